Background: an optimization exercise with open tools, aiming at small area and a short achievable clock period. Do not read the settings as production practice.
Where RTL was checked, it was by simulation tests only, not by an equivalence proof against the original.
The runs stand in the order in which they began. Some may have run side by side, so a run need not build on the results above it, and the first need not be the original design.
Some runs may be left out. An edit can pass the tests and still lose a function that they never use.
For runs 2 to 6, only the layout was checked, not whether the RTL still works.
The clock cells of runs 10 to 14 come from the design's own scripts or RTL, not from TritonCTS.
The flow treats the clock pin as an ideal source. Dropping or thinning the clock tree relies on that and would not hold on a real chip.

`design.v`:
```
module sigma_delta_ADC(
    input clk,
    input reset,
    input [23:0] analog_in,
    output reg [32:0] digital_out
);
reg [23:0] integrator1;
reg [23:0] integrator2;
reg [23:0] integrator3;
reg [23:0] integrator4;
reg [23:0] integrator5;
reg [23:0] integrator6;
reg [23:0] integrator7;
reg [23:0] integrator8;
reg [23:0] feedback;
always @(posedge clk or posedge reset) begin
    if (reset) begin
        integrator1 <= 0;
        integrator2 <= 0;
        integrator3 <= 0;
        integrator4 <= 0;
        integrator5 <= 0;
        integrator6 <= 0;
        integrator7 <= 0;
        integrator8 <= 0;
        feedback <= 0;
        digital_out <= 0;
    end else begin
        integrator1 <= integrator1 + analog_in - feedback;
        integrator2 <= integrator2 + integrator1 - feedback;
        integrator3 <= integrator3 + integrator2 - feedback;
        integrator4 <= integrator4 + integrator3 - feedback;
        integrator5 <= integrator5 + integrator4 - feedback;
        integrator6 <= integrator6 + integrator5 - feedback;
        integrator7 <= integrator7 + integrator6 - feedback;
        integrator8 <= integrator8 + integrator7 - feedback;
        if (integrator8 > 23'd8388607) begin
            feedback <= 24'hFFFFFF;
        end else begin
            feedback <= 0;
        end
        digital_out <= {feedback, 8'b00000000};
    end
end
endmodule
```
`run.sh`:
```
#!/bin/bash
# synth_recipe.tcl (not shown) runs the flow's synth.tcl, then flattens the netlist and writes it again
# the make line also repeats each setting of config.mk as NAME=value (left out here)
make -C /OpenROAD-flow-scripts/flow DESIGN_CONFIG=/design/flow/config.mk WORK_HOME=/design/flow/orfs CLKGATE_MAP_FILE= SYNTH_SCRIPT=/design/flow/synth_recipe.tcl finish
```
`config.mk`:
```
export PLATFORM = sky130hd
export DESIGN_NAME = sigma_delta_ADC
export DESIGN_NICKNAME = sigma_delta_ADC
export VERILOG_FILES = /design/flow/design.v
export SDC_FILE = /design/flow/constraint.sdc
export NUM_CORES = 4
export LEC_CHECK = 0
export CAP_MARGIN = 20
export CORE_MARGIN = 2
export CORE_UTILIZATION = 40
export SLEW_MARGIN = 20
```
`constraint.sdc`:
```
create_clock -name core_clock -period 4.0 [get_ports {clk}]
set_input_delay 0.8000 -clock core_clock [delete_from_list [all_inputs] [get_ports {clk}]]
set_output_delay 0.8000 -clock core_clock [all_outputs]
set_load 0.01 [all_outputs]
```
==> results of run 1 <==
cells by family (layout without fill, tap and decap cells):
kind of cell	after synthesis	count (layout)	synth area share (%)
AO/OA/AOI/OAI	440	440	14.79
XOR/XNOR	182	182	8.243
adder cells (fa/ha/maj)	376	376	31.47
buffers and inverters	654	725	13.32
flip-flops	194	194	25.10
multiplexers	2	2	0.1035
other	1	9	0.01939
AND/OR/NAND/NOR	272	272	6.955
synthesized netlist by cell type, types with 4 or more instances:
| cell type | number |
|---|---|
| nor2b_1 | 20 |
| nor2_1 | 68 |
| or2_2 | 8 |
| ha_1 | 192 |
| inv_1 | 606 |
| o41ai_1 | 4 |
| fa_1 | 184 |
| a31oi_1 | 19 |
| clkbuf_1 | 15 |
| nand2_1 | 60 |
| o21bai_1 | 18 |
| a21o_1 | 76 |
| nand2b_1 | 23 |
| nand4_1 | 10 |
| a211o_1 | 7 |
| o22ai_1 | 4 |
| nand3_1 | 28 |
| nor3_1 | 14 |
| buf_4 | 32 |
| a31o_2 | 7 |
| a21oi_1 | 148 |
| dfrtp_1 | 194 |
| o211ai_1 | 7 |
| o21ai_0 | 70 |
| a311o_1 | 5 |
| xnor2_1 | 127 |
| o21a_1 | 21 |
| a211oi_1 | 11 |
| and3_1 | 20 |
| nor4_1 | 4 |
| xor2_1 | 55 |
| and2_1 | 6 |
| a21boi_0 | 4 |
area by class of cell:
type / instances / area share (%)
well taps: 615 / 3.466
inverters: 606 / 10.26
clock inverters: 4 / 0.09017
flip-flops and latches: 194 / 21.88
clock buffers: 28 / 2.418
multi-input cells: 1281 / 57.98
repair buffers: 87 / 3.905
path summary, 6_finish.rpt:
check / startpoint / slack [ns] / to
setup / recovery: feedback[22]$_DFF_PP0_ / 0.17 / integrator6[22]$_DFF_PP0_
hold / removal: integrator8[23]$_DFF_PP0_ / 0.46 / feedback[22]$_DFF_PP0_
setup reg to reg: feedback[22]$_DFF_PP0_ / 0.17 / integrator6[22]$_DFF_PP0_
hold reg to reg: integrator8[23]$_DFF_PP0_ / 0.46 / feedback[22]$_DFF_PP0_
max in group asynchronous: reset / 2.52 / integrator6[22]$_DFF_PP0_
min in group asynchronous: reset / 0.66 / integrator8[0]$_DFF_PP0_
registers in the layout, summed over array words and instances (netlist names):
| name | flops |
|---|---|
| integrator1 | 24 |
| integrator2 | 24 |
| integrator3 | 24 |
| integrator4 | 24 |
| integrator5 | 24 |
| integrator6 | 24 |
| integrator7 | 24 |
| integrator8 | 24 |
| digital_out | 1 |
| feedback | 1 |
what timing repair did:
item / 4_1_cts / 5_1_grt
endpoints found under the setup margin: 0 / 10
setup buffers: 0 / 5
hold endpoints to repair: 0 / 0
resized for setup: 0 / 3
through the flow:
stage	cells	area [um^2]	setup TNS [ns]	worst slack, ns
global route	2815	22200	0	0.002800
global placement	2777	21570	-0.1929	-0.1103
detailed placement	2777	21570	-0.2747	-0.1457
floorplan	2129	20300	-400.01	-2.984
finish	2815	22200	0	0.1745
CTS	2809	22130	0	0.06708
metal layers:
metal	wire [um]	up-vias
met5	0	-
met3	809	55
met4	675	0
met1	15430	6296
li1	-	6782
met2	17530	162
==> results.txt, run 1 <==
- Status: complete, no violations
- CP Class: register to register
- Worst-skew pair later-pin latency: 0.46 ns
- Detailed Place HPWL: 29080 um
- Fin nets: 2589
- Area Overhead vs Synth: 14.81%
- H-tree lvl count: 4
- Drt first pass iters: 5
- CTS sink cnt: 194
- Final setup viols: 0
- Overflow left after global routing: 0
- CP cell instances: buf_4 > ha_1 > inv_2 > ha_4 > fa_1 > a21o_1 > a21o_1 > a211oi_2 > o21ai_1 > a31oi_1 > o21ai_1 > a311oi_1 > o21bai_1 > xor2_1
- Crit-path slowest cell: dfrtp_4
- F_max: 261.4 MHz
- Worst-Margin Slew: 0.5683 ns
- Number of remaining DRC errors: 0
- Min Tclk post-route: 3.826 ns
- I/O pin total: 59
- Die area: 50120 um^2
- Commonest non-fill, non-tap cell in the layout: inv_1
- Worst hold slack: 0.4581 ns
- Final core occ: 46.50%
- Dominant cell type by area after synthesis: dfrtp_1
- Commonest non-fill, non-tap cells in the layout: 576 x inv_1, 193 x dfrtp_1, 178 x fa_1
- Mapped Cells: 2121
- CTS Buf Count: 17
- Register area share after synthesis: 25.10%
- Critical path depth: 14
- Final period utilization: 95.64%
- Cell variety after synth: 62
- CP Buf/Inv Count: 2
- Critical Path Sink Type: register
- Multi-input logic area: 12870 um^2
- CP top delay family: compound AO/OA/AOI/OAI gates
- Pin count of the biggest net entering global routing: 50
- Critical path required time: 4.34 ns
- Startpoint Class: register
- Final wirelength: 34440 um
- FF-to-FF path depth: 14
- 1st-iter DRT viols: 461
- Initial antenna violation count: 0
- GR Util All Layers: 15.13%
- Met2 Track Usage GR: 27.53%
- CTS tree: done
- Worst Hold Class: register to register
- CTS Root Buffer Type: clkbuf_16
- Synth warn: 1
- Post-synth EDFFs: 0
- Routing usage on met1: 18.35%
- Reg area: 4858 um^2
- Final Hold Fails: 0
- Vias in the first global route: 13940
- Share of post-route cells with drive strength above 1: 11.82%
- Vias: 13300
- Crit path largest cell delay: 0.62 ns
- Final clock skew: 0.008745 ns
- Port Buffers: 49
- Synth Flop Type: dfrtp_1
- CTS Hold Bufs: 0
- Post-Syn Area: 19340 um^2
- First-pass GRT wire length: 62420 um
- Routed Antenna Nets: 0
- Ranking of synthesized cells by area: dfrtp_1 25%, fa_1 19%, ha_1 12%
- Fraction of registers with async set/reset: 100.0%
- Vias per cell: 4.723
- Global routing's busiest layer: met2
- Worst-path fanout max: 15
- Pins over their slew limit: 0
- Flops & latches, synth: 194
- Die height: 223.9 um
- Effective utilization at floorplan: 40.50%
- Met3 Resource Use GR: 2.531%
- Clk buf depth: 2
- Fill cells: 4523
- Routed length per placed instance: 12.23 um
- # diodes: 0
- RSZ-0062 raised after global routing: false
- CORE AREA: 47750 um^2
- Min-Delay Path Depth: 0
- Slew margin rel.: 62.11%
- Worst-path clk slew: 0.07 ns
- Synth top area share: 25.10%
- Crit path DAT: 4.16 ns
- GPL Wtd Cong: 0.8442
- Avg Cell Area, Syn: 9.118 um^2
- Cell Rows: 80
- Max cap viols: 0
- Width of the die: 223.9 um
Power of run 1 is left out: the tool's default activity adds up to more than one toggle a clock period on the data nets, which glitch-free logic cannot reach.
==> run 2, diff against run 1 <==
==> design.v (replaced) <==
module sigma_delta_ADC(
    input clk,
    input reset,
    input [23:0] analog_in,
    output [32:0] digital_out
);
wire [12*9-1:0] lo_all;   
wire [12*9-1:0] hi_all;
wire f;
reg [11:0] in_hi;         
reg        dout;
assign lo_all[11:0] = analog_in[11:0];
assign hi_all[11:0] = in_hi;
genvar k;
generate for (k = 1; k <= 8; k = k + 1) begin : integ
    reg [11:0] lo;    
    reg [11:0] hi;    
    reg        cy;    
    always @(posedge clk or posedge reset) begin
        if (reset) begin
            lo <= 12'd0;
            hi <= 12'd0;
            cy <= 1'b0;
        end else begin
            {cy, lo} <= {1'b0, lo} + {1'b0, lo_all[12*(k-1) +: 12]} + {12'd0, f};
            hi <= hi + hi_all[12*(k-1) +: 12] + {11'd0, cy};
        end
    end
    assign lo_all[12*k +: 12] = lo;
    assign hi_all[12*k +: 12] = hi;
end endgenerate
assign f = hi_all[12*8 + 11];    
always @(posedge clk or posedge reset) begin
    if (reset) begin
        in_hi <= 12'd0;
        dout <= 1'b0;
    end else begin
        in_hi <= analog_in[23:12];
        dout <= f;
    end
end
assign digital_out = {1'b0, {24{dout}}, 8'b0};
endmodule
==> results.txt, run 2 <==
- Status: complete, no violations
- Crit path DAT: 3.34 ns (-0.82 ns)
- Fin Setup TNS: 0 ns (unchanged)
- Final wirelength: 25030 um (-27%)
- Worst-path clk slew: 0.06 ns (about the same)
- GPL Wtd Cong: 0.8400 (-0.50%)
- First-pass GRT wire length: 43520 um (-30%)
- Ranking of synthesized cells by area: dfrtp_1 38%, ha_1 15%, xnor2_1 6.5%
- Slew margin rel.: 52.98% (-9.1 points)
- 1st-iter DRT viols: 382 (-17%)
- Pins over their slew limit: 0 (unchanged)
- Clk buf depth: 3 (+1)
- Synth cell count leaders: 213 x dfrtp_1, 168 x ha_1, 103 x xnor2_1, 90 x nor2_1, 82 x inv_1
- Routed Antenna Nets: 0 (unchanged)
- Final Hold Fails: 0 (unchanged)
- CTS Root Buffer Type: clkbuf_16
- Final clock skew: 0.005451 ns (-0.003294 ns)
- Fraction of registers with async set/reset: 100.0% (unchanged)
- Synth top area share: 38.23% (+13 points)
- Cell variety after synth: 45 (-27%)
- Pin count of the biggest net entering global routing: 53 (+6.0%)
- Worst-skew pair later-pin latency: 0.53 ns (+0.07 ns)
- Dominant cell type by area after synthesis: dfrtp_1
- Setup WS pre-CTS: 0.6035 ns (+0.7493 ns)
- Commonest non-fill, non-tap cell in the layout: dfrtp_1
- Fin nets: 1577 (-39%)
- Post-synth EDFFs: 0 (unchanged)
- GR Util All Layers: 14.18% (-0.94 points)
- F_max: 346.2 MHz (+32%)
- Mapped Cells: 1292 (-39%)
- CTS Buf Count: 26 (+9)
- Area Overhead vs Synth: 13.29%
- Critical Path Sink Type: register
- Initial antenna violation count: 0 (unchanged)
- CTS tree: done
- Drt first pass iters: 4 (-1)
- Synth Flop Type: dfrtp_1
- Commonest non-fill, non-tap cells in the layout: 213 x dfrtp_1, 168 x ha_1, 103 x xnor2_1
- Min Tclk post-route: 2.889 ns (-0.9370 ns)
- Critical path required time: 4.45 ns (+0.11 ns)
- Width of the die: 190.7 um (-15%)
- CTS resizes: 0 (unchanged)
- Effective utilization at floorplan: 40.46% (-0.042 points)
- RSZ-0062 raised after global routing: false
- Final period utilization: 72.21% (-23 points)
- Final core occ: 45.84% (-0.66 points)
- Hold Crit Start: integ[7].cy$_DFF_PP0_
- Overflow left after global routing: 0 (unchanged)
- Routed length per placed instance: 13.71 um (+12%)
- I/O pin total: 59 (unchanged)
- Die height: 190.7 um (-15%)
- Worst-path fanout max: 10 (-5)
- Most common cell in the synthesized netlist: dfrtp_1
- Worst-Margin Slew: 0.7053 ns (+0.1370 ns)
- Startpoint Class: register
- CTS sink cnt: 213 (+9.8%)
- Worst Hold Class: register to register
- # diodes: 0 (unchanged)
- Critical path startpoint: integ[8].hi[11]$_DFF_PP0_
- CTS Hold Bufs: 0 (unchanged)
- Synth warn: 1 (unchanged)
- Postcts setup bufs: 0 (unchanged)
- Largest regs: integ.hi: 96 flops, integ.lo: 96 flops, in_hi: 12 flops
- Post-Syn Area: 13940 um^2 (-28%)
- Die area: 36360 um^2 (-27%)
- CP Class: register to register
- Detailed Place HPWL: 19600 um (-33%)
- CORE AREA: 34460 um^2 (-28%)
- Vias per cell: 5.289 (+12%)
- Share of post-route cells with drive strength above 1: 7.226% (-4.6 points)
- H-tree lvl count: 1 (-3)
- Number of remaining DRC errors: 0 (unchanged)
- Cell Rows: 68 (-15%)
- Final setup viols: 0 (unchanged)
- Origin of the critical flop-to-flop path: integ[8].hi[11]$_DFF_PP0_
- Flops & latches, synth: 213 (+9.8%)
- Register area share after synthesis: 38.23% (+13 points)
- Vias in the first global route: 9648 (-31%)
- Avg Cell Area, Syn: 10.79 um^2 (+18%)
- Port Buffers: 49 (unchanged)
- Max cap viols: 0 (unchanged)
- Vias: 9653 (-27%)
- Worst setup margin: 1.112 ns (+0.9370 ns)
==> run 2: logic make-up after synthesis <==
group / synth area share, %
xor gates and xnor gates: 8.481
muxes: 0.2154
buffers and inverters: 4.012
DFF: 38.23
AOI/OAI and AO/OA: 20.74
and+or+nand+nor: 8.624
other: 0.02690
adders and majority gates: 19.67
==> run 2: worst max-delay path, cell delays in order (launching register included) <==
cell and delay, ns:
dfrtp_1 0.64, fa_1 0.60, fa_1 0.42, a21o_2 0.24, a2111oi_4 0.49, o31ai_2 0.13
a21oi_2 0.16, xnor2_1 0.12
==> run 2: final cells by class <==
cell class | instances | area, um^2
Fill cell | 3162 | 18660
Multi-Input combinational cell | 971 | 8083
Sequential cell | 213 | 5330
Clock buffer | 37 | 773.2
Timing Repair Buffer | 57 | 575.6
Tap cell | 455 | 569.3
Inverter | 82 | 311.5
Clock inverter | 10 | 152.6
==> run 2: path summary, 6_finish.rpt <==
check                                             to  slack, ns  depth (start not counted)
max in group asynchronous   integ[5].lo[0]$_DFF_PP0_       2.81                          3
max reg2reg                integ[2].lo[10]$_DFF_PP0_       1.11                          7
min                         integ[7].hi[0]$_DFF_PP0_       0.52                          1
max                        integ[2].lo[10]$_DFF_PP0_       1.11                          7
min in group asynchronous        in_hi[11]$_DFF_PP0_       0.58                          2
min reg2reg                 integ[7].hi[0]$_DFF_PP0_       0.52                          1
==> run 2: per-stage QoR <==
stage / hold WS [ns] / instances / area (um^2)
6_report: 0.5171 / 1825 / 15800
5_1_grt: 0.5336 / 1825 / 15800
4_1_cts: 0.5222 / 1824 / 15780
3_5_place_dp: 0.5084 / 1777 / 14850
3_3_place_gp: 0.4992 / 1777 / 14850
2_1_floorplan: 0.4960 / 1300 / 13980
==> run 2: routing by layer <==
metal  vias up  track usage [%]  wire [um]  part of all wire [%]
met5         -                0          0                     0
met4         0            3.280        466                   1.9
met1      4564            18.90      11890                    47
li1       4935                -          -                     -
met3        35            2.006        677                   2.7
met2       119            24.38      12000                    48
Power of run 2 is left out for the same reason.
==> run 3, diff against run 2 <==
--- a/config.mk
+++ b/config.mk
@@ -5,7 +5,9 @@
 export SDC_FILE = /design/flow/constraint.sdc
 export NUM_CORES = 4
 export LEC_CHECK = 0
+export ABC_CLOCK_PERIOD_IN_PS = 1500
 export CAP_MARGIN = 20
 export CORE_MARGIN = 2
-export CORE_UTILIZATION = 40
+export CORE_UTILIZATION = 65
+export SETUP_SLACK_MARGIN = 2.4
 export SLEW_MARGIN = 20
==> results.txt, run 3 <==
- Status: complete, no violations
- Largest regs: integ.hi: 96 flops, integ.lo: 96 flops, in_hi: 12 flops
- Vias per cell: 6.222 (+18%)
- Max cap viols: 0 (unchanged)
- Area Overhead vs Synth: 28.33%
- Die height: 150.5 um (-21%)
- Worst-path fanout max: 5 (-5)
- Die area: 22640 um^2 (-38%)
- Register area share after synthesis: 38.23% (unchanged)
- Pins over their slew limit: 0 (unchanged)
- F_max: 348.1 MHz (+0.56%)
- CTS Hold Bufs: 0 (unchanged)
- Worst-Margin Slew: 0.9334 ns (+0.2282 ns)
- Width of the die: 150.5 um (-21%)
- Synth cell count leaders: 213 x dfrtp_1, 168 x ha_1, 103 x xnor2_1, 90 x nor2_1, 82 x inv_1
- Crit path DAT: 3.32 ns (-0.02 ns)
- Final clock skew: 0.01335 ns (+0.007901 ns)
- Worst hold slack: 0.5672 ns (+0.05010 ns)
- CTS sink cnt: 213 (unchanged)
- Synth Flop Type: dfrtp_1
- Number of remaining DRC errors: 0 (unchanged)
- Synth warn: 1 (unchanged)
- Vias: 10860 (+12%)
- Final Hold Fails: 0 (unchanged)
- Share of post-route cells with drive strength above 1: 30.14% (+23 points)
- Port Buffers: 49 (unchanged)
- Vias in the first global route: 10430 (+8.1%)
- Worst Hold Class: register to register
- Fraction of registers with async set/reset: 100.0% (unchanged)
- Pin count of the biggest net entering global routing: 52 (-1.9%)
- Slew margin rel.: 37.43% (-16 points)
- CTS Root Buffer Type: clkbuf_16
- Initial antenna violation count: 0 (unchanged)
- Commonest non-fill, non-tap cells in the layout: 209 x dfrtp_1, 157 x ha_1, 96 x xnor2_1
- Final wirelength: 33760 um (+35%)
- GR Util All Layers: 26.04% (+12 points)
- Final period utilization: 71.81% (-0.40 points)
- Critical Path Sink Type: register
- CORE AREA: 21020 um^2 (-39%)
- Final setup viols: 0 (unchanged)
- Dominant cell type by area after synthesis: dfrtp_1
- Detailed Place HPWL: 19670 um (+0.37%)
- Flops & latches, synth: 213 (unchanged)
- Overflow left after global routing: 0 (unchanged)
- FF-to-FF path depth: 9 (+2)
- 1st-iter DRT viols: 459 (+20%)
- RSZ-0062 raised after global routing: true
- Post-synth EDFFs: 0 (unchanged)
- Routed Antenna Nets: 0 (unchanged)
- Origin of the critical flop-to-flop path: integ[8].hi[11]$_DFF_PP0_
- First-pass GRT wire length: 48380 um (+11%)
- Worst reg-to-reg setup slack: 1.13 ns (+0.02 ns)
- Fin nets: 1679 (+6.5%)
- Cell Rows: 53 (-22%)
- CTS tree: done
- Fill cells: 1087 (-66%)
- Worst-skew pair later-pin latency: 0.53 ns (about the same)
- Critical path required time: 4.45 ns (about the same)
- Ranking of synthesized cells by area: dfrtp_1 38%, ha_1 15%, xnor2_1 6.5%
- Drt first pass iters: 5 (+1)
- Startpoint Class: register
- H-tree lvl count: 1 (unchanged)
- Mapped Cells: 1292 (unchanged)
- Cell variety after synth: 45 (unchanged)
- # diodes: 0 (unchanged)
- Min-Delay Path Depth: 2 (+1)
- I/O pin total: 59 (unchanged)
- Critical path startpoint: integ[8].hi[11]$_DFF_PP0_
- CTS Buf Count: 24 (-7.7%)
- Min Tclk post-route: 2.872 ns (-0.01602 ns)
- Synth top area share: 38.23% (unchanged)
- Most common cell in the synthesized netlist: dfrtp_1
- Commonest non-fill, non-tap cell in the layout: dfrtp_1
- Post-Syn Area: 13940 um^2 (unchanged)
- Clk buf depth: 3 (unchanged)
- Effective utilization at floorplan: 66.32% (+26 points)
- Avg Cell Area, Syn: 10.79 um^2 (unchanged)
- CP endpoint: integ[8].lo[10]$_DFF_PP0_
- CP Class: register to register
- Fin Setup TNS: 0 ns (unchanged)
- Worst-path clk slew: 0.06 ns (about the same)
- Routed length per placed instance: 19.35 um (+41%)
- RR Endpoint: integ[8].lo[10]$_DFF_PP0_
- GPL Wtd Cong: 0.9056 (+7.8%)
run 3: cell type report:
type | instances | area (um^2) | area share, %
clock buffers | 38 | 744.5 | 4.161
well taps | 275 | 344.1 | 1.923
clock inverters | 5 | 125.1 | 0.6993
repair inverters | 2 | 10.01 | 0.05594
multi-input cells | 971 | 9433 | 52.72
flip-flops and latches | 213 | 5338 | 29.83
repair buffers | 159 | 1587 | 8.867
inverters | 82 | 311.5 | 1.741
run 3: worst min-delay path by stage:
| stage | startpoint | slack (ns) | endpoint |
|---|---|---|---|
| finish | in_hi[11]$_DFF_PP0_ | 0.57 | integ[1].hi[11]$_DFF_PP0_ |
| global route | integ[5].cy$_DFF_PP0_ | 0.59 | integ[5].hi[0]$_DFF_PP0_ |
| CTS | in_hi[11]$_DFF_PP0_ | 0.57 | integ[1].hi[11]$_DFF_PP0_ |
| detailed placement | integ[8].lo[0]$_DFF_PP0_ | 0.53 | integ[8].lo[0]$_DFF_PP0_ |
| global placement | integ[8].lo[0]$_DFF_PP0_ | 0.52 | integ[8].lo[0]$_DFF_PP0_ |
| floorplan | integ[8].lo[0]$_DFF_PP0_ | 0.50 | integ[8].lo[0]$_DFF_PP0_ |
run 3: worst max-delay path, cell delays in order (launching register included):
cell       delay, ns
dfrtp_4         0.50
buf_12          0.15
buf_4           0.13
fa_2            0.42
fa_2            0.46
a21o_4          0.27
a2111oi_4       0.40
o31ai_2         0.11
a21oi_2         0.19
xnor2_1         0.15
run 3: cell families (layout without fill, tap and decap cells):
family | Yosys count | after routing | synth area share, %
buf+inv | 116 | 286 | 4.012
mux | 3 | 3 | 0.2154
other cells | 1 | 9 | 0.02690
flops | 213 | 213 | 38.23
simple gates | 237 | 237 | 8.624
compound gates | 387 | 387 | 20.74
xor+xnor | 135 | 135 | 8.481
fa+ha+maj | 200 | 200 | 19.67
run 3: what timing repair did:
| item | 4_1_cts | 5_1_grt |
|---|---|---|
| resized for setup | 234 | 137 |
| gates cloned | 1 | 3 |
| pin swaps | 143 | 95 |
| buffers inserted | 60 | 40 |
| setup endpoints to repair | 292 | 188 |
run 3: routing by layer:
metal	part of all wire [%]	global-route usage (%)
met5	0	0
met4	3.4	8.255
met1	41	33.49
met3	4.0	2.848
met2	51	46.16
run 3: through the flow:
step,instance area [um^2],setup slack [ns],utilization [%],std cells
3_5_place_dp,15120,0.8510,71.92,1598
5_1_grt,17890,1.092,85.11,1745
2_1_floorplan,14440,0.4298,-,1300
3_3_place_gp,15120,0.9254,71.92,1598
4_1_cts,16930,1.440,80.52,1702
6_report,17890,1.128,85.11,1745
Power of run 3 is left out for the same reason.
==> run 4, diff against run 3 <==
--- a/config.mk
+++ b/config.mk
@@ -8,6 +8,6 @@
 export ABC_CLOCK_PERIOD_IN_PS = 1500
 export CAP_MARGIN = 20
 export CORE_MARGIN = 2
-export CORE_UTILIZATION = 65
+export CORE_UTILIZATION = 40
 export SETUP_SLACK_MARGIN = 2.4
 export SLEW_MARGIN = 20
==> results.txt, run 4 <==
- Status: complete, no violations
- Synth warn: 1 (unchanged)
- Vias in the first global route: 10360 (-0.67%)
- Slew margin rel.: 51.17% (+14 points)
- Critical path required time: 4.45 ns (about the same)
- Clk buf depth: 3 (unchanged)
- Routed Antenna Nets: 0 (unchanged)
- CORE AREA: 34460 um^2 (+64%)
- Crit path DAT: 3.10 ns (-0.22 ns)
- Worst reg-to-reg setup slack: 1.35 ns (+0.22 ns)
- Synth cell count leaders: 213 x dfrtp_1, 168 x ha_1, 103 x xnor2_1, 90 x nor2_1, 82 x inv_1
- GR Util All Layers: 15.57% (-10 points)
- Fin nets: 1695 (+0.95%)
- Commonest non-fill, non-tap cell in the layout: dfrtp_1
- Die area: 36360 um^2 (+61%)
- Largest regs: integ.hi: 96 flops, integ.lo: 96 flops, in_hi: 12 flops
- Most common cell in the synthesized netlist: dfrtp_1
- Die height: 190.7 um (+27%)
- Overflow left after global routing: 0 (unchanged)
- H-tree lvl count: 1 (unchanged)
- CTS sink cnt: 213 (unchanged)
- Worst-path clk slew: 0.06 ns (about the same)
- Synth top area share: 38.23% (unchanged)
- Vias: 10320 (-5.0%)
- Share of post-route cells with drive strength above 1: 32.39% (+2.3 points)
- Synth Flop Type: dfrtp_1
- CTS Root Buffer Type: clkbuf_16
- Width of the die: 190.7 um (+27%)
- I/O pin total: 59 (unchanged)
- Max cap viols: 0 (unchanged)
- 1st-iter DRT viols: 306 (-33%)
- Commonest non-fill, non-tap cells in the layout: 207 x dfrtp_1, 157 x ha_1, 92 x xnor2_1, 92 x buf_6, 72 x inv_1
- F_max: 377.0 MHz (+8.3%)
- Worst Hold Class: register to register
- Effective utilization at floorplan: 40.46% (-26 points)
- Port Buffers: 49 (unchanged)
- CTS tree: done
- Detailed Place HPWL: 19830 um (+0.81%)
- Critical Path Sink Type: register
- Final period utilization: 66.31% (-5.5 points)
- Ranking of synthesized cells by area: dfrtp_1 38%, ha_1 15%, xnor2_1 6.5%
- RSZ-0062 raised after global routing: true
- Drt first pass iters: 4 (-1)
- Worst-Margin Slew: 0.7285 ns (-0.2050 ns)
- Final clock skew: 0.007111 ns (-0.006241 ns)
- Dominant cell type by area after synthesis: dfrtp_1
- Area Overhead vs Synth: 31.91%
- GPL Wtd Cong: 0.8551 (-5.6%)
- CP Class: register to register
- Mapped Cells: 1292 (unchanged)
- Post-Syn Area: 13940 um^2 (unchanged)
- Pins over their slew limit: 0 (unchanged)
- Register area share after synthesis: 38.23% (unchanged)
- Min Tclk post-route: 2.652 ns (-0.2201 ns)
- Final Hold Fails: 0 (unchanged)
- Final setup viols: 0 (unchanged)
- Startpoint Class: register
- Vias per cell: 5.310 (-15%)
- Worst-path fanout max: 4 (-1)
- Cell Rows: 68 (+28%)
- Avg Cell Area, Syn: 10.79 um^2 (unchanged)
- First-pass GRT wire length: 47620 um (-1.6%)
- Cell variety after synth: 45 (unchanged)
- Fin Setup TNS: 0 ns (unchanged)
- Pin count of the biggest net entering global routing: 76 (+46%)
- Fraction of registers with async set/reset: 100.0% (unchanged)
- Number of remaining DRC errors: 0 (unchanged)
- Worst-skew pair later-pin latency: 0.53 ns (about the same)
- Flops & latches, synth: 213 (unchanged)
- # diodes: 0 (unchanged)
- Post-synth EDFFs: 0 (unchanged)
- CTS Buf Count: 26 (+8.3%)
- Initial antenna violation count: 0 (unchanged)
- Final wirelength: 28830 um (-15%)
- Routed length per placed instance: 14.84 um (-23%)
==> run 4: through the flow <==
stage                     setup WS (ns)  utilization (%)  cell area, um^2  hold WS [ns]  std cells
final                             1.348            53.37            18390        0.5620       1943
after global placement           0.8818            44.45            15320        0.5180       1776
after detailed placement         0.8627            44.45            15320        0.5203       1776
after CTS                         1.421            50.38            17360        0.5666       1898
after floorplan                  0.4298                -            14440        0.4960       1300
after global routing              1.310            53.37            18390        0.5953       1943
==> run 4: cell type report <==
cell class,count,area [um^2]
clock buffers,42,822.0
clock inverters,5,50.05
fillers,2854,16070
inverters,82,311.5
multi-input cells,971,9513
flip-flops and latches,213,5340
well taps,455,569.3
repair buffers,174,1780
repair inverters,1,5.005
==> run 4: path summary, 6_finish.rpt <==
kind	start	end	depth (start not counted)
worst min register to register	in_hi[11]$_DFF_PP0_	integ[1].hi[11]$_DFF_PP0_	2
min in group asynchronous	reset	integ[2].hi[5]$_DFF_PP0_	2
worst max-delay path	integ[8].hi[11]$_DFF_PP0_	integ[1].lo[10]$_DFF_PP0_	9
max in group asynchronous	reset	integ[8].hi[11]$_DFF_PP0_	3
worst min-delay path	in_hi[11]$_DFF_PP0_	integ[1].hi[11]$_DFF_PP0_	2
worst max register to register	integ[8].hi[11]$_DFF_PP0_	integ[1].lo[10]$_DFF_PP0_	9
==> run 4: cell families (layout without fill, tap and decap cells) <==
group                    after synthesis  after routing  share of synthesized area (%)
flip-flops                           213            213                          38.23
multiplexers                           3              3                         0.2154
buffers and inverters                116            304                          4.012
AO/OA/AOI/OAI                        387            387                          20.74
XOR/XNOR                             135            135                          8.481
adder cells (fa/ha/maj)              200            200                          19.67
AND/OR/NAND/NOR                      237            237                          8.624
other                                  1              9                        0.02690
==> run 4: critical path: stages, from the launching register on <==
cell and delay [ns]:
dfrtp_4 0.50, buf_8 0.14, buf_12 0.12, fa_2 0.37, fa_2 0.38, a21o_4 0.25
a2111oi_4 0.43, o31ai_2 0.12, a21oi_2 0.15, xnor2_1 0.12
==> run 4: timing repair <==
item	in CTS	in global routing
resized for setup	268	147
buffers inserted	74	44
pin swaps	171	107
endpoints found under the setup margin	179	312
cloned	1	1
hold buffers	0	0
==> run 4: routing by layer <==
layer	wire length, um	global-route usage [%]
met1	13250	20.45
met2	14240	27.22
met3	671	1.877
met4	661	3.936
met5	0	0
Power of run 4 is left out for the same reason.
==> run 5, diff against run 4 <==
--- a/design.v
+++ b/design.v
@@ -16,14 +16,19 @@
     reg [11:0] lo;    
     reg [11:0] hi;    
     reg        cy;    
+    wire [11:0] lo_n, hi_n;
+    wire cy_n;
+    add_lo u_lo(.a(lo), .b(lo_all[12*(k-1) +: 12]), .ci(f), .s(lo_n), .co(cy_n));
+    add_hi u_hi(.a(hi), .b(hi_all[12*(k-1) +: 12]), .ci(cy), .s(hi_n));
     always @(posedge clk or posedge reset) begin
         if (reset) begin
             lo <= 12'd0;
             hi <= 12'd0;
             cy <= 1'b0;
         end else begin
-            {cy, lo} <= {1'b0, lo} + {1'b0, lo_all[12*(k-1) +: 12]} + {12'd0, f};
-            hi <= hi + hi_all[12*(k-1) +: 12] + {11'd0, cy};
+            lo <= lo_n;
+            cy <= cy_n;
+            hi <= hi_n;
         end
     end
     assign lo_all[12*k +: 12] = lo;
@@ -41,3 +46,224 @@
 end
 assign digital_out = {1'b0, {24{dout}}, 8'b0};
 endmodule
+module add_lo(input [11:0] a, input [11:0] b, input ci, output [11:0] s, output co);
+wire [11:0] p = a ^ b;
+wire [11:0] g0 = a & b;
+wire [11:0] gl0, pl0;
+assign gl0[0] = g0[0] | (p[0] & ci);
+assign pl0[0] = 1'b0;
+assign gl0[11:1] = g0[11:1];
+assign pl0[11:1] = p[11:1];
+wire [11:0] gl1, pl1;
+assign gl1[0] = gl0[0];
+assign pl1[0] = pl0[0];
+assign gl1[1] = gl0[1] | (pl0[1] & gl0[0]);
+assign pl1[1] = pl0[1] & pl0[0];
+assign gl1[2] = gl0[2];
+assign pl1[2] = pl0[2];
+assign gl1[3] = gl0[3] | (pl0[3] & gl0[2]);
+assign pl1[3] = pl0[3] & pl0[2];
+assign gl1[4] = gl0[4];
+assign pl1[4] = pl0[4];
+assign gl1[5] = gl0[5] | (pl0[5] & gl0[4]);
+assign pl1[5] = pl0[5] & pl0[4];
+assign gl1[6] = gl0[6];
+assign pl1[6] = pl0[6];
+assign gl1[7] = gl0[7] | (pl0[7] & gl0[6]);
+assign pl1[7] = pl0[7] & pl0[6];
+assign gl1[8] = gl0[8];
+assign pl1[8] = pl0[8];
+assign gl1[9] = gl0[9] | (pl0[9] & gl0[8]);
+assign pl1[9] = pl0[9] & pl0[8];
+assign gl1[10] = gl0[10];
+assign pl1[10] = pl0[10];
+assign gl1[11] = gl0[11] | (pl0[11] & gl0[10]);
+assign pl1[11] = pl0[11] & pl0[10];
+wire [11:0] gl2, pl2;
+assign gl2[0] = gl1[0];
+assign pl2[0] = pl1[0];
+assign gl2[1] = gl1[1];
+assign pl2[1] = pl1[1];
+assign gl2[2] = gl1[2] | (pl1[2] & gl1[1]);
+assign pl2[2] = pl1[2] & pl1[1];
+assign gl2[3] = gl1[3] | (pl1[3] & gl1[1]);
+assign pl2[3] = pl1[3] & pl1[1];
+assign gl2[4] = gl1[4];
+assign pl2[4] = pl1[4];
+assign gl2[5] = gl1[5];
+assign pl2[5] = pl1[5];
+assign gl2[6] = gl1[6] | (pl1[6] & gl1[5]);
+assign pl2[6] = pl1[6] & pl1[5];
+assign gl2[7] = gl1[7] | (pl1[7] & gl1[5]);
+assign pl2[7] = pl1[7] & pl1[5];
+assign gl2[8] = gl1[8];
+assign pl2[8] = pl1[8];
+assign gl2[9] = gl1[9];
+assign pl2[9] = pl1[9];
+assign gl2[10] = gl1[10] | (pl1[10] & gl1[9]);
+assign pl2[10] = pl1[10] & pl1[9];
+assign gl2[11] = gl1[11] | (pl1[11] & gl1[9]);
+assign pl2[11] = pl1[11] & pl1[9];
+wire [11:0] gl3, pl3;
+assign gl3[0] = gl2[0];
+assign pl3[0] = pl2[0];
+assign gl3[1] = gl2[1];
+assign pl3[1] = pl2[1];
+assign gl3[2] = gl2[2];
+assign pl3[2] = pl2[2];
+assign gl3[3] = gl2[3];
+assign pl3[3] = pl2[3];
+assign gl3[4] = gl2[4] | (pl2[4] & gl2[3]);
+assign pl3[4] = pl2[4] & pl2[3];
+assign gl3[5] = gl2[5] | (pl2[5] & gl2[3]);
+assign pl3[5] = pl2[5] & pl2[3];
+assign gl3[6] = gl2[6] | (pl2[6] & gl2[3]);
+assign pl3[6] = pl2[6] & pl2[3];
+assign gl3[7] = gl2[7] | (pl2[7] & gl2[3]);
+assign pl3[7] = pl2[7] & pl2[3];
+assign gl3[8] = gl2[8];
+assign pl3[8] = pl2[8];
+assign gl3[9] = gl2[9];
+assign pl3[9] = pl2[9];
+assign gl3[10] = gl2[10];
+assign pl3[10] = pl2[10];
+assign gl3[11] = gl2[11];
+assign pl3[11] = pl2[11];
+wire [11:0] gl4, pl4;
+assign gl4[0] = gl3[0];
+assign pl4[0] = pl3[0];
+assign gl4[1] = gl3[1];
+assign pl4[1] = pl3[1];
+assign gl4[2] = gl3[2];
+assign pl4[2] = pl3[2];
+assign gl4[3] = gl3[3];
+assign pl4[3] = pl3[3];
+assign gl4[4] = gl3[4];
+assign pl4[4] = pl3[4];
+assign gl4[5] = gl3[5];
+assign pl4[5] = pl3[5];
+assign gl4[6] = gl3[6];
+assign pl4[6] = pl3[6];
+assign gl4[7] = gl3[7];
+assign pl4[7] = pl3[7];
+assign gl4[8] = gl3[8] | (pl3[8] & gl3[7]);
+assign pl4[8] = pl3[8] & pl3[7];
+assign gl4[9] = gl3[9] | (pl3[9] & gl3[7]);
+assign pl4[9] = pl3[9] & pl3[7];
+assign gl4[10] = gl3[10] | (pl3[10] & gl3[7]);
+assign pl4[10] = pl3[10] & pl3[7];
+assign gl4[11] = gl3[11] | (pl3[11] & gl3[7]);
+assign pl4[11] = pl3[11] & pl3[7];
+assign s = p ^ {gl4[10:0], ci};
+assign co = gl4[11];
+endmodule
+module add_hi(input [11:0] a, input [11:0] b, input ci, output [11:0] s);
+wire [11:0] p = a ^ b;
+wire [11:0] g0 = a & b;
+wire [11:0] gl0, pl0;
+assign gl0[0] = g0[0] | (p[0] & ci);
+assign pl0[0] = 1'b0;
+assign gl0[11:1] = g0[11:1];
+assign pl0[11:1] = p[11:1];
+wire [11:0] gl1, pl1;
+assign gl1[0] = gl0[0];
+assign pl1[0] = pl0[0];
+assign gl1[1] = gl0[1] | (pl0[1] & gl0[0]);
+assign pl1[1] = pl0[1] & pl0[0];
+assign gl1[2] = gl0[2];
+assign pl1[2] = pl0[2];
+assign gl1[3] = gl0[3] | (pl0[3] & gl0[2]);
+assign pl1[3] = pl0[3] & pl0[2];
+assign gl1[4] = gl0[4];
+assign pl1[4] = pl0[4];
+assign gl1[5] = gl0[5] | (pl0[5] & gl0[4]);
+assign pl1[5] = pl0[5] & pl0[4];
+assign gl1[6] = gl0[6];
+assign pl1[6] = pl0[6];
+assign gl1[7] = gl0[7] | (pl0[7] & gl0[6]);
+assign pl1[7] = pl0[7] & pl0[6];
+assign gl1[8] = gl0[8];
+assign pl1[8] = pl0[8];
+assign gl1[9] = gl0[9] | (pl0[9] & gl0[8]);
+assign pl1[9] = pl0[9] & pl0[8];
+assign gl1[10] = gl0[10];
+assign pl1[10] = pl0[10];
+assign gl1[11] = gl0[11] | (pl0[11] & gl0[10]);
+assign pl1[11] = pl0[11] & pl0[10];
+wire [11:0] gl2, pl2;
+assign gl2[0] = gl1[0];
+assign pl2[0] = pl1[0];
+assign gl2[1] = gl1[1];
+assign pl2[1] = pl1[1];
+assign gl2[2] = gl1[2] | (pl1[2] & gl1[1]);
+assign pl2[2] = pl1[2] & pl1[1];
+assign gl2[3] = gl1[3] | (pl1[3] & gl1[1]);
+assign pl2[3] = pl1[3] & pl1[1];
+assign gl2[4] = gl1[4];
+assign pl2[4] = pl1[4];
+assign gl2[5] = gl1[5];
+assign pl2[5] = pl1[5];
+assign gl2[6] = gl1[6] | (pl1[6] & gl1[5]);
+assign pl2[6] = pl1[6] & pl1[5];
+assign gl2[7] = gl1[7] | (pl1[7] & gl1[5]);
+assign pl2[7] = pl1[7] & pl1[5];
+assign gl2[8] = gl1[8];
+assign pl2[8] = pl1[8];
+assign gl2[9] = gl1[9];
+assign pl2[9] = pl1[9];
+assign gl2[10] = gl1[10] | (pl1[10] & gl1[9]);
+assign pl2[10] = pl1[10] & pl1[9];
+assign gl2[11] = gl1[11] | (pl1[11] & gl1[9]);
+assign pl2[11] = pl1[11] & pl1[9];
+wire [11:0] gl3, pl3;
+assign gl3[0] = gl2[0];
+assign pl3[0] = pl2[0];
+assign gl3[1] = gl2[1];
+assign pl3[1] = pl2[1];
+assign gl3[2] = gl2[2];
+assign pl3[2] = pl2[2];
+assign gl3[3] = gl2[3];
+assign pl3[3] = pl2[3];
+assign gl3[4] = gl2[4] | (pl2[4] & gl2[3]);
+assign pl3[4] = pl2[4] & pl2[3];
+assign gl3[5] = gl2[5] | (pl2[5] & gl2[3]);
+assign pl3[5] = pl2[5] & pl2[3];
+assign gl3[6] = gl2[6] | (pl2[6] & gl2[3]);
+assign pl3[6] = pl2[6] & pl2[3];
+assign gl3[7] = gl2[7] | (pl2[7] & gl2[3]);
+assign pl3[7] = pl2[7] & pl2[3];
+assign gl3[8] = gl2[8];
+assign pl3[8] = pl2[8];
+assign gl3[9] = gl2[9];
+assign pl3[9] = pl2[9];
+assign gl3[10] = gl2[10];
+assign pl3[10] = pl2[10];
+assign gl3[11] = gl2[11];
+assign pl3[11] = pl2[11];
+wire [11:0] gl4, pl4;
+assign gl4[0] = gl3[0];
+assign pl4[0] = pl3[0];
+assign gl4[1] = gl3[1];
+assign pl4[1] = pl3[1];
+assign gl4[2] = gl3[2];
+assign pl4[2] = pl3[2];
+assign gl4[3] = gl3[3];
+assign pl4[3] = pl3[3];
+assign gl4[4] = gl3[4];
+assign pl4[4] = pl3[4];
+assign gl4[5] = gl3[5];
+assign pl4[5] = pl3[5];
+assign gl4[6] = gl3[6];
+assign pl4[6] = pl3[6];
+assign gl4[7] = gl3[7];
+assign pl4[7] = pl3[7];
+assign gl4[8] = gl3[8] | (pl3[8] & gl3[7]);
+assign pl4[8] = pl3[8] & pl3[7];
+assign gl4[9] = gl3[9] | (pl3[9] & gl3[7]);
+assign pl4[9] = pl3[9] & pl3[7];
+assign gl4[10] = gl3[10] | (pl3[10] & gl3[7]);
+assign pl4[10] = pl3[10] & pl3[7];
+assign gl4[11] = gl3[11] | (pl3[11] & gl3[7]);
+assign pl4[11] = pl3[11] & pl3[7];
+assign s = p ^ {gl4[10:0], ci};
+endmodule
--- a/config.mk
+++ b/config.mk
@@ -5,7 +5,7 @@
 export SDC_FILE = /design/flow/constraint.sdc
 export NUM_CORES = 4
 export LEC_CHECK = 0
-export ABC_CLOCK_PERIOD_IN_PS = 1500
+export ABC_CLOCK_PERIOD_IN_PS = 1200
 export CAP_MARGIN = 20
 export CORE_MARGIN = 2
 export CORE_UTILIZATION = 40
==> results.txt, run 5 <==
- Worst-path fanout max: 8 (+4)
- Final Hold Fails: 0 (unchanged)
- Largest family of logic cells by synthesized area: adder cells
- Most common cell in the synthesized netlist: dfrtp_1
- Die area: 33560 um^2 (-7.7%)
- Clk buf depth: 3 (unchanged)
- Hold Crit Start: integ[8].hi[11]$_DFF_PP0_
- Mapped Cells: 1081 (-16%)
- Synth cell count leaders: 213 x dfrtp_1, 152 x ha_1, 146 x inv_1, 80 x fa_1, 62 x xor2_1
- First-pass GRT wire length: 39240 um (-18%)
- Multi-input logic area: 7361 um^2 (-23%)
- Compound-cell area share of the yosys netlist: 11.61% (-9.1 points)
- Flops & latches, synth: 213 (unchanged)
- Commonest non-fill, non-tap cell in the layout: dfrtp_1
- CTS Root Buffer Type: clkbuf_16
- Cell Count Post-Placement: 1511 (-15%)
- CP Class: register to register
- CTS sink cnt: 213 (unchanged)
- Routed length per placed instance: 13.12 um (-12%)
- Dominant cell type by area after synthesis: dfrtp_1
- GPL Wtd Cong: 0.8302 (-2.9%)
- Overflow left after global routing: 0 (unchanged)
- Cell variety after synth: 33 (-27%)
- Vias per cell: 4.888 (-7.9%)
- Critical path required time: 4.39 ns (-0.06 ns)
- Min Tclk post-route: 2.558 ns (-0.09430 ns)
- Worst-path clk slew: 0.06 ns (about the same)
- CORE AREA: 31560 um^2 (-8.4%)
- GR Util All Layers: 14.05% (-1.5 points)
- Startpoint Class: register
- H-tree lvl count: 1 (unchanged)
- Adder-Cell Fraction of Synth Area: 27.28% (+7.6 points)
- Drt first pass iters: 4 (unchanged)
- Post-synthesis mux area share: 0% (-0.22 points)
- Routed Antenna Nets: 0 (unchanged)
- Crit path DAT: 2.95 ns (-0.15 ns)
- Synth Area in XOR/XNOR: 8.183% (-0.30 points)
- I/O pin total: 59 (unchanged)
- Fraction of registers with async set/reset: 100.0% (unchanged)
- Register area share after synthesis: 41.50% (+3.3 points)
- Post-route insts no fill: 1658 (-15%)
- Die height: 183.2 um (-3.9%)
- CTS Buf Count: 24 (-7.7%)
- Synth top area share: 41.50% (+3.3 points)
- Post-Syn Area: 12840 um^2 (-7.9%)
- Critical Path Sink Type: register
- F_max: 390.9 MHz (+3.7%)
- Width of the die: 183.2 um (-3.9%)
- Design area: 16190 um^2 (-12%)
- Initial antenna violation count: 0 (unchanged)
- Final period utilization: 63.95% (-2.4 points)
- Final clock skew: 0.006999 ns (-0.0001119 ns)
- Cell Rows: 65 (-4.4%)
- Max cap viols: 0 (unchanged)
- Number of remaining DRC errors: 0 (unchanged)
- Fin Setup TNS: 0 ns (unchanged)
- Worst hold slack: 0.5729 ns (+0.01088 ns)
- Avg Cell Area, Syn: 11.88 um^2 (+10%)
- Reg area: 5333 um^2 (-0.14%)
- Commonest non-fill, non-tap cells in the layout: 211 x dfrtp_1, 152 x ha_1, 96 x inv_1
- # diodes: 0 (unchanged)
- CTS tree: done
- Detailed Place HPWL: 15110 um (-24%)
- 1st-iter DRT viols: 210 (-31%)
- Post-synth EDFFs: 0 (unchanged)
- Pin count of the biggest net entering global routing: 81 (+6.6%)
- Final wirelength: 21760 um (-25%)
- Fill cells: 2661 (-6.8%)
- Vias: 8105 (-21%)
- Area Overhead vs Synth: 26.05%
- Simple-Gate Fraction of Synth Area: 5.202% (-3.4 points)
- Pins over their slew limit: 0 (unchanged)
- Worst Hold Class: register to register
- Origin of the critical flop-to-flop path: integ[8].hi[11]$_DFF_PP0_
- RSZ-0062 raised after global routing: true
- Port Buffers: 49 (unchanged)
- Vias in the first global route: 8759 (-15%)
- Fin nets: 1496 (-12%)
- Status: complete, no violations
- Synth warn: 1 (unchanged)
- Final setup viols: 0 (unchanged)
- Placed inst area: 14000 um^2 (-8.6%)
- Worst-Margin Slew: 0.8265 ns (+0.09807 ns)
- Share of post-route cells with drive strength above 1: 31.21% (-1.2 points)
- Synth Flop Type: dfrtp_1
- Effective utilization at floorplan: 40.70% (+0.24 points)
- Ranking of synthesized cells by area: dfrtp_1 42%, ha_1 15%, fa_1 12%
- Largest regs: integ.hi: 96 flops, integ.lo: 96 flops, in_hi: 12 flops
- Worst-skew pair later-pin latency: 0.52 ns (about the same)
- Slew margin rel.: 44.59% (-6.6 points)
- Critical path startpoint: integ[8].hi[11]$_DFF_PP0_
[run 5: cell types whose count changed after synthesis, sizes merged, moves of 16 or more]
cell	delta
a211oi	-22
nand3	+19
ha	-16
xor2	+30
nor3	-22
fa	+48
nor2b	-16
o21a	-26
a2111oi	-24
nor2	-64
a21o	-18
inv	+64
xnor2	-45
a21oi	-26
[run 5: per-stage QoR]
| stage | utilization [%] | setup WS [ns] |
|---|---|---|
| final | 51.30 | 1.442 |
| after global routing | 51.30 | 1.329 |
| after CTS | 49.56 | 1.419 |
| after detailed placement | 44.37 | 0.5934 |
| after global placement | 44.37 | 0.6255 |
| after floorplan | - | 0.4298 |
[run 5: layout make-up]
class / instances / area share, %
tap: 402 / 3.107
sequential: 213 / 32.94
inverter: 146 / 3.509
timing repair buffer: 155 / 10.01
clock inverter: 6 / 0.3401
clock buffer: 38 / 4.598
multi-input combinational: 697 / 45.47
timing repair inverter: 1 / 0.03091
[run 5: logic make-up after synthesis]
logic type                 Yosys count
other                                1
adders and majority gates          232
xor gates and xnor gates           120
DFF                                213
AOI/OAI and AO/OA                  206
buffers and inverters              179
and+or+nand+nor                    130
[run 5: routing by layer]
layer / share of wire, % / global-route usage [%]
met1: 44 / 17.36
met4: 1.7 / 3.712
met3: 3.2 / 1.787
met5: 0 / 0
met2: 51 / 25.86
[run 5: final timing paths]
path | to | slack [ns] | cells after the start
min in group asynchronous | integ[5].lo[11]$_DFF_PP0_ | 0.87 | 3
min | dout$_DFF_PP0_ | 0.57 | 1
max reg2reg | integ[3].lo[4]$_DFF_PP0_ | 1.44 | 13
max in group asynchronous | dout$_DFF_PP0_ | 2.64 | 3
max | integ[3].lo[4]$_DFF_PP0_ | 1.44 | 13
min reg2reg | dout$_DFF_PP0_ | 0.57 | 1
[run 5: timing repair]
| item | 4_1_cts | 5_1_grt |
|---|---|---|
| cloned | 1 | 2 |
| gates resized for setup | 175 | 80 |
| pin swaps | 85 | 48 |
| setup endpoints to repair | 305 | 200 |
| buffers inserted | 75 | 25 |
| hold buffers | 0 | 0 |
[run 5: worst max-delay path, cell delays in order, from the launching register on]
cell and delay, ns:
dfrtp_2 0.41, clkinvlp_4 0.11, buf_12 0.15, fa_2 0.33, inv_2 0.06, fa_2 0.23
a21oi_4 0.07, buf_4 0.13, buf_6 0.10, buf_6 0.10, buf_6 0.10, buf_6 0.10
o21bai_4 0.10, fa_2 0.43
Power of run 5 is left out for the same reason.
==> run 6, diff against run 5 <==
--- a/config.mk
+++ b/config.mk
@@ -5,9 +5,7 @@
 export SDC_FILE = /design/flow/constraint.sdc
 export NUM_CORES = 4
 export LEC_CHECK = 0
-export ABC_CLOCK_PERIOD_IN_PS = 1200
 export CAP_MARGIN = 20
 export CORE_MARGIN = 2
 export CORE_UTILIZATION = 40
-export SETUP_SLACK_MARGIN = 2.4
 export SLEW_MARGIN = 20
==> results.txt, run 6 <==
- Status: complete, no violations
- Die area: 33560 um^2 (unchanged)
- CTS Root Buffer Type: clkbuf_16
- Overflow left after global routing: 0 (unchanged)
- GPL Wtd Cong: 0.7821 (-5.8%)
- Met3 Resource Use GR: 2.025% (+0.24 points)
- Port Buffers: 49 (unchanged)
- Detailed Place HPWL: 15090 um (-0.14%)
- Min Tclk post-route: 3.064 ns (+0.5056 ns)
- Final period utilization: 76.59% (+13 points)
- Hold path endpoint: dout$_DFF_PP0_
- Fin Setup TNS: 0 ns (unchanged)
- RSZ-0062 raised after global routing: false
- Met2 Track Usage GR: 23.79% (-2.1 points)
- Mapped Cells: 1081 (unchanged)
- Commonest non-fill, non-tap cell in the layout: dfrtp_1
- Synth cell count leaders: 213 x dfrtp_1, 152 x ha_1, 146 x inv_1, 80 x fa_1, 62 x xor2_1
- FF-to-FF path depth: 10 (-3)
- Cell Rows: 65 (unchanged)
- Min-Delay Path Depth: 0 (-1)
- Crit-path slowest cell: dfrtp_1
- Initial antenna violation count: 0 (unchanged)
- Flops & latches, synth: 213 (unchanged)
- Number of remaining DRC errors: 0 (unchanged)
- Critical Path Sink Type: register
- Crit path DAT: 3.45 ns (+0.50 ns)
- First-pass GRT wire length: 36410 um (-7.2%)
- Synth Flop Type: dfrtp_1
- Clk buf depth: 3 (unchanged)
- Post-route insts no fill: 1557 (-6.1%)
- Synth warn: 1 (unchanged)
- Worst-path clk slew: 0.06 ns (about the same)
- Area Overhead vs Synth: 12.93%
- Critical path required time: 4.39 ns (about the same)
- Cell Count Post-Placement: 1512 (+0.066%)
- F_max: 326.4 MHz (-17%)
- RR Endpoint: integ[1].lo[9]$_DFF_PP0_
- Design area: 14500 um^2 (-10%)
- CTS sink cnt: 213 (unchanged)
- Worst-skew pair later-pin latency: 0.51 ns (about the same)
- Pins over their slew limit: 0 (unchanged)
- CP cell instances: inv_1 > fa_1 > inv_1 > fa_1 > a21oi_1 > o211ai_2 > a21o_1 > a21o_1 > fa_1 > xor2_1
- Placed inst area: 13690 um^2 (-2.3%)
- Routing usage on met1: 16.21% (-1.2 points)
- Vias in the first global route: 8120 (-7.3%)
- Hold Crit Start: integ[8].hi[11]$_DFF_PP0_
- CP Buf/Inv Count: 2 (-6)
- CTS tree: done
- Share of post-route cells with drive strength above 1: 7.532% (-24 points)
- Fraction of registers with async set/reset: 100.0% (unchanged)
- Vias per cell: 4.821 (-1.4%)
- Crit-path most repeated cell: fa_1
- Die height: 183.2 um (unchanged)
- Cell variety after synth: 33 (unchanged)
- Worst-Margin Slew: 0.8160 ns (-0.01056 ns)
- Largest regs: integ.hi: 96 flops, integ.lo: 96 flops, in_hi: 12 flops
- Worst Hold Class: register to register
- Avg Cell Area, Syn: 11.88 um^2 (unchanged)
- Startpoint Class: register
- Routed Antenna Nets: 0 (unchanged)
- Synth top area share: 41.50% (unchanged)
- 1st-iter DRT viols: 207 (-1.4%)
- CP top delay family: adder cells
- Vias: 7507 (-7.4%)
- Drt first pass iters: 4 (unchanged)
- Commonest non-fill, non-tap cells in the layout: 213 x dfrtp_1, 152 x ha_1, 145 x inv_1
- Max cap viols: 0 (unchanged)
- Ranking of synthesized cells by area: dfrtp_1 42%, ha_1 15%, fa_1 12%
- Final setup viols: 0 (unchanged)
- Effective utilization at floorplan: 40.70% (unchanged)
- Most common cell in the synthesized netlist: dfrtp_1
- Worst-path fanout max: 8 (unchanged)
- Register area share after synthesis: 41.50% (unchanged)
- CTS resizes: 0 (-100%)
- CP Class: register to register
- Crit path largest cell delay: 0.43 ns (about the same)
- GR Util All Layers: 13.01% (-1.0 points)
- Final core occ: 45.96% (-5.3 points)
- # diodes: 0 (unchanged)
- I/O pin total: 59 (unchanged)
- Final clock skew: 0.008517 ns (+0.001518 ns)
- CORE AREA: 31560 um^2 (unchanged)
- Post-Syn Area: 12840 um^2 (unchanged)
- Postcts setup bufs: 0 (-100%)
- Pin count of the biggest net entering global routing: 60 (-26%)
- Worst reg-to-reg setup slack: 0.94 ns (-0.51 ns)
- Slew margin rel.: 45.49% (+0.89 points)
- Global routing's busiest layer: met2
- Post-synth EDFFs: 0 (unchanged)
- CTS Buf Count: 25 (+4.2%)
- Width of the die: 183.2 um (unchanged)
- Final wirelength: 19700 um (-9.5%)
- Fin nets: 1395 (-6.8%)
- Dominant cell type by area after synthesis: dfrtp_1
- H-tree lvl count: 1 (unchanged)
- Fill cells: 2849 (+7.1%)
- Routed length per placed instance: 12.65 um (-3.6%)
- Final Hold Fails: 0 (unchanged)
- Origin of the critical flop-to-flop path: integ[8].hi[11]$_DFF_PP0_
- CTS Hold Bufs: 0 (unchanged)
-- run 6: stage by stage --
stage / hold WS [ns] / setup slack (ns)
floorplan: 0.3919 / 0.4298
global placement: 0.4827 / 0.6206
detailed placement: 0.4890 / 0.5749
CTS: 0.5029 / 0.8669
global route: 0.5161 / 0.6583
finish: 0.4856 / 0.9363
-- run 6: cell type report --
type / count / area, um^2 / area share (%)
tap: 402 / 503.0 / 3.468
inverter: 146 / 551.8 / 3.804
timing repair buffer: 54 / 553.0 / 3.813
clock buffer: 39 / 738.2 / 5.090
sequential: 213 / 5330 / 36.75
clock inverter: 6 / 80.08 / 0.5521
multi-input combinational: 697 / 6748 / 46.52
-- run 6: layer usage --
layer  vias to the layer above  part of all wire [%]
met5                         -                     0
met4                         0                   1.6
met3                        24                   3.5
met2                        82                    50
met1                      3623                    45
li1                       3778                     -
-- run 6: worst max-delay path by stage --
stage	start	to	slack, ns	depth (start not counted)
final	integ[8].hi[11]$_DFF_PP0_	integ[1].lo[9]$_DFF_PP0_	0.94	10
after global routing	integ[8].hi[11]$_DFF_PP0_	integ[1].lo[9]$_DFF_PP0_	0.66	10
after CTS	integ[8].hi[11]$_DFF_PP0_	integ[5].lo[9]$_DFF_PP0_	0.87	10
after detailed placement	analog_in[0]	integ[1].lo[9]$_DFF_PP0_	0.57	11
after global placement	analog_in[0]	integ[1].lo[9]$_DFF_PP0_	0.62	11
after floorplan	reset	dout$_DFF_PP0_	0.43	1
-- run 6: cell families after synthesis --
| family | share of synthesized area, % |
|---|---|
| AOI/OAI and AO/OA | 11.61 |
| xor gates and xnor gates | 8.183 |
| adders and majority gates | 27.28 |
| buffers and inverters | 6.196 |
| DFF | 41.50 |
| other | 0.02920 |
| and+or+nand+nor | 5.202 |
Power of run 6 is left out for the same reason.
==> run 7, diff against run 6 <==
==> design.v (replaced) <==
module sigma_delta_ADC(
    input clk,
    input reset,
    input [23:0] analog_in,
    output [32:0] digital_out
);
wire [12*9-1:0] lo_all;   
wire [12*9-1:0] hi_all;
wire f;
reg [12-1:0] in_hi;       
reg          dout;
assign lo_all[12-1:0] = analog_in[12-1:0];
assign hi_all[12-1:0] = in_hi;
genvar k;
generate for (k = 1; k <= 8; k = k + 1) begin : integ
    reg [12-1:0] lo;    
    reg [12-1:0] hi;    
    reg          cy;    
    wire [12-1:0] lo_n;
    wire [12-1:0] hi_n;
    wire cy_n;
    add_lo u_lo(.a(lo), .b(lo_all[12*(k-1) +: 12]), .ci(f), .s(lo_n), .co(cy_n));
    add_hi u_hi(.a(hi), .b(hi_all[12*(k-1) +: 12]), .ci(cy), .s(hi_n));
    always @(posedge clk or posedge reset) begin
        if (reset) begin
            lo <= 0;
            hi <= 0;
            cy <= 1'b0;
        end else begin
            lo <= lo_n;
            cy <= cy_n;
            hi <= hi_n;
        end
    end
    assign lo_all[12*k +: 12] = lo;
    assign hi_all[12*k +: 12] = hi;
end endgenerate
assign f = hi_all[12*8 + 12-1];    
always @(posedge clk or posedge reset) begin
    if (reset) begin
        in_hi <= 0;
        dout <= 1'b0;
    end else begin
        in_hi <= analog_in[23:12];
        dout <= f;
    end
end
assign digital_out = {1'b0, {24{dout}}, 8'b0};
endmodule
module add_lo(input [11:0] a, input [11:0] b, input ci, output [11:0] s, output co);
wire n1;
g_xor2 u1(.a(a[0]), .b(b[0]), .y(n1));
wire n2;
g_nand2 u2(.a(a[0]), .b(b[0]), .y(n2));
wire n3;
g_nor2 u3(.a(a[0]), .b(b[0]), .y(n3));
wire n4;
g_xor2 u4(.a(a[1]), .b(b[1]), .y(n4));
wire n5;
g_nand2 u5(.a(a[1]), .b(b[1]), .y(n5));
wire n6;
g_nor2 u6(.a(a[1]), .b(b[1]), .y(n6));
wire n7;
g_xor2 u7(.a(a[2]), .b(b[2]), .y(n7));
wire n8;
g_nand2 u8(.a(a[2]), .b(b[2]), .y(n8));
wire n9;
g_nor2 u9(.a(a[2]), .b(b[2]), .y(n9));
wire n10;
g_xor2 u10(.a(a[3]), .b(b[3]), .y(n10));
wire n11;
g_nand2 u11(.a(a[3]), .b(b[3]), .y(n11));
wire n12;
g_nor2 u12(.a(a[3]), .b(b[3]), .y(n12));
wire n13;
g_xor2 u13(.a(a[4]), .b(b[4]), .y(n13));
wire n14;
g_nand2 u14(.a(a[4]), .b(b[4]), .y(n14));
wire n15;
g_nor2 u15(.a(a[4]), .b(b[4]), .y(n15));
wire n16;
g_xor2 u16(.a(a[5]), .b(b[5]), .y(n16));
wire n17;
g_nand2 u17(.a(a[5]), .b(b[5]), .y(n17));
wire n18;
g_nor2 u18(.a(a[5]), .b(b[5]), .y(n18));
wire n19;
g_xor2 u19(.a(a[6]), .b(b[6]), .y(n19));
wire n20;
g_nand2 u20(.a(a[6]), .b(b[6]), .y(n20));
wire n21;
g_nor2 u21(.a(a[6]), .b(b[6]), .y(n21));
wire n22;
g_xor2 u22(.a(a[7]), .b(b[7]), .y(n22));
wire n23;
g_nand2 u23(.a(a[7]), .b(b[7]), .y(n23));
wire n24;
g_nor2 u24(.a(a[7]), .b(b[7]), .y(n24));
wire n25;
g_xor2 u25(.a(a[8]), .b(b[8]), .y(n25));
wire n26;
g_nand2 u26(.a(a[8]), .b(b[8]), .y(n26));
wire n27;
g_nor2 u27(.a(a[8]), .b(b[8]), .y(n27));
wire n28;
g_xor2 u28(.a(a[9]), .b(b[9]), .y(n28));
wire n29;
g_nand2 u29(.a(a[9]), .b(b[9]), .y(n29));
wire n30;
g_nor2 u30(.a(a[9]), .b(b[9]), .y(n30));
wire n31;
g_xor2 u31(.a(a[10]), .b(b[10]), .y(n31));
wire n32;
g_nand2 u32(.a(a[10]), .b(b[10]), .y(n32));
wire n33;
g_nor2 u33(.a(a[10]), .b(b[10]), .y(n33));
wire n34;
g_xor2 u34(.a(a[11]), .b(b[11]), .y(n34));
wire n35;
g_nand2 u35(.a(a[11]), .b(b[11]), .y(n35));
wire n36;
g_nor2 u36(.a(a[11]), .b(b[11]), .y(n36));
wire n37;
g_inv u37(.a(ci), .y(n37));
wire n38;
g_oai21 u38(.a1(n3), .a2(n37), .b1(n2), .y(n38));
wire n39;
g_oai21 u39(.a1(n9), .a2(n5), .b1(n8), .y(n39));
wire n40;
g_nor2 u40(.a(n9), .b(n6), .y(n40));
wire n41;
g_oai21 u41(.a1(n15), .a2(n11), .b1(n14), .y(n41));
wire n42;
g_nor2 u42(.a(n15), .b(n12), .y(n42));
wire n43;
g_oai21 u43(.a1(n21), .a2(n17), .b1(n20), .y(n43));
wire n44;
g_nor2 u44(.a(n21), .b(n18), .y(n44));
wire n45;
g_oai21 u45(.a1(n27), .a2(n23), .b1(n26), .y(n45));
wire n46;
g_nor2 u46(.a(n27), .b(n24), .y(n46));
wire n47;
g_oai21 u47(.a1(n33), .a2(n29), .b1(n32), .y(n47));
wire n48;
g_nor2 u48(.a(n33), .b(n30), .y(n48));
wire n49;
g_inv u49(.a(n38), .y(n49));
wire n50;
g_oai21 u50(.a1(n6), .a2(n49), .b1(n5), .y(n50));
wire n51;
g_aoi21 u51(.a1(n40), .a2(n38), .b1(n39), .y(n51));
wire n52;
g_inv u52(.a(n41), .y(n52));
wire n53;
g_oai21 u53(.a1(n18), .a2(n52), .b1(n17), .y(n53));
wire n54;
g_inv u54(.a(n42), .y(n54));
wire n55;
g_nor2 u55(.a(n18), .b(n54), .y(n55));
wire n56;
g_aoi21 u56(.a1(n44), .a2(n41), .b1(n43), .y(n56));
wire n57;
g_nand2 u57(.a(n44), .b(n42), .y(n57));
wire n58;
g_inv u58(.a(n45), .y(n58));
wire n59;
g_oai21 u59(.a1(n30), .a2(n58), .b1(n29), .y(n59));
wire n60;
g_inv u60(.a(n46), .y(n60));
wire n61;
g_nor2 u61(.a(n30), .b(n60), .y(n61));
wire n62;
g_aoi21 u62(.a1(n48), .a2(n45), .b1(n47), .y(n62));
wire n63;
g_nand2 u63(.a(n48), .b(n46), .y(n63));
wire n64;
g_oai21 u64(.a1(n12), .a2(n51), .b1(n11), .y(n64));
wire n65;
g_oai21 u65(.a1(n54), .a2(n51), .b1(n52), .y(n65));
wire n66;
g_inv u66(.a(n51), .y(n66));
wire n67;
g_aoi21 u67(.a1(n55), .a2(n66), .b1(n53), .y(n67));
wire n68;
g_oai21 u68(.a1(n57), .a2(n51), .b1(n56), .y(n68));
wire n69;
g_oai21 u69(.a1(n36), .a2(n62), .b1(n35), .y(n69));
wire n70;
g_nor2 u70(.a(n36), .b(n63), .y(n70));
wire n71;
g_inv u71(.a(n68), .y(n71));
wire n72;
g_oai21 u72(.a1(n24), .a2(n71), .b1(n23), .y(n72));
wire n73;
g_oai21 u73(.a1(n60), .a2(n71), .b1(n58), .y(n73));
wire n74;
g_aoi21 u74(.a1(n61), .a2(n68), .b1(n59), .y(n74));
wire n75;
g_oai21 u75(.a1(n63), .a2(n71), .b1(n62), .y(n75));
wire n76;
g_aoi21 u76(.a1(n70), .a2(n68), .b1(n69), .y(n76));
wire n77;
g_xor2 u77(.a(n1), .b(ci), .y(n77));
wire n78;
g_xor2 u78(.a(n4), .b(n38), .y(n78));
wire n79;
g_xor2 u79(.a(n7), .b(n50), .y(n79));
wire n80;
g_xor2 u80(.a(n10), .b(n66), .y(n80));
wire n81;
g_xor2 u81(.a(n13), .b(n64), .y(n81));
wire n82;
g_xor2 u82(.a(n16), .b(n65), .y(n82));
wire n83;
g_xnor2 u83(.a(n19), .b(n67), .y(n83));
wire n84;
g_xor2 u84(.a(n22), .b(n68), .y(n84));
wire n85;
g_xor2 u85(.a(n25), .b(n72), .y(n85));
wire n86;
g_xor2 u86(.a(n28), .b(n73), .y(n86));
wire n87;
g_xnor2 u87(.a(n31), .b(n74), .y(n87));
wire n88;
g_xor2 u88(.a(n34), .b(n75), .y(n88));
wire n89;
g_inv u89(.a(n76), .y(n89));
assign s[0] = n77;
assign s[1] = n78;
assign s[2] = n79;
assign s[3] = n80;
assign s[4] = n81;
assign s[5] = n82;
assign s[6] = n83;
assign s[7] = n84;
assign s[8] = n85;
assign s[9] = n86;
assign s[10] = n87;
assign s[11] = n88;
assign co = n89;
endmodule
module add_hi(input [11:0] a, input [11:0] b, input ci, output [11:0] s);
wire n1;
g_xor2 u1(.a(a[0]), .b(b[0]), .y(n1));
wire n2;
g_nand2 u2(.a(a[0]), .b(b[0]), .y(n2));
wire n3;
g_nor2 u3(.a(a[0]), .b(b[0]), .y(n3));
wire n4;
g_xor2 u4(.a(a[1]), .b(b[1]), .y(n4));
wire n5;
g_nand2 u5(.a(a[1]), .b(b[1]), .y(n5));
wire n6;
g_nor2 u6(.a(a[1]), .b(b[1]), .y(n6));
wire n7;
g_xor2 u7(.a(a[2]), .b(b[2]), .y(n7));
wire n8;
g_nand2 u8(.a(a[2]), .b(b[2]), .y(n8));
wire n9;
g_nor2 u9(.a(a[2]), .b(b[2]), .y(n9));
wire n10;
g_xor2 u10(.a(a[3]), .b(b[3]), .y(n10));
wire n11;
g_nand2 u11(.a(a[3]), .b(b[3]), .y(n11));
wire n12;
g_nor2 u12(.a(a[3]), .b(b[3]), .y(n12));
wire n13;
g_xor2 u13(.a(a[4]), .b(b[4]), .y(n13));
wire n14;
g_nand2 u14(.a(a[4]), .b(b[4]), .y(n14));
wire n15;
g_nor2 u15(.a(a[4]), .b(b[4]), .y(n15));
wire n16;
g_xor2 u16(.a(a[5]), .b(b[5]), .y(n16));
wire n17;
g_nand2 u17(.a(a[5]), .b(b[5]), .y(n17));
wire n18;
g_nor2 u18(.a(a[5]), .b(b[5]), .y(n18));
wire n19;
g_xor2 u19(.a(a[6]), .b(b[6]), .y(n19));
wire n20;
g_nand2 u20(.a(a[6]), .b(b[6]), .y(n20));
wire n21;
g_nor2 u21(.a(a[6]), .b(b[6]), .y(n21));
wire n22;
g_xor2 u22(.a(a[7]), .b(b[7]), .y(n22));
wire n23;
g_nand2 u23(.a(a[7]), .b(b[7]), .y(n23));
wire n24;
g_nor2 u24(.a(a[7]), .b(b[7]), .y(n24));
wire n25;
g_xor2 u25(.a(a[8]), .b(b[8]), .y(n25));
wire n26;
g_nand2 u26(.a(a[8]), .b(b[8]), .y(n26));
wire n27;
g_nor2 u27(.a(a[8]), .b(b[8]), .y(n27));
wire n28;
g_xor2 u28(.a(a[9]), .b(b[9]), .y(n28));
wire n29;
g_nand2 u29(.a(a[9]), .b(b[9]), .y(n29));
wire n30;
g_nor2 u30(.a(a[9]), .b(b[9]), .y(n30));
wire n31;
g_xor2 u31(.a(a[10]), .b(b[10]), .y(n31));
wire n32;
g_nand2 u32(.a(a[10]), .b(b[10]), .y(n32));
wire n33;
g_nor2 u33(.a(a[10]), .b(b[10]), .y(n33));
wire n34;
g_xor2 u34(.a(a[11]), .b(b[11]), .y(n34));
wire n35;
g_inv u35(.a(ci), .y(n35));
wire n36;
g_oai21 u36(.a1(n3), .a2(n35), .b1(n2), .y(n36));
wire n37;
g_oai21 u37(.a1(n9), .a2(n5), .b1(n8), .y(n37));
wire n38;
g_nor2 u38(.a(n9), .b(n6), .y(n38));
wire n39;
g_oai21 u39(.a1(n15), .a2(n11), .b1(n14), .y(n39));
wire n40;
g_nor2 u40(.a(n15), .b(n12), .y(n40));
wire n41;
g_oai21 u41(.a1(n21), .a2(n17), .b1(n20), .y(n41));
wire n42;
g_nor2 u42(.a(n21), .b(n18), .y(n42));
wire n43;
g_oai21 u43(.a1(n27), .a2(n23), .b1(n26), .y(n43));
wire n44;
g_nor2 u44(.a(n27), .b(n24), .y(n44));
wire n45;
g_oai21 u45(.a1(n33), .a2(n29), .b1(n32), .y(n45));
wire n46;
g_nor2 u46(.a(n33), .b(n30), .y(n46));
wire n47;
g_inv u47(.a(n36), .y(n47));
wire n48;
g_oai21 u48(.a1(n6), .a2(n47), .b1(n5), .y(n48));
wire n49;
g_aoi21 u49(.a1(n38), .a2(n36), .b1(n37), .y(n49));
wire n50;
g_inv u50(.a(n39), .y(n50));
wire n51;
g_oai21 u51(.a1(n18), .a2(n50), .b1(n17), .y(n51));
wire n52;
g_inv u52(.a(n40), .y(n52));
wire n53;
g_nor2 u53(.a(n18), .b(n52), .y(n53));
wire n54;
g_aoi21 u54(.a1(n42), .a2(n39), .b1(n41), .y(n54));
wire n55;
g_nand2 u55(.a(n42), .b(n40), .y(n55));
wire n56;
g_inv u56(.a(n43), .y(n56));
wire n57;
g_oai21 u57(.a1(n30), .a2(n56), .b1(n29), .y(n57));
wire n58;
g_inv u58(.a(n44), .y(n58));
wire n59;
g_nor2 u59(.a(n30), .b(n58), .y(n59));
wire n60;
g_aoi21 u60(.a1(n46), .a2(n43), .b1(n45), .y(n60));
wire n61;
g_nand2 u61(.a(n46), .b(n44), .y(n61));
wire n62;
g_oai21 u62(.a1(n12), .a2(n49), .b1(n11), .y(n62));
wire n63;
g_oai21 u63(.a1(n52), .a2(n49), .b1(n50), .y(n63));
wire n64;
g_inv u64(.a(n49), .y(n64));
wire n65;
g_aoi21 u65(.a1(n53), .a2(n64), .b1(n51), .y(n65));
wire n66;
g_oai21 u66(.a1(n55), .a2(n49), .b1(n54), .y(n66));
wire n67;
g_inv u67(.a(n66), .y(n67));
wire n68;
g_oai21 u68(.a1(n24), .a2(n67), .b1(n23), .y(n68));
wire n69;
g_oai21 u69(.a1(n58), .a2(n67), .b1(n56), .y(n69));
wire n70;
g_aoi21 u70(.a1(n59), .a2(n66), .b1(n57), .y(n70));
wire n71;
g_oai21 u71(.a1(n61), .a2(n67), .b1(n60), .y(n71));
wire n72;
g_xor2 u72(.a(n1), .b(ci), .y(n72));
wire n73;
g_xor2 u73(.a(n4), .b(n36), .y(n73));
wire n74;
g_xor2 u74(.a(n7), .b(n48), .y(n74));
wire n75;
g_xor2 u75(.a(n10), .b(n64), .y(n75));
wire n76;
g_xor2 u76(.a(n13), .b(n62), .y(n76));
wire n77;
g_xor2 u77(.a(n16), .b(n63), .y(n77));
wire n78;
g_xnor2 u78(.a(n19), .b(n65), .y(n78));
wire n79;
g_xor2 u79(.a(n22), .b(n66), .y(n79));
wire n80;
g_xor2 u80(.a(n25), .b(n68), .y(n80));
wire n81;
g_xor2 u81(.a(n28), .b(n69), .y(n81));
wire n82;
g_xnor2 u82(.a(n31), .b(n70), .y(n82));
wire n83;
g_xor2 u83(.a(n34), .b(n71), .y(n83));
assign s[0] = n72;
assign s[1] = n73;
assign s[2] = n74;
assign s[3] = n75;
assign s[4] = n76;
assign s[5] = n77;
assign s[6] = n78;
assign s[7] = n79;
assign s[8] = n80;
assign s[9] = n81;
assign s[10] = n82;
assign s[11] = n83;
endmodule
module g_inv(input a, output y);            assign y = ~a;              endmodule
module g_nand2(input a, input b, output y); assign y = ~(a & b);        endmodule
module g_nor2(input a, input b, output y);  assign y = ~(a | b);        endmodule
module g_xor2(input a, input b, output y);  assign y = a ^ b;           endmodule
module g_xnor2(input a, input b, output y); assign y = ~(a ^ b);        endmodule
module g_aoi21(input a1, input a2, input b1, output y); assign y = ~((a1 & a2) | b1); endmodule
module g_oai21(input a1, input a2, input b1, output y); assign y = ~((a1 | a2) & b1); endmodule
--- a/config.mk
+++ b/config.mk
@@ -9,3 +9,5 @@
 export CORE_MARGIN = 2
 export CORE_UTILIZATION = 40
 export SLEW_MARGIN = 20
+export SYNTH_HIERARCHICAL = 1
+export SYNTH_MINIMUM_KEEP_SIZE = 0
==> results.txt, run 7 <==
- Crit-path slowest cell: dfrtp_1
- Avg Cell Area, Syn: 8.185 um^2 (-31%)
- Fin nets: 1704 (+22%)
- Dominant cell type by area after synthesis: dfrtp_1
- Synth Flop Type: dfrtp_1
- Synth cell count leaders: 352 x xor2_1, 304 x nor2_1, 248 x o21ai_1, 225 x buf_4, 216 x nand2_1
- Crit path largest cell delay: 0.76 ns (+0.33 ns)
- Cell variety after synth: 10 (-70%)
- Post-synth EDFFs: 0 (unchanged)
- Pins over their slew limit: 0 (unchanged)
- Share of post-route cells with drive strength above 1: 7.896% (+0.36 points)
- Largest regs: integ.hi: 96 flops, integ.lo: 96 flops, in_hi: 12 flops
- Ranking of synthesized cells by area: dfrtp_1 36%, xor2_1 21%, buf_4 11%
- Crit path DAT: 1.95 ns (-1.50 ns)
- Postcts setup bufs: 0 (unchanged)
- Final period utilization: 68.79% (-7.8 points)
- Initial antenna violation count: 0 (unchanged)
- CTS sink cnt: 213 (unchanged)
- CTS tree: done
- Worst-Margin Slew: 0.8541 ns (+0.03813 ns)
- CORE AREA: 36610 um^2 (+16%)
- Register area share after synthesis: 35.86% (-5.6 points)
- Number of remaining DRC errors: 0 (unchanged)
- Clk buf depth: 3 (unchanged)
- # diodes: 0 (unchanged)
- CTS Root Buffer Type: clkbuf_16
- Detailed Place HPWL: 16540 um (+9.6%)
- Vias: 9727 (+30%)
- CP Class: register to primary output
- Mapped Cells: 1816 (+68%)
- Critical Path Sink Type: primary output
- Fin Setup TNS: 0 ns (unchanged)
- Worst Hold Class: register to register
- Die height: 196.8 um (+7.4%)
- Synth warn: 7 (+6)
- Status: complete, no violations
- CTS resizes: 0 (unchanged)
- Startpoint Class: register
- F_max: 363.4 MHz (+11%)
- Overflow left after global routing: 0 (unchanged)
- H-tree lvl count: 1 (unchanged)
- First-pass GRT wire length: 41280 um (+13%)
- Most common cell in the synthesized netlist: xor2_1
- Width of the die: 196.8 um (+7.4%)
- Area Overhead vs Synth: 2.374%
- RSZ-0062 raised after global routing: false
- Fraction of registers with async set/reset: 100.0% (unchanged)
- Final wirelength: 23330 um (+18%)
- Flops & latches, synth: 213 (unchanged)
- Port Buffers: 49 (unchanged)
- GPL Wtd Cong: 0.7867 (+0.59%)
- Max cap viols: 0 (unchanged)
- Slew margin rel.: 43.06% (-2.4 points)
- Synth top area share: 35.86% (-5.6 points)
- Commonest non-fill, non-tap cell in the layout: xor2_1
- Worst-skew pair later-pin latency: 0.53 ns (+0.02 ns)
- Vias per cell: 4.493 (-6.8%)
- CP top delay family: flip-flops
- GR Util All Layers: 12.29% (-0.73 points)
- CTS Hold Bufs: 0 (unchanged)
- CTS Buf Count: 26 (+4.0%)
- Worst-path fanout max: 24 (+16)
- Effective utilization at floorplan: 40.60% (-0.10 points)
- 1st-iter DRT viols: 401 (+94%)
- Commonest non-fill, non-tap cells in the layout: 352 x xor2_1, 304 x nor2_1, 248 x o21ai_1
- Cell Rows: 70 (+7.7%)
- Worst-path clk slew: 0.06 ns (about the same)
- Routed length per placed instance: 10.78 um (-15%)
- Vias in the first global route: 9346 (+15%)
- Post-Syn Area: 14860 um^2 (+16%)
- Final Hold Fails: 0 (unchanged)
- Final clock skew: 0.01140 ns (+0.002886 ns)
- Pin count of the biggest net entering global routing: 130 (+120%)
- CP Buf/Inv Count: 1 (-1)
- CP cell instances: clkdlybuf4s50_1
- Routed Antenna Nets: 0 (unchanged)
- Final setup viols: 0 (unchanged)
- Die area: 38720 um^2 (+15%)
- I/O pin total: 59 (unchanged)
- Critical path required time: 3.20 ns (-1.19 ns)
- Min Tclk post-route: 2.752 ns (-0.3121 ns)
- Drt first pass iters: 4 (unchanged)
-- run 7: cell count changes after synthesis, sizes merged, moves of 80 or more --
cell and delta:
buf +192, fa -80, ha -152, nand2 +200, nor2 +278, o21ai +210, xor2 +290
-- run 7: through the flow --
| step | utilization, % | hold slack, ns | instances | area [um^2] | setup slack, ns |
|---|---|---|---|---|---|
| 6_report | 41.57 | 0.4583 | 2165 | 15220 | 1.248 |
| 5_1_grt | 41.57 | 0.4651 | 2165 | 15220 | 1.072 |
| 4_1_cts | 41.57 | 0.4455 | 2165 | 15220 | 1.158 |
| 3_5_place_dp | 39.13 | 0.4512 | 2118 | 14330 | 1.234 |
| 3_3_place_gp | 39.13 | 0.4461 | 2118 | 14330 | 1.247 |
| 2_1_floorplan | - | 0.5567 | 1824 | 14900 | 0.4298 |
-- run 7: worst paths after layout --
check                                           from                   endpoint  slack [ns]  cells after the start
max                                   dout$_DFF_PP0_            digital_out[24]        1.25                      1
min                            integ[3].cy$_DFF_PP0_   integ[3].hi[0]$_DFF_PP0_        0.46                      1
max reg2reg                integ[8].hi[11]$_DFF_PP0_   integ[6].lo[9]$_DFF_PP0_        1.57                      7
min reg2reg                    integ[3].cy$_DFF_PP0_   integ[3].hi[0]$_DFF_PP0_        0.46                      1
max in group asynchronous                      reset  integ[4].hi[10]$_DFF_PP0_        2.59                      3
min in group asynchronous                      reset             dout$_DFF_PP0_        0.52                      2
-- run 7: kinds of logic (layout without fill, tap and decap cells) --
group | count (synthesis) | count (layout) | share of synthesized area, %
AOI/OAI and AO/OA | 336 | 336 | 13.54
xor gates and xnor gates | 384 | 384 | 22.63
buffers and inverters | 362 | 235 | 14.82
DFF | 213 | 213 | 35.86
other | 1 | 9 | 0.02523
and+or+nand+nor | 520 | 520 | 13.13
-- run 7: layer usage --
layer  up-vias  share of wire, %  global-route usage, %
met3        33               2.2                  1.814
met1      4406                49                  15.91
li1       5227                 -                      -
met5         -                 0                      0
met4         0               2.1                  2.813
met2        61                47                  21.63
-- run 7: cell type report --
class                           count  area (um^2)
Fill cell                        3562        21390
Inverter                          137        518.0
Tap cell                          468        585.6
Timing Repair Buffer               51        530.5
Multi-Input combinational cell   1249         7361
Clock buffer                       36        759.5
Clock inverter                     11        132.6
Sequential cell                   213         5330
-- run 7: Yosys stat by module (local to each module, per instance) --
module,flops+latches,times used,cell area [um^2]
sigma_delta_ADC,213,1,5585
add_hi,0,8,90.09
add_lo,0,8,90.09
g_aoi21,0,88,8.758
g_xnor2,0,32,8.758
g_xor2,0,352,8.758
g_oai21,0,248,5.005
g_inv,0,136,3.754
g_nand2,0,216,3.754
g_nor2,0,304,3.754
Power of run 7 is not shown: the default activity estimate is doubtful for this run.
==> run 8, diff against run 7 <==
--- a/config.mk
+++ b/config.mk
@@ -8,6 +8,7 @@
 export CAP_MARGIN = 20
 export CORE_MARGIN = 2
 export CORE_UTILIZATION = 40
+export SETUP_SLACK_MARGIN = 2.4
 export SLEW_MARGIN = 20
 export SYNTH_HIERARCHICAL = 1
 export SYNTH_MINIMUM_KEEP_SIZE = 0
==> results.txt, run 8 <==
- Width of the die: 196.8 um (unchanged)
- Multi-input logic area: 8041 um^2 (+9.2%)
- CTS Root Buffer Type: clkbuf_16
- RR Endpoint: integ[1].lo[10]$_DFF_PP0_
- First-pass GRT wire length: 43010 um (+4.2%)
- Startpoint Class: register
- Routed Antenna Nets: 0 (unchanged)
- Dominant cell type by area after synthesis: dfrtp_1
- Synth Flop Type: dfrtp_1
- Die height: 196.8 um (unchanged)
- Critical path startpoint: dout$_DFF_PP0_
- Max cap viols: 0 (unchanged)
- Ranking of synthesized cells by area: dfrtp_1 36%, xor2_1 21%, buf_4 11%
- Detailed Place HPWL: 17190 um (+4.0%)
- Flops & latches, synth: 213 (unchanged)
- Area Overhead vs Synth: 13.01%
- Effective utilization at floorplan: 40.60% (unchanged)
- Worst-skew pair later-pin latency: 0.52 ns (about the same)
- FF-to-FF path depth: 9 (+2)
- Fin Setup TNS: 0 ns (unchanged)
- Routed length per placed instance: 11.50 um (+6.7%)
- Worst-path clk slew: 0.06 ns (about the same)
- # diodes: 0 (unchanged)
- Pin count of the biggest net entering global routing: 53 (-59%)
- Post-synth EDFFs: 0 (unchanged)
- Hold Crit Start: integ[4].cy$_DFF_PP0_
- Avg Cell Area, Syn: 8.185 um^2 (unchanged)
- Synth cell count leaders: 352 x xor2_1, 304 x nor2_1, 248 x o21ai_1, 225 x buf_4, 216 x nand2_1
- Number of remaining DRC errors: 0 (unchanged)
- Fraction of registers with async set/reset: 100.0% (unchanged)
- Worst Hold Class: register to register
- Cell variety after synth: 10 (unchanged)
- Pins over their slew limit: 0 (unchanged)
- Vias in the first global route: 9666 (+3.4%)
- RSZ-0062 raised after global routing: true
- Vias: 10330 (+6.2%)
- Vias per cell: 4.609 (+2.6%)
- GPL Wtd Cong: 0.7477 (-5.0%)
- CTS tree: done
- F_max: 465.0 MHz (+28%)
- Critical Path Sink Type: primary output
- Largest regs: integ.hi: 96 flops, integ.lo: 96 flops, in_hi: 12 flops
- Most common cell in the synthesized netlist: xor2_1
- CTS sink cnt: 213 (unchanged)
- Commonest non-fill, non-tap cells in the layout: 352 x xor2_1, 269 x nor2_1, 215 x nand2_1
- Clk buf depth: 3 (unchanged)
- Mapped Cells: 1816 (unchanged)
- Overflow left after global routing: 0 (unchanged)
- CORE AREA: 36610 um^2 (unchanged)
- Origin of the critical flop-to-flop path: integ[8].hi[11]$_DFF_PP0_
- Fin nets: 1781 (+4.5%)
- Port Buffers: 49 (unchanged)
- CP Class: register to primary output
- Final period utilization: 53.76% (-15 points)
- Die area: 38720 um^2 (unchanged)
- Min Tclk post-route: 2.150 ns (-0.6012 ns)
- Cell Rows: 70 (unchanged)
- H-tree lvl count: 1 (unchanged)
- Final clock skew: 0.009081 ns (-0.002321 ns)
- Post-Syn Area: 14860 um^2 (unchanged)
- CP endpoint: digital_out[12]
- Worst-path fanout max: 6 (-75%)
- Synth warn: 7 (unchanged)
- Worst reg-to-reg setup slack: 2.39 ns (+0.82 ns)
- CTS Buf Count: 25 (-3.8%)
- Reg area: 5425 um^2 (+1.8%)
- Initial antenna violation count: 0 (unchanged)
- Status: complete, no violations
- 1st-iter DRT viols: 355 (-11%)
- Register area share after synthesis: 35.86% (unchanged)
- Final wirelength: 25770 um (+10%)
- Crit path DAT: 1.35 ns (-0.60 ns)
- Final setup viols: 0 (unchanged)
- Final Hold Fails: 0 (unchanged)
- Synth top area share: 35.86% (unchanged)
- Critical path required time: 3.20 ns (about the same)
- Share of post-route cells with drive strength above 1: 25.04% (+17 points)
- I/O pin total: 59 (unchanged)
- GR Util All Layers: 12.85% (+0.56 points)
- Fill cells: 3512 (-1.4%)
- Commonest non-fill, non-tap cell in the layout: xor2_1
- Drt first pass iters: 4 (unchanged)
==> run 8: cell counts after synthesis <==
Identical to the previous run, type by type.
==> run 8: how the worst min path moves through the flow <==
stage	to	slack, ns	cells after the start
after floorplan	integ[1].hi[0]$_DFF_PP0_	0.56	2
after global placement	integ[2].hi[0]$_DFF_PP0_	0.45	1
after detailed placement	integ[4].hi[0]$_DFF_PP0_	0.45	1
after CTS	integ[4].hi[0]$_DFF_PP0_	0.44	1
after global routing	integ[4].hi[0]$_DFF_PP0_	0.47	1
final	integ[4].hi[0]$_DFF_PP0_	0.44	1
==> run 8: cell families (layout without fill, tap and decap cells) <==
kind of cell              count (synthesis)  in the layout  synth area share [%]
and+or+nand+nor                         520            520                 13.13
DFF                                     213            213                 35.86
xor gates and xnor gates                384            384                 22.63
other                                     1              9               0.02523
AOI/OAI and AO/OA                       336            336                 13.54
buffers and inverters                   362            311                 14.82
==> run 8: area by class of cell <==
cell class | instances | area share, %
Clock buffer | 30 | 4.074
Clock inverter | 15 | 1.356
Inverter | 137 | 3.277
Multi-Input combinational cell | 1249 | 47.87
Sequential cell | 213 | 32.30
Tap cell | 468 | 3.486
Timing Repair Buffer | 129 | 7.642
==> run 8: Yosys stat by module (local to each module, per instance), excerpt <==
module,flip-flops and latches,area [um^2]
g_xnor2,0,8.758
g_xor2,0,8.758
g_inv,0,3.754
g_nand2,0,3.754
g_aoi21,0,8.758
add_lo,0,90.09
g_nor2,0,3.754
g_oai21,0,5.005
add_hi,0,90.09
==> run 8: repair_timing <==
| item | in CTS | in global routing |
|---|---|---|
| cloned | 0 | 2 |
| resized for setup | 164 | 229 |
| setup endpoints to repair | 137 | 95 |
| pin swaps | 26 | 81 |
| setup buffers | 27 | 45 |
| endpoints found under the hold margin | 0 | 0 |
| hold buffers | 0 | 0 |
==> run 8: worst max-delay path: stages (launching register included) <==
cell	delay [ns]
dfrtp_4	0.53
clkbuf_16	0.18
buf_6	0.12
==> run 8: per-layer routing <==
metal	track usage (%)	vias to the layer above	part of all wire, %
met1	16.46	4834	46
met4	3.091	0	2.0
met2	23.01	61	50
met5	0	-	0
li1	-	5395	-
met3	1.591	38	1.9
==> run 8: stage by stage <==
stage	hold slack, ns	worst slack, ns	area, um^2	util, %	std cells
final	0.4430	1.850	16800	45.89	2241
after global routing	0.4680	1.811	16800	45.89	2241
after CTS	0.4427	1.791	15880	43.39	2194
after detailed placement	0.4509	1.427	14450	39.46	2122
after global placement	0.4455	1.475	14430	39.40	2121
after floorplan	0.5567	0.4298	14950	-	1824
Power of run 8 is left out: the tool's default activity adds up to more than one toggle a clock period on the data nets, which glitch-free logic cannot reach.
==> run 9, diff against run 8 <==
==> design.v (replaced) <==
module sigma_delta_ADC(
    input clk,
    input reset,
    input [23:0] analog_in,
    output [32:0] digital_out
);
wire [12*9-1:0] lo_all;   
wire [12*9-1:0] hi_all;
wire [4-1:0] f;           
wire [4-1:1] f_n;         
reg [12-1:0] in_hi;        
reg [4-1:1] fcp;          
reg [4-1:0] dout;         
assign lo_all[12-1:0] = analog_in[12-1:0];
assign hi_all[12-1:0] = in_hi;
genvar k;
generate for (k = 1; k <= 8; k = k + 1) begin : integ
    reg [12-1:0] lo;    
    reg [12-1:0] hi;    
    reg          cy;    
    wire [12-1:0] lo_n;
    wire [12-1:0] hi_n;
    wire cy_n;
    add_lo u_lo(.a(lo), .b(lo_all[12*(k-1) +: 12]), .ci(f[(k-1)*4/8]), .s(lo_n), .co(cy_n));
    if (k == 8) begin : last
        add_hi8 u_hi(.a(hi), .b(hi_all[12*(k-1) +: 12]), .ci(cy), .s(hi_n), .st(f_n[4-1:1]));
    end else begin : mid
        add_hi u_hi(.a(hi), .b(hi_all[12*(k-1) +: 12]), .ci(cy), .s(hi_n));
    end
    always @(posedge clk or posedge reset) begin
        if (reset) begin
            lo <= 0;
            hi <= 0;
            cy <= 1'b0;
        end else begin
            lo <= lo_n;
            cy <= cy_n;
            hi <= hi_n;
        end
    end
    assign lo_all[12*k +: 12] = lo;
    assign hi_all[12*k +: 12] = hi;
end endgenerate
assign f = {fcp[4-1:1], hi_all[12*8 + 12-1]};
always @(posedge clk or posedge reset) begin
    if (reset) begin
        in_hi <= 0;
        fcp <= 0;
        dout <= 0;
    end else begin
        in_hi <= analog_in[23:12];
        fcp <= f_n;
        dout <= f;
    end
end
assign digital_out = {1'b0, dout[3], dout[3], dout[3], dout[3], dout[3], dout[3], dout[2], dout[2], dout[2], dout[2], dout[2], dout[2], dout[1], dout[1], dout[1], dout[1], dout[1], dout[1], dout[0], dout[0], dout[0], dout[0], dout[0], dout[0], 8'b0};
endmodule
module add_lo(input [11:0] a, input [11:0] b, input ci, output [11:0] s, output co);
wire n1;
g_xor2 u1(.a(a[0]), .b(b[0]), .y(n1));
wire n2;
g_and2 u2(.a(a[0]), .b(b[0]), .y(n2));
wire n3;
g_or2 u3(.a(a[0]), .b(b[0]), .y(n3));
wire n4;
g_xor2 u4(.a(a[1]), .b(b[1]), .y(n4));
wire n5;
g_nand2 u5(.a(a[1]), .b(b[1]), .y(n5));
wire n6;
g_nor2 u6(.a(a[1]), .b(b[1]), .y(n6));
wire n7;
g_xor2 u7(.a(a[2]), .b(b[2]), .y(n7));
wire n8;
g_nand2 u8(.a(a[2]), .b(b[2]), .y(n8));
wire n9;
g_nor2 u9(.a(a[2]), .b(b[2]), .y(n9));
wire n10;
g_xor2 u10(.a(a[3]), .b(b[3]), .y(n10));
wire n11;
g_nand2 u11(.a(a[3]), .b(b[3]), .y(n11));
wire n12;
g_nor2 u12(.a(a[3]), .b(b[3]), .y(n12));
wire n13;
g_xor2 u13(.a(a[4]), .b(b[4]), .y(n13));
wire n14;
g_nand2 u14(.a(a[4]), .b(b[4]), .y(n14));
wire n15;
g_nor2 u15(.a(a[4]), .b(b[4]), .y(n15));
wire n16;
g_xor2 u16(.a(a[5]), .b(b[5]), .y(n16));
wire n17;
g_nand2 u17(.a(a[5]), .b(b[5]), .y(n17));
wire n18;
g_nor2 u18(.a(a[5]), .b(b[5]), .y(n18));
wire n19;
g_xor2 u19(.a(a[6]), .b(b[6]), .y(n19));
wire n20;
g_nand2 u20(.a(a[6]), .b(b[6]), .y(n20));
wire n21;
g_nor2 u21(.a(a[6]), .b(b[6]), .y(n21));
wire n22;
g_xor2 u22(.a(a[7]), .b(b[7]), .y(n22));
wire n23;
g_nand2 u23(.a(a[7]), .b(b[7]), .y(n23));
wire n24;
g_nor2 u24(.a(a[7]), .b(b[7]), .y(n24));
wire n25;
g_xor2 u25(.a(a[8]), .b(b[8]), .y(n25));
wire n26;
g_nand2 u26(.a(a[8]), .b(b[8]), .y(n26));
wire n27;
g_nor2 u27(.a(a[8]), .b(b[8]), .y(n27));
wire n28;
g_xor2 u28(.a(a[9]), .b(b[9]), .y(n28));
wire n29;
g_nand2 u29(.a(a[9]), .b(b[9]), .y(n29));
wire n30;
g_nor2 u30(.a(a[9]), .b(b[9]), .y(n30));
wire n31;
g_xor2 u31(.a(a[10]), .b(b[10]), .y(n31));
wire n32;
g_nand2 u32(.a(a[10]), .b(b[10]), .y(n32));
wire n33;
g_nor2 u33(.a(a[10]), .b(b[10]), .y(n33));
wire n34;
g_xor2 u34(.a(a[11]), .b(b[11]), .y(n34));
wire n35;
g_nand2 u35(.a(a[11]), .b(b[11]), .y(n35));
wire n36;
g_nor2 u36(.a(a[11]), .b(b[11]), .y(n36));
wire n37;
g_aoi21 u37(.a1(n3), .a2(ci), .b1(n2), .y(n37));
wire n38;
g_oai21 u38(.a1(n9), .a2(n5), .b1(n8), .y(n38));
wire n39;
g_nor2 u39(.a(n9), .b(n6), .y(n39));
wire n40;
g_oai21 u40(.a1(n15), .a2(n11), .b1(n14), .y(n40));
wire n41;
g_nor2 u41(.a(n15), .b(n12), .y(n41));
wire n42;
g_oai21 u42(.a1(n21), .a2(n17), .b1(n20), .y(n42));
wire n43;
g_nor2 u43(.a(n21), .b(n18), .y(n43));
wire n44;
g_oai21 u44(.a1(n27), .a2(n23), .b1(n26), .y(n44));
wire n45;
g_nor2 u45(.a(n27), .b(n24), .y(n45));
wire n46;
g_oai21 u46(.a1(n33), .a2(n29), .b1(n32), .y(n46));
wire n47;
g_nor2 u47(.a(n33), .b(n30), .y(n47));
wire n48;
g_oai21 u48(.a1(n6), .a2(n37), .b1(n5), .y(n48));
wire n49;
g_inv u49(.a(n39), .y(n49));
wire n50;
g_inv u50(.a(n38), .y(n50));
wire n51;
g_oai21 u51(.a1(n49), .a2(n37), .b1(n50), .y(n51));
wire n52;
g_inv u52(.a(n18), .y(n52));
wire n53;
g_inv u53(.a(n17), .y(n53));
wire n54;
g_aoi21 u54(.a1(n52), .a2(n40), .b1(n53), .y(n54));
wire n55;
g_nand2 u55(.a(n52), .b(n41), .y(n55));
wire n56;
g_aoi21 u56(.a1(n43), .a2(n40), .b1(n42), .y(n56));
wire n57;
g_nand2 u57(.a(n43), .b(n41), .y(n57));
wire n58;
g_inv u58(.a(n30), .y(n58));
wire n59;
g_inv u59(.a(n29), .y(n59));
wire n60;
g_aoi21 u60(.a1(n58), .a2(n44), .b1(n59), .y(n60));
wire n61;
g_nand2 u61(.a(n58), .b(n45), .y(n61));
wire n62;
g_aoi21 u62(.a1(n47), .a2(n44), .b1(n46), .y(n62));
wire n63;
g_nand2 u63(.a(n47), .b(n45), .y(n63));
wire n64;
g_inv u64(.a(n12), .y(n64));
wire n65;
g_inv u65(.a(n11), .y(n65));
wire n66;
g_aoi21 u66(.a1(n64), .a2(n51), .b1(n65), .y(n66));
wire n67;
g_aoi21 u67(.a1(n41), .a2(n51), .b1(n40), .y(n67));
wire n68;
g_inv u68(.a(n55), .y(n68));
wire n69;
g_inv u69(.a(n54), .y(n69));
wire n70;
g_aoi21 u70(.a1(n68), .a2(n51), .b1(n69), .y(n70));
wire n71;
g_inv u71(.a(n57), .y(n71));
wire n72;
g_inv u72(.a(n56), .y(n72));
wire n73;
g_aoi21 u73(.a1(n71), .a2(n51), .b1(n72), .y(n73));
wire n74;
g_oai21 u74(.a1(n36), .a2(n62), .b1(n35), .y(n74));
wire n75;
g_nor2 u75(.a(n36), .b(n63), .y(n75));
wire n76;
g_oai21 u76(.a1(n24), .a2(n73), .b1(n23), .y(n76));
wire n77;
g_inv u77(.a(n45), .y(n77));
wire n78;
g_inv u78(.a(n44), .y(n78));
wire n79;
g_oai21 u79(.a1(n77), .a2(n73), .b1(n78), .y(n79));
wire n80;
g_oai21 u80(.a1(n61), .a2(n73), .b1(n60), .y(n80));
wire n81;
g_oai21 u81(.a1(n63), .a2(n73), .b1(n62), .y(n81));
wire n82;
g_inv u82(.a(n75), .y(n82));
wire n83;
g_inv u83(.a(n74), .y(n83));
wire n84;
g_oai21 u84(.a1(n82), .a2(n73), .b1(n83), .y(n84));
wire n85;
g_xor2 u85(.a(n1), .b(ci), .y(n85));
wire n86;
g_xnor2 u86(.a(n4), .b(n37), .y(n86));
wire n87;
g_xor2 u87(.a(n7), .b(n48), .y(n87));
wire n88;
g_xor2 u88(.a(n10), .b(n51), .y(n88));
wire n89;
g_xnor2 u89(.a(n13), .b(n66), .y(n89));
wire n90;
g_xnor2 u90(.a(n16), .b(n67), .y(n90));
wire n91;
g_xnor2 u91(.a(n19), .b(n70), .y(n91));
wire n92;
g_xnor2 u92(.a(n22), .b(n73), .y(n92));
wire n93;
g_xor2 u93(.a(n25), .b(n76), .y(n93));
wire n94;
g_xor2 u94(.a(n28), .b(n79), .y(n94));
wire n95;
g_xor2 u95(.a(n31), .b(n80), .y(n95));
wire n96;
g_xor2 u96(.a(n34), .b(n81), .y(n96));
assign s[0] = n85;
assign s[1] = n86;
assign s[2] = n87;
assign s[3] = n88;
assign s[4] = n89;
assign s[5] = n90;
assign s[6] = n91;
assign s[7] = n92;
assign s[8] = n93;
assign s[9] = n94;
assign s[10] = n95;
assign s[11] = n96;
assign co = n84;
endmodule
module add_hi(input [11:0] a, input [11:0] b, input ci, output [11:0] s);
wire n1;
g_xor2 u1(.a(a[0]), .b(b[0]), .y(n1));
wire n2;
g_and2 u2(.a(a[0]), .b(b[0]), .y(n2));
wire n3;
g_or2 u3(.a(a[0]), .b(b[0]), .y(n3));
wire n4;
g_xor2 u4(.a(a[1]), .b(b[1]), .y(n4));
wire n5;
g_nand2 u5(.a(a[1]), .b(b[1]), .y(n5));
wire n6;
g_nor2 u6(.a(a[1]), .b(b[1]), .y(n6));
wire n7;
g_xor2 u7(.a(a[2]), .b(b[2]), .y(n7));
wire n8;
g_nand2 u8(.a(a[2]), .b(b[2]), .y(n8));
wire n9;
g_nor2 u9(.a(a[2]), .b(b[2]), .y(n9));
wire n10;
g_xor2 u10(.a(a[3]), .b(b[3]), .y(n10));
wire n11;
g_nand2 u11(.a(a[3]), .b(b[3]), .y(n11));
wire n12;
g_nor2 u12(.a(a[3]), .b(b[3]), .y(n12));
wire n13;
g_xor2 u13(.a(a[4]), .b(b[4]), .y(n13));
wire n14;
g_nand2 u14(.a(a[4]), .b(b[4]), .y(n14));
wire n15;
g_nor2 u15(.a(a[4]), .b(b[4]), .y(n15));
wire n16;
g_xor2 u16(.a(a[5]), .b(b[5]), .y(n16));
wire n17;
g_nand2 u17(.a(a[5]), .b(b[5]), .y(n17));
wire n18;
g_nor2 u18(.a(a[5]), .b(b[5]), .y(n18));
wire n19;
g_xor2 u19(.a(a[6]), .b(b[6]), .y(n19));
wire n20;
g_nand2 u20(.a(a[6]), .b(b[6]), .y(n20));
wire n21;
g_nor2 u21(.a(a[6]), .b(b[6]), .y(n21));
wire n22;
g_xor2 u22(.a(a[7]), .b(b[7]), .y(n22));
wire n23;
g_nand2 u23(.a(a[7]), .b(b[7]), .y(n23));
wire n24;
g_nor2 u24(.a(a[7]), .b(b[7]), .y(n24));
wire n25;
g_xor2 u25(.a(a[8]), .b(b[8]), .y(n25));
wire n26;
g_nand2 u26(.a(a[8]), .b(b[8]), .y(n26));
wire n27;
g_nor2 u27(.a(a[8]), .b(b[8]), .y(n27));
wire n28;
g_xor2 u28(.a(a[9]), .b(b[9]), .y(n28));
wire n29;
g_nand2 u29(.a(a[9]), .b(b[9]), .y(n29));
wire n30;
g_nor2 u30(.a(a[9]), .b(b[9]), .y(n30));
wire n31;
g_xor2 u31(.a(a[10]), .b(b[10]), .y(n31));
wire n32;
g_nand2 u32(.a(a[10]), .b(b[10]), .y(n32));
wire n33;
g_nor2 u33(.a(a[10]), .b(b[10]), .y(n33));
wire n34;
g_xor2 u34(.a(a[11]), .b(b[11]), .y(n34));
wire n35;
g_aoi21 u35(.a1(n3), .a2(ci), .b1(n2), .y(n35));
wire n36;
g_oai21 u36(.a1(n9), .a2(n5), .b1(n8), .y(n36));
wire n37;
g_nor2 u37(.a(n9), .b(n6), .y(n37));
wire n38;
g_oai21 u38(.a1(n15), .a2(n11), .b1(n14), .y(n38));
wire n39;
g_nor2 u39(.a(n15), .b(n12), .y(n39));
wire n40;
g_oai21 u40(.a1(n21), .a2(n17), .b1(n20), .y(n40));
wire n41;
g_nor2 u41(.a(n21), .b(n18), .y(n41));
wire n42;
g_oai21 u42(.a1(n27), .a2(n23), .b1(n26), .y(n42));
wire n43;
g_nor2 u43(.a(n27), .b(n24), .y(n43));
wire n44;
g_oai21 u44(.a1(n33), .a2(n29), .b1(n32), .y(n44));
wire n45;
g_nor2 u45(.a(n33), .b(n30), .y(n45));
wire n46;
g_oai21 u46(.a1(n6), .a2(n35), .b1(n5), .y(n46));
wire n47;
g_inv u47(.a(n37), .y(n47));
wire n48;
g_inv u48(.a(n36), .y(n48));
wire n49;
g_oai21 u49(.a1(n47), .a2(n35), .b1(n48), .y(n49));
wire n50;
g_inv u50(.a(n18), .y(n50));
wire n51;
g_inv u51(.a(n17), .y(n51));
wire n52;
g_aoi21 u52(.a1(n50), .a2(n38), .b1(n51), .y(n52));
wire n53;
g_nand2 u53(.a(n50), .b(n39), .y(n53));
wire n54;
g_aoi21 u54(.a1(n41), .a2(n38), .b1(n40), .y(n54));
wire n55;
g_nand2 u55(.a(n41), .b(n39), .y(n55));
wire n56;
g_inv u56(.a(n30), .y(n56));
wire n57;
g_inv u57(.a(n29), .y(n57));
wire n58;
g_aoi21 u58(.a1(n56), .a2(n42), .b1(n57), .y(n58));
wire n59;
g_nand2 u59(.a(n56), .b(n43), .y(n59));
wire n60;
g_aoi21 u60(.a1(n45), .a2(n42), .b1(n44), .y(n60));
wire n61;
g_nand2 u61(.a(n45), .b(n43), .y(n61));
wire n62;
g_inv u62(.a(n12), .y(n62));
wire n63;
g_inv u63(.a(n11), .y(n63));
wire n64;
g_aoi21 u64(.a1(n62), .a2(n49), .b1(n63), .y(n64));
wire n65;
g_aoi21 u65(.a1(n39), .a2(n49), .b1(n38), .y(n65));
wire n66;
g_inv u66(.a(n53), .y(n66));
wire n67;
g_inv u67(.a(n52), .y(n67));
wire n68;
g_aoi21 u68(.a1(n66), .a2(n49), .b1(n67), .y(n68));
wire n69;
g_inv u69(.a(n55), .y(n69));
wire n70;
g_inv u70(.a(n54), .y(n70));
wire n71;
g_aoi21 u71(.a1(n69), .a2(n49), .b1(n70), .y(n71));
wire n72;
g_oai21 u72(.a1(n24), .a2(n71), .b1(n23), .y(n72));
wire n73;
g_inv u73(.a(n43), .y(n73));
wire n74;
g_inv u74(.a(n42), .y(n74));
wire n75;
g_oai21 u75(.a1(n73), .a2(n71), .b1(n74), .y(n75));
wire n76;
g_oai21 u76(.a1(n59), .a2(n71), .b1(n58), .y(n76));
wire n77;
g_oai21 u77(.a1(n61), .a2(n71), .b1(n60), .y(n77));
wire n78;
g_xor2 u78(.a(n1), .b(ci), .y(n78));
wire n79;
g_xnor2 u79(.a(n4), .b(n35), .y(n79));
wire n80;
g_xor2 u80(.a(n7), .b(n46), .y(n80));
wire n81;
g_xor2 u81(.a(n10), .b(n49), .y(n81));
wire n82;
g_xnor2 u82(.a(n13), .b(n64), .y(n82));
wire n83;
g_xnor2 u83(.a(n16), .b(n65), .y(n83));
wire n84;
g_xnor2 u84(.a(n19), .b(n68), .y(n84));
wire n85;
g_xnor2 u85(.a(n22), .b(n71), .y(n85));
wire n86;
g_xor2 u86(.a(n25), .b(n72), .y(n86));
wire n87;
g_xor2 u87(.a(n28), .b(n75), .y(n87));
wire n88;
g_xor2 u88(.a(n31), .b(n76), .y(n88));
wire n89;
g_xor2 u89(.a(n34), .b(n77), .y(n89));
assign s[0] = n78;
assign s[1] = n79;
assign s[2] = n80;
assign s[3] = n81;
assign s[4] = n82;
assign s[5] = n83;
assign s[6] = n84;
assign s[7] = n85;
assign s[8] = n86;
assign s[9] = n87;
assign s[10] = n88;
assign s[11] = n89;
endmodule
module add_hi8(input [11:0] a, input [11:0] b, input ci, output [11:0] s, output [2:0] st);
wire n1;
g_xor2 u1(.a(a[0]), .b(b[0]), .y(n1));
wire n2;
g_and2 u2(.a(a[0]), .b(b[0]), .y(n2));
wire n3;
g_or2 u3(.a(a[0]), .b(b[0]), .y(n3));
wire n4;
g_xor2 u4(.a(a[1]), .b(b[1]), .y(n4));
wire n5;
g_nand2 u5(.a(a[1]), .b(b[1]), .y(n5));
wire n6;
g_nor2 u6(.a(a[1]), .b(b[1]), .y(n6));
wire n7;
g_xor2 u7(.a(a[2]), .b(b[2]), .y(n7));
wire n8;
g_nand2 u8(.a(a[2]), .b(b[2]), .y(n8));
wire n9;
g_nor2 u9(.a(a[2]), .b(b[2]), .y(n9));
wire n10;
g_xor2 u10(.a(a[3]), .b(b[3]), .y(n10));
wire n11;
g_nand2 u11(.a(a[3]), .b(b[3]), .y(n11));
wire n12;
g_nor2 u12(.a(a[3]), .b(b[3]), .y(n12));
wire n13;
g_xor2 u13(.a(a[4]), .b(b[4]), .y(n13));
wire n14;
g_nand2 u14(.a(a[4]), .b(b[4]), .y(n14));
wire n15;
g_nor2 u15(.a(a[4]), .b(b[4]), .y(n15));
wire n16;
g_xor2 u16(.a(a[5]), .b(b[5]), .y(n16));
wire n17;
g_nand2 u17(.a(a[5]), .b(b[5]), .y(n17));
wire n18;
g_nor2 u18(.a(a[5]), .b(b[5]), .y(n18));
wire n19;
g_xor2 u19(.a(a[6]), .b(b[6]), .y(n19));
wire n20;
g_nand2 u20(.a(a[6]), .b(b[6]), .y(n20));
wire n21;
g_nor2 u21(.a(a[6]), .b(b[6]), .y(n21));
wire n22;
g_xor2 u22(.a(a[7]), .b(b[7]), .y(n22));
wire n23;
g_nand2 u23(.a(a[7]), .b(b[7]), .y(n23));
wire n24;
g_nor2 u24(.a(a[7]), .b(b[7]), .y(n24));
wire n25;
g_xor2 u25(.a(a[8]), .b(b[8]), .y(n25));
wire n26;
g_nand2 u26(.a(a[8]), .b(b[8]), .y(n26));
wire n27;
g_nor2 u27(.a(a[8]), .b(b[8]), .y(n27));
wire n28;
g_xor2 u28(.a(a[9]), .b(b[9]), .y(n28));
wire n29;
g_nand2 u29(.a(a[9]), .b(b[9]), .y(n29));
wire n30;
g_nor2 u30(.a(a[9]), .b(b[9]), .y(n30));
wire n31;
g_xor2 u31(.a(a[10]), .b(b[10]), .y(n31));
wire n32;
g_nand2 u32(.a(a[10]), .b(b[10]), .y(n32));
wire n33;
g_nor2 u33(.a(a[10]), .b(b[10]), .y(n33));
wire n34;
g_xor2 u34(.a(a[11]), .b(b[11]), .y(n34));
wire n35;
g_aoi21 u35(.a1(n3), .a2(ci), .b1(n2), .y(n35));
wire n36;
g_oai21 u36(.a1(n9), .a2(n5), .b1(n8), .y(n36));
wire n37;
g_nor2 u37(.a(n9), .b(n6), .y(n37));
wire n38;
g_oai21 u38(.a1(n15), .a2(n11), .b1(n14), .y(n38));
wire n39;
g_nor2 u39(.a(n15), .b(n12), .y(n39));
wire n40;
g_oai21 u40(.a1(n21), .a2(n17), .b1(n20), .y(n40));
wire n41;
g_nor2 u41(.a(n21), .b(n18), .y(n41));
wire n42;
g_oai21 u42(.a1(n27), .a2(n23), .b1(n26), .y(n42));
wire n43;
g_nor2 u43(.a(n27), .b(n24), .y(n43));
wire n44;
g_oai21 u44(.a1(n33), .a2(n29), .b1(n32), .y(n44));
wire n45;
g_nor2 u45(.a(n33), .b(n30), .y(n45));
wire n46;
g_oai21 u46(.a1(n6), .a2(n35), .b1(n5), .y(n46));
wire n47;
g_inv u47(.a(n37), .y(n47));
wire n48;
g_inv u48(.a(n36), .y(n48));
wire n49;
g_oai21 u49(.a1(n47), .a2(n35), .b1(n48), .y(n49));
wire n50;
g_inv u50(.a(n18), .y(n50));
wire n51;
g_inv u51(.a(n17), .y(n51));
wire n52;
g_aoi21 u52(.a1(n50), .a2(n38), .b1(n51), .y(n52));
wire n53;
g_nand2 u53(.a(n50), .b(n39), .y(n53));
wire n54;
g_aoi21 u54(.a1(n41), .a2(n38), .b1(n40), .y(n54));
wire n55;
g_nand2 u55(.a(n41), .b(n39), .y(n55));
wire n56;
g_inv u56(.a(n30), .y(n56));
wire n57;
g_inv u57(.a(n29), .y(n57));
wire n58;
g_aoi21 u58(.a1(n56), .a2(n42), .b1(n57), .y(n58));
wire n59;
g_nand2 u59(.a(n56), .b(n43), .y(n59));
wire n60;
g_aoi21 u60(.a1(n45), .a2(n42), .b1(n44), .y(n60));
wire n61;
g_nand2 u61(.a(n45), .b(n43), .y(n61));
wire n62;
g_inv u62(.a(n12), .y(n62));
wire n63;
g_inv u63(.a(n11), .y(n63));
wire n64;
g_aoi21 u64(.a1(n62), .a2(n49), .b1(n63), .y(n64));
wire n65;
g_aoi21 u65(.a1(n39), .a2(n49), .b1(n38), .y(n65));
wire n66;
g_inv u66(.a(n53), .y(n66));
wire n67;
g_inv u67(.a(n52), .y(n67));
wire n68;
g_aoi21 u68(.a1(n66), .a2(n49), .b1(n67), .y(n68));
wire n69;
g_inv u69(.a(n55), .y(n69));
wire n70;
g_inv u70(.a(n54), .y(n70));
wire n71;
g_aoi21 u71(.a1(n69), .a2(n49), .b1(n70), .y(n71));
wire n72;
g_oai21 u72(.a1(n24), .a2(n71), .b1(n23), .y(n72));
wire n73;
g_inv u73(.a(n43), .y(n73));
wire n74;
g_inv u74(.a(n42), .y(n74));
wire n75;
g_oai21 u75(.a1(n73), .a2(n71), .b1(n74), .y(n75));
wire n76;
g_oai21 u76(.a1(n59), .a2(n71), .b1(n58), .y(n76));
wire n77;
g_oai21 u77(.a1(n61), .a2(n71), .b1(n60), .y(n77));
wire n78;
g_xor2 u78(.a(n1), .b(ci), .y(n78));
wire n79;
g_xnor2 u79(.a(n4), .b(n35), .y(n79));
wire n80;
g_xor2 u80(.a(n7), .b(n46), .y(n80));
wire n81;
g_xor2 u81(.a(n10), .b(n49), .y(n81));
wire n82;
g_xnor2 u82(.a(n13), .b(n64), .y(n82));
wire n83;
g_xnor2 u83(.a(n16), .b(n65), .y(n83));
wire n84;
g_xnor2 u84(.a(n19), .b(n68), .y(n84));
wire n85;
g_xnor2 u85(.a(n22), .b(n71), .y(n85));
wire n86;
g_xor2 u86(.a(n25), .b(n72), .y(n86));
wire n87;
g_xor2 u87(.a(n28), .b(n75), .y(n87));
wire n88;
g_xor2 u88(.a(n31), .b(n76), .y(n88));
wire n89;
g_xor2 u89(.a(n34), .b(n77), .y(n89));
wire n90;
g_xor2 u90(.a(n34), .b(n77), .y(n90));
wire n91;
g_xor2 u91(.a(n34), .b(n77), .y(n91));
wire n92;
g_xor2 u92(.a(n34), .b(n77), .y(n92));
assign s[0] = n78;
assign s[1] = n79;
assign s[2] = n80;
assign s[3] = n81;
assign s[4] = n82;
assign s[5] = n83;
assign s[6] = n84;
assign s[7] = n85;
assign s[8] = n86;
assign s[9] = n87;
assign s[10] = n88;
assign s[11] = n89;
assign st[0] = n90;
assign st[1] = n91;
assign st[2] = n92;
endmodule
module g_inv(input a, output y);            assign y = ~a;              endmodule
module g_nand2(input a, input b, output y); assign y = ~(a & b);        endmodule
module g_nor2(input a, input b, output y);  assign y = ~(a | b);        endmodule
module g_and2(input a, input b, output y);  assign y = a & b;           endmodule
module g_or2(input a, input b, output y);   assign y = a | b;           endmodule
module g_xor2(input a, input b, output y);  assign y = a ^ b;           endmodule
module g_xnor2(input a, input b, output y); assign y = ~(a ^ b);        endmodule
module g_aoi21(input a1, input a2, input b1, output y); assign y = ~((a1 & a2) | b1); endmodule
module g_oai21(input a1, input a2, input b1, output y); assign y = ~((a1 | a2) & b1); endmodule
==> results.txt, run 9 <==
- Status: complete, no violations
- Fin nets: 1934 (+8.6%)
- Port Buffers: 49 (unchanged)
- # diodes: 0 (unchanged)
- Register area share after synthesis: 34.88% (-0.98 points)
- Mapped Cells: 1928 (+6.2%)
- Width of the die: 202.2 um (+2.8%)
- First-pass GRT wire length: 45860 um (+6.6%)
- Ranking of synthesized cells by area: dfrtp_1 35%, xor2_1 17%, buf_4 11%
- CTS Hold Bufs: 0 (unchanged)
- GPL Wtd Cong: 0.7199 (-3.7%)
- GR Util All Layers: 13.04% (+0.19 points)
- Die area: 40890 um^2 (+5.6%)
- Area Overhead vs Synth: 13.56%
- CTS Root Buffer Type: clkbuf_16
- Worst Hold Class: register to register
- Post-Syn Area: 15710 um^2 (+5.7%)
- Fraction of registers with async set/reset: 100.0% (unchanged)
- Initial antenna violation count: 0 (unchanged)
- Synth Flop Type: dfrtp_1
- CP top delay family: flip-flops
- CP Buf/Inv Count: 2 (unchanged)
- Vias: 10980 (+6.3%)
- Most common cell in the synthesized netlist: xor2_1
- 1st-iter DRT viols: 305 (-14%)
- Number of remaining DRC errors: 0 (unchanged)
- Worst-Margin Slew: 0.7038 ns
- Critical path required time: 3.20 ns (about the same)
- Worst-path clk slew: 0.06 ns (about the same)
- Post-synth EDFFs: 0 (unchanged)
- Final setup viols: 0 (unchanged)
- Pins over their slew limit: 0 (unchanged)
- Min Tclk post-route: 2.016 ns (-0.1349 ns)
- Clk buf depth: 3 (unchanged)
- RSZ-0062 raised after global routing: true
- Die height: 202.2 um (+2.8%)
- Critical Path Sink Type: primary output
- Largest regs: integ.hi: 96 flops, integ.lo: 96 flops, in_hi: 12 flops
- Flops & latches, synth: 219 (+2.8%)
- Cell variety after synth: 12 (+2)
- CTS tree: done
- Commonest non-fill, non-tap cell in the layout: xor2_1
- Crit-path most repeated cell: buf_6
- CTS sink cnt: 219 (+2.8%)
- CORE AREA: 38740 um^2 (+5.8%)
- Startpoint Class: register
- CTS Buf Count: 27 (+8.0%)
- I/O pin total: 59 (unchanged)
- Synth top area share: 34.88% (-0.98 points)
- Final clock skew: 0.01612 ns (+0.007036 ns)
- CP Class: register to primary output
- Dominant cell type by area after synthesis: dfrtp_1
- Cell Rows: 72 (+2.9%)
- Final Hold Fails: 0 (unchanged)
- Fin Setup TNS: 0 ns (unchanged)
- Vias per cell: 4.495 (-2.5%)
- Avg Cell Area, Syn: 8.150 um^2 (-0.43%)
- Vias in the first global route: 10510 (+8.7%)
- Final wirelength: 27010 um (+4.8%)
- Overflow left after global routing: 0 (unchanged)
- Detailed Place HPWL: 17990 um (+4.6%)
- Worst hold slack: 0.5107 ns (+0.06771 ns)
- CP cell instances: buf_6 > buf_6
- Effective utilization at floorplan: 40.57% (about the same)
- F_max: 496.2 MHz (+6.7%)
- Drt first pass iters: 4 (unchanged)
- Worst-path fanout max: 5 (-1)
- H-tree lvl count: 1 (unchanged)
- Commonest non-fill, non-tap cells in the layout: 307 x xor2_1, 244 x nor2_1, 240 x inv_1
- Final core occ: 46.07% (+0.18 points)
- Synth warn: 7 (unchanged)
- Share of post-route cells with drive strength above 1: 25.05% (about the same)
- Final period utilization: 50.39% (-3.4 points)
- Crit path DAT: 1.22 ns (-0.13 ns)
- Slew margin rel.: 53.08%
- Routed length per placed instance: 11.06 um (-3.8%)
- Crit path largest cell delay: 0.42 ns (-0.11 ns)
- Max cap viols: 0 (unchanged)
- Synth cell count leaders: 307 x xor2_1, 256 x nor2_1, 241 x inv_1, 232 x nand2_1, 224 x buf_4
- Worst-skew pair later-pin latency: 0.56 ns (+0.04 ns)
- Routed Antenna Nets: 0 (unchanged)
- Pin count of the biggest net entering global routing: 135 (+150%)
- Crit-path slowest cell: dfrtp_1
[run 9: repair_timing]
item	CTS	global route
setup endpoints to repair	98	120
resized for setup	144	141
buffers inserted	64	52
pin swaps	51	75
[run 9: through the flow]
stage / setup slack [ns] / instances / area [um^2]
floorplan: 0.3459 / 1936 / 16180
detailed placement: 1.480 / 2281 / 15680
global route: 1.929 / 2442 / 17840
CTS: 1.943 / 2390 / 16960
finish: 1.984 / 2442 / 17840
global placement: 1.515 / 2281 / 15680
[run 9: worst reg2reg max path, stage by stage (launching register included)]
cell	delay, ns
dfrtp_1	0.42
or2_1	0.27
a21oi_4	0.20
o21ai_4	0.11
a21oi_4	0.31
o21ai_2	0.09
xor2_1	0.15
[run 9: path summary, 6_finish.rpt]
check / startpoint / endpoint / slack, ns / cells past startpoint
min in group asynchronous: reset / in_hi[0]$_DFF_PP0_ / 0.77 / 3
min: integ[7].cy$_DFF_PP0_ / integ[7].hi[0]$_DFF_PP0_ / 0.51 / 1
max reg2reg: integ[3].lo[0]$_DFF_PP0_ / integ[3].lo[8]$_DFF_PP0_ / 2.33 / 6
max: dout[1]$_DFF_PP0_ / digital_out[17] / 1.98 / 2
max in group asynchronous: reset / integ[7].lo[4]$_DFF_PP0_ / 2.60 / 3
min reg2reg: integ[7].cy$_DFF_PP0_ / integ[7].hi[0]$_DFF_PP0_ / 0.51 / 1
[run 9: cell type report]
type | count | area (um^2)
Tap cell | 518 | 648.1
Multi-Input combinational cell | 1252 | 8566
Timing Repair Buffer | 167 | 1429
Clock inverter | 2 | 25.02
Inverter | 241 | 908.4
Sequential cell | 219 | 5513
Clock buffer | 43 | 755.7
Fill cell | 3676 | 20890
[run 9: per-layer routing]
metal / part of all wire, % / wire length [um] / global-route usage (%) / up-vias
met2: 49 / 13300 / 23.42 / 87
li1: - / - / - / 5712
met1: 46 / 12350 / 16.12 / 5143
met3: 3.2 / 862 / 2.064 / 34
met4: 1.8 / 485 / 3.728 / 0
met5: 0 / 0 / 0 / -
[run 9: cell families (layout without fill, tap and decap cells)]
kind of cell,count (synthesis),count (layout),share of synthesized area [%]
flops,219,219,34.88
buf+inv,465,453,16.46
compound gates,336,336,14.14
xor+xnor,387,387,21.57
simple gates,520,520,12.93
other cells,1,9,0.02386
[run 9: per-module statistics from Yosys (local to each module, per instance), a selection]
module / area [um^2] / flops+latches / cells
add_lo: 90.09 / 0 / 12
add_hi8: 112.6 / 0 / 15
g_and2: 6.256 / 0 / 1
g_inv: 3.754 / 0 / 1
add_hi: 90.09 / 0 / 12
g_xor2: 8.758 / 0 / 1
g_xnor2: 8.758 / 0 / 1
g_or2: 6.256 / 0 / 1
g_nor2: 3.754 / 0 / 1
g_oai21: 5.005 / 0 / 1
sigma_delta_ADC: 5705 / 219 / 250
g_aoi21: 8.758 / 0 / 1
Power of run 9 is left out for the same reason.
==> run 10, diff against run 9 <==
==> flow/run.sh (new file) <==
#!/bin/bash
# The standard layout (standard.sh: its synthesis, floorplan, power grid,
# placement, CTS, routing), with one addition: after CTS, flow/clock_tree.tcl
# rebuilds the clock tree as two balanced buffer levels (the port drives
# CT_ROOTS root buffers, which drive CT_LEAVES leaf buffers at k-means centres
# of the flip-flops). The make output goes to make.log; each ORFS step's tool
# output is in orfs/logs/.
set -euo pipefail
here=$(pwd)
export CT_ROOTS=4
export CT_LEAVES=12
bash standard.sh POST_CTS_TCL="$here/flow/clock_tree.tcl" CT_ROOTS=$CT_ROOTS CT_LEAVES=$CT_LEAVES finish > "$here/make.log" 2>&1
==> flow/clock_tree.tcl (new file) <==
# Rebuild the clock tree after CTS as two balanced levels: the clock port drives
# ROOTS root buffers, each driving its share of LEAVES leaf buffers placed at the
# centres of k-means clusters of the flip-flops. Every flip-flop is one leaf level
# below the port, so the tree stays balanced; it only has fewer levels than
# TritonCTS builds.
set nleaves [expr {[info exists ::env(CT_LEAVES)] ? $::env(CT_LEAVES) : 8}]
set nroots  [expr {[info exists ::env(CT_ROOTS)] ? $::env(CT_ROOTS) : 1}]
set leafcell [expr {[info exists ::env(CT_LEAF_CELL)] ? $::env(CT_LEAF_CELL) : "sky130_fd_sc_hd__clkbuf_16"}]
set rootcell [expr {[info exists ::env(CT_ROOT_CELL)] ? $::env(CT_ROOT_CELL) : "sky130_fd_sc_hd__clkbuf_16"}]

set block [ord::get_db_block]
set db [ord::get_db]
set clk_bterm [$block findBTerm clk]
set clk_net [$clk_bterm getNet]

# walk the existing tree from the port: buffers to delete, register clock pins to keep
set sinks {}
set bufs {}
set todo [list $clk_net]
while {[llength $todo]} {
  set net [lindex $todo 0]
  set todo [lrange $todo 1 end]
  foreach it [$net getITerms] {
    if {![$it isInputSignal]} { continue }
    set inst [$it getInst]
    set m [[$inst getMaster] getName]
    if {[string match "*clkbuf*" $m] || [string match "*__buf_*" $m] || [string match "*clkinv*" $m]} {
      lappend bufs $inst
      if {[string match "*clkinv*" $m]} {
        # a dummy load that CTS added for balance: it must drive nothing
        foreach o [$inst getITerms] {
          if {[$o isOutputSignal] && [$o getNet] ne "NULL" && [llength [[$o getNet] getITerms]] > 1} { error "inverter in clock tree: [$inst getName]" }
        }
        continue
      }
      foreach o [$inst getITerms] {
        if {[$o isOutputSignal] && [$o getNet] ne "NULL"} { lappend todo [$o getNet] }
      }
    } else {
      lappend sinks $it
    }
  }
}
puts "clock_tree: [llength $sinks] sinks, removing [llength $bufs] buffers"

# remove the old buffers and their output nets
foreach inst $bufs {
  foreach it [$inst getITerms] {
    set n [$it getNet]
    if {$n eq "NULL"} { continue }
    if {[$it isOutputSignal]} {
      foreach s [$n getITerms] { $s disconnect }
      odb::dbNet_destroy $n
    } else {
      $it disconnect
    }
  }
  odb::dbInst_destroy $inst
}
foreach s $sinks { if {[$s getNet] ne "NULL"} { $s disconnect } }

# k-means on the sink locations
set pts {}
foreach s $sinks {
  set b [[$s getInst] getBBox]
  lappend pts [list [expr {([$b xMin] + [$b xMax]) / 2.0}] [expr {([$b yMin] + [$b yMax]) / 2.0}]]
}
proc kmeans {pts k iters} {
  set n [llength $pts]
  set sorted [lsort -real -index 0 $pts]
  set cents {}
  # seed: spread along a space-filling order (sort by x, then stripes by y)
  for {set i 0} {$i < $k} {incr i} {
    lappend cents [lindex $sorted [expr {int(($i + 0.5) * $n / $k)}]]
  }
  set asg {}
  for {set it 0} {$it < $iters} {incr it} {
    set asg {}
    foreach p $pts {
      set best 0; set bd 1e30
      for {set c 0} {$c < $k} {incr c} {
        set cc [lindex $cents $c]
        set d [expr {pow([lindex $p 0]-[lindex $cc 0],2) + pow([lindex $p 1]-[lindex $cc 1],2)}]
        if {$d < $bd} { set bd $d; set best $c }
      }
      lappend asg $best
    }
    set sx {}; set sy {}; set cnt {}
    for {set c 0} {$c < $k} {incr c} { lappend sx 0.0; lappend sy 0.0; lappend cnt 0 }
    foreach p $pts a $asg {
      lset sx $a [expr {[lindex $sx $a] + [lindex $p 0]}]
      lset sy $a [expr {[lindex $sy $a] + [lindex $p 1]}]
      lset cnt $a [expr {[lindex $cnt $a] + 1}]
    }
    for {set c 0} {$c < $k} {incr c} {
      if {[lindex $cnt $c] > 0} {
        lset cents $c [list [expr {[lindex $sx $c] / [lindex $cnt $c]}] [expr {[lindex $sy $c] / [lindex $cnt $c]}]]
      }
    }
  }
  return [list $cents $asg]
}
lassign [kmeans $pts $nleaves 30] lcents lasg
set lcentpts {}
foreach c $lcents { lappend lcentpts $c }
if {$nroots > 1} {
  lassign [kmeans $lcentpts $nroots 30] rcents rasg
} else {
  set sx 0; set sy 0
  foreach c $lcents { set sx [expr {$sx + [lindex $c 0]}]; set sy [expr {$sy + [lindex $c 1]}] }
  set rcents [list [list [expr {$sx / $nleaves}] [expr {$sy / $nleaves}]]]
  set rasg {}
  foreach c $lcents { lappend rasg 0 }
}

set lm [$db findMaster $leafcell]
set rm [$db findMaster $rootcell]
proc place_at {inst x y} {
  $inst setLocation [expr {int($x)}] [expr {int($y)}]
  $inst setPlacementStatus PLACED
}
set roots {}
for {set r 0} {$r < $nroots} {incr r} {
  set inst [odb::dbInst_create $block $rm "ctroot_$r"]
  set net [odb::dbNet_create $block "ctroot_net_$r"]
  $net setSigType CLOCK
  [$inst findITerm A] connect $clk_net
  [$inst findITerm X] connect $net
  set c [lindex $rcents $r]
  place_at $inst [lindex $c 0] [lindex $c 1]
  lappend roots $net
}
for {set l 0} {$l < $nleaves} {incr l} {
  set inst [odb::dbInst_create $block $lm "ctleaf_$l"]
  set net [odb::dbNet_create $block "ctleaf_net_$l"]
  $net setSigType CLOCK
  [$inst findITerm A] connect [lindex $roots [lindex $rasg $l]]
  [$inst findITerm X] connect $net
  set c [lindex $lcents $l]
  place_at $inst [lindex $c 0] [lindex $c 1]
  set leafnet($l) $net
}
foreach s $sinks a $lasg { $s connect $leafnet($a) }
$clk_net setSigType CLOCK

detailed_placement
check_placement -verbose
estimate_parasitics -placement
set_propagated_clock [all_clocks]
report_clock_skew
report_clock_latency
puts "clock_tree: done"
==> standard.sh (new file) <==
#!/bin/bash
# synth_recipe.tcl (not shown) runs the flow's synth.tcl, then flattens the netlist and writes it again
# the make line also repeats each setting of config.mk as NAME=value (left out here)
make -C /OpenROAD-flow-scripts/flow DESIGN_CONFIG=/design/flow/config.mk WORK_HOME=/design/flow/orfs CLKGATE_MAP_FILE= SYNTH_SCRIPT=/design/flow/synth_recipe.tcl "${@:-finish}"
--- a/config.mk
+++ b/config.mk
@@ -8,7 +8,7 @@
 export CAP_MARGIN = 20
 export CORE_MARGIN = 2
 export CORE_UTILIZATION = 40
-export SETUP_SLACK_MARGIN = 2.4
+export SETUP_SLACK_MARGIN = 2.3
 export SLEW_MARGIN = 20
 export SYNTH_HIERARCHICAL = 1
 export SYNTH_MINIMUM_KEEP_SIZE = 0
removed: run.sh
==> results.txt, run 10 <==
- Fraction of registers with async set/reset: 100.0% (unchanged)
- Adder-Cell Fraction of Synth Area: 0% (unchanged)
- Cell variety after synth: 12 (unchanged)
- Initial antenna violation count: 0 (unchanged)
- Final period utilization: 43.69% (-6.7 points)
- Fin Setup TNS: 0 ns (unchanged)
- Pins over their slew limit: 0 (unchanged)
- Vias: 10840 (-1.3%)
- Drt first pass iters: 4 (unchanged)
- Share of post-route cells with drive strength above 1: 23.78% (-1.3 points)
- Min Tclk post-route: 1.748 ns (-0.2680 ns)
- I/O pin total: 59 (unchanged)
- Effective utilization at floorplan: 40.57% (unchanged)
- Worst Hold Class: register to register
- Slew margin rel.: 64.57% (+11 points)
- # diodes: 0 (unchanged)
- Post-synth EDFFs: 0 (unchanged)
- CP Class: register to primary output
- Critical path required time: 3.20 ns (about the same)
- Mapped Cells: 1928 (unchanged)
- 1st-iter DRT viols: 420 (+38%)
- Worst-path fanout max: 4 (-1)
- Number of remaining DRC errors: 0 (unchanged)
- Startpoint Class: register
- Worst setup margin: 2.252 ns (+0.2680 ns)
- Critical Path Sink Type: primary output
- Setup WS pre-CTS: 1.568 ns (+0.08844 ns)
- Synth warn: 7 (unchanged)
- Crit-path slowest cell: dfrtp_1
- Area Overhead vs Synth: 11.50%
- Largest family of logic cells by synthesized area: XOR/XNOR gates
- Final clock skew: 0.03743 ns (+0.02132 ns)
- F_max: 572.2 MHz (+15%)
- Crit path DAT: 0.95 ns (-0.27 ns)
- Cell Rows: 72 (unchanged)
- Commonest non-fill, non-tap cells in the layout: 306 x xor2_1, 239 x inv_1, 237 x nor2_1
- Crit-path most repeated cell: buf_6
- First-pass GRT wire length: 45020 um (-1.8%)
- Crit path largest cell delay: 0.41 ns (about the same)
- Synth Flop Type: dfrtp_1
- Final setup viols: 0 (unchanged)
- Pin count of the biggest net entering global routing: 98 (-27%)
- Ranking of synthesized cells by area: dfrtp_1 35%, xor2_1 17%, buf_4 11%
- Largest regs: integ.hi: 96 flops, integ.lo: 96 flops, in_hi: 12 flops
- Synth cell count leaders: 307 x xor2_1, 256 x nor2_1, 241 x inv_1, 232 x nand2_1, 224 x buf_4
- Worst-path clk slew: 0.08 ns (+0.02 ns)
- Avg Cell Area, Syn: 8.150 um^2 (unchanged)
- Max cap viols: 0 (unchanged)
- Placed inst area: 15620 um^2 (-0.37%)
- Worst-Margin Slew: 0.5297 ns (-0.1741 ns)
- Register area share after synthesis: 34.88% (unchanged)
- CTS sink cnt: 219 (unchanged)
- Vias in the first global route: 10060 (-4.3%)
- Die area: 40890 um^2 (unchanged)
- Routed Antenna Nets: 0 (unchanged)
- CP Buf/Inv Count: 2 (unchanged)
- CORE AREA: 38740 um^2 (unchanged)
- Most common cell in the synthesized netlist: xor2_1
- Overflow left after global routing: 0 (unchanged)
- Detailed Place HPWL: 18490 um (+2.8%)
- Routed length per placed instance: 11.18 um (+1.1%)
- Synth Area in XOR/XNOR: 21.57% (unchanged)
- Width of the die: 202.2 um (unchanged)
- Final Hold Fails: 0 (unchanged)
- Compound-cell area share of the yosys netlist: 14.14% (unchanged)
- GR Util All Layers: 12.79% (-0.25 points)
- Fill cells: 3752 (+2.1%)
- RSZ-0062 raised after global routing: true
- Flops & latches, synth: 219 (unchanged)
- Dominant cell type by area after synthesis: dfrtp_1
- Synth top area share: 34.88% (unchanged)
- Design area: 17520 um^2 (-1.8%)
- Post-synthesis mux area share: 0% (unchanged)
- Worst-skew pair later-pin latency: 0.32 ns (-0.24 ns)
- Post-Syn Area: 15710 um^2 (unchanged)
- Commonest non-fill, non-tap cell in the layout: xor2_1
- GPL Wtd Cong: 0.7344 (+2.0%)
- Fin nets: 1935 (+0.052%)
- Post-route insts no fill: 2427 (-0.61%)
- Die height: 202.2 um (unchanged)
- Final wirelength: 27130 um (+0.47%)
- Port Buffers: 49 (unchanged)
- CP top delay family: flip-flops
- Simple-Gate Fraction of Synth Area: 12.93% (unchanged)
- CP cell instances: buf_6 > buf_6
- Vias per cell: 4.465 (-0.67%)
- Cell Count Post-Placement: 2284 (+0.13%)
- Status: complete, no violations
## run 10: cell counts after synthesis
Identical to the previous run, type by type.
## run 10: area by class of cell
type	instances	area, um^2	area share, %
multi-input combinational	1252	8452	48.24
buffer	16	400.4	2.285
sequential	219	5512	31.46
inverter	241	908.4	5.185
timing repair inverter	1	5.005	0.02857
clock inverter	2	60.06	0.3428
timing repair buffer	178	1535	8.762
tap	518	648.1	3.699
## run 10: per-layer routing
layer	wire, um	global-route usage (%)	part of all wire, %	vias up
li1	-	-	-	5675
met1	12520	16.33	46	5079
met2	13700	23.01	50	59
met3	539	1.564	2.0	23
met4	372	2.972	1.4	0
met5	0	0	0	-
## run 10: worst reg2reg max path: stages (launching register included)
cell	delay (ns)
dfrtp_2	0.45
or2_1	0.27
a21oi_4	0.16
o21ai_4	0.10
a21oi_4	0.25
o21ai_4	0.14
xor2_1	0.19
## run 10: through the flow
step           util [%]  hold WS (ns)
2_1_floorplan         -        0.5443
3_3_place_gp      40.33        0.5098
3_5_place_dp      40.33        0.5218
5_1_grt           45.23        0.5168
6_report          45.23        0.5017
## run 10: worst paths after layout
check                      slack (ns)                startpoint  cells past startpoint                       end
hold reg to reg                  0.50     integ[2].cy$_DFF_PP0_                      1  integ[2].hi[0]$_DFF_PP0_
setup / recovery                 2.25         dout[1]$_DFF_PP0_                      2           digital_out[17]
max in group asynchronous        2.73                     reset                      5  integ[2].hi[6]$_DFF_PP0_
min in group asynchronous        0.53                     reset                      2         dout[3]$_DFF_PP0_
hold / removal                   0.50     integ[2].cy$_DFF_PP0_                      1  integ[2].hi[0]$_DFF_PP0_
setup reg to reg                 2.28  integ[7].hi[0]$_DFF_PP0_                      6          fcp[3]$_DFF_PP0_
## run 10: cell families (layout without fill, tap and decap cells)
kind of cell           Yosys count  count (layout)
other                            1               9
flip-flops                     219             219
XOR/XNOR                       387             387
AND/OR/NAND/NOR                520             520
buffers and inverters          465             438
AO/OA/AOI/OAI                  336             336
## run 10: per-module statistics from Yosys (local to each module, per instance)
module	copies in the design	area, um^2	flops+latches
add_hi	7	90.09	0
g_nor2	256	3.754	0
g_aoi21	144	8.758	0
g_xnor2	80	8.758	0
g_xor2	307	8.758	0
add_lo	8	90.09	0
g_nand2	232	3.754	0
sigma_delta_ADC	1	5705	219
add_hi8	1	112.6	0
g_inv	240	3.754	0
g_oai21	192	5.005	0
g_or2	16	6.256	0
g_and2	16	6.256	0
Power of run 10 is left out for the same reason.
==> run 11, diff against run 10 <==
==> design.v (replaced) <==
module sigma_delta_ADC(
    input clk,
    input reset,
    input [23:0] analog_in,
    output [32:0] digital_out
);
wire [12*9-1:0] lo_all;   
wire [12*9-1:0] hi_all;
wire [8-1:0] f;           
wire [8-1:1] f_n;         
reg [12-1:0] in_hi;        
reg [8-1:1] fcp;          
reg [8-1:0] dout;         
assign lo_all[12-1:0] = analog_in[12-1:0];
assign hi_all[12-1:0] = in_hi;
genvar k;
generate for (k = 1; k <= 8; k = k + 1) begin : integ
    reg [12-1:0] lo;    
    reg [12-1:0] hi;    
    reg          cy;    
    wire [12-1:0] lo_n;
    wire [12-1:0] hi_n;
    wire cy_n;
    if (k == 1) begin : first
        add_lo1 u_lo(.a(lo), .b(lo_all[12*(k-1) +: 12]), .ci(f[(k-1)*8/8]), .s(lo_n), .co(cy_n));
    end else begin : rest
        add_lo u_lo(.a(lo), .b(lo_all[12*(k-1) +: 12]), .ci(f[(k-1)*8/8]), .s(lo_n), .co(cy_n));
    end
    if (k == 8) begin : last
        add_hi8 u_hi(.a(hi), .b(hi_all[12*(k-1) +: 12]), .ci(cy), .s(hi_n), .st(f_n[8-1:1]));
    end else begin : mid
        add_hi u_hi(.a(hi), .b(hi_all[12*(k-1) +: 12]), .ci(cy), .s(hi_n));
    end
    always @(posedge clk or posedge reset) begin
        if (reset) begin
            lo <= 0;
            hi <= 0;
            cy <= 1'b0;
        end else begin
            lo <= lo_n;
            cy <= cy_n;
            hi <= hi_n;
        end
    end
    assign lo_all[12*k +: 12] = lo;
    assign hi_all[12*k +: 12] = hi;
end endgenerate
assign f = {fcp[8-1:1], hi_all[12*8 + 12-1]};
always @(posedge clk or posedge reset) begin
    if (reset) begin
        in_hi <= 0;
        fcp <= 0;
        dout <= 0;
    end else begin
        in_hi <= analog_in[23:12];
        fcp <= f_n;
        dout <= f;
    end
end
assign digital_out = {1'b0, dout[7], dout[7], dout[7], dout[6], dout[6], dout[6], dout[5], dout[5], dout[5], dout[4], dout[4], dout[4], dout[3], dout[3], dout[3], dout[2], dout[2], dout[2], dout[1], dout[1], dout[1], dout[0], dout[0], dout[0], 8'b0};
endmodule
module add_lo1(input [11:0] a, input [11:0] b, input ci, output [11:0] s, output co);
wire n1;
g_xor2 u1(.a(a[0]), .b(b[0]), .y(n1));
wire n2;
g_nand2 u2(.a(a[0]), .b(b[0]), .y(n2));
wire n3;
g_nor2 u3(.a(a[0]), .b(b[0]), .y(n3));
wire n4;
g_xor2 u4(.a(a[1]), .b(b[1]), .y(n4));
wire n5;
g_nand2 u5(.a(a[1]), .b(b[1]), .y(n5));
wire n6;
g_nor2 u6(.a(a[1]), .b(b[1]), .y(n6));
wire n7;
g_xor2 u7(.a(a[2]), .b(b[2]), .y(n7));
wire n8;
g_nand2 u8(.a(a[2]), .b(b[2]), .y(n8));
wire n9;
g_nor2 u9(.a(a[2]), .b(b[2]), .y(n9));
wire n10;
g_xor2 u10(.a(a[3]), .b(b[3]), .y(n10));
wire n11;
g_nand2 u11(.a(a[3]), .b(b[3]), .y(n11));
wire n12;
g_nor2 u12(.a(a[3]), .b(b[3]), .y(n12));
wire n13;
g_xor2 u13(.a(a[4]), .b(b[4]), .y(n13));
wire n14;
g_nand2 u14(.a(a[4]), .b(b[4]), .y(n14));
wire n15;
g_nor2 u15(.a(a[4]), .b(b[4]), .y(n15));
wire n16;
g_xor2 u16(.a(a[5]), .b(b[5]), .y(n16));
wire n17;
g_nand2 u17(.a(a[5]), .b(b[5]), .y(n17));
wire n18;
g_nor2 u18(.a(a[5]), .b(b[5]), .y(n18));
wire n19;
g_xor2 u19(.a(a[6]), .b(b[6]), .y(n19));
wire n20;
g_nand2 u20(.a(a[6]), .b(b[6]), .y(n20));
wire n21;
g_nor2 u21(.a(a[6]), .b(b[6]), .y(n21));
wire n22;
g_xor2 u22(.a(a[7]), .b(b[7]), .y(n22));
wire n23;
g_nand2 u23(.a(a[7]), .b(b[7]), .y(n23));
wire n24;
g_nor2 u24(.a(a[7]), .b(b[7]), .y(n24));
wire n25;
g_xor2 u25(.a(a[8]), .b(b[8]), .y(n25));
wire n26;
g_nand2 u26(.a(a[8]), .b(b[8]), .y(n26));
wire n27;
g_nor2 u27(.a(a[8]), .b(b[8]), .y(n27));
wire n28;
g_xor2 u28(.a(a[9]), .b(b[9]), .y(n28));
wire n29;
g_nand2 u29(.a(a[9]), .b(b[9]), .y(n29));
wire n30;
g_nor2 u30(.a(a[9]), .b(b[9]), .y(n30));
wire n31;
g_xor2 u31(.a(a[10]), .b(b[10]), .y(n31));
wire n32;
g_nand2 u32(.a(a[10]), .b(b[10]), .y(n32));
wire n33;
g_nor2 u33(.a(a[10]), .b(b[10]), .y(n33));
wire n34;
g_xor2 u34(.a(a[11]), .b(b[11]), .y(n34));
wire n35;
g_nand2 u35(.a(a[11]), .b(b[11]), .y(n35));
wire n36;
g_nor2 u36(.a(a[11]), .b(b[11]), .y(n36));
wire n37;
g_inv u37(.a(ci), .y(n37));
wire n38;
g_oai21 u38(.a1(n3), .a2(n37), .b1(n2), .y(n38));
wire n39;
g_oai21 u39(.a1(n6), .a2(n2), .b1(n5), .y(n39));
wire n40;
g_nor2 u40(.a(n6), .b(n3), .y(n40));
wire n41;
g_oai21 u41(.a1(n9), .a2(n5), .b1(n8), .y(n41));
wire n42;
g_nor2 u42(.a(n9), .b(n6), .y(n42));
wire n43;
g_oai21 u43(.a1(n12), .a2(n8), .b1(n11), .y(n43));
wire n44;
g_nor2 u44(.a(n12), .b(n9), .y(n44));
wire n45;
g_oai21 u45(.a1(n15), .a2(n11), .b1(n14), .y(n45));
wire n46;
g_nor2 u46(.a(n15), .b(n12), .y(n46));
wire n47;
g_oai21 u47(.a1(n18), .a2(n14), .b1(n17), .y(n47));
wire n48;
g_nor2 u48(.a(n18), .b(n15), .y(n48));
wire n49;
g_oai21 u49(.a1(n21), .a2(n17), .b1(n20), .y(n49));
wire n50;
g_nor2 u50(.a(n21), .b(n18), .y(n50));
wire n51;
g_oai21 u51(.a1(n24), .a2(n20), .b1(n23), .y(n51));
wire n52;
g_nor2 u52(.a(n24), .b(n21), .y(n52));
wire n53;
g_oai21 u53(.a1(n27), .a2(n23), .b1(n26), .y(n53));
wire n54;
g_nor2 u54(.a(n27), .b(n24), .y(n54));
wire n55;
g_oai21 u55(.a1(n30), .a2(n26), .b1(n29), .y(n55));
wire n56;
g_nor2 u56(.a(n30), .b(n27), .y(n56));
wire n57;
g_oai21 u57(.a1(n33), .a2(n29), .b1(n32), .y(n57));
wire n58;
g_nor2 u58(.a(n33), .b(n30), .y(n58));
wire n59;
g_oai21 u59(.a1(n36), .a2(n32), .b1(n35), .y(n59));
wire n60;
g_nor2 u60(.a(n36), .b(n33), .y(n60));
wire n61;
g_aoi21 u61(.a1(n40), .a2(ci), .b1(n39), .y(n61));
wire n62;
g_aoi21 u62(.a1(n42), .a2(n38), .b1(n41), .y(n62));
wire n63;
g_aoi21 u63(.a1(n44), .a2(n39), .b1(n43), .y(n63));
wire n64;
g_nand2 u64(.a(n44), .b(n40), .y(n64));
wire n65;
g_aoi21 u65(.a1(n46), .a2(n41), .b1(n45), .y(n65));
wire n66;
g_nand2 u66(.a(n46), .b(n42), .y(n66));
wire n67;
g_aoi21 u67(.a1(n48), .a2(n43), .b1(n47), .y(n67));
wire n68;
g_nand2 u68(.a(n48), .b(n44), .y(n68));
wire n69;
g_aoi21 u69(.a1(n50), .a2(n45), .b1(n49), .y(n69));
wire n70;
g_nand2 u70(.a(n50), .b(n46), .y(n70));
wire n71;
g_aoi21 u71(.a1(n52), .a2(n47), .b1(n51), .y(n71));
wire n72;
g_nand2 u72(.a(n52), .b(n48), .y(n72));
wire n73;
g_aoi21 u73(.a1(n54), .a2(n49), .b1(n53), .y(n73));
wire n74;
g_nand2 u74(.a(n54), .b(n50), .y(n74));
wire n75;
g_aoi21 u75(.a1(n56), .a2(n51), .b1(n55), .y(n75));
wire n76;
g_nand2 u76(.a(n56), .b(n52), .y(n76));
wire n77;
g_aoi21 u77(.a1(n58), .a2(n53), .b1(n57), .y(n77));
wire n78;
g_nand2 u78(.a(n58), .b(n54), .y(n78));
wire n79;
g_aoi21 u79(.a1(n60), .a2(n55), .b1(n59), .y(n79));
wire n80;
g_nand2 u80(.a(n60), .b(n56), .y(n80));
wire n81;
g_oai21 u81(.a1(n64), .a2(n37), .b1(n63), .y(n81));
wire n82;
g_inv u82(.a(n38), .y(n82));
wire n83;
g_oai21 u83(.a1(n66), .a2(n82), .b1(n65), .y(n83));
wire n84;
g_oai21 u84(.a1(n68), .a2(n61), .b1(n67), .y(n84));
wire n85;
g_oai21 u85(.a1(n70), .a2(n62), .b1(n69), .y(n85));
wire n86;
g_oai21 u86(.a1(n72), .a2(n63), .b1(n71), .y(n86));
wire n87;
g_nor2 u87(.a(n72), .b(n64), .y(n87));
wire n88;
g_oai21 u88(.a1(n74), .a2(n65), .b1(n73), .y(n88));
wire n89;
g_nor2 u89(.a(n74), .b(n66), .y(n89));
wire n90;
g_oai21 u90(.a1(n76), .a2(n67), .b1(n75), .y(n90));
wire n91;
g_nor2 u91(.a(n76), .b(n68), .y(n91));
wire n92;
g_oai21 u92(.a1(n78), .a2(n69), .b1(n77), .y(n92));
wire n93;
g_nor2 u93(.a(n78), .b(n70), .y(n93));
wire n94;
g_oai21 u94(.a1(n80), .a2(n71), .b1(n79), .y(n94));
wire n95;
g_nor2 u95(.a(n80), .b(n72), .y(n95));
wire n96;
g_aoi21 u96(.a1(n87), .a2(ci), .b1(n86), .y(n96));
wire n97;
g_aoi21 u97(.a1(n89), .a2(n38), .b1(n88), .y(n97));
wire n98;
g_inv u98(.a(n61), .y(n98));
wire n99;
g_aoi21 u99(.a1(n91), .a2(n98), .b1(n90), .y(n99));
wire n100;
g_inv u100(.a(n62), .y(n100));
wire n101;
g_aoi21 u101(.a1(n93), .a2(n100), .b1(n92), .y(n101));
wire n102;
g_aoi21 u102(.a1(n95), .a2(n81), .b1(n94), .y(n102));
g_xor2 u103(.a(n1), .b(ci), .y(s[0]));
g_xor2 u104(.a(n4), .b(n38), .y(s[1]));
g_xor2 u105(.a(n7), .b(n98), .y(s[2]));
g_xor2 u106(.a(n10), .b(n100), .y(s[3]));
g_xor2 u107(.a(n13), .b(n81), .y(s[4]));
g_xor2 u108(.a(n16), .b(n83), .y(s[5]));
g_xor2 u109(.a(n19), .b(n84), .y(s[6]));
g_xor2 u110(.a(n22), .b(n85), .y(s[7]));
g_xnor2 u111(.a(n25), .b(n96), .y(s[8]));
g_xnor2 u112(.a(n28), .b(n97), .y(s[9]));
g_xnor2 u113(.a(n31), .b(n99), .y(s[10]));
g_xnor2 u114(.a(n34), .b(n101), .y(s[11]));
g_inv u115(.a(n102), .y(co));
endmodule
module add_lo(input [11:0] a, input [11:0] b, input ci, output [11:0] s, output co);
wire n1;
g_xor2 u1(.a(a[0]), .b(b[0]), .y(n1));
wire n2;
g_nand2 u2(.a(a[0]), .b(b[0]), .y(n2));
wire n3;
g_nor2 u3(.a(a[0]), .b(b[0]), .y(n3));
wire n4;
g_xor2 u4(.a(a[1]), .b(b[1]), .y(n4));
wire n5;
g_nand2 u5(.a(a[1]), .b(b[1]), .y(n5));
wire n6;
g_nor2 u6(.a(a[1]), .b(b[1]), .y(n6));
wire n7;
g_xor2 u7(.a(a[2]), .b(b[2]), .y(n7));
wire n8;
g_nand2 u8(.a(a[2]), .b(b[2]), .y(n8));
wire n9;
g_nor2 u9(.a(a[2]), .b(b[2]), .y(n9));
wire n10;
g_xor2 u10(.a(a[3]), .b(b[3]), .y(n10));
wire n11;
g_nand2 u11(.a(a[3]), .b(b[3]), .y(n11));
wire n12;
g_nor2 u12(.a(a[3]), .b(b[3]), .y(n12));
wire n13;
g_xor2 u13(.a(a[4]), .b(b[4]), .y(n13));
wire n14;
g_nand2 u14(.a(a[4]), .b(b[4]), .y(n14));
wire n15;
g_nor2 u15(.a(a[4]), .b(b[4]), .y(n15));
wire n16;
g_xor2 u16(.a(a[5]), .b(b[5]), .y(n16));
wire n17;
g_nand2 u17(.a(a[5]), .b(b[5]), .y(n17));
wire n18;
g_nor2 u18(.a(a[5]), .b(b[5]), .y(n18));
wire n19;
g_xor2 u19(.a(a[6]), .b(b[6]), .y(n19));
wire n20;
g_nand2 u20(.a(a[6]), .b(b[6]), .y(n20));
wire n21;
g_nor2 u21(.a(a[6]), .b(b[6]), .y(n21));
wire n22;
g_xor2 u22(.a(a[7]), .b(b[7]), .y(n22));
wire n23;
g_nand2 u23(.a(a[7]), .b(b[7]), .y(n23));
wire n24;
g_nor2 u24(.a(a[7]), .b(b[7]), .y(n24));
wire n25;
g_xor2 u25(.a(a[8]), .b(b[8]), .y(n25));
wire n26;
g_nand2 u26(.a(a[8]), .b(b[8]), .y(n26));
wire n27;
g_nor2 u27(.a(a[8]), .b(b[8]), .y(n27));
wire n28;
g_xor2 u28(.a(a[9]), .b(b[9]), .y(n28));
wire n29;
g_nand2 u29(.a(a[9]), .b(b[9]), .y(n29));
wire n30;
g_nor2 u30(.a(a[9]), .b(b[9]), .y(n30));
wire n31;
g_xor2 u31(.a(a[10]), .b(b[10]), .y(n31));
wire n32;
g_nand2 u32(.a(a[10]), .b(b[10]), .y(n32));
wire n33;
g_nor2 u33(.a(a[10]), .b(b[10]), .y(n33));
wire n34;
g_xor2 u34(.a(a[11]), .b(b[11]), .y(n34));
wire n35;
g_nand2 u35(.a(a[11]), .b(b[11]), .y(n35));
wire n36;
g_nor2 u36(.a(a[11]), .b(b[11]), .y(n36));
wire n37;
g_inv u37(.a(ci), .y(n37));
wire n38;
g_oai21 u38(.a1(n3), .a2(n37), .b1(n2), .y(n38));
wire n39;
g_oai21 u39(.a1(n9), .a2(n5), .b1(n8), .y(n39));
wire n40;
g_nor2 u40(.a(n9), .b(n6), .y(n40));
wire n41;
g_oai21 u41(.a1(n15), .a2(n11), .b1(n14), .y(n41));
wire n42;
g_nor2 u42(.a(n15), .b(n12), .y(n42));
wire n43;
g_oai21 u43(.a1(n21), .a2(n17), .b1(n20), .y(n43));
wire n44;
g_nor2 u44(.a(n21), .b(n18), .y(n44));
wire n45;
g_oai21 u45(.a1(n27), .a2(n23), .b1(n26), .y(n45));
wire n46;
g_nor2 u46(.a(n27), .b(n24), .y(n46));
wire n47;
g_oai21 u47(.a1(n33), .a2(n29), .b1(n32), .y(n47));
wire n48;
g_nor2 u48(.a(n33), .b(n30), .y(n48));
wire n49;
g_inv u49(.a(n38), .y(n49));
wire n50;
g_oai21 u50(.a1(n6), .a2(n49), .b1(n5), .y(n50));
wire n51;
g_aoi21 u51(.a1(n40), .a2(n38), .b1(n39), .y(n51));
wire n52;
g_inv u52(.a(n18), .y(n52));
wire n53;
g_inv u53(.a(n17), .y(n53));
wire n54;
g_aoi21 u54(.a1(n52), .a2(n41), .b1(n53), .y(n54));
wire n55;
g_nand2 u55(.a(n52), .b(n42), .y(n55));
wire n56;
g_aoi21 u56(.a1(n44), .a2(n41), .b1(n43), .y(n56));
wire n57;
g_nand2 u57(.a(n44), .b(n42), .y(n57));
wire n58;
g_inv u58(.a(n30), .y(n58));
wire n59;
g_inv u59(.a(n29), .y(n59));
wire n60;
g_aoi21 u60(.a1(n58), .a2(n45), .b1(n59), .y(n60));
wire n61;
g_nand2 u61(.a(n58), .b(n46), .y(n61));
wire n62;
g_aoi21 u62(.a1(n48), .a2(n45), .b1(n47), .y(n62));
wire n63;
g_nand2 u63(.a(n48), .b(n46), .y(n63));
wire n64;
g_oai21 u64(.a1(n12), .a2(n51), .b1(n11), .y(n64));
wire n65;
g_inv u65(.a(n51), .y(n65));
wire n66;
g_aoi21 u66(.a1(n42), .a2(n65), .b1(n41), .y(n66));
wire n67;
g_oai21 u67(.a1(n55), .a2(n51), .b1(n54), .y(n67));
wire n68;
g_oai21 u68(.a1(n57), .a2(n51), .b1(n56), .y(n68));
wire n69;
g_oai21 u69(.a1(n36), .a2(n62), .b1(n35), .y(n69));
wire n70;
g_nor2 u70(.a(n36), .b(n63), .y(n70));
wire n71;
g_inv u71(.a(n68), .y(n71));
wire n72;
g_oai21 u72(.a1(n24), .a2(n71), .b1(n23), .y(n72));
wire n73;
g_aoi21 u73(.a1(n46), .a2(n68), .b1(n45), .y(n73));
wire n74;
g_oai21 u74(.a1(n61), .a2(n71), .b1(n60), .y(n74));
wire n75;
g_oai21 u75(.a1(n63), .a2(n71), .b1(n62), .y(n75));
wire n76;
g_aoi21 u76(.a1(n70), .a2(n68), .b1(n69), .y(n76));
g_xor2 u77(.a(n1), .b(ci), .y(s[0]));
g_xor2 u78(.a(n4), .b(n38), .y(s[1]));
g_xor2 u79(.a(n7), .b(n50), .y(s[2]));
g_xor2 u80(.a(n10), .b(n65), .y(s[3]));
g_xor2 u81(.a(n13), .b(n64), .y(s[4]));
g_xnor2 u82(.a(n16), .b(n66), .y(s[5]));
g_xor2 u83(.a(n19), .b(n67), .y(s[6]));
g_xor2 u84(.a(n22), .b(n68), .y(s[7]));
g_xor2 u85(.a(n25), .b(n72), .y(s[8]));
g_xnor2 u86(.a(n28), .b(n73), .y(s[9]));
g_xor2 u87(.a(n31), .b(n74), .y(s[10]));
g_xor2 u88(.a(n34), .b(n75), .y(s[11]));
g_inv u89(.a(n76), .y(co));
endmodule
module add_hi(input [11:0] a, input [11:0] b, input ci, output [11:0] s);
wire n1;
g_xor2 u1(.a(a[0]), .b(b[0]), .y(n1));
wire n2;
g_nand2 u2(.a(a[0]), .b(b[0]), .y(n2));
wire n3;
g_nor2 u3(.a(a[0]), .b(b[0]), .y(n3));
wire n4;
g_xor2 u4(.a(a[1]), .b(b[1]), .y(n4));
wire n5;
g_nand2 u5(.a(a[1]), .b(b[1]), .y(n5));
wire n6;
g_nor2 u6(.a(a[1]), .b(b[1]), .y(n6));
wire n7;
g_xor2 u7(.a(a[2]), .b(b[2]), .y(n7));
wire n8;
g_nand2 u8(.a(a[2]), .b(b[2]), .y(n8));
wire n9;
g_nor2 u9(.a(a[2]), .b(b[2]), .y(n9));
wire n10;
g_xor2 u10(.a(a[3]), .b(b[3]), .y(n10));
wire n11;
g_nand2 u11(.a(a[3]), .b(b[3]), .y(n11));
wire n12;
g_nor2 u12(.a(a[3]), .b(b[3]), .y(n12));
wire n13;
g_xor2 u13(.a(a[4]), .b(b[4]), .y(n13));
wire n14;
g_nand2 u14(.a(a[4]), .b(b[4]), .y(n14));
wire n15;
g_nor2 u15(.a(a[4]), .b(b[4]), .y(n15));
wire n16;
g_xor2 u16(.a(a[5]), .b(b[5]), .y(n16));
wire n17;
g_nand2 u17(.a(a[5]), .b(b[5]), .y(n17));
wire n18;
g_nor2 u18(.a(a[5]), .b(b[5]), .y(n18));
wire n19;
g_xor2 u19(.a(a[6]), .b(b[6]), .y(n19));
wire n20;
g_nand2 u20(.a(a[6]), .b(b[6]), .y(n20));
wire n21;
g_nor2 u21(.a(a[6]), .b(b[6]), .y(n21));
wire n22;
g_xor2 u22(.a(a[7]), .b(b[7]), .y(n22));
wire n23;
g_nand2 u23(.a(a[7]), .b(b[7]), .y(n23));
wire n24;
g_nor2 u24(.a(a[7]), .b(b[7]), .y(n24));
wire n25;
g_xor2 u25(.a(a[8]), .b(b[8]), .y(n25));
wire n26;
g_nand2 u26(.a(a[8]), .b(b[8]), .y(n26));
wire n27;
g_nor2 u27(.a(a[8]), .b(b[8]), .y(n27));
wire n28;
g_xor2 u28(.a(a[9]), .b(b[9]), .y(n28));
wire n29;
g_nand2 u29(.a(a[9]), .b(b[9]), .y(n29));
wire n30;
g_nor2 u30(.a(a[9]), .b(b[9]), .y(n30));
wire n31;
g_xor2 u31(.a(a[10]), .b(b[10]), .y(n31));
wire n32;
g_nand2 u32(.a(a[10]), .b(b[10]), .y(n32));
wire n33;
g_nor2 u33(.a(a[10]), .b(b[10]), .y(n33));
wire n34;
g_xor2 u34(.a(a[11]), .b(b[11]), .y(n34));
wire n35;
g_inv u35(.a(ci), .y(n35));
wire n36;
g_oai21 u36(.a1(n3), .a2(n35), .b1(n2), .y(n36));
wire n37;
g_oai21 u37(.a1(n9), .a2(n5), .b1(n8), .y(n37));
wire n38;
g_nor2 u38(.a(n9), .b(n6), .y(n38));
wire n39;
g_oai21 u39(.a1(n15), .a2(n11), .b1(n14), .y(n39));
wire n40;
g_nor2 u40(.a(n15), .b(n12), .y(n40));
wire n41;
g_oai21 u41(.a1(n21), .a2(n17), .b1(n20), .y(n41));
wire n42;
g_nor2 u42(.a(n21), .b(n18), .y(n42));
wire n43;
g_oai21 u43(.a1(n27), .a2(n23), .b1(n26), .y(n43));
wire n44;
g_nor2 u44(.a(n27), .b(n24), .y(n44));
wire n45;
g_oai21 u45(.a1(n33), .a2(n29), .b1(n32), .y(n45));
wire n46;
g_nor2 u46(.a(n33), .b(n30), .y(n46));
wire n47;
g_inv u47(.a(n36), .y(n47));
wire n48;
g_oai21 u48(.a1(n6), .a2(n47), .b1(n5), .y(n48));
wire n49;
g_aoi21 u49(.a1(n38), .a2(n36), .b1(n37), .y(n49));
wire n50;
g_inv u50(.a(n39), .y(n50));
wire n51;
g_oai21 u51(.a1(n18), .a2(n50), .b1(n17), .y(n51));
wire n52;
g_inv u52(.a(n40), .y(n52));
wire n53;
g_nor2 u53(.a(n18), .b(n52), .y(n53));
wire n54;
g_aoi21 u54(.a1(n42), .a2(n39), .b1(n41), .y(n54));
wire n55;
g_nand2 u55(.a(n42), .b(n40), .y(n55));
wire n56;
g_inv u56(.a(n30), .y(n56));
wire n57;
g_inv u57(.a(n29), .y(n57));
wire n58;
g_aoi21 u58(.a1(n56), .a2(n43), .b1(n57), .y(n58));
wire n59;
g_nand2 u59(.a(n56), .b(n44), .y(n59));
wire n60;
g_aoi21 u60(.a1(n46), .a2(n43), .b1(n45), .y(n60));
wire n61;
g_nand2 u61(.a(n46), .b(n44), .y(n61));
wire n62;
g_oai21 u62(.a1(n12), .a2(n49), .b1(n11), .y(n62));
wire n63;
g_inv u63(.a(n49), .y(n63));
wire n64;
g_aoi21 u64(.a1(n40), .a2(n63), .b1(n39), .y(n64));
wire n65;
g_aoi21 u65(.a1(n53), .a2(n63), .b1(n51), .y(n65));
wire n66;
g_oai21 u66(.a1(n55), .a2(n49), .b1(n54), .y(n66));
wire n67;
g_inv u67(.a(n66), .y(n67));
wire n68;
g_oai21 u68(.a1(n24), .a2(n67), .b1(n23), .y(n68));
wire n69;
g_aoi21 u69(.a1(n44), .a2(n66), .b1(n43), .y(n69));
wire n70;
g_oai21 u70(.a1(n59), .a2(n67), .b1(n58), .y(n70));
wire n71;
g_oai21 u71(.a1(n61), .a2(n67), .b1(n60), .y(n71));
g_xor2 u72(.a(n1), .b(ci), .y(s[0]));
g_xor2 u73(.a(n4), .b(n36), .y(s[1]));
g_xor2 u74(.a(n7), .b(n48), .y(s[2]));
g_xor2 u75(.a(n10), .b(n63), .y(s[3]));
g_xor2 u76(.a(n13), .b(n62), .y(s[4]));
g_xnor2 u77(.a(n16), .b(n64), .y(s[5]));
g_xnor2 u78(.a(n19), .b(n65), .y(s[6]));
g_xor2 u79(.a(n22), .b(n66), .y(s[7]));
g_xor2 u80(.a(n25), .b(n68), .y(s[8]));
g_xnor2 u81(.a(n28), .b(n69), .y(s[9]));
g_xor2 u82(.a(n31), .b(n70), .y(s[10]));
g_xor2 u83(.a(n34), .b(n71), .y(s[11]));
endmodule
module add_hi8(input [11:0] a, input [11:0] b, input ci, output [11:0] s, output [6:0] st);
wire n1;
g_xor2 u1(.a(a[0]), .b(b[0]), .y(n1));
wire n2;
g_nand2 u2(.a(a[0]), .b(b[0]), .y(n2));
wire n3;
g_nor2 u3(.a(a[0]), .b(b[0]), .y(n3));
wire n4;
g_xor2 u4(.a(a[1]), .b(b[1]), .y(n4));
wire n5;
g_nand2 u5(.a(a[1]), .b(b[1]), .y(n5));
wire n6;
g_nor2 u6(.a(a[1]), .b(b[1]), .y(n6));
wire n7;
g_xor2 u7(.a(a[2]), .b(b[2]), .y(n7));
wire n8;
g_nand2 u8(.a(a[2]), .b(b[2]), .y(n8));
wire n9;
g_nor2 u9(.a(a[2]), .b(b[2]), .y(n9));
wire n10;
g_xor2 u10(.a(a[3]), .b(b[3]), .y(n10));
wire n11;
g_nand2 u11(.a(a[3]), .b(b[3]), .y(n11));
wire n12;
g_nor2 u12(.a(a[3]), .b(b[3]), .y(n12));
wire n13;
g_xor2 u13(.a(a[4]), .b(b[4]), .y(n13));
wire n14;
g_nand2 u14(.a(a[4]), .b(b[4]), .y(n14));
wire n15;
g_nor2 u15(.a(a[4]), .b(b[4]), .y(n15));
wire n16;
g_xor2 u16(.a(a[5]), .b(b[5]), .y(n16));
wire n17;
g_nand2 u17(.a(a[5]), .b(b[5]), .y(n17));
wire n18;
g_nor2 u18(.a(a[5]), .b(b[5]), .y(n18));
wire n19;
g_xor2 u19(.a(a[6]), .b(b[6]), .y(n19));
wire n20;
g_nand2 u20(.a(a[6]), .b(b[6]), .y(n20));
wire n21;
g_nor2 u21(.a(a[6]), .b(b[6]), .y(n21));
wire n22;
g_xor2 u22(.a(a[7]), .b(b[7]), .y(n22));
wire n23;
g_nand2 u23(.a(a[7]), .b(b[7]), .y(n23));
wire n24;
g_nor2 u24(.a(a[7]), .b(b[7]), .y(n24));
wire n25;
g_xor2 u25(.a(a[8]), .b(b[8]), .y(n25));
wire n26;
g_nand2 u26(.a(a[8]), .b(b[8]), .y(n26));
wire n27;
g_nor2 u27(.a(a[8]), .b(b[8]), .y(n27));
wire n28;
g_xor2 u28(.a(a[9]), .b(b[9]), .y(n28));
wire n29;
g_nand2 u29(.a(a[9]), .b(b[9]), .y(n29));
wire n30;
g_nor2 u30(.a(a[9]), .b(b[9]), .y(n30));
wire n31;
g_xor2 u31(.a(a[10]), .b(b[10]), .y(n31));
wire n32;
g_nand2 u32(.a(a[10]), .b(b[10]), .y(n32));
wire n33;
g_nor2 u33(.a(a[10]), .b(b[10]), .y(n33));
wire n34;
g_xor2 u34(.a(a[11]), .b(b[11]), .y(n34));
wire n35;
g_inv u35(.a(ci), .y(n35));
wire n36;
g_oai21 u36(.a1(n3), .a2(n35), .b1(n2), .y(n36));
wire n37;
g_oai21 u37(.a1(n9), .a2(n5), .b1(n8), .y(n37));
wire n38;
g_nor2 u38(.a(n9), .b(n6), .y(n38));
wire n39;
g_oai21 u39(.a1(n15), .a2(n11), .b1(n14), .y(n39));
wire n40;
g_nor2 u40(.a(n15), .b(n12), .y(n40));
wire n41;
g_oai21 u41(.a1(n21), .a2(n17), .b1(n20), .y(n41));
wire n42;
g_nor2 u42(.a(n21), .b(n18), .y(n42));
wire n43;
g_oai21 u43(.a1(n27), .a2(n23), .b1(n26), .y(n43));
wire n44;
g_nor2 u44(.a(n27), .b(n24), .y(n44));
wire n45;
g_oai21 u45(.a1(n33), .a2(n29), .b1(n32), .y(n45));
wire n46;
g_nor2 u46(.a(n33), .b(n30), .y(n46));
wire n47;
g_inv u47(.a(n36), .y(n47));
wire n48;
g_oai21 u48(.a1(n6), .a2(n47), .b1(n5), .y(n48));
wire n49;
g_aoi21 u49(.a1(n38), .a2(n36), .b1(n37), .y(n49));
wire n50;
g_inv u50(.a(n39), .y(n50));
wire n51;
g_oai21 u51(.a1(n18), .a2(n50), .b1(n17), .y(n51));
wire n52;
g_inv u52(.a(n40), .y(n52));
wire n53;
g_nor2 u53(.a(n18), .b(n52), .y(n53));
wire n54;
g_aoi21 u54(.a1(n42), .a2(n39), .b1(n41), .y(n54));
wire n55;
g_nand2 u55(.a(n42), .b(n40), .y(n55));
wire n56;
g_inv u56(.a(n30), .y(n56));
wire n57;
g_inv u57(.a(n29), .y(n57));
wire n58;
g_aoi21 u58(.a1(n56), .a2(n43), .b1(n57), .y(n58));
wire n59;
g_nand2 u59(.a(n56), .b(n44), .y(n59));
wire n60;
g_aoi21 u60(.a1(n46), .a2(n43), .b1(n45), .y(n60));
wire n61;
g_nand2 u61(.a(n46), .b(n44), .y(n61));
wire n62;
g_oai21 u62(.a1(n12), .a2(n49), .b1(n11), .y(n62));
wire n63;
g_inv u63(.a(n49), .y(n63));
wire n64;
g_aoi21 u64(.a1(n40), .a2(n63), .b1(n39), .y(n64));
wire n65;
g_aoi21 u65(.a1(n53), .a2(n63), .b1(n51), .y(n65));
wire n66;
g_oai21 u66(.a1(n55), .a2(n49), .b1(n54), .y(n66));
wire n67;
g_inv u67(.a(n66), .y(n67));
wire n68;
g_oai21 u68(.a1(n24), .a2(n67), .b1(n23), .y(n68));
wire n69;
g_aoi21 u69(.a1(n44), .a2(n66), .b1(n43), .y(n69));
wire n70;
g_oai21 u70(.a1(n59), .a2(n67), .b1(n58), .y(n70));
wire n71;
g_oai21 u71(.a1(n61), .a2(n67), .b1(n60), .y(n71));
g_xor2 u72(.a(n1), .b(ci), .y(s[0]));
g_xor2 u73(.a(n4), .b(n36), .y(s[1]));
g_xor2 u74(.a(n7), .b(n48), .y(s[2]));
g_xor2 u75(.a(n10), .b(n63), .y(s[3]));
g_xor2 u76(.a(n13), .b(n62), .y(s[4]));
g_xnor2 u77(.a(n16), .b(n64), .y(s[5]));
g_xnor2 u78(.a(n19), .b(n65), .y(s[6]));
g_xor2 u79(.a(n22), .b(n66), .y(s[7]));
g_xor2 u80(.a(n25), .b(n68), .y(s[8]));
g_xnor2 u81(.a(n28), .b(n69), .y(s[9]));
g_xor2 u82(.a(n31), .b(n70), .y(s[10]));
g_xor2 u83(.a(n34), .b(n71), .y(s[11]));
g_xor2 u84(.a(n34), .b(n71), .y(st[0]));
g_xor2 u85(.a(n34), .b(n71), .y(st[1]));
g_xor2 u86(.a(n34), .b(n71), .y(st[2]));
g_xor2 u87(.a(n34), .b(n71), .y(st[3]));
g_xor2 u88(.a(n34), .b(n71), .y(st[4]));
g_xor2 u89(.a(n34), .b(n71), .y(st[5]));
g_xor2 u90(.a(n34), .b(n71), .y(st[6]));
endmodule
module g_inv(input a, output y);            assign y = ~a;              endmodule
module g_nand2(input a, input b, output y); assign y = ~(a & b);        endmodule
module g_nor2(input a, input b, output y);  assign y = ~(a | b);        endmodule
module g_and2(input a, input b, output y);  assign y = a & b;           endmodule
module g_or2(input a, input b, output y);   assign y = a | b;           endmodule
module g_xor2(input a, input b, output y);  assign y = a ^ b;           endmodule
module g_xnor2(input a, input b, output y); assign y = ~(a ^ b);        endmodule
module g_aoi21(input a1, input a2, input b1, output y); assign y = ~((a1 & a2) | b1); endmodule
module g_oai21(input a1, input a2, input b1, output y); assign y = ~((a1 | a2) & b1); endmodule
==> results.txt, run 11 <==
- Status: complete, no violations
- Largest regs: integ.hi: 96 flops, integ.lo: 96 flops, in_hi: 12 flops
- Synth cell count leaders: 349 x xor2_1, 290 x nor2_1, 245 x nand2_1, 227 x dfrtp_1, 223 x o21ai_1
- Vias: 10370 (-4.3%)
- Avg Cell Area, Syn: 8.443 um^2 (+3.6%)
- Effective utilization at floorplan: 40.65% (+0.082 points)
- Synth warn: 7 (unchanged)
- Pin count of the biggest net entering global routing: 55 (-44%)
- Critical path required time: 4.22 ns (+1.02 ns)
- Final clock skew: 0.04639 ns (+0.008960 ns)
- Worst-path fanout max: 6 (+2)
- Worst-skew pair later-pin latency: 0.32 ns (about the same)
- Fraction of registers with async set/reset: 100.0% (unchanged)
- Final period utilization: 41.51% (-2.2 points)
- 1st-iter DRT viols: 384 (-8.6%)
- Die height: 191.4 um (-5.4%)
- Worst-Margin Slew: 0.7620 ns (+0.2323 ns)
- Cell Rows: 68 (-5.6%)
- Port Buffers: 49 (unchanged)
- Final Hold Fails: 0 (unchanged)
- Width of the die: 191.4 um (-5.4%)
- Number of remaining DRC errors: 0 (unchanged)
- Synth Flop Type: dfrtp_1
- Drt first pass iters: 5 (+1)
- Final setup viols: 0 (unchanged)
- RSZ-0062 raised after global routing: true
- Worst Hold Class: register to register
- Slew margin rel.: 49.16% (-15 points)
- Fin Setup TNS: 0 ns (unchanged)
- CORE AREA: 34540 um^2 (-11%)
- Ranking of synthesized cells by area: dfrtp_1 40%, xor2_1 22%, a21oi_2 8.0%
- Post-Syn Area: 14040 um^2 (-11%)
- Synth top area share: 40.46% (+5.6 points)
- First-pass GRT wire length: 45180 um (+0.35%)
- Fill cells: 3269 (-13%)
- Worst-path clk slew: 0.10 ns (+0.02 ns)
- Cell variety after synth: 10 (-2)
- Share of post-route cells with drive strength above 1: 24.41% (+0.63 points)
- Final wirelength: 26580 um (-2.0%)
- GR Util All Layers: 14.67% (+1.9 points)
- Max cap viols: 0 (unchanged)
- Most common cell in the synthesized netlist: xor2_1
- Initial antenna violation count: 0 (unchanged)
- I/O pin total: 59 (unchanged)
- Post-synth EDFFs: 0 (unchanged)
- Crit path DAT: 1.88 ns (+0.93 ns)
- Commonest non-fill, non-tap cell in the layout: xor2_1
- Routed length per placed instance: 11.90 um (+6.5%)
- Min Tclk post-route: 1.660 ns (-0.08719 ns)
- Routed Antenna Nets: 0 (unchanged)
- CP Class: register to register
- Die area: 36620 um^2 (-10%)
- Pins over their slew limit: 0 (unchanged)
- GPL Wtd Cong: 0.7930 (+8.0%)
- Overflow left after global routing: 0 (unchanged)
- Area Overhead vs Synth: 17.86%
- # diodes: 0 (unchanged)
- Detailed Place HPWL: 18710 um (+1.2%)
- Critical Path Sink Type: register
- Register area share after synthesis: 40.46% (+5.6 points)
- Flops & latches, synth: 227 (+3.7%)
- CTS sink cnt: 227 (+3.7%)
- Mapped Cells: 1663 (-14%)
- Dominant cell type by area after synthesis: dfrtp_1
- Commonest non-fill, non-tap cells in the layout: 344 x xor2_1, 245 x nor2_1, 242 x nand2_1
- F_max: 602.3 MHz (+5.3%)
- Fin nets: 1801 (-6.9%)
- Startpoint Class: register
- Vias in the first global route: 9985 (-0.75%)
- Vias per cell: 4.645 (+4.0%)
-- run 11: critical path, stage by stage, from the launching register on --
cell     delay [ns]
dfrtp_2        0.43
nor2_1         0.07
o21ai_2        0.19
a21oi_2        0.13
o21ai_2        0.25
inv_1          0.13
o21ai_1        0.21
xor2_1         0.16
-- run 11: worst paths after layout --
check	from	to	slack [ns]	cells past startpoint
max in group asynchronous	reset	integ[7].lo[1]$_DFF_PP0_	2.41	4
worst min-delay path	fcp[5]$_DFF_PP0_	dout[5]$_DFF_PP0_	0.42	0
worst max-delay path	integ[1].hi[0]$_DFF_PP0_	integ[2].hi[11]$_DFF_PP0_	2.34	7
min in group asynchronous	reset	integ[5].hi[7]$_DFF_PP0_	1.03	2
worst max register to register	integ[1].hi[0]$_DFF_PP0_	integ[2].hi[11]$_DFF_PP0_	2.34	7
worst min register to register	fcp[5]$_DFF_PP0_	dout[5]$_DFF_PP0_	0.42	0
-- run 11: cell families (layout without fill, tap and decap cells) --
| group | after synthesis | in the layout | share of synthesized area, % |
|---|---|---|---|
| flops | 227 | 227 | 40.46 |
| xor+xnor | 391 | 391 | 24.39 |
| buf+inv | 158 | 265 | 4.892 |
| other cells | 1 | 9 | 0.02671 |
| compound gates | 351 | 351 | 15.93 |
| simple gates | 535 | 535 | 14.30 |
-- run 11: final cells by class --
type | instances | area, um^2 | area share (%)
sequential | 227 | 5788 | 34.98
tap | 455 | 569.3 | 3.440
inverter | 133 | 503.0 | 3.039
buffer | 16 | 400.4 | 2.419
multi-input combinational | 1286 | 8218 | 49.66
timing repair inverter | 1 | 7.507 | 0.04537
clock inverter | 5 | 128.9 | 0.7788
timing repair buffer | 110 | 933.4 | 5.640
-- run 11: layer usage --
| metal | part of all wire (%) | global-route usage [%] | vias to the layer above |
|---|---|---|---|
| met2 | 49 | 25.97 | 92 |
| li1 | - | - | 5474 |
| met1 | 47 | 18.88 | 4787 |
| met5 | 0 | 0 | - |
| met4 | 1.4 | 2.959 | 0 |
| met3 | 2.5 | 2.295 | 20 |
-- run 11: per-module statistics from Yosys (local to each module, per instance), excerpt --
module | area, um^2 | times used | cells inside | flip-flops and latches
sigma_delta_ADC | 5876 | 1 | 254 | 227
g_aoi21 | 8.758 | 128 | 1 | 0
g_xnor2 | 8.758 | 42 | 1 | 0
g_xor2 | 8.758 | 349 | 1 | 0
g_oai21 | 5.005 | 223 | 1 | 0
g_inv | 3.754 | 132 | 1 | 0
g_nand2 | 3.754 | 245 | 1 | 0
g_nor2 | 3.754 | 290 | 1 | 0
-- run 11: per-stage QoR --
step / hold WS [ns] / std cells / setup WS, ns / cell area, um^2 / util (%)
floorplan: 0.3919 / 1671 / 0.2340 / 14090 / -
global placement: 0.4090 / 2157 / 1.649 / 15050 / 43.57
detailed placement: 0.4066 / 2157 / 1.648 / 15050 / 43.57
global route: 0.4479 / 2233 / 2.227 / 16550 / 47.91
finish: 0.4229 / 2233 / 2.340 / 16550 / 47.91
Power of run 11 is left out for the same reason.
==> run 12, diff against run 11 <==
==> design.v (replaced) <==
module sigma_delta_ADC(
    input clk,
    input reset,
    input [23:0] analog_in,
    output [32:0] digital_out
);
wire [12*9-1:0] lo_all;   
wire [12*9-1:0] hi_all;
wire [8-1:0] f;           
wire [8-1:1] f_n;         
reg [12-1:0] in_hi;        
reg [8-1:1] fcp;          
reg [8-1:0] dout;         
assign lo_all[12-1:0] = analog_in[12-1:0];
assign hi_all[12-1:0] = in_hi;
genvar k;
generate for (k = 1; k <= 8; k = k + 1) begin : integ
    reg [12-1:0] lo;    
    reg [12-1:0] hi;    
    reg          cy;    
    wire [12-1:0] lo_n;
    wire [12-1:0] hi_n;
    wire cy_n;
    if (k == 1) begin : first
        add_lo1 u_lo(.a(lo), .b(lo_all[12*(k-1) +: 12]), .ci(f[(k-1)*8/8]), .s(lo_n), .co(cy_n));
    end else begin : rest
        add_lo u_lo(.a(lo), .b(lo_all[12*(k-1) +: 12]), .ci(f[(k-1)*8/8]), .s(lo_n), .co(cy_n));
    end
    if (k == 8) begin : last
        add_hi8 u_hi(.a(hi), .b(hi_all[12*(k-1) +: 12]), .ci(cy), .s(hi_n), .st(f_n[8-1:1]));
    end else begin : mid
        add_hi u_hi(.a(hi), .b(hi_all[12*(k-1) +: 12]), .ci(cy), .s(hi_n));
    end
    always @(posedge clk or posedge reset) begin
        if (reset) begin
            lo <= 0;
            hi <= 0;
            cy <= 1'b0;
        end else begin
            lo <= lo_n;
            cy <= cy_n;
            hi <= hi_n;
        end
    end
    assign lo_all[12*k +: 12] = lo;
    assign hi_all[12*k +: 12] = hi;
end endgenerate
assign f = {fcp[8-1:1], hi_all[12*8 + 12-1]};
always @(posedge clk or posedge reset) begin
    if (reset) begin
        in_hi <= 0;
        fcp <= 0;
        dout <= 0;
    end else begin
        in_hi <= analog_in[23:12];
        fcp <= f_n;
        dout <= f;
    end
end
assign digital_out = {1'b0, dout[7], dout[7], dout[7], dout[6], dout[6], dout[6], dout[5], dout[5], dout[5], dout[4], dout[4], dout[4], dout[3], dout[3], dout[3], dout[2], dout[2], dout[2], dout[1], dout[1], dout[1], dout[0], dout[0], dout[0], 8'b0};
endmodule
module add_lo1(input [11:0] a, input [11:0] b, input ci, output [11:0] s, output co);
wire n1;
g_nand2 u1(.a(a[0]), .b(b[0]), .y(n1));
wire n2;
g_nor2 u2(.a(a[0]), .b(b[0]), .y(n2));
wire n3;
g_nor2b u3(.a(n2), .b_n(n1), .y(n3));
wire n4;
g_nand2 u4(.a(a[1]), .b(b[1]), .y(n4));
wire n5;
g_nor2 u5(.a(a[1]), .b(b[1]), .y(n5));
wire n6;
g_nor2b u6(.a(n5), .b_n(n4), .y(n6));
wire n7;
g_nand2 u7(.a(a[2]), .b(b[2]), .y(n7));
wire n8;
g_nor2 u8(.a(a[2]), .b(b[2]), .y(n8));
wire n9;
g_nor2b u9(.a(n8), .b_n(n7), .y(n9));
wire n10;
g_nand2 u10(.a(a[3]), .b(b[3]), .y(n10));
wire n11;
g_nor2 u11(.a(a[3]), .b(b[3]), .y(n11));
wire n12;
g_nor2b u12(.a(n11), .b_n(n10), .y(n12));
wire n13;
g_nand2 u13(.a(a[4]), .b(b[4]), .y(n13));
wire n14;
g_nor2 u14(.a(a[4]), .b(b[4]), .y(n14));
wire n15;
g_nor2b u15(.a(n14), .b_n(n13), .y(n15));
wire n16;
g_nand2 u16(.a(a[5]), .b(b[5]), .y(n16));
wire n17;
g_nor2 u17(.a(a[5]), .b(b[5]), .y(n17));
wire n18;
g_nor2b u18(.a(n17), .b_n(n16), .y(n18));
wire n19;
g_nand2 u19(.a(a[6]), .b(b[6]), .y(n19));
wire n20;
g_nor2 u20(.a(a[6]), .b(b[6]), .y(n20));
wire n21;
g_nor2b u21(.a(n20), .b_n(n19), .y(n21));
wire n22;
g_nand2 u22(.a(a[7]), .b(b[7]), .y(n22));
wire n23;
g_nor2 u23(.a(a[7]), .b(b[7]), .y(n23));
wire n24;
g_nor2b u24(.a(n23), .b_n(n22), .y(n24));
wire n25;
g_nand2 u25(.a(a[8]), .b(b[8]), .y(n25));
wire n26;
g_nor2 u26(.a(a[8]), .b(b[8]), .y(n26));
wire n27;
g_nor2b u27(.a(n26), .b_n(n25), .y(n27));
wire n28;
g_nand2 u28(.a(a[9]), .b(b[9]), .y(n28));
wire n29;
g_nor2 u29(.a(a[9]), .b(b[9]), .y(n29));
wire n30;
g_nor2b u30(.a(n29), .b_n(n28), .y(n30));
wire n31;
g_nand2 u31(.a(a[10]), .b(b[10]), .y(n31));
wire n32;
g_nor2 u32(.a(a[10]), .b(b[10]), .y(n32));
wire n33;
g_nor2b u33(.a(n32), .b_n(n31), .y(n33));
wire n34;
g_nand2 u34(.a(a[11]), .b(b[11]), .y(n34));
wire n35;
g_nor2 u35(.a(a[11]), .b(b[11]), .y(n35));
wire n36;
g_nor2b u36(.a(n35), .b_n(n34), .y(n36));
wire n37;
g_inv u37(.a(ci), .y(n37));
wire n38;
g_oai21 u38(.a1(n2), .a2(n37), .b1(n1), .y(n38));
wire n39;
g_oai21 u39(.a1(n5), .a2(n1), .b1(n4), .y(n39));
wire n40;
g_nor2 u40(.a(n5), .b(n2), .y(n40));
wire n41;
g_oai21 u41(.a1(n8), .a2(n4), .b1(n7), .y(n41));
wire n42;
g_nor2 u42(.a(n8), .b(n5), .y(n42));
wire n43;
g_oai21 u43(.a1(n11), .a2(n7), .b1(n10), .y(n43));
wire n44;
g_nor2 u44(.a(n11), .b(n8), .y(n44));
wire n45;
g_oai21 u45(.a1(n14), .a2(n10), .b1(n13), .y(n45));
wire n46;
g_nor2 u46(.a(n14), .b(n11), .y(n46));
wire n47;
g_oai21 u47(.a1(n17), .a2(n13), .b1(n16), .y(n47));
wire n48;
g_nor2 u48(.a(n17), .b(n14), .y(n48));
wire n49;
g_oai21 u49(.a1(n20), .a2(n16), .b1(n19), .y(n49));
wire n50;
g_nor2 u50(.a(n20), .b(n17), .y(n50));
wire n51;
g_oai21 u51(.a1(n23), .a2(n19), .b1(n22), .y(n51));
wire n52;
g_nor2 u52(.a(n23), .b(n20), .y(n52));
wire n53;
g_oai21 u53(.a1(n26), .a2(n22), .b1(n25), .y(n53));
wire n54;
g_nor2 u54(.a(n26), .b(n23), .y(n54));
wire n55;
g_oai21 u55(.a1(n29), .a2(n25), .b1(n28), .y(n55));
wire n56;
g_nor2 u56(.a(n29), .b(n26), .y(n56));
wire n57;
g_oai21 u57(.a1(n32), .a2(n28), .b1(n31), .y(n57));
wire n58;
g_nor2 u58(.a(n32), .b(n29), .y(n58));
wire n59;
g_oai21 u59(.a1(n35), .a2(n31), .b1(n34), .y(n59));
wire n60;
g_nor2 u60(.a(n35), .b(n32), .y(n60));
wire n61;
g_aoi21 u61(.a1(n40), .a2(ci), .b1(n39), .y(n61));
wire n62;
g_aoi21 u62(.a1(n42), .a2(n38), .b1(n41), .y(n62));
wire n63;
g_aoi21 u63(.a1(n44), .a2(n39), .b1(n43), .y(n63));
wire n64;
g_nand2 u64(.a(n44), .b(n40), .y(n64));
wire n65;
g_aoi21 u65(.a1(n46), .a2(n41), .b1(n45), .y(n65));
wire n66;
g_nand2 u66(.a(n46), .b(n42), .y(n66));
wire n67;
g_aoi21 u67(.a1(n48), .a2(n43), .b1(n47), .y(n67));
wire n68;
g_nand2 u68(.a(n48), .b(n44), .y(n68));
wire n69;
g_aoi21 u69(.a1(n50), .a2(n45), .b1(n49), .y(n69));
wire n70;
g_nand2 u70(.a(n50), .b(n46), .y(n70));
wire n71;
g_aoi21 u71(.a1(n52), .a2(n47), .b1(n51), .y(n71));
wire n72;
g_nand2 u72(.a(n52), .b(n48), .y(n72));
wire n73;
g_aoi21 u73(.a1(n54), .a2(n49), .b1(n53), .y(n73));
wire n74;
g_nand2 u74(.a(n54), .b(n50), .y(n74));
wire n75;
g_aoi21 u75(.a1(n56), .a2(n51), .b1(n55), .y(n75));
wire n76;
g_nand2 u76(.a(n56), .b(n52), .y(n76));
wire n77;
g_aoi21 u77(.a1(n58), .a2(n53), .b1(n57), .y(n77));
wire n78;
g_nand2 u78(.a(n58), .b(n54), .y(n78));
wire n79;
g_aoi21 u79(.a1(n60), .a2(n55), .b1(n59), .y(n79));
wire n80;
g_nand2 u80(.a(n60), .b(n56), .y(n80));
wire n81;
g_oai21 u81(.a1(n64), .a2(n37), .b1(n63), .y(n81));
wire n82;
g_inv u82(.a(n38), .y(n82));
wire n83;
g_oai21 u83(.a1(n66), .a2(n82), .b1(n65), .y(n83));
wire n84;
g_oai21 u84(.a1(n68), .a2(n61), .b1(n67), .y(n84));
wire n85;
g_oai21 u85(.a1(n70), .a2(n62), .b1(n69), .y(n85));
wire n86;
g_oai21 u86(.a1(n72), .a2(n63), .b1(n71), .y(n86));
wire n87;
g_nor2 u87(.a(n72), .b(n64), .y(n87));
wire n88;
g_oai21 u88(.a1(n74), .a2(n65), .b1(n73), .y(n88));
wire n89;
g_nor2 u89(.a(n74), .b(n66), .y(n89));
wire n90;
g_oai21 u90(.a1(n76), .a2(n67), .b1(n75), .y(n90));
wire n91;
g_nor2 u91(.a(n76), .b(n68), .y(n91));
wire n92;
g_oai21 u92(.a1(n78), .a2(n69), .b1(n77), .y(n92));
wire n93;
g_nor2 u93(.a(n78), .b(n70), .y(n93));
wire n94;
g_oai21 u94(.a1(n80), .a2(n71), .b1(n79), .y(n94));
wire n95;
g_nor2 u95(.a(n80), .b(n72), .y(n95));
wire n96;
g_aoi21 u96(.a1(n87), .a2(ci), .b1(n86), .y(n96));
wire n97;
g_aoi21 u97(.a1(n89), .a2(n38), .b1(n88), .y(n97));
wire n98;
g_inv u98(.a(n61), .y(n98));
wire n99;
g_aoi21 u99(.a1(n91), .a2(n98), .b1(n90), .y(n99));
wire n100;
g_inv u100(.a(n62), .y(n100));
wire n101;
g_aoi21 u101(.a1(n93), .a2(n100), .b1(n92), .y(n101));
wire n102;
g_aoi21 u102(.a1(n95), .a2(n81), .b1(n94), .y(n102));
g_xor2 u103(.a(n3), .b(ci), .y(s[0]));
g_xor2 u104(.a(n6), .b(n38), .y(s[1]));
g_xor2 u105(.a(n9), .b(n98), .y(s[2]));
g_xor2 u106(.a(n12), .b(n100), .y(s[3]));
g_xor2 u107(.a(n15), .b(n81), .y(s[4]));
g_xor2 u108(.a(n18), .b(n83), .y(s[5]));
g_xor2 u109(.a(n21), .b(n84), .y(s[6]));
g_xor2 u110(.a(n24), .b(n85), .y(s[7]));
g_xnor2 u111(.a(n27), .b(n96), .y(s[8]));
g_xnor2 u112(.a(n30), .b(n97), .y(s[9]));
g_xnor2 u113(.a(n33), .b(n99), .y(s[10]));
g_xnor2 u114(.a(n36), .b(n101), .y(s[11]));
g_inv u115(.a(n102), .y(co));
endmodule
module add_lo(input [11:0] a, input [11:0] b, input ci, output [11:0] s, output co);
wire n1;
g_nand2 u1(.a(a[0]), .b(b[0]), .y(n1));
wire n2;
g_nor2 u2(.a(a[0]), .b(b[0]), .y(n2));
wire n3;
g_nor2b u3(.a(n2), .b_n(n1), .y(n3));
wire n4;
g_nand2 u4(.a(a[1]), .b(b[1]), .y(n4));
wire n5;
g_nor2 u5(.a(a[1]), .b(b[1]), .y(n5));
wire n6;
g_nor2b u6(.a(n5), .b_n(n4), .y(n6));
wire n7;
g_nand2 u7(.a(a[2]), .b(b[2]), .y(n7));
wire n8;
g_nor2 u8(.a(a[2]), .b(b[2]), .y(n8));
wire n9;
g_nor2b u9(.a(n8), .b_n(n7), .y(n9));
wire n10;
g_nand2 u10(.a(a[3]), .b(b[3]), .y(n10));
wire n11;
g_nor2 u11(.a(a[3]), .b(b[3]), .y(n11));
wire n12;
g_nor2b u12(.a(n11), .b_n(n10), .y(n12));
wire n13;
g_nand2 u13(.a(a[4]), .b(b[4]), .y(n13));
wire n14;
g_nor2 u14(.a(a[4]), .b(b[4]), .y(n14));
wire n15;
g_nor2b u15(.a(n14), .b_n(n13), .y(n15));
wire n16;
g_nand2 u16(.a(a[5]), .b(b[5]), .y(n16));
wire n17;
g_nor2 u17(.a(a[5]), .b(b[5]), .y(n17));
wire n18;
g_nor2b u18(.a(n17), .b_n(n16), .y(n18));
wire n19;
g_nand2 u19(.a(a[6]), .b(b[6]), .y(n19));
wire n20;
g_nor2 u20(.a(a[6]), .b(b[6]), .y(n20));
wire n21;
g_nor2b u21(.a(n20), .b_n(n19), .y(n21));
wire n22;
g_nand2 u22(.a(a[7]), .b(b[7]), .y(n22));
wire n23;
g_nor2 u23(.a(a[7]), .b(b[7]), .y(n23));
wire n24;
g_nor2b u24(.a(n23), .b_n(n22), .y(n24));
wire n25;
g_nand2 u25(.a(a[8]), .b(b[8]), .y(n25));
wire n26;
g_nor2 u26(.a(a[8]), .b(b[8]), .y(n26));
wire n27;
g_nor2b u27(.a(n26), .b_n(n25), .y(n27));
wire n28;
g_nand2 u28(.a(a[9]), .b(b[9]), .y(n28));
wire n29;
g_nor2 u29(.a(a[9]), .b(b[9]), .y(n29));
wire n30;
g_nor2b u30(.a(n29), .b_n(n28), .y(n30));
wire n31;
g_nand2 u31(.a(a[10]), .b(b[10]), .y(n31));
wire n32;
g_nor2 u32(.a(a[10]), .b(b[10]), .y(n32));
wire n33;
g_nor2b u33(.a(n32), .b_n(n31), .y(n33));
wire n34;
g_nand2 u34(.a(a[11]), .b(b[11]), .y(n34));
wire n35;
g_nor2 u35(.a(a[11]), .b(b[11]), .y(n35));
wire n36;
g_nor2b u36(.a(n35), .b_n(n34), .y(n36));
wire n37;
g_inv u37(.a(ci), .y(n37));
wire n38;
g_oai21 u38(.a1(n2), .a2(n37), .b1(n1), .y(n38));
wire n39;
g_oai21 u39(.a1(n8), .a2(n4), .b1(n7), .y(n39));
wire n40;
g_nor2 u40(.a(n8), .b(n5), .y(n40));
wire n41;
g_oai21 u41(.a1(n14), .a2(n10), .b1(n13), .y(n41));
wire n42;
g_nor2 u42(.a(n14), .b(n11), .y(n42));
wire n43;
g_oai21 u43(.a1(n20), .a2(n16), .b1(n19), .y(n43));
wire n44;
g_nor2 u44(.a(n20), .b(n17), .y(n44));
wire n45;
g_oai21 u45(.a1(n26), .a2(n22), .b1(n25), .y(n45));
wire n46;
g_nor2 u46(.a(n26), .b(n23), .y(n46));
wire n47;
g_oai21 u47(.a1(n32), .a2(n28), .b1(n31), .y(n47));
wire n48;
g_nor2 u48(.a(n32), .b(n29), .y(n48));
wire n49;
g_inv u49(.a(n38), .y(n49));
wire n50;
g_oai21 u50(.a1(n5), .a2(n49), .b1(n4), .y(n50));
wire n51;
g_aoi21 u51(.a1(n40), .a2(n38), .b1(n39), .y(n51));
wire n52;
g_inv u52(.a(n17), .y(n52));
wire n53;
g_inv u53(.a(n16), .y(n53));
wire n54;
g_aoi21 u54(.a1(n52), .a2(n41), .b1(n53), .y(n54));
wire n55;
g_nand2 u55(.a(n52), .b(n42), .y(n55));
wire n56;
g_aoi21 u56(.a1(n44), .a2(n41), .b1(n43), .y(n56));
wire n57;
g_nand2 u57(.a(n44), .b(n42), .y(n57));
wire n58;
g_inv u58(.a(n29), .y(n58));
wire n59;
g_inv u59(.a(n28), .y(n59));
wire n60;
g_aoi21 u60(.a1(n58), .a2(n45), .b1(n59), .y(n60));
wire n61;
g_nand2 u61(.a(n58), .b(n46), .y(n61));
wire n62;
g_aoi21 u62(.a1(n48), .a2(n45), .b1(n47), .y(n62));
wire n63;
g_nand2 u63(.a(n48), .b(n46), .y(n63));
wire n64;
g_oai21 u64(.a1(n11), .a2(n51), .b1(n10), .y(n64));
wire n65;
g_inv u65(.a(n51), .y(n65));
wire n66;
g_aoi21 u66(.a1(n42), .a2(n65), .b1(n41), .y(n66));
wire n67;
g_oai21 u67(.a1(n55), .a2(n51), .b1(n54), .y(n67));
wire n68;
g_oai21 u68(.a1(n57), .a2(n51), .b1(n56), .y(n68));
wire n69;
g_oai21 u69(.a1(n35), .a2(n62), .b1(n34), .y(n69));
wire n70;
g_nor2 u70(.a(n35), .b(n63), .y(n70));
wire n71;
g_inv u71(.a(n68), .y(n71));
wire n72;
g_oai21 u72(.a1(n23), .a2(n71), .b1(n22), .y(n72));
wire n73;
g_aoi21 u73(.a1(n46), .a2(n68), .b1(n45), .y(n73));
wire n74;
g_oai21 u74(.a1(n61), .a2(n71), .b1(n60), .y(n74));
wire n75;
g_oai21 u75(.a1(n63), .a2(n71), .b1(n62), .y(n75));
wire n76;
g_aoi21 u76(.a1(n70), .a2(n68), .b1(n69), .y(n76));
g_xor2 u77(.a(n3), .b(ci), .y(s[0]));
g_xor2 u78(.a(n6), .b(n38), .y(s[1]));
g_xor2 u79(.a(n9), .b(n50), .y(s[2]));
g_xor2 u80(.a(n12), .b(n65), .y(s[3]));
g_xor2 u81(.a(n15), .b(n64), .y(s[4]));
g_xnor2 u82(.a(n18), .b(n66), .y(s[5]));
g_xor2 u83(.a(n21), .b(n67), .y(s[6]));
g_xor2 u84(.a(n24), .b(n68), .y(s[7]));
g_xor2 u85(.a(n27), .b(n72), .y(s[8]));
g_xnor2 u86(.a(n30), .b(n73), .y(s[9]));
g_xor2 u87(.a(n33), .b(n74), .y(s[10]));
g_xor2 u88(.a(n36), .b(n75), .y(s[11]));
g_inv u89(.a(n76), .y(co));
endmodule
module add_hi(input [11:0] a, input [11:0] b, input ci, output [11:0] s);
wire n1;
g_nand2 u1(.a(a[0]), .b(b[0]), .y(n1));
wire n2;
g_nor2 u2(.a(a[0]), .b(b[0]), .y(n2));
wire n3;
g_nor2b u3(.a(n2), .b_n(n1), .y(n3));
wire n4;
g_nand2 u4(.a(a[1]), .b(b[1]), .y(n4));
wire n5;
g_nor2 u5(.a(a[1]), .b(b[1]), .y(n5));
wire n6;
g_nor2b u6(.a(n5), .b_n(n4), .y(n6));
wire n7;
g_nand2 u7(.a(a[2]), .b(b[2]), .y(n7));
wire n8;
g_nor2 u8(.a(a[2]), .b(b[2]), .y(n8));
wire n9;
g_nor2b u9(.a(n8), .b_n(n7), .y(n9));
wire n10;
g_nand2 u10(.a(a[3]), .b(b[3]), .y(n10));
wire n11;
g_nor2 u11(.a(a[3]), .b(b[3]), .y(n11));
wire n12;
g_nor2b u12(.a(n11), .b_n(n10), .y(n12));
wire n13;
g_nand2 u13(.a(a[4]), .b(b[4]), .y(n13));
wire n14;
g_nor2 u14(.a(a[4]), .b(b[4]), .y(n14));
wire n15;
g_nor2b u15(.a(n14), .b_n(n13), .y(n15));
wire n16;
g_nand2 u16(.a(a[5]), .b(b[5]), .y(n16));
wire n17;
g_nor2 u17(.a(a[5]), .b(b[5]), .y(n17));
wire n18;
g_nor2b u18(.a(n17), .b_n(n16), .y(n18));
wire n19;
g_nand2 u19(.a(a[6]), .b(b[6]), .y(n19));
wire n20;
g_nor2 u20(.a(a[6]), .b(b[6]), .y(n20));
wire n21;
g_nor2b u21(.a(n20), .b_n(n19), .y(n21));
wire n22;
g_nand2 u22(.a(a[7]), .b(b[7]), .y(n22));
wire n23;
g_nor2 u23(.a(a[7]), .b(b[7]), .y(n23));
wire n24;
g_nor2b u24(.a(n23), .b_n(n22), .y(n24));
wire n25;
g_nand2 u25(.a(a[8]), .b(b[8]), .y(n25));
wire n26;
g_nor2 u26(.a(a[8]), .b(b[8]), .y(n26));
wire n27;
g_nor2b u27(.a(n26), .b_n(n25), .y(n27));
wire n28;
g_nand2 u28(.a(a[9]), .b(b[9]), .y(n28));
wire n29;
g_nor2 u29(.a(a[9]), .b(b[9]), .y(n29));
wire n30;
g_nor2b u30(.a(n29), .b_n(n28), .y(n30));
wire n31;
g_nand2 u31(.a(a[10]), .b(b[10]), .y(n31));
wire n32;
g_nor2 u32(.a(a[10]), .b(b[10]), .y(n32));
wire n33;
g_nor2b u33(.a(n32), .b_n(n31), .y(n33));
wire n34;
g_xor2 u34(.a(a[11]), .b(b[11]), .y(n34));
wire n35;
g_inv u35(.a(ci), .y(n35));
wire n36;
g_oai21 u36(.a1(n2), .a2(n35), .b1(n1), .y(n36));
wire n37;
g_oai21 u37(.a1(n8), .a2(n4), .b1(n7), .y(n37));
wire n38;
g_nor2 u38(.a(n8), .b(n5), .y(n38));
wire n39;
g_oai21 u39(.a1(n14), .a2(n10), .b1(n13), .y(n39));
wire n40;
g_nor2 u40(.a(n14), .b(n11), .y(n40));
wire n41;
g_oai21 u41(.a1(n20), .a2(n16), .b1(n19), .y(n41));
wire n42;
g_nor2 u42(.a(n20), .b(n17), .y(n42));
wire n43;
g_oai21 u43(.a1(n26), .a2(n22), .b1(n25), .y(n43));
wire n44;
g_nor2 u44(.a(n26), .b(n23), .y(n44));
wire n45;
g_oai21 u45(.a1(n32), .a2(n28), .b1(n31), .y(n45));
wire n46;
g_nor2 u46(.a(n32), .b(n29), .y(n46));
wire n47;
g_inv u47(.a(n36), .y(n47));
wire n48;
g_oai21 u48(.a1(n5), .a2(n47), .b1(n4), .y(n48));
wire n49;
g_aoi21 u49(.a1(n38), .a2(n36), .b1(n37), .y(n49));
wire n50;
g_inv u50(.a(n39), .y(n50));
wire n51;
g_oai21 u51(.a1(n17), .a2(n50), .b1(n16), .y(n51));
wire n52;
g_inv u52(.a(n40), .y(n52));
wire n53;
g_nor2 u53(.a(n17), .b(n52), .y(n53));
wire n54;
g_aoi21 u54(.a1(n42), .a2(n39), .b1(n41), .y(n54));
wire n55;
g_nand2 u55(.a(n42), .b(n40), .y(n55));
wire n56;
g_inv u56(.a(n29), .y(n56));
wire n57;
g_inv u57(.a(n28), .y(n57));
wire n58;
g_aoi21 u58(.a1(n56), .a2(n43), .b1(n57), .y(n58));
wire n59;
g_nand2 u59(.a(n56), .b(n44), .y(n59));
wire n60;
g_aoi21 u60(.a1(n46), .a2(n43), .b1(n45), .y(n60));
wire n61;
g_nand2 u61(.a(n46), .b(n44), .y(n61));
wire n62;
g_oai21 u62(.a1(n11), .a2(n49), .b1(n10), .y(n62));
wire n63;
g_inv u63(.a(n49), .y(n63));
wire n64;
g_aoi21 u64(.a1(n40), .a2(n63), .b1(n39), .y(n64));
wire n65;
g_aoi21 u65(.a1(n53), .a2(n63), .b1(n51), .y(n65));
wire n66;
g_oai21 u66(.a1(n55), .a2(n49), .b1(n54), .y(n66));
wire n67;
g_inv u67(.a(n66), .y(n67));
wire n68;
g_oai21 u68(.a1(n23), .a2(n67), .b1(n22), .y(n68));
wire n69;
g_aoi21 u69(.a1(n44), .a2(n66), .b1(n43), .y(n69));
wire n70;
g_oai21 u70(.a1(n59), .a2(n67), .b1(n58), .y(n70));
wire n71;
g_oai21 u71(.a1(n61), .a2(n67), .b1(n60), .y(n71));
g_xor2 u72(.a(n3), .b(ci), .y(s[0]));
g_xor2 u73(.a(n6), .b(n36), .y(s[1]));
g_xor2 u74(.a(n9), .b(n48), .y(s[2]));
g_xor2 u75(.a(n12), .b(n63), .y(s[3]));
g_xor2 u76(.a(n15), .b(n62), .y(s[4]));
g_xnor2 u77(.a(n18), .b(n64), .y(s[5]));
g_xnor2 u78(.a(n21), .b(n65), .y(s[6]));
g_xor2 u79(.a(n24), .b(n66), .y(s[7]));
g_xor2 u80(.a(n27), .b(n68), .y(s[8]));
g_xnor2 u81(.a(n30), .b(n69), .y(s[9]));
g_xor2 u82(.a(n33), .b(n70), .y(s[10]));
g_xor2 u83(.a(n34), .b(n71), .y(s[11]));
endmodule
module add_hi8(input [11:0] a, input [11:0] b, input ci, output [11:0] s, output [6:0] st);
wire n1;
g_nand2 u1(.a(a[0]), .b(b[0]), .y(n1));
wire n2;
g_nor2 u2(.a(a[0]), .b(b[0]), .y(n2));
wire n3;
g_nor2b u3(.a(n2), .b_n(n1), .y(n3));
wire n4;
g_nand2 u4(.a(a[1]), .b(b[1]), .y(n4));
wire n5;
g_nor2 u5(.a(a[1]), .b(b[1]), .y(n5));
wire n6;
g_nor2b u6(.a(n5), .b_n(n4), .y(n6));
wire n7;
g_nand2 u7(.a(a[2]), .b(b[2]), .y(n7));
wire n8;
g_nor2 u8(.a(a[2]), .b(b[2]), .y(n8));
wire n9;
g_nor2b u9(.a(n8), .b_n(n7), .y(n9));
wire n10;
g_nand2 u10(.a(a[3]), .b(b[3]), .y(n10));
wire n11;
g_nor2 u11(.a(a[3]), .b(b[3]), .y(n11));
wire n12;
g_nor2b u12(.a(n11), .b_n(n10), .y(n12));
wire n13;
g_nand2 u13(.a(a[4]), .b(b[4]), .y(n13));
wire n14;
g_nor2 u14(.a(a[4]), .b(b[4]), .y(n14));
wire n15;
g_nor2b u15(.a(n14), .b_n(n13), .y(n15));
wire n16;
g_nand2 u16(.a(a[5]), .b(b[5]), .y(n16));
wire n17;
g_nor2 u17(.a(a[5]), .b(b[5]), .y(n17));
wire n18;
g_nor2b u18(.a(n17), .b_n(n16), .y(n18));
wire n19;
g_nand2 u19(.a(a[6]), .b(b[6]), .y(n19));
wire n20;
g_nor2 u20(.a(a[6]), .b(b[6]), .y(n20));
wire n21;
g_nor2b u21(.a(n20), .b_n(n19), .y(n21));
wire n22;
g_nand2 u22(.a(a[7]), .b(b[7]), .y(n22));
wire n23;
g_nor2 u23(.a(a[7]), .b(b[7]), .y(n23));
wire n24;
g_nor2b u24(.a(n23), .b_n(n22), .y(n24));
wire n25;
g_nand2 u25(.a(a[8]), .b(b[8]), .y(n25));
wire n26;
g_nor2 u26(.a(a[8]), .b(b[8]), .y(n26));
wire n27;
g_nor2b u27(.a(n26), .b_n(n25), .y(n27));
wire n28;
g_nand2 u28(.a(a[9]), .b(b[9]), .y(n28));
wire n29;
g_nor2 u29(.a(a[9]), .b(b[9]), .y(n29));
wire n30;
g_nor2b u30(.a(n29), .b_n(n28), .y(n30));
wire n31;
g_nand2 u31(.a(a[10]), .b(b[10]), .y(n31));
wire n32;
g_nor2 u32(.a(a[10]), .b(b[10]), .y(n32));
wire n33;
g_nor2b u33(.a(n32), .b_n(n31), .y(n33));
wire n34;
g_xor2 u34(.a(a[11]), .b(b[11]), .y(n34));
wire n35;
g_inv u35(.a(ci), .y(n35));
wire n36;
g_oai21 u36(.a1(n2), .a2(n35), .b1(n1), .y(n36));
wire n37;
g_oai21 u37(.a1(n8), .a2(n4), .b1(n7), .y(n37));
wire n38;
g_nor2 u38(.a(n8), .b(n5), .y(n38));
wire n39;
g_oai21 u39(.a1(n14), .a2(n10), .b1(n13), .y(n39));
wire n40;
g_nor2 u40(.a(n14), .b(n11), .y(n40));
wire n41;
g_oai21 u41(.a1(n20), .a2(n16), .b1(n19), .y(n41));
wire n42;
g_nor2 u42(.a(n20), .b(n17), .y(n42));
wire n43;
g_oai21 u43(.a1(n26), .a2(n22), .b1(n25), .y(n43));
wire n44;
g_nor2 u44(.a(n26), .b(n23), .y(n44));
wire n45;
g_oai21 u45(.a1(n32), .a2(n28), .b1(n31), .y(n45));
wire n46;
g_nor2 u46(.a(n32), .b(n29), .y(n46));
wire n47;
g_inv u47(.a(n36), .y(n47));
wire n48;
g_oai21 u48(.a1(n5), .a2(n47), .b1(n4), .y(n48));
wire n49;
g_aoi21 u49(.a1(n38), .a2(n36), .b1(n37), .y(n49));
wire n50;
g_inv u50(.a(n39), .y(n50));
wire n51;
g_oai21 u51(.a1(n17), .a2(n50), .b1(n16), .y(n51));
wire n52;
g_inv u52(.a(n40), .y(n52));
wire n53;
g_nor2 u53(.a(n17), .b(n52), .y(n53));
wire n54;
g_aoi21 u54(.a1(n42), .a2(n39), .b1(n41), .y(n54));
wire n55;
g_nand2 u55(.a(n42), .b(n40), .y(n55));
wire n56;
g_inv u56(.a(n29), .y(n56));
wire n57;
g_inv u57(.a(n28), .y(n57));
wire n58;
g_aoi21 u58(.a1(n56), .a2(n43), .b1(n57), .y(n58));
wire n59;
g_nand2 u59(.a(n56), .b(n44), .y(n59));
wire n60;
g_aoi21 u60(.a1(n46), .a2(n43), .b1(n45), .y(n60));
wire n61;
g_nand2 u61(.a(n46), .b(n44), .y(n61));
wire n62;
g_oai21 u62(.a1(n11), .a2(n49), .b1(n10), .y(n62));
wire n63;
g_inv u63(.a(n49), .y(n63));
wire n64;
g_aoi21 u64(.a1(n40), .a2(n63), .b1(n39), .y(n64));
wire n65;
g_aoi21 u65(.a1(n53), .a2(n63), .b1(n51), .y(n65));
wire n66;
g_oai21 u66(.a1(n55), .a2(n49), .b1(n54), .y(n66));
wire n67;
g_inv u67(.a(n66), .y(n67));
wire n68;
g_oai21 u68(.a1(n23), .a2(n67), .b1(n22), .y(n68));
wire n69;
g_aoi21 u69(.a1(n44), .a2(n66), .b1(n43), .y(n69));
wire n70;
g_oai21 u70(.a1(n59), .a2(n67), .b1(n58), .y(n70));
wire n71;
g_oai21 u71(.a1(n61), .a2(n67), .b1(n60), .y(n71));
g_xor2 u72(.a(n3), .b(ci), .y(s[0]));
g_xor2 u73(.a(n6), .b(n36), .y(s[1]));
g_xor2 u74(.a(n9), .b(n48), .y(s[2]));
g_xor2 u75(.a(n12), .b(n63), .y(s[3]));
g_xor2 u76(.a(n15), .b(n62), .y(s[4]));
g_xnor2 u77(.a(n18), .b(n64), .y(s[5]));
g_xnor2 u78(.a(n21), .b(n65), .y(s[6]));
g_xor2 u79(.a(n24), .b(n66), .y(s[7]));
g_xor2 u80(.a(n27), .b(n68), .y(s[8]));
g_xnor2 u81(.a(n30), .b(n69), .y(s[9]));
g_xor2 u82(.a(n33), .b(n70), .y(s[10]));
g_xor2 u83(.a(n34), .b(n71), .y(s[11]));
g_xor2 u84(.a(n34), .b(n71), .y(st[0]));
g_xor2 u85(.a(n34), .b(n71), .y(st[1]));
g_xor2 u86(.a(n34), .b(n71), .y(st[2]));
g_xor2 u87(.a(n34), .b(n71), .y(st[3]));
g_xor2 u88(.a(n34), .b(n71), .y(st[4]));
g_xor2 u89(.a(n34), .b(n71), .y(st[5]));
g_xor2 u90(.a(n34), .b(n71), .y(st[6]));
endmodule
module g_inv(input a, output y);            assign y = ~a;              endmodule
module g_nand2(input a, input b, output y); assign y = ~(a & b);        endmodule
module g_nor2(input a, input b, output y);  assign y = ~(a | b);        endmodule
module g_and2(input a, input b, output y);  assign y = a & b;           endmodule
module g_nor2b(input a, input b_n, output y); assign y = ~(a | ~b_n);   endmodule
module g_or2(input a, input b, output y);   assign y = a | b;           endmodule
module g_xor2(input a, input b, output y);  assign y = a ^ b;           endmodule
module g_xnor2(input a, input b, output y); assign y = ~(a ^ b);        endmodule
module g_aoi21(input a1, input a2, input b1, output y); assign y = ~((a1 & a2) | b1); endmodule
module g_oai21(input a1, input a2, input b1, output y); assign y = ~((a1 | a2) & b1); endmodule
==> flow/run.sh (replaced) <==
#!/bin/bash
# The standard layout (standard.sh: its synthesis, floorplan, power grid,
# placement, CTS, routing), with two hooks:
#  - after floorplan, flow/downsize.tcl sets every combinational cell to drive
#    strength 1 (the repair steps that follow size up what timing needs);
#  - after CTS, flow/clock_tree.tcl rebuilds the clock tree as two balanced
#    buffer levels (the port drives CT_ROOTS root buffers, which drive CT_LEAVES
#    leaf buffers at k-means centres of the flip-flops).
# The make output goes to make.log; each ORFS step's tool output is in orfs/logs/.
set -euo pipefail
here=$(pwd)
export CT_ROOTS=4
export CT_LEAVES=12
bash standard.sh POST_FLOORPLAN_TCL="$here/flow/downsize.tcl" POST_CTS_TCL="$here/flow/clock_tree.tcl" \
  CT_ROOTS=$CT_ROOTS CT_LEAVES=$CT_LEAVES finish > "$here/make.log" 2>&1
--- a/flow/clock_tree.tcl
+++ b/flow/clock_tree.tcl
@@ -23,21 +23,20 @@
   foreach it [$net getITerms] {
     if {![$it isInputSignal]} { continue }
     set inst [$it getInst]
-    set m [[$inst getMaster] getName]
-    if {[string match "*clkbuf*" $m] || [string match "*__buf_*" $m] || [string match "*clkinv*" $m]} {
-      lappend bufs $inst
-      if {[string match "*clkinv*" $m]} {
-        # a dummy load that CTS added for balance: it must drive nothing
-        foreach o [$inst getITerms] {
-          if {[$o isOutputSignal] && [$o getNet] ne "NULL" && [llength [[$o getNet] getITerms]] > 1} { error "inverter in clock tree: [$inst getName]" }
-        }
-        continue
+    set master [$inst getMaster]
+    if {[$master isSequential]} {
+      lappend sinks $it
+      continue
+    }
+    # a buffer of the old tree, or a dummy load CTS added for balance: remove it
+    set m [$master getName]
+    if {![string match "*buf*" $m] && ![string match "*inv*" $m]} { error "unexpected cell in clock tree: [$inst getName] $m" }
+    lappend bufs $inst
+    foreach o [$inst getITerms] {
+      if {[$o isOutputSignal] && [$o getNet] ne "NULL"} {
+        if {[string match "*inv*" $m] && [llength [[$o getNet] getITerms]] > 1} { error "inverter in clock tree: [$inst getName]" }
+        lappend todo [$o getNet]
       }
-      foreach o [$inst getITerms] {
-        if {[$o isOutputSignal] && [$o getNet] ne "NULL"} { lappend todo [$o getNet] }
-      }
-    } else {
-      lappend sinks $it
     }
   }
 }
@@ -149,4 +148,27 @@
 set_propagated_clock [all_clocks]
 report_clock_skew
 report_clock_latency
+
+# Size down cells that have slack to spare against a tighter clock (RECOVER_TP ns),
+# then put the design's clock back. Only the optimisation target changes; the
+# constraints the layout is written and signed off with are the design's.
+if {[info exists ::env(RECOVER_TP)] && $::env(RECOVER_TP) > 0} {
+  set sdcf $::env(RESULTS_DIR)/4_cts_in.sdc
+  write_sdc -no_timestamp $sdcf
+  set f [open $sdcf]; set t [read $f]; close $f
+  regsub -- {-period\s+[0-9.]+} $t "-period $::env(RECOVER_TP)" t2
+  set f [open $::env(RESULTS_DIR)/4_cts_tight.sdc w]; puts $f $t2; close $f
+  read_sdc $::env(RESULTS_DIR)/4_cts_tight.sdc
+  set_propagated_clock [all_clocks]
+  estimate_parasitics -placement
+  puts "clock_tree: recover at $::env(RECOVER_TP) ns, worst slack [worst_slack -max]"
+  repair_timing -recover_power 100
+  puts "clock_tree: after recover, worst slack [worst_slack -max]"
+  read_sdc $sdcf
+  set_propagated_clock [all_clocks]
+  estimate_parasitics -placement
+  detailed_placement
+  check_placement -verbose
+  puts "clock_tree: restored clock, worst slack [worst_slack -max]"
+}
 puts "clock_tree: done"
==> flow/downsize.tcl (new file) <==
# After floorplan: set every combinational cell to drive strength 1. Synthesis maps
# each one-gate module on its own and often picks a strong variant; the later
# repair steps size up only the cells that timing needs.
set db [ord::get_db]
set n 0
foreach inst [[ord::get_db_block] getInsts] {
  set m [$inst getMaster]
  if {[$m isSequential]} { continue }
  if {[regexp {^(sky130_fd_sc_hd__[a-z0-9]+)_([0-9]+)$} [$m getName] -> base drive] && $drive > 1} {
    set nm [$db findMaster ${base}_1]
    if {$nm ne "NULL"} {
      $inst swapMaster $nm
      incr n
    }
  }
}
puts "downsize: $n cells set to drive strength 1"
==> results.txt, run 12 <==
- I/O pin total: 59 (unchanged)
- F_max: 605.4 MHz (+0.52%)
- Die area: 38970 um^2 (+6.4%)
- Fin Setup TNS: 0 ns (unchanged)
- Avg Cell Area, Syn: 8.997 um^2 (+6.6%)
- Width of the die: 197.4 um (+3.2%)
- 1st-iter DRT viols: 462 (+20%)
- Routed length per placed instance: 11.94 um (+0.27%)
- CP top delay family: compound AO/OA/AOI/OAI gates
- Number of remaining DRC errors: 0 (unchanged)
- Synth top area share: 37.97% (-2.5 points)
- GPL Wtd Cong: 0.8739 (+10%)
- Final setup viols: 0 (unchanged)
- Worst-skew pair later-pin latency: 0.33 ns (about the same)
- Vias: 10520 (+1.4%)
- Area Overhead vs Synth: 2.969%
- RSZ-0062 raised after global routing: true
- Crit-path most repeated cell: buf_4
- CORE AREA: 36700 um^2 (+6.2%)
- Die height: 197.4 um (+3.2%)
- Synth Flop Type: dfrtp_1
- Crit-path slowest cell: dfrtp_1
- First-pass GRT wire length: 43370 um (-4.0%)
- Min Tclk post-route: 1.652 ns (-0.008580 ns)
- Post-Syn Area: 14960 um^2 (+6.6%)
- Overflow left after global routing: 0 (unchanged)
- Post-synth EDFFs: 0 (unchanged)
- Min-Delay Path Depth: 1 (+1)
- Drt first pass iters: 5 (unchanged)
- # diodes: 0 (unchanged)
- Pin count of the biggest net entering global routing: 116 (+110%)
- Routed Antenna Nets: 0 (unchanged)
- Most common cell in the synthesized netlist: nor2_1
- Commonest non-fill, non-tap cell in the layout: nor2_1
- Final period utilization: 41.29% (-0.21 points)
- Vias per cell: 4.747 (+2.2%)
- Final Hold Fails: 0 (unchanged)
- Dominant cell type by area after synthesis: dfrtp_1
- Max cap viols: 0 (unchanged)
- Vias in the first global route: 9865 (-1.2%)
- Slew margin rel.: 42.32% (-6.8 points)
- Crit path largest cell delay: 0.43 ns (about the same)
- Cell variety after synth: 11 (+1)
- Origin of the critical flop-to-flop path: integ[6].hi[0]$_DFF_PP0_
- Status: complete, no violations
- Startpoint Class: register
- Worst-path clk slew: 0.09 ns (about the same)
- Pins over their slew limit: 0 (unchanged)
- CTS sink cnt: 227 (unchanged)
- Worst reg-to-reg setup slack: 2.35 ns (about the same)
- Worst-Margin Slew: 0.8623 ns (+0.1003 ns)
- Detailed Place HPWL: 18080 um (-3.4%)
- Register area share after synthesis: 37.97% (-2.5 points)
- Fill cells: 3538 (+8.2%)
- FF-to-FF path depth: 8 (+1)
- Final wirelength: 26470 um (-0.44%)
- Hold path endpoint: integ[7].hi[0]$_DFF_PP0_
- CP Buf/Inv Count: 2 (+1)
- Hold Crit Start: integ[7].cy$_DFF_PP0_
- Effective utilization at floorplan: 40.77% (+0.12 points)
- Fin nets: 1777 (-1.3%)
- Largest regs: integ.hi: 96 flops, integ.lo: 96 flops, in_hi: 12 flops
- Synth warn: 7 (unchanged)
- Commonest non-fill, non-tap cells in the layout: 240 x nor2_1, 238 x nand2_1, 220 x dfrtp_1
- RR Endpoint: integ[6].hi[9]$_DFF_PP0_
- Fraction of registers with async set/reset: 100.0% (unchanged)
- Crit path DAT: 1.86 ns (-0.02 ns)
- Ranking of synthesized cells by area: dfrtp_1 38%, nor2b_4 17%, xor2_1 9.7%
- Worst-path fanout max: 4 (-2)
- Critical path required time: 4.21 ns (about the same)
- Mapped Cells: 1663 (unchanged)
- Initial antenna violation count: 0 (unchanged)
- Final clock skew: 0.05466 ns (+0.008265 ns)
- Critical Path Sink Type: register
- Synth cell count leaders: 290 x nor2_1, 245 x nand2_1, 227 x dfrtp_1, 223 x o21ai_1, 184 x nor2b_4
- GR Util All Layers: 13.16% (-1.5 points)
- CP Class: register to register
- CP cell instances: buf_4 > nand2_1 > o21ai_4 > a21oi_4 > o21ai_2 > buf_4 > a21oi_1 > xnor2_1
- Flops & latches, synth: 227 (unchanged)
- Worst Hold Class: register to register
- Cell Rows: 70 (+2.9%)
- Share of post-route cells with drive strength above 1: 13.49% (-11 points)
- Port Buffers: 49 (unchanged)
-- run 12: cell count changes in the layout (fill, tap and decap cells not counted), moves of 6 or more --
cell     before  now
dfrtp_1     141  220
xor2_1      344  165
dfrtp_2      86    7
o21ai_2      46   38
buf_4        55   32
a21oi_2     128   27
a21oi_1       0   95
nor2b_1       0  184
a21oi_4       0    6
-- run 12: layer usage --
| metal | GRT usage (%) | vias to the layer above | part of all wire [%] |
|---|---|---|---|
| met4 | 3.676 | 0 | 2.4 |
| li1 | - | 5444 | - |
| met2 | 23.14 | 151 | 48 |
| met1 | 17.04 | 4887 | 47 |
| met3 | 1.588 | 41 | 2.7 |
| met5 | 0 | - | 0 |
-- run 12: how the worst max path moves through the flow --
stage	to	slack, ns	startpoint	depth (start not counted)
floorplan	dout[0]$_DFF_PP0_	0.23	reset	1
global placement	fcp[1]$_DFF_PP0_	1.68	integ[7].hi[0]$_DFF_PP0_	7
detailed placement	fcp[4]$_DFF_PP0_	1.64	integ[7].hi[0]$_DFF_PP0_	7
global route	integ[6].hi[11]$_DFF_PP0_	2.23	integ[6].hi[0]$_DFF_PP0_	8
finish	integ[6].hi[9]$_DFF_PP0_	2.35	integ[6].hi[0]$_DFF_PP0_	8
-- run 12: cells by family after synthesis --
group | after synthesis | share of synthesized area [%]
AO/OA/AOI/OAI | 351 | 14.95
other | 1 | 0.02506
AND/OR/NAND/NOR | 719 | 30.35
flip-flops | 227 | 37.97
buffers and inverters | 158 | 4.591
XOR/XNOR | 207 | 12.12
-- run 12: stage by stage --
stage                     area, um^2  hold WS [ns]  utilization (%)  setup slack [ns]  cells
after floorplan                15030        0.3919                -            0.2340   1671
after global placement         14060        0.4254            38.31             1.682   2166
after detailed placement       14060        0.4115            38.31             1.638   2166
after global routing           15410        0.4393            41.98             2.233   2217
final                          15410        0.4285            41.98             2.348   2217
-- run 12: layout make-up --
class / instances / area (um^2) / area share, %
Timing Repair Buffer: 87 / 750.7 / 4.873
Buffer: 16 / 400.4 / 2.599
Multi-Input combinational cell: 1286 / 7477 / 48.53
Sequential cell: 227 / 5689 / 36.93
Tap cell: 468 / 585.6 / 3.801
Inverter: 133 / 503.0 / 3.265
-- run 12: modules after synthesis (local to each module, per instance), a selection --
module           flip-flops and latches  cell area (um^2)  copies in the design
g_nor2                                0             3.754                   290
g_xnor2                               0             8.758                    42
g_nor2b                               0             13.76                   184
g_nand2                               0             3.754                   245
sigma_delta_ADC                     227              5876                     1
g_xor2                                0             8.758                   165
g_inv                                 0             3.754                   132
g_oai21                               0             5.005                   223
g_aoi21                               0             8.758                   128
Power of run 12 is not shown: the default activity estimate is doubtful for this run.
==> run 13, diff against run 12 <==
--- a/flow/run.sh
+++ b/flow/run.sh
@@ -6,10 +6,13 @@
 #  - after CTS, flow/clock_tree.tcl rebuilds the clock tree as two balanced
 #    buffer levels (the port drives CT_ROOTS root buffers, which drive CT_LEAVES
 #    leaf buffers at k-means centres of the flip-flops).
+# Port buffers are buf_2 (the standard flow's buffer_ports with -buffer_cell);
+# the repair steps size up the ones on critical paths.
 # The make output goes to make.log; each ORFS step's tool output is in orfs/logs/.
 set -euo pipefail
 here=$(pwd)
 export CT_ROOTS=4
 export CT_LEAVES=12
 bash standard.sh POST_FLOORPLAN_TCL="$here/flow/downsize.tcl" POST_CTS_TCL="$here/flow/clock_tree.tcl" \
+  "BUFFER_PORTS_ARGS=-buffer_cell sky130_fd_sc_hd__buf_2" \
   CT_ROOTS=$CT_ROOTS CT_LEAVES=$CT_LEAVES finish > "$here/make.log" 2>&1
==> results.txt, run 13 <==
- Status: complete, no violations
- Final period utilization: 41.27% (about the same)
- Startpoint Class: primary input
- Ranking of synthesized cells by area: dfrtp_1 38%, nor2b_4 17%, xor2_1 9.7%
- RR Endpoint: fcp[2]$_DFF_PP0_
- Vias: 10280 (-2.3%)
- Metal3 WL: 626 um (-11%)
- Final Hold Fails: 0 (unchanged)
- Max cap viols: 0 (unchanged)
- Flops & latches, synth: 227 (unchanged)
- Most common cell in the synthesized netlist: nor2_1
- I/O pin total: 59 (unchanged)
- Initial antenna violation count: 0 (unchanged)
- Hold Crit Start: fcp[3]$_DFF_PP0_
- Width of the die: 197.4 um (unchanged)
- Final wirelength: 25310 um (-4.4%)
- Worst Hold Class: register to register
- Final setup viols: 0 (unchanged)
- Pins over their slew limit: 0 (unchanged)
- GR Util All Layers: 13.12% (-0.039 points)
- Cell variety after synth: 11 (unchanged)
- Crit path DAT: 1.89 ns (+0.03 ns)
- Commonest non-fill, non-tap cells in the layout: 262 x nor2_1, 245 x nand2_1, 224 x dfrtp_1
- Fin nets: 1767 (-0.56%)
- Detailed Place HPWL: 18140 um (+0.28%)
- Worst-Margin Slew: 0.9576 ns (+0.09534 ns)
- Mapped Cells: 1663 (unchanged)
- Avg Cell Area, Syn: 8.997 um^2 (unchanged)
- Effective utilization at floorplan: 40.77% (unchanged)
- Routed length per placed instance: 11.47 um (-3.9%)
- F_max: 605.8 MHz (about the same)
- Dominant cell type by area after synthesis: dfrtp_1
- WL met1: 11960 um (-4.0%)
- CORE AREA: 36700 um^2 (unchanged)
- Vias per cell: 4.658 (-1.9%)
- Post-synth EDFFs: 0 (unchanged)
- Port Buffers: 49 (unchanged)
- Origin of the critical flop-to-flop path: integ[7].hi[0]$_DFF_PP0_
- Hold path endpoint: dout[3]$_DFF_PP0_
- Area Overhead vs Synth: -1.146%
- Synth Flop Type: dfrtp_1
- Critical path required time: 4.24 ns (+0.03 ns)
- GPL Wtd Cong: 0.8026 (-8.2%)
- Worst-skew pair later-pin latency: 0.31 ns (-0.02 ns)
- Overflow left after global routing: 0 (unchanged)
- Worst-path fanout max: 4 (unchanged)
- Largest regs: integ.hi: 96 flops, integ.lo: 96 flops, in_hi: 12 flops
- Drt first pass iters: 5 (unchanged)
- Critical Path Sink Type: register
- Share of post-route cells with drive strength above 1: 10.70% (-2.8 points)
- Vias in the first global route: 9790 (-0.76%)
- Min Tclk post-route: 1.651 ns (-0.001130 ns)
- First-pass GRT wire length: 43370 um (about the same)
- Synth top area share: 37.97% (unchanged)
- Slew margin rel.: 35.94% (-6.4 points)
- DR WL met2: 12390 um (-2.2%)
- FF-to-FF path depth: 8 (unchanged)
- CTS sink cnt: 227 (unchanged)
- Die height: 197.4 um (unchanged)
- Synth warn: 7 (unchanged)
- Worst-path clk slew: 0.10 ns (about the same)
- CP Class: primary input to register
- Register area share after synthesis: 37.97% (unchanged)
- Number of remaining DRC errors: 0 (unchanged)
- RSZ-0062 raised after global routing: true
- Synth cell count leaders: 290 x nor2_1, 245 x nand2_1, 227 x dfrtp_1, 223 x o21ai_1, 184 x nor2b_4
- Fraction of registers with async set/reset: 100.0% (unchanged)
- Die area: 38970 um^2 (unchanged)
- Worst reg-to-reg setup slack: 2.39 ns (+0.04 ns)
- Fin Setup TNS: 0 ns (unchanged)
- Routed Antenna Nets: 0 (unchanged)
- Pin count of the biggest net entering global routing: 144 (+24%)
- # diodes: 0 (unchanged)
- Cell Rows: 70 (unchanged)
- 1st-iter DRT viols: 438 (-5.2%)
- Top Metal Used: met4
- Post-Syn Area: 14960 um^2 (unchanged)
- Commonest non-fill, non-tap cell in the layout: nor2_1
- Final clock skew: 0.02442 ns (-0.03023 ns)
- Min-Delay Path Depth: 0 (-1)
run 13: changes by cell type in the layout (fill, tap and decap cells not counted), sizes merged:
cell	change
clkbuf	-1
clkdlybuf4s50	-13
buf	+16
dlymetal6s2s	-12
run 13: per-layer routing:
layer	track usage (%)	vias up
met5	0	-
met4	2.451	0
met3	1.656	23
met2	23.64	106
met1	16.93	4721
li1	-	5431
run 13: critical path, stage by stage:
cell	delay, ns
buf_2	0.11
nor2_1	0.19
o21ai_1	0.18
a21oi_2	0.19
inv_1	0.09
a21oi_1	0.19
xnor2_1	0.13
run 13: final cells by class:
type | count | area, um^2
Sequential cell | 227 | 5684
Fill cell | 3643 | 21910
Timing Repair Buffer | 77 | 493.0
Inverter | 133 | 503.0
Tap cell | 468 | 585.6
Multi-Input combinational cell | 1286 | 7124
Buffer | 16 | 400.4
run 13: how the worst max path moves through the flow:
stage / from / endpoint / slack, ns / depth (start not counted)
2_1_floorplan: reset / dout[0]$_DFF_PP0_ / 0.23 / 1
3_3_place_gp: integ[7].hi[0]$_DFF_PP0_ / fcp[1]$_DFF_PP0_ / 1.68 / 7
3_5_place_dp: integ[7].hi[0]$_DFF_PP0_ / fcp[4]$_DFF_PP0_ / 1.55 / 7
5_1_grt: analog_in[1] / integ[1].lo[10]$_DFF_PP0_ / 2.26 / 7
6_report: analog_in[0] / integ[1].lo[11]$_DFF_PP0_ / 2.35 / 7
run 13: per-stage QoR:
step / instance area [um^2] / utilization [%] / worst slack, ns / hold WS (ns) / instances
detailed placement: 13820 / 37.65 / 1.552 / 0.4041 / 2165
floorplan: 15030 / - / 0.2340 / 0.3919 / 1671
global placement: 13820 / 37.65 / 1.679 / 0.4175 / 2165
finish: 14790 / 40.30 / 2.349 / 0.4323 / 2207
global route: 14790 / 40.30 / 2.257 / 0.4553 / 2207
run 13: logic make-up after synthesis:
logic type | after synthesis | share of synthesized area, %
flops | 227 | 37.97
simple gates | 719 | 30.35
buf+inv | 158 | 4.591
compound gates | 351 | 14.95
other cells | 1 | 0.02506
xor+xnor | 207 | 12.12
run 13: modules after synthesis (local to each module, per instance), a selection:
| module | flops+latches | copies in the design | cell area, um^2 |
|---|---|---|---|
| sigma_delta_ADC | 227 | 1 | 5876 |
| g_nor2b | 0 | 184 | 13.76 |
| g_aoi21 | 0 | 128 | 8.758 |
| g_xnor2 | 0 | 42 | 8.758 |
| g_xor2 | 0 | 165 | 8.758 |
| g_oai21 | 0 | 223 | 5.005 |
| g_inv | 0 | 132 | 3.754 |
| g_nand2 | 0 | 245 | 3.754 |
| g_nor2 | 0 | 290 | 3.754 |
Power of run 13 is not shown: the default activity estimate is doubtful for this run.
==> run 14, diff against run 13 <==
--- a/flow/run.sh
+++ b/flow/run.sh
@@ -6,7 +6,7 @@
 #  - after CTS, flow/clock_tree.tcl rebuilds the clock tree as two balanced
 #    buffer levels (the port drives CT_ROOTS root buffers, which drive CT_LEAVES
 #    leaf buffers at k-means centres of the flip-flops).
-# Port buffers are buf_2 (the standard flow's buffer_ports with -buffer_cell);
+# Port buffers are buf_1 (the standard flow's buffer_ports with -buffer_cell);
 # the repair steps size up the ones on critical paths.
 # The make output goes to make.log; each ORFS step's tool output is in orfs/logs/.
 set -euo pipefail
@@ -14,5 +14,5 @@
 export CT_ROOTS=4
 export CT_LEAVES=12
 bash standard.sh POST_FLOORPLAN_TCL="$here/flow/downsize.tcl" POST_CTS_TCL="$here/flow/clock_tree.tcl" \
-  "BUFFER_PORTS_ARGS=-buffer_cell sky130_fd_sc_hd__buf_2" \
+  "BUFFER_PORTS_ARGS=-buffer_cell sky130_fd_sc_hd__buf_1" \
   CT_ROOTS=$CT_ROOTS CT_LEAVES=$CT_LEAVES finish > "$here/make.log" 2>&1
==> results.txt, run 14 <==
- GR Util All Layers: 13.11% (-0.014 points)
- RR Endpoint: fcp[7]$_DFF_PP0_
- Commonest non-fill, non-tap cell in the layout: nor2_1
- Final Hold Fails: 0 (unchanged)
- Final wirelength: 25170 um (-0.55%)
- CP cell instances: nor2_2 > o21ai_2 > a21oi_2 > o21ai_2 > inv_2 > o21ai_4 > buf_12 > xor2_1
- Vias: 10290 (+0.11%)
- Width of the die: 197.4 um (unchanged)
- Largest regs: integ.hi: 96 flops, integ.lo: 96 flops, in_hi: 12 flops
- First-pass GRT wire length: 43080 um (-0.67%)
- Slew margin rel.: 41.34% (+5.4 points)
- Synth cell count leaders: 290 x nor2_1, 245 x nand2_1, 227 x dfrtp_1, 223 x o21ai_1, 184 x nor2b_4
- Post-synth EDFFs: 0 (unchanged)
- Area Overhead vs Synth: -1.773%
- Die height: 197.4 um (unchanged)
- Critical Path Sink Type: register
- Startpoint Class: register
- CP Buf/Inv Count: 2 (unchanged)
- Avg Cell Area, Syn: 8.997 um^2 (unchanged)
- Hold Crit Start: fcp[3]$_DFF_PP0_
- Hold path endpoint: dout[3]$_DFF_PP0_
- Vias per cell: 4.672 (+0.29%)
- Ranking of synthesized cells by area: dfrtp_1 38%, nor2b_4 17%, xor2_1 9.7%
- Detailed Place HPWL: 18250 um (+0.63%)
- Max cap viols: 0 (unchanged)
- Vias in the first global route: 9695 (-0.97%)
- Dominant cell type by area after synthesis: dfrtp_1
- Min Tclk post-route: 1.635 ns (-0.01561 ns)
- Multi-input logic area: 7112 um^2 (-0.18%)
- Crit path largest cell delay: 0.43 ns (+0.24 ns)
- Share of post-route cells with drive strength above 1: 7.608% (-3.1 points)
- Post-Syn Area: 14960 um^2 (unchanged)
- Synth warn: 7 (unchanged)
- I/O pin total: 59 (unchanged)
- Cell variety after synth: 11 (unchanged)
- Pin count of the biggest net entering global routing: 67 (-53%)
- Final clock skew: 0.07517 ns (+0.05075 ns)
- CP Class: register to register
- Drt first pass iters: 5 (unchanged)
- Effective utilization at floorplan: 40.77% (unchanged)
- Fill cells: 3611 (-0.88%)
- Worst reg-to-reg setup slack: 2.36 ns (-0.03 ns)
- Crit-path slowest cell: dfrtp_1
- Commonest non-fill, non-tap cells in the layout: 265 x nor2_1, 244 x nand2_1, 226 x dfrtp_1
- Critical path required time: 4.10 ns (-0.14 ns)
- Fin Setup TNS: 0 ns (unchanged)
- Cell Rows: 70 (unchanged)
- Final setup viols: 0 (unchanged)
- Port Buffers: 49 (unchanged)
- Reg area: 5682 um^2 (about the same)
- Synth top area share: 37.97% (unchanged)
- Min-Delay Path Depth: 0 (unchanged)
- Synth Flop Type: dfrtp_1
- Number of remaining DRC errors: 0 (unchanged)
- CORE AREA: 36700 um^2 (unchanged)
- 1st-iter DRT viols: 482 (+10%)
- Worst-skew pair later-pin latency: 0.33 ns (+0.02 ns)
- Crit-path most repeated cell: o21ai_2
- # diodes: 0 (unchanged)
- Routed Antenna Nets: 0 (unchanged)
- Final period utilization: 40.88% (-0.39 points)
- Origin of the critical flop-to-flop path: integ[7].hi[0]$_DFF_PP0_
- Flops & latches, synth: 227 (unchanged)
- FF-to-FF path depth: 8 (unchanged)
- Status: complete, no violations
- CP top delay family: compound AO/OA/AOI/OAI gates
- F_max: 611.6 MHz (+0.95%)
- Fin nets: 1763 (-0.23%)
- RSZ-0062 raised after global routing: true
- CTS sink cnt: 227 (unchanged)
- Mapped Cells: 1663 (unchanged)
- Worst-path clk slew: 0.08 ns (-0.02 ns)
- Pins over their slew limit: 0 (unchanged)
- Most common cell in the synthesized netlist: nor2_1
- Overflow left after global routing: 0 (unchanged)
- Worst Hold Class: register to register
- Initial antenna violation count: 0 (unchanged)
- Worst-Margin Slew: 0.8769 ns (-0.08074 ns)
- Die area: 38970 um^2 (unchanged)
- Routed length per placed instance: 11.42 um (-0.36%)
- Fraction of registers with async set/reset: 100.0% (unchanged)
- Register area share after synthesis: 37.97% (unchanged)
- Crit path DAT: 1.74 ns (-0.15 ns)
- Worst-path fanout max: 8 (+4)
- GPL Wtd Cong: 0.7953 (-0.91%)
## run 14: cell counts after synthesis
Identical to the previous run, type by type.
## run 14: logic make-up after synthesis
logic type / share of synthesized area, %
xor+xnor: 12.12
compound gates: 14.95
other cells: 0.02506
flops: 37.97
simple gates: 30.35
buf+inv: 4.591
## run 14: routing by layer
layer / wire [um] / track usage [%] / vias to the layer above / share of wire, %
li1: - / - / 5424 / -
met1: 11870 / 16.98 / 4740 / 47
met2: 12260 / 23.08 / 100 / 49
met3: 631 / 1.827 / 28 / 2.5
met4: 408 / 3.175 / 0 / 1.6
met5: 0 / 0 / - / 0
## run 14: worst max path at each step
| stage | start | to | depth (start not counted) |
|---|---|---|---|
| 2_1_floorplan | reset | dout[0]$_DFF_PP0_ | 1 |
| 3_3_place_gp | integ[7].hi[0]$_DFF_PP0_ | fcp[5]$_DFF_PP0_ | 7 |
| 3_5_place_dp | integ[7].hi[0]$_DFF_PP0_ | fcp[7]$_DFF_PP0_ | 7 |
| 5_1_grt | integ[7].hi[0]$_DFF_PP0_ | fcp[5]$_DFF_PP0_ | 8 |
| 6_report | integ[7].hi[0]$_DFF_PP0_ | fcp[7]$_DFF_PP0_ | 8 |
## run 14: cell type report
class,instances,share of cell area [%]
buffer,16,2.724
inverter,133,3.422
multi-input combinational,1286,48.39
sequential,227,38.66
tap,468,3.984
timing repair buffer,73,2.818
## run 14: metrics by stage
step | std cells | hold WS, ns | setup WS [ns] | util, % | cell area [um^2]
6_report | 2203 | 0.4209 | 2.365 | 40.05 | 14700
5_1_grt | 2203 | 0.4384 | 2.250 | 40.05 | 14700
3_5_place_dp | 2167 | 0.4047 | 1.592 | 37.56 | 13780
3_3_place_gp | 2167 | 0.4176 | 1.673 | 37.56 | 13780
2_1_floorplan | 1671 | 0.3919 | 0.2340 | - | 15030
## run 14: worst register-to-register path, delay by kind of cell (launching register included)
kind	cells	cell delay [ns]
xor gates and xnor gates	1	0.17
and+or+nand+nor	1	0.13
buffers and inverters	2	0.25
AOI/OAI and AO/OA	4	0.46
DFF	1	0.43
## run 14: Yosys stat by module, one instance, submodules excluded, a selection
module / flops+latches / copies in the design / cells inside
g_xnor2: 0 / 42 / 1
g_nor2b: 0 / 184 / 1
g_xor2: 0 / 165 / 1
g_inv: 0 / 132 / 1
g_aoi21: 0 / 128 / 1
g_nor2: 0 / 290 / 1
g_nand2: 0 / 245 / 1
sigma_delta_ADC: 227 / 1 / 254
g_oai21: 0 / 223 / 1
Power of run 14 is not shown: the default activity estimate is doubtful for this run.

[separate check: timing with driven ports]
The results above use ideal ports. As a check the final layouts listed here were re-extracted and re-timed, cells and wires unchanged. Step 1: set_driving_cell puts a clkbuf_16 on clk and a buf_2 on each other input, an assumption about the parent block. Step 2 moves the port delays by t, midway between the first and last clock arrival at a register: inputs arrive t later, outputs are due t later. That takes back most of the time a late clock gives input paths. a / b / c = ideal ports / drivers / drivers and shift; a / b = the first two.
run	t (ns)	slack for setup (ns)	worst hold slack (ns)	worst setup path after step 2	latest minus earliest clock arrival (ns)
run 1	0.506	0.174 / 0.174 / -0.135	0.458 / 0.458 / 0.458	input to register	0.009 / 0.008
run 2	0.569	1.111 / 1.111 / 0.606	0.517 / 0.517 / 0.517	input to register	0.009 / 0.009
run 3	0.569	1.128 / 1.128 / 1.099	0.567 / 0.567 / 0.567	input to register	0.015 / 0.015
run 4	0.572	1.348 / 1.348 / 1.018	0.562 / 0.562 / 0.562	input to register	0.007 / 0.008
run 5	0.559	1.442 / 1.442 / 0.929	0.573 / 0.573 / 0.573	input to register	0.010 / 0.010
run 6	0.554	0.936 / 0.936 / 0.587	0.486 / 0.486 / 0.486	input to register	0.012 / 0.011
run 7	0.570	1.248 / 1.200 / 1.250	0.458 / 0.458 / 0.458	input to register	0.014 / 0.014
run 8	0.566	1.850 / 1.801 / 1.874	0.443 / 0.443 / 0.443	input to register	0.010 / 0.011
run 9	0.601	1.984 / 1.933 / 1.800	0.511 / 0.511 / 0.511	input to register	0.019 / 0.018
run 10	0.395	2.252 / 2.158 / 2.006	0.502 / 0.452 / 0.502	input to register	0.038 / 0.037
run 11	0.401	2.340 / 2.261 / 2.061	0.423 / 0.423 / 0.423	input to register	0.049 / 0.049
run 12	0.404	2.348 / 2.267 / 2.022	0.429 / 0.428 / 0.428	input, reset recovery	0.059 / 0.059
run 13	0.392	2.349 / 2.262 / 2.036	0.432 / 0.432 / 0.432	input to register	0.024 / 0.025
run 14	0.386	2.365 / 2.285 / 2.099	0.421 / 0.421 / 0.421	input to register	0.078 / 0.077
With both steps, setup timing fails in run 1, where it was met with ideal ports. The setup slack of run 5, which loses most, moves by 0.000 ns with the drivers and by -0.513 ns with both steps. The worst setup slack also covers recovery checks on asynchronous resets.
